This is an optimization exercise on Yosys and OpenROAD, whose aim is small area, not a production implementation.
At most, simulation tests tie the RTL to the original design; equivalence was not proved.
The runs stand in the order in which they began. Some may have run side by side, so a run need not build on the results above it, and the first need not be the original design.
Not every run is shown, and edits may drop behaviour that the tests do not exercise.
For runs 5 and 6, only the layout was checked, not whether the RTL still works.
No driver is modelled on the clock port, so clocking that relies on it looks cheaper here than on a real chip.
Power is estimated from default activity; no workload was simulated.

### flow/design.v
module VGA(
	input CLOCK_50,
	input rst,
	input [11:0] TRI_P1X,
	input [11:0] TRI_P1Y,
	input [11:0] TRI_P2X,
	input [11:0] TRI_P2Y,
	input [11:0] TRI_P3X,
	input [11:0] TRI_P3Y,
	output [3:0] VGA_R,
	output [3:0] VGA_G,
	output [3:0] VGA_B,
   	output [3:0] LEDG,
	output VGA_HS,
	output VGA_VS
);
reg [30:0] h_count;
reg [30:0] v_count;
reg [3:0] R;
reg [3:0] G;
reg [3:0] B;
assign LEDG = 4'b1111;
assign VGA_HS = ~(h_count < 190);
assign VGA_VS = ~(v_count < 2);
wire [12:0] x;
wire [12:0] y;
assign x = h_count - 285;
assign y = v_count - 35;
wire q = (x >= 0) & (x < 1300) & (y >= 0) & (y < 505);
reg [11:0] P1X;
reg [11:0] P1Y;
reg [11:0] P2X;
reg [11:0] P2Y;
reg [11:0] P3X;
reg [11:0] P3Y;
wire [11:0] PTX;
wire [11:0] PTY;
assign PTX = x;
assign PTY = y;
wire InTriangle;
PointInTriangle pt( P1X, P1Y, P2X, P2Y, P3X, P3Y, PTX, PTY, InTriangle);
wire visible;
assign visible = (v_count > 35) & (v_count < 515) & (h_count > 285) & (h_count < 1505);
assign VGA_R = visible ? R : 0;
assign VGA_G = visible ? G : 0;
assign VGA_B = visible ? B : 0;
always @(posedge CLOCK_50) begin
	if(rst || (h_count == 1585 && v_count == 525)) begin
		P1X <= TRI_P1X;
		P1Y <= TRI_P1Y;
		P2X <= TRI_P2X;
		P2Y <= TRI_P2Y;
		P3X <= TRI_P3X;
		P3Y <= TRI_P3Y;
	end
end
always @(posedge CLOCK_50) begin
	if(rst) begin
		h_count <= 0;
		v_count <= 0;
	end
	else if(h_count == 1585) begin
    	h_count <= 0;
    	if(v_count == 525) begin
        	v_count <= 0;
    	end
    	else begin
        	v_count <= v_count + 1;
    	end
	end
	else begin
    	h_count <= h_count + 1;
	end
end
always@(*) begin
	if(InTriangle) begin
		R <= 4'hf;
		G <= 4'h0;
		B <= 4'h0;
	end
	else begin
		R <= 4'hf;
		G <= 4'hf;
		B <= 4'hf;
	end
end
endmodule
module sing(
    input [11:0] PTX,
    input [11:0] PTY,
    input [11:0] P1X,
    input [11:0] P1Y,
    input [11:0] P2X,
    input [11:0] P2Y,
    output sin
);
    wire signed [11:0] Sub1;
    wire signed [11:0] Sub2;
    wire signed [11:0] Sub3;
    wire signed [11:0] Sub4;
    wire signed [22:0] Sub5;
    wire signed [22:0] Mult1;
    wire signed [22:0] Mult2;
    assign Sub1 = PTX - P2X;
    assign Sub2 = P1Y - P2Y;
    assign Sub3 = P1X - P2X;
    assign Sub4 = PTY - P2Y;
    assign Mult1 = Sub1 * Sub2;
    assign Mult2 = Sub3 * Sub4;
    assign Sub5 = Mult1 - Mult2;
    assign sin = (Sub5 >= 0) ? 1 : 0;
endmodule
module PointInTriangle(
    input [11:0] P1X,
    input [11:0] P1Y,
    input [11:0] P2X,
    input [11:0] P2Y,
    input [11:0] P3X,
    input [11:0] P3Y,
    input [11:0] PTX,
    input [11:0] PTY,
    output inTriangle
);
    wire sin1;
    wire sin2;
    wire sin3;
    sing S1(PTX, PTY, P1X, P1Y, P2X, P2Y, sin1);
    sing S2(PTX, PTY, P2X, P2Y, P3X, P3Y, sin2);
    sing S3(PTX, PTY, P3X, P3Y, P1X, P1Y, sin3);
    assign inTriangle = (sin1 == sin2 && sin2 == sin3) ? 1 : 0;
endmodule
### flow/run.sh
#!/bin/bash
# synth_recipe.tcl (not shown) runs the flow's synth.tcl, then flattens the netlist and writes it again
# the make line also repeats each setting of config.mk as NAME=value (left out here)
make -C /OpenROAD-flow-scripts/flow DESIGN_CONFIG=/design/flow/config.mk WORK_HOME=/design/flow/orfs CLKGATE_MAP_FILE= SYNTH_SCRIPT=/design/flow/synth_recipe.tcl finish
### flow/config.mk
export PLATFORM = sky130hd
export DESIGN_NAME = VGA
export DESIGN_NICKNAME = VGA
export VERILOG_FILES = /design/flow/design.v
export SDC_FILE = /design/flow/constraint.sdc
export NUM_CORES = 4
export LEC_CHECK = 0
export CAP_MARGIN = 20
export CORE_MARGIN = 2
export CORE_UTILIZATION = 40
export SLEW_MARGIN = 20
### flow/constraint.sdc
create_clock -name core_clock -period 20.0 [get_ports {CLOCK_50}]
set_input_delay 4.0000 -clock core_clock [delete_from_list [all_inputs] [get_ports {CLOCK_50}]]
set_output_delay 4.0000 -clock core_clock [all_outputs]
set_load 0.01 [all_outputs]
==> summary.md, run 1 <==
| Metric | Value |
|---|---|
| Status | no timing/DRC/antenna violations |
| Final Setup Violations | 0 |
| Ports | between 90 and 100 |
| Die Y-Extent | roughly 330 um |
| CTS sink cnt | around 130 |
| Wire length per cell | between 15 and 20 um |
| CP max-delay cell | fa_1 |
| Initial core utilization | ~40% |
| Number of global-route vias before repair | between 30000 and 40000 |
| Final TNS setup | 0 ns |
| CTS tree | built |
| GRT Overall Usage | 22.4% |
| First-pass GRT wire length | ~190 mm |
| Initial drt markers | 2100 |
| Worst rel slew slack | 25.9% |
| Clk Latency, worst-skew pair | about 0.47 ns |
| Final Max Tran Viols | 0 |
| HPWL Detailed | 102 mm |
| Crit start category | flop |
| Rows | around 120 |
| Layout cells sized above 1 | approximately 3.4% |
| DR pass1 iterations | 6 |
| Fmax | 0.0626 GHz |
| Resized cells post-CTS | 0 |
| Tightest Pin Transition | roughly 1.1 ns |
| Worst EP arrival | roughly 12 ns |
| Via Count | about 30000 |
| Synthesized area per cell | around 9.4 sq um |
| WS Path Type | reg2out |
| Core ar. | 105000 sq um |
| Post-Syn Area | 42200 sq um |
| Num CTS Buffers | 17 |
| Initial antenna violation count | 3 |
| Crit path required time | between 15 and 20 ns |
| Grt total ovfl | 0 |
| Worst Hold Class | reg2reg |
| Yosys Warn Count | 1 |
| Async SR Flop Fraction | 0% |
| Worst Setup End Kind | output pin |
| Die width | 329 um |
| Post-Synthesis Cells | approximately 4500 |
| Post-CTS Setup Inserts | 0 |
| Clock Skew | ~0.018 ns |
| Largest net degree at the start of global routing | 60 |
| Final Hold Fails | 0 |
| Layout Nets | 5995 |
| Number of flops mapped to enable cells by yosys | 72 |
| Root Driver | clkbuf_16 |
| Longest Clk Path Bufs | 2 |
| Max_cap viols | 0 |
| Total Wirelength | 115 mm |
| Seq/Total Area, Yosys | under 10% |
| Worst-path clk slew | ~0.070 ns |
| # hold bufs at CTS | 0 |
| Antenna cells | 0 |
| Max incr delay on CP | approximately 0.7 ns |
| Port Buf Inserts | 87 |
| Period utilisation layout | approximately four fifths |
| Synth Register Bits | between 100 and 150 |
| Clock H-tree levels | 4 |
| Post-synthesis cell type count | 77 |
| GPL Wtd Cong | between 0.9 and 1 |
| Critical path peak fanout | 11 |
| ANT nets after route | 0 |
| DRC Markers | 0 |
| Unrepaired setup endpoints after global routing | no |
| Ys flop type | edfxtp_1 |
| Via-to-Cell Ratio | roughly 5 |
| Final worst path period need | ~16 ns |
| Die ar. | roughly 110000 sq um |
| Area Growth Syn to Fin | 7.78% |
cells by family (layout without fill, tap and decap cells):
family / after synthesis / in the layout / synth area share, %
fa+ha+maj: 1361 / 1361 / 56.8
simple gates: 1298 / 1298 / 14.0
buf+inv: 1117 / 1178 / 10.1
xor+xnor: 314 / 314 / 6.62
compound gates: 274 / 274 / 4.09
flops: 134 / 134 / 8.06
mux: 10 / 10 / 0.237
other cells: 1 / 4 / 0.00888
final timing paths:
kind                                  start           to  slack, ns  cells after the start
worst max-delay path             h_count[0]     VGA_B[2]       4.03                     36
worst min-delay path            v_count[27]  v_count[27]       0.50                      2
worst max register to register  h_count[23]       P2Y[5]      16.08                      8
worst min register to register  v_count[27]  v_count[27]       0.50                      2
placed cells by master, fill, tap and decap left out, types with 58 or more instances in the layout:
cell,synthesis,final
nor2b_1,69,69
fa_1,930,930
xnor2_1,199,190
and2_1,90,90
nor2_1,413,412
o21ai_0,58,58
clkdlybuf4s50_1,0,87
buf_4,15,63
edfxtp_1,72,72
dfxtp_1,62,62
nand2b_1,72,72
ha_1,431,431
a21oi_1,92,91
inv_1,992,992
nand2_1,456,456
xor2_1,109,105
Yosys cell counts (5+ instances only):
master,n,area share [%]
o31a_1,5,0.10
or3_1,19,0.28
and2_1,90,1.3
nand2b_1,72,1.1
dfxtp_1,62,2.9
o21ai_0,58,0.69
and3_1,22,0.33
o21a_1,15,0.27
nor3_1,33,0.39
buf_2,9,0.11
nor2b_1,69,1.0
xor2_1,109,2.3
nand4_1,21,0.31
a21oi_1,92,1.1
inv_1,992,8.8
mux2i_1,10,0.24
or2_2,25,0.37
clkbuf_1,97,0.86
nand2_1,456,4.1
xnor2_1,199,4.1
edfxtp_1,72,5.1
nor2_1,413,3.7
o21bai_1,16,0.28
o211ai_1,7,0.12
nand3_1,34,0.40
fa_1,930,44
a21o_1,31,0.55
nor4_1,16,0.24
a211oi_1,7,0.12
buf_4,15,0.27
a31oi_1,5,0.074
ha_1,431,13
final cells by class:
| cell class | instances | area [sq um] |
|---|---|---|
| fillers | 10300 | 59400 |
| multi-input cells | 3261 | 34700 |
| inverters | 995 | 3730 |
| flip-flops and latches | 134 | 3400 |
| well taps | 1391 | 1740 |
| repair buffers | 151 | 1360 |
| clock buffers | 18 | 429 |
| clock inverters | 14 | 163 |
stage by stage:
stage	setup WS (ns)	util, %	cells	cell area, sq um	hold slack, ns
floorplan	6.94	-	4512	42300	0.461
finish	4.03	43.4	5964	45500	0.502
global route	3.46	43.4	5964	45500	0.529
global placement	4.56	42.7	5931	44900	0.477
detailed placement	4.55	42.7	5931	44900	0.490
CTS	4.01	43.3	5963	45500	0.500
state kept, by name, summed over array words and instances, names as in the netlist:
signal	count
P1X	12
P1Y	12
P2X	12
P2Y	12
P3X	12
P3Y	12
h_count	31
v_count	31
per-layer routing:
layer / global-route usage [%] / wire length [um] / vias up
met3: 3.23 / 6910 / 116
met2: 35.8 / 53100 / 869
met4: 4.63 / 2500 / 4
met5: 0 / 28 / -
li1: - / - / 13600
met1: 32.5 / 52900 / 15400
worst max-delay path, delay by kind of cell (launching register included):
kind | cells | cell delay (ns)
adders and majority gates | 10 | 5.01
and+or+nand+nor | 7 | 1.85
buffers and inverters | 8 | 1.37
xor gates and xnor gates | 4 | 1.36
AOI/OAI and AO/OA | 7 | 1.29
DFF | 1 | 0.63
Power of run 1 is left out: the tool's default activity adds up to more than one toggle a clock period on the data nets, which glitch-free logic cannot reach.
==> run 2, diff against run 1 <==
==> flow/design.v (replaced) <==
module VGA(
	input CLOCK_50,
	input rst,
	input [11:0] TRI_P1X,
	input [11:0] TRI_P1Y,
	input [11:0] TRI_P2X,
	input [11:0] TRI_P2Y,
	input [11:0] TRI_P3X,
	input [11:0] TRI_P3Y,
	output [3:0] VGA_R,
	output [3:0] VGA_G,
	output [3:0] VGA_B,
	output [3:0] LEDG,
	output VGA_HS,
	output VGA_VS
);
reg [10:0] hx;
reg [9:0]  vy;
wire h_end = (hx == 11'd1300);
wire v_end = (vy == 10'd490);
wire frame_end = h_end & v_end;
always @(posedge CLOCK_50) begin
	if (rst) begin
		hx <= 11'h6e3;           
		vy <= 10'h3dd;           
	end else if (h_end) begin
		hx <= 11'h6e3;
		vy <= v_end ? 10'h3dd : vy + 10'd1;
	end else
		hx <= hx + 11'd1;
end
assign LEDG = 4'b1111;
assign VGA_HS = ~((hx > 11'd1300) & (hx < 11'd1953));
assign VGA_VS = ~((vy > 10'd490) & (vy < 10'd991));
wire visible = (hx != 11'd0) & (hx < 11'd1220) & (vy != 10'd0) & (vy < 10'd480);
reg [9:0] V0X, V0Y, V1X, V1Y, V2X, V2Y;
wire win  = (hx[10:8] == 3'b111);           
wire [2:0] job  = hx[7:5];
wire [4:0] step = hx[4:0];
wire act  = win & (job != 3'd3) & ~job[2];
wire rot  = act & (step == 5'd31);
always @(posedge CLOCK_50) begin
	if (rst | frame_end) begin
		V0X <= TRI_P1X[9:0]; V0Y <= TRI_P1Y[9:0];
		V1X <= TRI_P2X[9:0]; V1Y <= TRI_P2Y[9:0];
		V2X <= TRI_P3X[9:0]; V2Y <= TRI_P3Y[9:0];
	end else if (rot) begin
		V0X <= V1X; V0Y <= V1Y;
		V1X <= V2X; V1Y <= V2Y;
		V2X <= V0X; V2Y <= V0Y;
	end
end
wire signed [10:0] a  = {1'b0, V0Y} - {1'b0, V1Y};
wire signed [10:0] bp = {1'b0, V1X} - {1'b0, V0X};
wire negA = a[10];
reg [21:0] Z;
reg s;
wire mul = (step < 5'd10);
wire yk  = vy[step[3:0]];
wire bk  = V1Y[step[3:0]];
wire [11:0] opm = (yk == bk) ? 12'd0 : (yk ? {bp[10], bp} : -{bp[10], bp});
wire [11:0] X   = (step == 5'd0) ? 12'd0 : Z[21:10];
wire [11:0] S   = X + opm;
wire first = (step == 5'd10);
wire sg    = first ? Z[21] : s;
wire [9:0]  R    = Z[21:12] ^ {10{first & Z[21]}};
wire [10:0] cand = {R, Z[11] ^ sg};
wire [11:0] diff = {1'b0, cand} + ({a[10], a} ^ {12{~negA}}) + {11'd0, ~negA};
wire q = ~diff[11];
wire [9:0] Rn = q ? diff[9:0] : cand[9:0];
always @(posedge CLOCK_50) begin
	if (mul)
		Z <= {S[11], S, Z[9:1]};
	else
		Z <= {Rn, Z[10:0], q};
	if (first)
		s <= Z[21];
end
wire [11:0] Q = Z[11:0];
wire m = s ^ negA;
wire [13:0] Tsum = {4'd0, V1X} + ({2'd0, Q} ^ {14{~m}}) + 14'd1;
wire [10:0] Tc = Tsum[13] ? 11'd0 : ((Tsum[12:11] != 2'd0) ? 11'd2047 : Tsum[10:0]);
wire wr = win & (step == 5'd22);
reg [10:0] T0, T1, T2;
reg inv0, inv1, inv2;
always @(posedge CLOCK_50) begin
	if (wr & (job == 3'd0)) begin T0 <= Tc; inv0 <= negA; end
	if (wr & (job == 3'd1)) begin T1 <= Tc; inv1 <= negA; end
	if (wr & (job == 3'd2)) begin T2 <= Tc; inv2 <= negA; end
end
wire sin0 = (hx >= T0) ^ inv0;
wire sin1 = (hx >= T1) ^ inv1;
wire sin2 = (hx >= T2) ^ inv2;
wire intri = (sin0 == sin1) & (sin1 == sin2);
assign VGA_R = {4{visible}};
assign VGA_G = {4{visible & ~intri}};
assign VGA_B = {4{visible & ~intri}};
endmodule
==> run 2 against run 1 <==
Against the previous run:
- critical path depth shrank 24
- register-to-register slack got worse by 1.6 ns
- die area is 76% lower
- first-iteration DRC count down 87%
- sequential cell count rose by 6
==> summary.md, run 2 <==
| Metric | Value |
|---|---|
| Clock H-tree levels | 4 (unchanged) |
| Root Driver | clkbuf_16 |
| Critical Path Start | hx[0] |
| First-pass GRT wire length | 34.6 mm (-81%) |
| Crit start category | flop |
| Critical path peak fanout | 13 (+2) |
| # hold bufs at CTS | 0 (unchanged) |
| Flop-to-flop setup slack | 14.47 ns (-1.61 ns) |
| Via-to-Cell Ratio | 5.20 (+3.3%) |
| Clk Latency, worst-skew pair | 0.43 ns (-0.04 ns) |
| Longest Clk Path Bufs | 2 (unchanged) |
| Worst rel slew slack | 42.6% (+17 points) |
| Ports | 92 (unchanged) |
| Top reg by flops | Z |
| P_leak | about 4.7 nW |
| Total Power | around 1.5 mW |
| Critical Path Most Common Cell | a21o_1 |
| Crit path required time | 16.00 ns (about the same) |
| Net Sw Frac | between 30 and 40% |
| Unrepaired setup endpoints after global routing | no |
| Post-Syn Area | 9860 sq um (-77%) |
| Port Buf Inserts | 75 (-14%) |
| Ys flop type | edfxtp_1 |
| Die ar. | 25900 sq um (-76%) |
| Fmax | 0.130 GHz (+110%) |
| Initial antenna violation count | 0 (-3) |
| Max_cap viols | 0 (unchanged) |
| Layout cells sized above 1 | 11.8% (+8.4 points) |
| Rows | 57 (-52%) |
| Seq/Total Area, Yosys | 38.2% (+30 points) |
| Worst Setup End Kind | output pin |
| Largest net degree at the start of global routing | 69 (+15%) |
| Grt total ovfl | 0 (unchanged) |
| Async SR Flop Fraction | 0% (unchanged) |
| Worst-path clk slew | 0.06 ns (about the same) |
| Final TNS setup | 0 ns (unchanged) |
| CTS tree | built |
| Max reg flops | 22 |
| Synth Register Bits | 140 (+4.5%) |
| Fillers | 2345 (-77%) |
| CTS sink cnt | 140 (+4.5%) |
| Internal power component | just over 900 uW |
| CP max-delay cell | clkdlybuf4s50_1 |
| CP Cell Sequence | buf_4 -> inv_1 -> ha_1 -> nand2b_1 -> a21o_1 -> a21o_1 -> a211oi_1 -> o21ai_0 -> a31oi_1 -> xor2_1 -> o311a_1 -> clkdlybuf4s50_1 |
| Maximum VDD drop | about 0.00008 V |
| Commonest non-fill, non-tap cell in the layout | edfxtp_1 |
| Buf/Inv on CP | 3 (-5) |
| Initial core utilization | 40.7% (+0.41 points) |
| Status | no timing/DRC/antenna violations |
| Layout Nets | 1209 (-80%) |
| Die width | 161 um (-51%) |
| Wire length per cell | 14.9 um (-23%) |
| Core ar. | 24200 sq um (-77%) |
| Power Dens Cells | approximately 130 nW/um^2 |
| Post-synthesis cell type count | 74 (-3.9%) |
| Final Hold Fails | 0 (unchanged) |
| Comb power frac | between 40% and 50% |
| Num CTS Buffers | 17 (unchanged) |
| Worst Hold Class | reg2reg |
| Net Sw Power | ~550 uW |
| Synthesized area per cell | 10.1 sq um (+7.4%) |
| Via Count | 7151 (-76%) |
| Crit path max-delay family | compound AO/OA/AOI/OAI gates |
| Clock Skew | 0.00928 ns (-0.00848 ns) |
| Post-CTS Setup Inserts | 0 (unchanged) |
| DR pass1 iterations | 5 (-1) |
| Post-Synthesis Cells | 980 (-78%) |
| Resized cells post-CTS | 0 (unchanged) |
| Synth top area share | 29.2% (-15 points) |
| Yosys Warn Count | 1 (unchanged) |
| Antenna cells | 0 (unchanged) |
| DRC Markers | 0 (unchanged) |
| RR Startpoint | V1Y[0] |
| Clk pwr share | between 20% and 30% |
| GPL Wtd Cong | 0.831 (-13%) |
| FF/Latch Area | 3760 sq um (+11%) |
| Cell taking the most area after synthesis | edfxtp_1 |
| Number of flops mapped to enable cells by yosys | 96 (+33%) |
| WS Path Type | reg2out |
| Synth top area cells | edfxtp_1, ha_1, dfxtp_1 |
| Seq pwr share | 28.3% |
| Multi-input combinational cell area | 5600 sq um (-84%) |
| Period utilisation layout | 38.5% (-41 points) |
| HPWL Detailed | 15.3 mm (-85%) |
| Area Growth Syn to Fin | 16.2% |
| Hold Startpoint | Z[0] |
| ANT nets after route | 0 (unchanged) |
| Most frequent cells in the layout | edfxtp_1, ha_1, nand2_1, clkdlybuf4s50_1, inv_1 |
| Number of global-route vias before repair | 7069 (-78%) |
| GRT Overall Usage | 16.6% (-5.9 points) |
| Top-count cell post-synth | edfxtp_1 |
| Final Setup Violations | 0 (unchanged) |
| Tightest Pin Transition | 0.858 ns (-0.245 ns) |
| Final Max Tran Viols | 0 (unchanged) |
| Initial drt markers | 280 (-87%) |
| Final worst path period need | 7.70 ns (-8.28 ns) |
| Max incr delay on CP | 0.58 ns (-0.14 ns) |
| Top cells by count, synth | edfxtp_1, ha_1, nand2_1 |
| Die Y-Extent | 161 um (-51%) |
| Total Wirelength | 20.5 mm (-82%) |
| Worst EP arrival | 3.70 ns (-8.27 ns) |
==> run 2: cell type report <==
cell class / instances / area share (%)
Multi-Input combinational cell: 725 / 48.9
Timing Repair Buffer: 84 / 7.14
Sequential cell: 140 / 32.8
Clock buffer: 20 / 3.81
Tap cell: 324 / 3.54
Inverter: 70 / 2.29
Clock inverter: 12 / 1.50
==> run 2: layer usage <==
metal / wire length (um) / vias to the layer above / global-route usage (%)
li1: - / 3632 / -
met1: 9860 / 3374 / 22.0
met2: 9680 / 121 / 27.8
met3: 596 / 24 / 2.52
met4: 333 / 0 / 5.40
met5: 0 / - / 0
==> run 2: power by group through the flow <==
stage          clock network, mW  logic (mW)  registers [mW]
2_1_floorplan                  0       0.581           0.408
3_3_place_gp                   0       0.707           0.419
3_5_place_dp                   0       0.713           0.420
4_1_cts                    0.341       0.719           0.414
5_1_grt                    0.353       0.807           0.419
6_report                   0.334       0.710           0.413
==> run 2: worst min-delay path, cell delays in order, from the launching register on <==
cell and delay [ns]:
dfxtp_1 0.32, nand2_1 0.05, nand2_1 0.04
==> run 2: path summary, 6_finish.rpt <==
check,to,cells past startpoint
worst max-delay path,VGA_B[2],12
worst min-delay path,Z[1],2
worst max register to register,T0[9],21
worst min register to register,Z[1],2
==> run 2: per-stage QoR <==
stage	util [%]	area, sq um	setup slack [ns]	hold WS [ns]	std cells
final	47.3	11500	12.30	0.461	1375
after global routing	47.3	11500	12.03	0.490	1375
after CTS	47.2	11500	12.26	0.464	1375
after detailed placement	44.7	10800	12.73	0.450	1343
after global placement	44.7	10800	12.77	0.447	1343
after floorplan	-	9870	13.23	0.435	983
==> run 2: kinds of logic (layout without fill, tap and decap cells) <==
| logic type | after synthesis | in the layout | synth area share [%] |
|---|---|---|---|
| AND/OR/NAND/NOR | 267 | 267 | 13.6 |
| AO/OA/AOI/OAI | 187 | 187 | 12.7 |
| flip-flops | 140 | 140 | 38.2 |
| buffers and inverters | 118 | 186 | 5.27 |
| adder cells (fa/ha/maj) | 97 | 97 | 12.7 |
| XOR/XNOR | 90 | 90 | 8.00 |
| multiplexers | 80 | 80 | 9.47 |
| other | 1 | 4 | 0.0380 |
==> run 3, diff against run 2 <==
--- a/flow/design.v
+++ b/flow/design.v
@@ -15,4 +15,43 @@
 	output VGA_VS
 );
+function automatic [11:0] add12(input [11:0] x, input [11:0] y, input ci);
+	integer i; reg c;
+	begin
+		c = ci;
+		for (i = 0; i < 12; i = i + 1) begin
+			add12[i] = x[i] ^ y[i] ^ c;
+			c = (x[i] & y[i]) | (c & (x[i] ^ y[i]));
+		end
+	end
+endfunction
+function automatic [13:0] add14(input [13:0] x, input [13:0] y, input ci);
+	integer i; reg c;
+	begin
+		c = ci;
+		for (i = 0; i < 14; i = i + 1) begin
+			add14[i] = x[i] ^ y[i] ^ c;
+			c = (x[i] & y[i]) | (c & (x[i] ^ y[i]));
+		end
+	end
+endfunction
+function automatic ge11(input [10:0] x, input [10:0] yn);
+	integer i; reg c;
+	begin
+		c = 1'b1;
+		for (i = 0; i < 11; i = i + 1)
+			c = (x[i] & yn[i]) | (x[i] & c) | (yn[i] & c);
+		ge11 = c;
+	end
+endfunction
+function automatic [10:0] inc11(input [10:0] x);
+	integer i; reg c;
+	begin
+		c = 1'b1;
+		for (i = 0; i < 11; i = i + 1) begin
+			inc11[i] = x[i] ^ c;
+			c = c & x[i];
+		end
+	end
+endfunction
 reg [10:0] hx;
 reg [9:0]  vy;
@@ -20,4 +59,5 @@
 wire v_end = (vy == 10'd490);
 wire frame_end = h_end & v_end;
+wire [10:0] vy1 = inc11({1'b0, vy});
 always @(posedge CLOCK_50) begin
 	if (rst) begin
@@ -26,7 +66,7 @@
 	end else if (h_end) begin
 		hx <= 11'h6e3;
-		vy <= v_end ? 10'h3dd : vy + 10'd1;
+		vy <= v_end ? 10'h3dd : vy1[9:0];
 	end else
-		hx <= hx + 11'd1;
+		hx <= inc11(hx);
 end
 assign LEDG = 4'b1111;
@@ -51,6 +91,8 @@
 	end
 end
-wire signed [10:0] a  = {1'b0, V0Y} - {1'b0, V1Y};
-wire signed [10:0] bp = {1'b0, V1X} - {1'b0, V0X};
+wire [11:0] a_w  = add12({2'b0, V0Y}, ~{2'b0, V1Y}, 1'b1);
+wire [11:0] bp_w = add12({2'b0, V1X}, ~{2'b0, V0X}, 1'b1);
+wire [10:0] a  = a_w[10:0];
+wire [10:0] bp = bp_w[10:0];
 wire negA = a[10];
 reg [21:0] Z;
@@ -59,12 +101,14 @@
 wire yk  = vy[step[3:0]];
 wire bk  = V1Y[step[3:0]];
-wire [11:0] opm = (yk == bk) ? 12'd0 : (yk ? {bp[10], bp} : -{bp[10], bp});
+wire nz  = yk ^ bk;
+wire ng  = bk;                        
+wire [11:0] opm = ({bp[10], bp} ^ {12{ng}}) & {12{nz}};
 wire [11:0] X   = (step == 5'd0) ? 12'd0 : Z[21:10];
-wire [11:0] S   = X + opm;
+wire [11:0] S   = add12(X, opm, nz & ng);
 wire first = (step == 5'd10);
 wire sg    = first ? Z[21] : s;
 wire [9:0]  R    = Z[21:12] ^ {10{first & Z[21]}};
 wire [10:0] cand = {R, Z[11] ^ sg};
-wire [11:0] diff = {1'b0, cand} + ({a[10], a} ^ {12{~negA}}) + {11'd0, ~negA};
+wire [11:0] diff = add12({1'b0, cand}, {a[10], a} ^ {12{~negA}}, ~negA);
 wire q = ~diff[11];
 wire [9:0] Rn = q ? diff[9:0] : cand[9:0];
@@ -79,17 +123,17 @@
 wire [11:0] Q = Z[11:0];
 wire m = s ^ negA;
-wire [13:0] Tsum = {4'd0, V1X} + ({2'd0, Q} ^ {14{~m}}) + 14'd1;
+wire [13:0] Tsum = add14({4'd0, V1X}, {2'd0, Q} ^ {14{~m}}, 1'b1);
 wire [10:0] Tc = Tsum[13] ? 11'd0 : ((Tsum[12:11] != 2'd0) ? 11'd2047 : Tsum[10:0]);
 wire wr = win & (step == 5'd22);
-reg [10:0] T0, T1, T2;
+reg [10:0] T0, T1, T2;       
 reg inv0, inv1, inv2;
 always @(posedge CLOCK_50) begin
-	if (wr & (job == 3'd0)) begin T0 <= Tc; inv0 <= negA; end
-	if (wr & (job == 3'd1)) begin T1 <= Tc; inv1 <= negA; end
-	if (wr & (job == 3'd2)) begin T2 <= Tc; inv2 <= negA; end
+	if (wr & (job == 3'd0)) begin T0 <= ~Tc; inv0 <= negA; end
+	if (wr & (job == 3'd1)) begin T1 <= ~Tc; inv1 <= negA; end
+	if (wr & (job == 3'd2)) begin T2 <= ~Tc; inv2 <= negA; end
 end
-wire sin0 = (hx >= T0) ^ inv0;
-wire sin1 = (hx >= T1) ^ inv1;
-wire sin2 = (hx >= T2) ^ inv2;
+wire sin0 = ge11(hx, T0) ^ inv0;
+wire sin1 = ge11(hx, T1) ^ inv1;
+wire sin2 = ge11(hx, T2) ^ inv2;
 wire intri = (sin0 == sin1) & (sin1 == sin2);
 assign VGA_R = {4{visible}};
==> run 3 against run 2 <==
Against the previous run:
- hold slack gained 0.047 ns
- clock-buffer cell count down 2
- synthesized cell count shrank 30%
- critical path type is now reg2reg
- power down 20%
- routed wire length fell by 18%
- final cell count down 25%
- non-clock buffer count is 2 lower
- die area down 16%
- critical endpoint is now T2[9]
- clock skew up 0.00073 ns
- highest routed layer unchanged
==> summary.md, run 3 <==
| Metric | Value |
|---|---|
| CTS tree | built |
| Ys flop type | edfxtp_1 |
| Power Dens Cells | 120 nW/um^2 (-5.8%) |
| Pre-CTS WS | 10.30 ns (-2.43 ns) |
| First-pass GRT wire length | 27.4 mm (-21%) |
| Reg2Reg Depth | 31 (+48%) |
| Smallest hold slack | 0.508 ns (+0.0467 ns) |
| Die width | 147 um (-8.4%) |
| Number of global-route vias before repair | 5549 (-22%) |
| Worst Setup End Kind | flop |
| GRT Overall Usage | 16.1% (-0.51 points) |
| Hold Startpoint | Z[0] |
| Grt total ovfl | 0 (unchanged) |
| Worst rel slew slack | 40.1% (-2.4 points) |
| Post-Place Cell Area | 9100 sq um (-16%) |
| Antenna cells | 0 (unchanged) |
| Initial drt markers | 329 (+18%) |
| Synth Register Bits | 140 (unchanged) |
| Fmax | 0.103 GHz (-21%) |
| Layout cells sized above 1 | 9.40% (-2.4 points) |
| Via Count | 5251 (-27%) |
| CP max-delay cell | fa_1 |
| Layout Nets | 889 (-26%) |
| Final worst path period need | 9.73 ns (+2.04 ns) |
| Crit path required time | 20.26 ns (+4.26 ns) |
| DRC Markers | 0 (unchanged) |
| Wire length per cell | 16.3 um (+9.8%) |
| Net Sw Power | 392 uW (-28%) |
| # hold bufs at CTS | 0 (unchanged) |
| Internal power component | 767 uW (-16%) |
| WHS Endpoint | Z[1] |
| HPWL Detailed | 12.3 mm (-20%) |
| Post-CTS Setup Inserts | 0 (unchanged) |
| Die ar. | 21700 sq um (-16%) |
| Synthesized area per cell | 12.0 sq um (+19%) |
| Initial core utilization | 40.7% (about the same) |
| Resized cells post-CTS | 0 (unchanged) |
| Clock Skew | 0.0100 ns (+0.000728 ns) |
| Ports | 92 (unchanged) |
| Status | no timing/DRC/antenna violations |
| Max incr delay on CP | 0.65 ns (+0.07 ns) |
| Number of flops mapped to enable cells by yosys | 96 (unchanged) |
| Cell taking the most area after synthesis | edfxtp_1 |
| Crit start category | flop |
| Via-to-Cell Ratio | 5.12 (-1.5%) |
| DR pass1 iterations | 4 (-1) |
| Max reg flops | 22 (unchanged) |
| Top-count cell post-synth | edfxtp_1 |
| Num CTS Buffers | 17 (unchanged) |
| Post-Syn Area | 8230 sq um (-16%) |
| ANT nets after route | 0 (unchanged) |
| Port Buf Inserts | 75 (unchanged) |
| P_leak | 3.67 nW (-22%) |
| Area Growth Syn to Fin | 17.5% |
| Critical Path Most Common Cell | fa_1 |
| RR Startpoint | V1Y[0] |
| Net Sw Frac | 33.8% (-3.6 points) |
| Worst Hold Class | reg2reg |
| Longest Clk Path Bufs | 2 (unchanged) |
| Worst r2r dst | T2[9] |
| Synth top area share | 35.0% (+5.8 points) |
| Final Hold Fails | 0 (unchanged) |
| Final instance area | 9680 sq um (-16%) |
| Die Y-Extent | 147 um (-8.4%) |
| Worst Setup Slack, final | 10.27 ns (-2.04 ns) |
| Root Driver | clkbuf_16 |
| WS Path Type | reg2reg |
| Hold path cells | 1 (-1) |
| Final TNS setup | 0 ns (unchanged) |
| Initial antenna violation count | 0 (unchanged) |
| GPL Wtd Cong | 0.836 (+0.54%) |
| Post-Synthesis Cells | 686 (-30%) |
| Clk Latency, worst-skew pair | 0.42 ns (about the same) |
| Worst-path clk slew | 0.06 ns (about the same) |
| Critical path peak fanout | 14 (+1) |
| Flop-to-flop setup slack | 10.27 ns (-4.20 ns) |
| Maximum VDD drop | 0.0000730 V (-11%) |
| Top reg by flops | Z |
| Unrepaired setup endpoints after global routing | no |
| Final Setup Violations | 0 (unchanged) |
| Seq pwr share | 35.0% (+6.7 points) |
| Post-synthesis cell type count | 61 (-18%) |
| Total Wirelength | 16.8 mm (-18%) |
| Worst EP arrival | 9.99 ns (+6.29 ns) |
| Core ar. | 20200 sq um (-17%) |
| Async SR Flop Fraction | 0% (unchanged) |
| Utilization after layout | 47.8% (+0.56 points) |
| Fillers | 1823 (-22%) |
| Final Max Tran Viols | 0 (unchanged) |
| Tightest Pin Transition | 0.898 ns (+0.0397 ns) |
| Seq/Total Area, Yosys | 45.7% (+7.5 points) |
| Clock H-tree levels | 4 (unchanged) |
| Max_cap viols | 0 (unchanged) |
| Largest net degree at the start of global routing | 89 (+29%) |
| Commonest non-fill, non-tap cell in the layout | edfxtp_1 |
| Period utilisation layout | 48.7% (+10 points) |
| Rows | 52 (-8.8%) |
| Top cells by count, synth | edfxtp_1, fa_1, nand2_1 |
| Synth top area cells | edfxtp_1, fa_1, dfxtp_1 |
| Comb power frac | 38.7% (-10 points) |
| CTS sink cnt | 140 (unchanged) |
| Clk pwr share | 26.3% (+3.4 points) |
| Yosys Warn Count | 1 (unchanged) |
| Most frequent cells in the layout | edfxtp_1, clkdlybuf4s50_1, nand2_1, fa_1, inv_1 |
-- run 3: cell types whose count changed after synthesis, sizes merged, moves of 12 or more --
cell   previous run  this run
xor2             40        11
nand2            89        47
ha               92        26
nor2             41        24
inv              70        47
a21oi            57        10
fa                5        47
o21ai            31        44
mux2             63        48
nand3            20         3
xnor2            50        38
-- run 3: layout make-up --
type,count,area [sq um],area share [%]
multi-input combinational,454,4020,41.6
timing repair buffer,82,803,8.30
clock buffer,18,439,4.54
tap,270,338,3.49
inverter,47,176,1.82
sequential,140,3760,38.9
clock inverter,14,134,1.38
-- run 3: power groups by stage --
stage	clock (mW)	sequential [mW]	combinational, mW
global placement	0	0.411	0.427
global route	0.323	0.411	0.510
floorplan	0	0.402	0.337
finish	0.305	0.406	0.448
CTS	0.311	0.406	0.453
detailed placement	0	0.412	0.446
-- run 3: worst max path at each step --
stage | from | end | slack, ns | cells after the start
after floorplan | V1Y[0] | T0[0] | 11.01 | 31
after global placement | V1Y[0] | T0[9] | 10.43 | 31
after detailed placement | V1Y[0] | T2[7] | 10.30 | 31
after CTS | V1Y[0] | T0[7] | 10.25 | 31
after global routing | V1Y[0] | T0[6] | 9.77 | 31
final | V1Y[0] | T2[9] | 10.27 | 31
-- run 3: critical path: cells and delay by family (launching register included) --
| family | cells | cell delay (ns) |
|---|---|---|
| flip-flops | 1 | 0.41 |
| AND/OR/NAND/NOR | 1 | 0.41 |
| buffers and inverters | 5 | 0.54 |
| XOR/XNOR | 2 | 0.29 |
| adder cells (fa/ha/maj) | 21 | 7.28 |
| multiplexers | 1 | 0.36 |
| AO/OA/AOI/OAI | 1 | 0.26 |
-- run 3: routing by layer --
| metal | part of all wire, % | routed length, um | global-route usage, % |
|---|---|---|---|
| met5 | 0 | 0 | 0 |
| met2 | 48 | 8060 | 27.0 |
| met4 | 2.3 | 378 | 6.63 |
| met1 | 46 | 7710 | 20.4 |
| met3 | 3.7 | 617 | 3.15 |
-- run 3: through the flow --
step	power, mW	cells
finish	1.16	1025
global route	1.24	1025
CTS	1.17	1025
detailed placement	0.858	993
global placement	0.838	993
floorplan	0.738	689
-- run 3: cells by family (layout without fill, tap and decap cells) --
kind of cell | count (synthesis) | in the layout | share of synthesized area, %
flops | 140 | 140 | 45.7
compound gates | 117 | 117 | 9.55
other cells | 1 | 4 | 0.0456
mux | 65 | 65 | 9.29
buf+inv | 95 | 161 | 5.61
xor+xnor | 49 | 49 | 5.21
fa+ha+maj | 73 | 73 | 15.4
simple gates | 146 | 146 | 9.20
==> run 4, diff against run 3 <==
==> flow/flow/run.sh (new file) <==
#!/bin/bash
# Standard ORFS layout (standard.sh), with two changes:
#  - port buffers use the smallest buffer cell (buf_1) instead of clkdlybuf4s50_1
#  - clock tree built from small clock buffers, without dummy loads
set -euo pipefail
export BUFFER_PORTS_ARGS="-buffer_cell sky130_fd_sc_hd__buf_1"
export CTS_ARGS="-sink_clustering_enable -repair_clock_nets -dont_use_dummy_load -buf_list {sky130_fd_sc_hd__clkbuf_2 sky130_fd_sc_hd__clkbuf_4 sky130_fd_sc_hd__clkbuf_8}"
bash standard.sh > standard.log 2>&1
==> flow/standard.sh (new file) <==
#!/bin/bash
# synth_recipe.tcl (not shown) runs the flow's synth.tcl, then flattens the netlist and writes it again
# the make line also repeats each setting of config.mk as NAME=value (left out here)
make -C /OpenROAD-flow-scripts/flow DESIGN_CONFIG=/design/flow/config.mk WORK_HOME=/design/flow/orfs CLKGATE_MAP_FILE= SYNTH_SCRIPT=/design/flow/synth_recipe.tcl "${@:-finish}"
removed: flow/run.sh
==> run 4 against run 3 <==
Against the previous run:
- still clean
- global-route usage shrank 0.30 points
- area after synthesis did not move
- routed wire length is 3.8% lower
- combinational power fell by 2%
- sequential share of layout area rose by 3.5 points
- die area is the same
- power fell by 13%
- hold slack better by 0.017 ns
- utilization decreased by 4.0 points
- register-to-register slack improved by 0.04 ns
- design area down 8.4%
- clock skew up 0.024 ns
- largest power group unchanged
==> summary.md, run 4 <==
| Metric | Value |
|---|---|
| Critical Path Start | V1Y[0] |
| Crit path capture | T1[7] |
| Commonest non-fill, non-tap cell in the layout | edfxtp_1 |
| Synthesized area per cell | 12.0 sq um (unchanged) |
| Met2 Use GR | 26.6% (-0.42 points) |
| CP max-delay cell | fa_1 |
| Worst rel slew slack | 40.1% (about the same) |
| Worst Hold Class | reg2reg |
| Ports | 92 (unchanged) |
| Seq/Total Area, Yosys | 45.7% (unchanged) |
| Worst EP arrival | 9.96 ns (-0.03 ns) |
| Via Count | 5107 (-2.7%) |
| Period utilisation layout | 48.5% (-0.20 points) |
| Num CTS Buffers | 17 (unchanged) |
| Tightest Pin Transition | 0.898 ns (-0.0000107 ns) |
| Cell taking the most area after synthesis | edfxtp_1 |
| Reg2Reg Depth | 31 (unchanged) |
| Number of flops mapped to enable cells by yosys | 96 (unchanged) |
| CTS sink cnt | 140 (unchanged) |
| WS Path Type | reg2reg |
| Die Y-Extent | 147 um (unchanged) |
| Area Growth Syn to Fin | 7.72% |
| Crit path required time | 20.27 ns (about the same) |
| Critical Path Most Common Cell | fa_1 |
| Max incr delay on CP | 0.63 ns (-0.02 ns) |
| Fillers | 1908 (+4.7%) |
| Core ar. | 20200 sq um (unchanged) |
| Async SR Flop Fraction | 0% (unchanged) |
| Max_cap viols | 0 (unchanged) |
| Top-count cell post-synth | edfxtp_1 |
| Worst r2r dst | T1[7] |
| Fmax | 0.103 GHz (+0.41%) |
| Initial antenna violation count | 0 (unchanged) |
| Final Max Tran Viols | 0 (unchanged) |
| GR Util met1 | 20.7% (+0.28 points) |
| Max reg flops | 22 (unchanged) |
| Final Setup Violations | 0 (unchanged) |
| HPWL Detailed | 12.0 mm (-2.0%) |
| Die width | 147 um (unchanged) |
| Post-synthesis cell type count | 61 (unchanged) |
| Port Buf Inserts | 75 (unchanged) |
| Met3 usage | 2.99% (-0.15 points) |
| Number of global-route vias before repair | 5379 (-3.1%) |
| Root Driver | clkbuf_8 |
| Synth top area cells | edfxtp_1, fa_1, dfxtp_1 |
| Multi-input combinational cell area | 4020 sq um (unchanged) |
| Rows | 52 (unchanged) |
| Layout cells sized above 1 | 7.57% (-1.8 points) |
| RR Startpoint | V1Y[0] |
| DRC Markers | 0 (unchanged) |
| Clk Latency, worst-skew pair | 0.44 ns (+0.02 ns) |
| Final worst path period need | 9.69 ns (-0.0399 ns) |
| ANT nets after route | 0 (unchanged) |
| Hold path cells | 2 (+1) |
| GPL Wtd Cong | 0.791 (-5.4%) |
| Clock H-tree levels | 4 (unchanged) |
| Initial core utilization | 40.7% (unchanged) |
| P_leak | 3.32 nW (-9.5%) |
| Post-CTS Setup Inserts | 0 (unchanged) |
| Crit start category | flop |
| Largest net degree at the start of global routing | 89 (unchanged) |
| Worst-path clk slew | 0.07 ns (about the same) |
| Clock Skew | 0.0339 ns (+0.0239 ns) |
| Critical path peak fanout | 14 (unchanged) |
| Wire length per cell | 16.0 um (-2.3%) |
| GR peak layer | met2 |
| Post-Synthesis Cells | 686 (unchanged) |
| Power Dens Cells | 114 nW/um^2 (-5.1%) |
| GRT Overall Usage | 15.8% (-0.30 points) |
| FF/Latch Area | 3760 sq um (unchanged) |
| Layout Nets | 889 (unchanged) |
| Post-Place Cell Area | 8630 sq um (-5.2%) |
| Ys flop type | edfxtp_1 |
| First-pass GRT wire length | 27.0 mm (-1.4%) |
| Initial drt markers | 263 (-20%) |
| Synth Register Bits | 140 (unchanged) |
| Synth top area share | 35.0% (unchanged) |
| Final Hold Fails | 0 (unchanged) |
| Status | no timing/DRC/antenna violations |
| DR pass1 iterations | 4 (unchanged) |
| Longest Clk Path Bufs | 2 (unchanged) |
| Resized cells post-CTS | 0 (unchanged) |
| Antenna cells | 0 (unchanged) |
| Post-Syn Area | 8230 sq um (unchanged) |
| Flop-to-flop setup slack | 10.31 ns (+0.04 ns) |
| Top reg by flops | Z |
| Via-to-Cell Ratio | 5.06 (-1.3%) |
| # hold bufs at CTS | 0 (unchanged) |
| Yosys Warn Count | 1 (unchanged) |
| Worst Setup End Kind | flop |
| Die ar. | 21700 sq um (unchanged) |
| Grt total ovfl | 0 (unchanged) |
| Unrepaired setup endpoints after global routing | no |
| Final TNS setup | 0 ns (unchanged) |
| Maximum VDD drop | 0.0000463 V (-37%) |
| Final instance area | 8870 sq um (-8.4%) |
| Top cells by count, synth | edfxtp_1, fa_1, nand2_1 |
| Most frequent cells in the layout | edfxtp_1, buf_1, nand2_1, fa_1, inv_1 |
| Total Wirelength | 16.1 mm (-3.8%) |
| CTS tree | built |
[run 4: changes by cell type in the layout (fill, tap and decap cells not counted), sizes merged]
cell           previous run  this run
clkinvlp                  4         0
inv                      53        47
bufinv                    1         0
clkinv                    3         0
clkdlybuf4s50            75         0
buf                       7        82
clkbuf                   18        17
[run 4: cell type report]
class,instances,share of cell area (%)
inverters,47,1.99
repair buffers,82,3.77
well taps,270,3.81
flip-flops and latches,140,42.4
clock buffers,17,2.64
multi-input cells,454,45.4
[run 4: kinds of logic (layout without fill, tap and decap cells)]
| logic type | Yosys count | count (layout) | synth area share (%) |
|---|---|---|---|
| AND/OR/NAND/NOR | 146 | 146 | 9.20 |
| flip-flops | 140 | 140 | 45.7 |
| AO/OA/AOI/OAI | 117 | 117 | 9.55 |
| buffers and inverters | 95 | 146 | 5.61 |
| adder cells (fa/ha/maj) | 73 | 73 | 15.4 |
| multiplexers | 65 | 65 | 9.29 |
| XOR/XNOR | 49 | 49 | 5.21 |
| other | 1 | 4 | 0.0456 |
[run 4: per-layer routing]
| layer | part of all wire [%] | wire (um) |
|---|---|---|
| met2 | 49 | 7900 |
| met5 | 0 | 0 |
| met3 | 3.1 | 506 |
| met1 | 47 | 7530 |
| met4 | 1.2 | 198 |
[run 4: critical path, delay by kind of cell (launching register included)]
family	cells	cell delay [ns]
adders and majority gates	21	7.28
buffers and inverters	5	0.52
xor gates and xnor gates	2	0.28
AOI/OAI and AO/OA	1	0.27
and+or+nand+nor	1	0.41
muxes	1	0.37
DFF	1	0.40
[run 4: report_power, final]
part	switching [mW]	total, mW	internal [mW]
Sequential	0.0278	0.406	0.378
Clock	0.0902	0.165	0.0748
Combinational	0.234	0.437	0.203
[run 4: worst min path at each step]
stage / start / endpoint / slack (ns)
finish: s / s / 0.52
floorplan: s / s / 0.47
detailed placement: s / s / 0.51
CTS: s / s / 0.53
global placement: Z[0] / Z[1] / 0.49
global route: s / s / 0.54
[run 4: metrics by stage]
step / hold slack [ns] / util, % / worst slack (ns) / power [mW] / std cells
finish: 0.525 / 43.8 / 10.31 / 1.01 / 1010
global route: 0.536 / 43.8 / 9.81 / 1.10 / 1010
CTS: 0.526 / 43.8 / 10.32 / 1.02 / 1010
detailed placement: 0.511 / 42.7 / 10.34 / 0.852 / 993
global placement: 0.493 / 42.7 / 10.40 / 0.831 / 993
floorplan: 0.467 / - / 11.01 / 0.738 / 689
==> run 5, diff against run 4 <==
--- a/flow/design.v
+++ b/flow/design.v
@@ -74,54 +74,54 @@
 assign VGA_VS = ~((vy > 10'd490) & (vy < 10'd991));
 wire visible = (hx != 11'd0) & (hx < 11'd1220) & (vy != 10'd0) & (vy < 10'd480);
-reg [9:0] V0X, V0Y, V1X, V1Y, V2X, V2Y;
+reg [9:0] C0, C1, C2, C3, C4, C5;
 wire win  = (hx[10:8] == 3'b111);           
 wire [2:0] job  = hx[7:5];
 wire [4:0] step = hx[4:0];
 wire act  = win & (job != 3'd3) & ~job[2];
-wire rot  = act & (step == 5'd31);
+wire rot  = act & ((step == 5'd9) | (step == 5'd22));
+wire ld  = rst | frame_end;
+wire [9:0] mld = {10{ld}};
+wire [9:0] mrt = {10{~ld & rot}};
+wire [9:0] mhd = {10{~ld & ~rot}};
 always @(posedge CLOCK_50) begin
-	if (rst | frame_end) begin
-		V0X <= TRI_P1X[9:0]; V0Y <= TRI_P1Y[9:0];
-		V1X <= TRI_P2X[9:0]; V1Y <= TRI_P2Y[9:0];
-		V2X <= TRI_P3X[9:0]; V2Y <= TRI_P3Y[9:0];
-	end else if (rot) begin
-		V0X <= V1X; V0Y <= V1Y;
-		V1X <= V2X; V1Y <= V2Y;
-		V2X <= V0X; V2Y <= V0Y;
-	end
+	C0 <= (mld & TRI_P1X[9:0]) | (mrt & C1) | (mhd & C0);
+	C1 <= (mld & TRI_P1Y[9:0]) | (mrt & C2) | (mhd & C1);
+	C2 <= (mld & TRI_P2X[9:0]) | (mrt & C3) | (mhd & C2);
+	C3 <= (mld & TRI_P2Y[9:0]) | (mrt & C4) | (mhd & C3);
+	C4 <= (mld & TRI_P3X[9:0]) | (mrt & C5) | (mhd & C4);
+	C5 <= (mld & TRI_P3Y[9:0]) | (mrt & C0) | (mhd & C5);
 end
-wire [11:0] a_w  = add12({2'b0, V0Y}, ~{2'b0, V1Y}, 1'b1);
-wire [11:0] bp_w = add12({2'b0, V1X}, ~{2'b0, V0X}, 1'b1);
-wire [10:0] a  = a_w[10:0];
-wire [10:0] bp = bp_w[10:0];
-wire negA = a[10];
-reg [21:0] Z;
+wire [11:0] df_w = add12({2'b0, C2}, ~{2'b0, C0}, 1'b1);
+wire [10:0] df = df_w[10:0];        
+wire nap  = df[10];                 
+wire negA = ~nap;                   
+reg [22:0] Z;
 reg s;
 wire mul = (step < 5'd10);
 wire yk  = vy[step[3:0]];
-wire bk  = V1Y[step[3:0]];
+wire bk  = C3[step[3:0]];
 wire nz  = yk ^ bk;
 wire ng  = bk;                        
-wire [11:0] opm = ({bp[10], bp} ^ {12{ng}}) & {12{nz}};
+wire [11:0] opm = ({df[10], df} ^ {12{ng}}) & {12{nz}};
 wire [11:0] X   = (step == 5'd0) ? 12'd0 : Z[21:10];
 wire [11:0] S   = add12(X, opm, nz & ng);
 wire first = (step == 5'd10);
-wire sg    = first ? Z[21] : s;
-wire [9:0]  R    = Z[21:12] ^ {10{first & Z[21]}};
-wire [10:0] cand = {R, Z[11] ^ sg};
-wire [11:0] diff = add12({1'b0, cand}, {a[10], a} ^ {12{~negA}}, ~negA);
+wire sg    = first ? Z[22] : s;
+wire [10:0] R    = Z[22:12] ^ {11{first & Z[22]}};
+wire [11:0] cand = {R, Z[11] ^ sg};
+wire sub  = ~(R[10] ^ nap);
+wire [11:0] diff = add12(cand, {df[10], df} ^ {12{sub}}, sub);
 wire q = ~diff[11];
-wire [9:0] Rn = q ? diff[9:0] : cand[9:0];
 always @(posedge CLOCK_50) begin
 	if (mul)
-		Z <= {S[11], S, Z[9:1]};
+		Z <= {S[11], S[11], S, Z[9:1]};
 	else
-		Z <= {Rn, Z[10:0], q};
+		Z <= {diff[10:0], Z[10:0], q};
 	if (first)
-		s <= Z[21];
+		s <= Z[22];
 end
 wire [11:0] Q = Z[11:0];
 wire m = s ^ negA;
-wire [13:0] Tsum = add14({4'd0, V1X}, {2'd0, Q} ^ {14{~m}}, 1'b1);
+wire [13:0] Tsum = add14({4'd0, C1}, {2'd0, Q} ^ {14{~m}}, 1'b1);
 wire [10:0] Tc = Tsum[13] ? 11'd0 : ((Tsum[12:11] != 2'd0) ? 11'd2047 : Tsum[10:0]);
 wire wr = win & (step == 5'd22);
==> flow/flow/run.sh (replaced) <==
#!/bin/bash
# Standard ORFS layout (standard.sh), with two changes:
#  - port buffers use the smallest buffer cell (buf_1) instead of clkdlybuf4s50_1
#  - clock tree built from small clock buffers in large sink clusters, without dummy loads
set -euo pipefail
export BUFFER_PORTS_ARGS="-buffer_cell sky130_fd_sc_hd__buf_1"
export CTS_ARGS="-sink_clustering_enable -repair_clock_nets -dont_use_dummy_load -sink_clustering_size 50 -sink_clustering_max_diameter 150 -buf_list {sky130_fd_sc_hd__clkbuf_8 sky130_fd_sc_hd__clkbuf_16}"
bash standard.sh > standard.log 2>&1
==> run 5 against run 4 <==
Against the previous run:
- highest routed layer unchanged
- critical path depth is 1 higher
- worst setup slack lost 0.093 ns
- power rose by 18%
- largest power group unchanged
- combinational power up 23%
- design area shrank 0.42%
- hold slack worse by 0.071 ns
- critical path type unchanged
- first-iteration DRC count is 6.1% higher
- clock-buffer cell count unchanged
- fmax is 0.95% lower
- routed wire length up 9.0%
- sequential power is essentially flat
- clock skew is 0.010 ns lower
==> summary.md, run 5 <==
| Metric | Value |
|---|---|
| Port Buf Inserts | 75 (unchanged) |
| Initial antenna violation count | 0 (unchanged) |
| Buf/Inv on CP | 6 (+1) |
| Crit start category | flop |
| Critical path peak fanout | 14 (unchanged) |
| Layout Nets | 1017 (+14%) |
| Total Wirelength | 17.6 mm (+9.0%) |
| Met2 wire len | 8.04 mm (+1.8%) |
| Ports | 92 (unchanged) |
| Post-synthesis cell type count | 60 (-1.6%) |
| Rows | 51 (-1.9%) |
| Number of flops mapped to enable cells by yosys | 36 (-63%) |
| Area Growth Syn to Fin | 10.4% |
| Worst Hold Class | reg2reg |
| Total Power | 1.19 mW (+18%) |
| Met1 wire length | 8.43 mm (+12%) |
| Async SR Flop Fraction | 0% (unchanged) |
| Top reg by flops | Z |
| Final TNS setup | 0 ns (unchanged) |
| GPL Wtd Cong | 0.787 (-0.49%) |
| Reg2Reg Depth | 32 (+3.2%) |
| Initial core utilization | 41.0% (+0.28 points) |
| Worst r2r dst | T1[9] |
| GRT Overall Usage | 17.2% (+1.4 points) |
| Ys flop type | dfxtp_1 |
| Grt total ovfl | 0 (unchanged) |
| Tightest Pin Transition | 1.04 ns (+0.145 ns) |
| Core ar. | 19500 sq um (-3.5%) |
| Fillers | 1960 (+2.7%) |
| WP depth | 32 (+3.2%) |
| Synth top area share | 26.3% (-8.7 points) |
| ANT nets after route | 0 (unchanged) |
| Top Layer Used | met4 |
| Wire length per cell | 15.4 um (-3.5%) |
| Layout cells sized above 1 | 5.14% (-2.4 points) |
| Synth Register Bits | 141 (+0.71%) |
| Final instance area | 8830 sq um (-0.42%) |
| Post-Place Cell Area | 8400 sq um (-2.7%) |
| Unrepaired setup endpoints after global routing | no |
| Final Hold Fails | 0 (unchanged) |
| Via-to-Cell Ratio | 5.11 (+1.1%) |
| Utilization after layout | 45.2% (+1.4 points) |
| Worst Setup Slack, final | 10.22 ns (-0.0928 ns) |
| Status | no timing/DRC/antenna violations |
| Yosys Warn Count | 1 (unchanged) |
| Synth top area cells | dfxtp_1, edfxtp_1, fa_1 |
| # hold bufs at CTS | 0 (unchanged) |
| P_leak | 3.82 nW (+15%) |
| First-pass GRT wire length | 28.7 mm (+6.2%) |
| Hold path cells | 2 (unchanged) |
| Maximum VDD drop | 0.0000689 V (+49%) |
| Post-CTS Setup Inserts | 0 (unchanged) |
| Crit path max-delay family | adder cells |
| Die Y-Extent | 145 um (-1.4%) |
| HPWL Detailed | 12.6 mm (+4.5%) |
| Largest net degree at the start of global routing | 80 (-10%) |
| Cell taking the most area after synthesis | dfxtp_1 |
| Crit path required time | 20.26 ns (about the same) |
| Top-count cell post-synth | dfxtp_1 |
| Hold Startpoint | Z[4] |
| Worst Setup End Kind | flop |
| Clk Latency, worst-skew pair | 0.43 ns (about the same) |
| Max reg flops | 23 (+4.5%) |
| Most frequent cells in the layout | dfxtp_1, nor2_1, a21oi_1, buf_1, nand2_1 |
| Clock Skew | 0.0238 ns (-0.0101 ns) |
| WHS Endpoint | Z[3] |
| Worst EP arrival | 10.05 ns (+0.09 ns) |
| Via Count | 5832 (+14%) |
| Max_cap viols | 0 (unchanged) |
| Critical Path Most Common Cell | fa_1 |
| Num CTS Buffers | 17 (unchanged) |
| Die ar. | 21100 sq um (-2.8%) |
| Worst rel slew slack | 30.5% (-9.7 points) |
| Post-Syn Area | 8000 sq um (-2.8%) |
| Seq/Total Area, Yosys | 39.8% (-5.9 points) |
| Synthesized area per cell | 9.60 sq um (-20%) |
| WS Path Type | reg2reg |
| DRC Markers | 0 (unchanged) |
| Commonest non-fill, non-tap cell in the layout | dfxtp_1 |
| CTS tree | built |
| Root Driver | clkbuf_16 |
| Final Setup Violations | 0 (unchanged) |
| Worst-path clk slew | 0.06 ns (about the same) |
| Period utilisation layout | 48.9% (+0.46 points) |
| Post-Synthesis Cells | 833 (+21%) |
| Top cells by count, synth | dfxtp_1, nor2_1, a21oi_1 |
| Power Dens Cells | 135 nW/um^2 (+19%) |
| Antenna cells | 0 (unchanged) |
| Flop-to-flop setup slack | 10.22 ns (-0.09 ns) |
| Met3 wire len | 765 um (+51%) |
| RR Startpoint | C0[0] |
| Final Max Tran Viols | 0 (unchanged) |
| CTS sink cnt | 141 (+0.71%) |
| Longest Clk Path Bufs | 2 (unchanged) |
| Final worst path period need | 9.79 ns (+0.0928 ns) |
| Pre-CTS WS | 10.29 ns (-0.0524 ns) |
| CP max-delay cell | nor2_1 |
| Initial drt markers | 279 (+6.1%) |
| Die width | 145 um (-1.4%) |
| Number of global-route vias before repair | 5692 (+5.8%) |
| Resized cells post-CTS | 0 (unchanged) |
| Fmax | 0.102 GHz (-0.95%) |
| Max incr delay on CP | 0.43 ns (-0.20 ns) |
| Clock H-tree levels | 4 (unchanged) |
| DR pass1 iterations | 5 (+1) |
run 5: report_power, final:
| part | leakage (nW) | internal, mW | switching, mW | total (mW) |
|---|---|---|---|---|
| clock | 0.209 | 0.147 | 0.104 | 0.250 |
| sequential | 1.20 | 0.374 | 0.0342 | 0.408 |
| combinational | 2.41 | 0.236 | 0.300 | 0.536 |
| total | 3.82 | 0.756 | 0.438 | 1.19 |
run 5: per-stage QoR:
stage                     hold WS [ns]  std cells
final                            0.454       1141
after global routing             0.480       1141
after CTS                        0.455       1141
after detailed placement         0.462       1124
after global placement           0.460       1124
after floorplan                  0.435        836
run 5: area by class of cell:
class                   count  area (sq um)  share of cell area [%]
repair buffers             85           357                    4.04
inverters                  38           143                    1.62
clock buffers              17           425                    4.82
flip-flops and latches    141          3180                    36.0
well taps                 265           332                    3.76
multi-input cells         595          4390                    49.7
run 5: logic make-up after synthesis:
logic type                 count (synthesis)  synth area share (%)
and+or+nand+nor                          257                  14.6
AOI/OAI and AO/OA                        169                  13.3
DFF                                      141                  39.8
buffers and inverters                    100                  5.77
adders and majority gates                 65                  13.7
muxes                                     51                  7.32
xor gates and xnor gates                  49                  5.46
other                                      1                0.0469
run 5: worst reg2reg max path, delay by kind of cell (launching register included):
family | cells | cell delay [ns]
buffers and inverters | 6 | 0.57
XOR/XNOR | 2 | 0.28
flip-flops | 1 | 0.38
multiplexers | 1 | 0.36
adder cells (fa/ha/maj) | 21 | 7.37
AO/OA/AOI/OAI | 1 | 0.27
AND/OR/NAND/NOR | 1 | 0.43
run 5: worst max-delay path by stage:
stage	from	to	slack (ns)
after global placement	C0[0]	T1[9]	10.38
after floorplan	C2[0]	T0[0]	10.79
final	C0[0]	T1[9]	10.22
after CTS	C0[0]	T2[6]	10.24
after global routing	C2[0]	T2[6]	9.79
after detailed placement	C0[0]	T1[9]	10.29
run 5: per-layer routing:
metal | GRT usage (%) | up-vias
li1 | - | 2922
met1 | 22.9 | 2745
met2 | 27.8 | 144
met3 | 3.29 | 21
met4 | 6.37 | 0
met5 | 0 | -
==> run 6, diff against run 5 <==
==> flow/flow/run.sh (replaced) <==
#!/bin/bash
# Standard ORFS layout (standard.sh), with two changes:
#  - port buffers use the smallest buffer cell (buf_1) instead of clkdlybuf4s50_1
#  - clock tree built from small clock buffers in large sink clusters, without dummy loads
set -euo pipefail
export BUFFER_PORTS_ARGS="-buffer_cell sky130_fd_sc_hd__buf_1"
export CTS_ARGS="-sink_clustering_enable -repair_clock_nets -dont_use_dummy_load -sink_clustering_size 30 -sink_clustering_max_diameter 80 -buf_list {sky130_fd_sc_hd__clkbuf_4 sky130_fd_sc_hd__clkbuf_8}"
bash standard.sh > standard.log 2>&1
==> run 6 against run 5 <==
Against the previous run:
- routed wire length down 1.1%
- via count about the same
- critical path depth unchanged
- utilization down 0.98 points
- die area unchanged
- register-to-register slack better by 0.02 ns
==> summary.md, run 6 <==
| Metric | Value |
|---|---|
| Status | no timing/DRC/antenna violations |
| Final Max Tran Viols | 0 (unchanged) |
| Worst Setup End Kind | flop |
| Die width | 145 um (unchanged) |
| Final Hold Fails | 0 (unchanged) |
| Top cells by count, synth | dfxtp_1, nor2_1, a21oi_1 |
| Post-Synthesis Cells | 833 (unchanged) |
| Async SR Flop Fraction | 0% (unchanged) |
| Clock H-tree levels | 4 (unchanged) |
| Worst Setup Slack, final | 10.24 ns (+0.0242 ns) |
| Initial drt markers | 256 (-8.2%) |
| GPL Wtd Cong | 0.787 (unchanged) |
| Initial antenna violation count | 0 (unchanged) |
| Yosys Warn Count | 1 (unchanged) |
| Max_cap viols | 0 (unchanged) |
| Total Power | 1.11 mW (-7.2%) |
| Final std cells w/o fill | 1141 (unchanged) |
| Rows | 51 (unchanged) |
| Layout cells sized above 1 | 5.14% (unchanged) |
| Worst Hold Class | reg2reg |
| Crit path required time | 20.29 ns (+0.03 ns) |
| P_leak | 3.73 nW (-2.3%) |
| Die Y-Extent | 145 um (unchanged) |
| Most frequent cells in the layout | dfxtp_1, nor2_1, a21oi_1, buf_1, nand2_1 |
| CTS sink cnt | 141 (unchanged) |
| Tightest Pin Transition | 1.03 ns (-0.0109 ns) |
| Critical Path Most Common Cell | fa_1 |
| Number of flops mapped to enable cells by yosys | 36 (unchanged) |
| Root Driver | clkbuf_8 |
| CTS tree | built |
| Longest Clk Path Bufs | 2 (unchanged) |
| Post-synthesis cell type count | 60 (unchanged) |
| Post-Place Cell Area | 8400 sq um (unchanged) |
| Antenna cells | 0 (unchanged) |
| Seq/Total Area, Yosys | 39.8% (unchanged) |
| Max reg flops | 23 (unchanged) |
| Synth top area cells | dfxtp_1, edfxtp_1, fa_1 |
| Clock Skew | 0.0367 ns (+0.0129 ns) |
| Ports | 92 (unchanged) |
| Synth Register Bits | 141 (unchanged) |
| Synthesized area per cell | 9.60 sq um (unchanged) |
| Post-Syn Area | 8000 sq um (unchanged) |
| Post-CTS Setup Inserts | 0 (unchanged) |
| Via Count | 5829 (-0.051%) |
| Wire length per cell | 15.2 um (-1.1%) |
| # hold bufs at CTS | 0 (unchanged) |
| Total Wirelength | 17.4 mm (-1.1%) |
| Power Dens Cells | 128 nW/um^2 (-5.1%) |
| Fillers | 1986 (+1.3%) |
| HPWL Detailed | 12.6 mm (unchanged) |
| Largest net degree at the start of global routing | 80 (unchanged) |
| DR pass1 iterations | 5 (unchanged) |
| Utilization after layout | 44.2% (-0.98 points) |
| Grt total ovfl | 0 (unchanged) |
| Layout Nets | 1017 (unchanged) |
| Placed Cells | 1124 (unchanged) |
| DRC Markers | 0 (unchanged) |
| Final TNS setup | 0 ns (unchanged) |
| Ys flop type | dfxtp_1 |
| GRT Overall Usage | 17.0% (-0.16 points) |
| Top-count cell post-synth | dfxtp_1 |
| Maximum VDD drop | 0.0000662 V (-4.0%) |
| Critical path peak fanout | 14 (unchanged) |
| Crit start category | flop |
| Unrepaired setup endpoints after global routing | no |
| Worst EP arrival | 10.05 ns (about the same) |
| Die ar. | 21100 sq um (unchanged) |
| Port Buf Inserts | 75 (unchanged) |
| Worst-path clk slew | 0.07 ns (about the same) |
| Commonest non-fill, non-tap cell in the layout | dfxtp_1 |
| ANT nets after route | 0 (unchanged) |
| Top reg by flops | Z |
| Via-to-Cell Ratio | 5.11 (about the same) |
| Max incr delay on CP | 0.43 ns (about the same) |
| Core ar. | 19500 sq um (unchanged) |
| Smallest hold slack | 0.443 ns (-0.0108 ns) |
| Pre-CTS WS | 10.29 ns (unchanged) |
| Cell taking the most area after synthesis | dfxtp_1 |
| Area Growth Syn to Fin | 8.01% |
| Number of global-route vias before repair | 5610 (-1.4%) |
| Synth top area share | 26.3% (unchanged) |
| Resized cells post-CTS | 0 (unchanged) |
| Fmax | 0.102 GHz (+0.25%) |
| Final instance area | 8640 sq um (-2.2%) |
| Final worst path period need | 9.76 ns (-0.0242 ns) |
| Final Setup Violations | 0 (unchanged) |
| First-pass GRT wire length | 28.4 mm (-0.96%) |
| Clk Latency, worst-skew pair | 0.46 ns (+0.03 ns) |
| WS Path Type | reg2reg |
| Num CTS Buffers | 17 (unchanged) |
| Initial core utilization | 41.0% (unchanged) |
| Worst rel slew slack | 31.2% (+0.73 points) |
| Period utilisation layout | 48.8% (-0.12 points) |
| CP max-delay cell | nor2_1 |
run 6: cell counts after synthesis:
No cell type changed its count.
run 6: worst max-delay path: cells and delay by family, from the launching register on:
family / cells / cell delay (ns)
fa+ha+maj: 21 / 7.34
simple gates: 1 / 0.43
xor+xnor: 2 / 0.27
compound gates: 1 / 0.27
mux: 1 / 0.36
flops: 1 / 0.38
buf+inv: 6 / 0.57
run 6: cells by family (layout without fill, tap and decap cells):
family,after synthesis,in the layout,share of synthesized area (%)
and+or+nand+nor,257,257,14.6
xor gates and xnor gates,49,49,5.46
adders and majority gates,65,65,13.7
other,1,4,0.0469
buffers and inverters,100,140,5.77
AOI/OAI and AO/OA,169,169,13.3
DFF,141,141,39.8
muxes,51,51,7.32
run 6: routing by layer:
layer / vias to the layer above / part of all wire [%] / GRT usage (%)
met4: 0 / 1.5 / 5.69
met2: 151 / 46 / 27.7
li1: 2922 / - / -
met1: 2741 / 47 / 22.8
met3: 15 / 5.2 / 3.29
met5: - / 0 / 0
run 6: cell type report:
cell class	count	area, sq um	area share [%]
multi-input combinational	595	4390	50.8
tap	265	332	3.84
sequential	141	3180	36.8
clock buffer	17	234	2.71
inverter	38	143	1.65
timing repair buffer	85	357	4.13
run 6: final timing paths:
path	from	end	slack, ns	cells past startpoint
max	C0[0]	T1[9]	10.24	32
min	Z[4]	Z[3]	0.44	2
min reg2reg	Z[4]	Z[3]	0.44	2
max reg2reg	C0[0]	T1[9]	10.24	32
run 6: where the power goes:
group          switching, mW  total [mW]  internal (mW)
Combinational          0.298       0.533          0.236
Sequential            0.0342       0.407          0.373
Clock                 0.0928       0.167         0.0747
Total                  0.425        1.11          0.683
==> run 7, diff against run 6 <==
--- a/flow/design.v
+++ b/flow/design.v
@@ -74,63 +74,73 @@
 assign VGA_VS = ~((vy > 10'd490) & (vy < 10'd991));
 wire visible = (hx != 11'd0) & (hx < 11'd1220) & (vy != 10'd0) & (vy < 10'd480);
-reg [9:0] C0, C1, C2, C3, C4, C5;
+wire [9:0] C0, C1, C2, C3, C4, C5;
 wire win  = (hx[10:8] == 3'b111);           
 wire [2:0] job  = hx[7:5];
 wire [4:0] step = hx[4:0];
-wire act  = win & (job != 3'd3) & ~job[2];
-wire rot  = act & ((step == 5'd9) | (step == 5'd22));
+wire busy = win & (job[1:0] != 2'd0) & (step < 5'd23);
+wire rot  = win & (((step == 5'd31) & (job[1:0] != 2'd3)) |
+                   ((step == 5'd10) & (job[1:0] != 2'd0)));
 wire ld  = rst | frame_end;
 wire [9:0] mld = {10{ld}};
 wire [9:0] mrt = {10{~ld & rot}};
 wire [9:0] mhd = {10{~ld & ~rot}};
+reg [9:0] C0n, C1n, C2n, C3n, C4n, C5n;
 always @(posedge CLOCK_50) begin
-	C0 <= (mld & TRI_P1X[9:0]) | (mrt & C1) | (mhd & C0);
-	C1 <= (mld & TRI_P1Y[9:0]) | (mrt & C2) | (mhd & C1);
-	C2 <= (mld & TRI_P2X[9:0]) | (mrt & C3) | (mhd & C2);
-	C3 <= (mld & TRI_P2Y[9:0]) | (mrt & C4) | (mhd & C3);
-	C4 <= (mld & TRI_P3X[9:0]) | (mrt & C5) | (mhd & C4);
-	C5 <= (mld & TRI_P3Y[9:0]) | (mrt & C0) | (mhd & C5);
+	C0n <= ~((mld & TRI_P1Y[9:0]) | (mrt & C1) | (mhd & C0));
+	C1n <= ~((mld & TRI_P2X[9:0]) | (mrt & C2) | (mhd & C1));
+	C2n <= ~((mld & TRI_P2Y[9:0]) | (mrt & C3) | (mhd & C2));
+	C3n <= ~((mld & TRI_P3X[9:0]) | (mrt & C4) | (mhd & C3));
+	C4n <= ~((mld & TRI_P3Y[9:0]) | (mrt & C5) | (mhd & C4));
+	C5n <= ~((mld & TRI_P1X[9:0]) | (mrt & C0) | (mhd & C5));
 end
+assign C0 = ~C0n; assign C1 = ~C1n; assign C2 = ~C2n;
+assign C3 = ~C3n; assign C4 = ~C4n; assign C5 = ~C5n;
 wire [11:0] df_w = add12({2'b0, C2}, ~{2'b0, C0}, 1'b1);
 wire [10:0] df = df_w[10:0];        
 wire nap  = df[10];                 
 wire negA = ~nap;                   
-reg [22:0] Z;
+reg [22:12] Zh;
+reg [11:0]  Zl;
+wire [22:0] Z = {Zh, Zl};
 reg s;
-wire mul = (step < 5'd10);
-wire yk  = vy[step[3:0]];
-wire bk  = C3[step[3:0]];
-wire nz  = yk ^ bk;
-wire ng  = bk;                        
-wire [11:0] opm = ({df[10], df} ^ {12{ng}}) & {12{nz}};
-wire [11:0] X   = (step == 5'd0) ? 12'd0 : Z[21:10];
-wire [11:0] S   = add12(X, opm, nz & ng);
-wire first = (step == 5'd10);
-wire sg    = first ? Z[22] : s;
-wire [10:0] R    = Z[22:12] ^ {11{first & Z[22]}};
-wire [11:0] cand = {R, Z[11] ^ sg};
-wire sub  = ~(R[10] ^ nap);
-wire [11:0] diff = add12(cand, {df[10], df} ^ {12{sub}}, sub);
-wire q = ~diff[11];
+wire mul = (step < 5'd11);
+wire yk  = vy[step[3:0]] & ~step[3] | vy[{2'b10, step[1:0]}] & step[3] & ~step[1];
+wire bk  = C3[step[3:0]] & ~step[3] | C3[{2'b10, step[1:0]}] & step[3] & ~step[1];
+wire [11:0] U = Z[22:11];
+wire sub = ~(U[11] ^ nap);                
+wire inv = mul ? bk : sub;                
+wire en  = ~mul | (yk ^ bk);
+wire [11:0] A = (step == 5'd0) ? 12'd0 : U;
+wire [11:0] S = add12(A, ({df[10], df} ^ {12{inv}}) & {12{en}}, inv & en);
+wire q = ~S[11];
+wire first = (step == 5'd11);
 always @(posedge CLOCK_50) begin
 	if (mul)
-		Z <= {S[11], S[11], S, Z[9:1]};
+		Zh <= {S[11], S[11:2]};
 	else
-		Z <= {diff[10:0], Z[10:0], q};
-	if (first)
+		Zh <= S[10:0];
+	if (busy) begin
+		if (mul)
+			Zl <= {S[1:0], Z[10:1]};
+		else
+			Zl <= {Z[10:0], q};
+	end
+	if (first & busy)
 		s <= Z[22];
 end
-wire [11:0] Q = Z[11:0];
-wire m = s ^ negA;
-wire [13:0] Tsum = add14({4'd0, C1}, {2'd0, Q} ^ {14{~m}}, 1'b1);
-wire [10:0] Tc = Tsum[13] ? 11'd0 : ((Tsum[12:11] != 2'd0) ? 11'd2047 : Tsum[10:0]);
-wire wr = win & (step == 5'd22);
-reg [10:0] T0, T1, T2;       
-reg inv0, inv1, inv2;
+wire [11:0] F = Z[11:0];
+wire o = F[11] ^ s;
+wire [13:0] Tsum = add14({4'd0, C1}, {{2{F[11]}}, F} ^ {14{~negA}}, 1'b1);
+wire [10:0] Tc = o ? {11{s ^ negA}} :
+                 Tsum[13] ? 11'd0 : ((Tsum[12:11] != 2'd0) ? 11'd2047 : Tsum[10:0]);
+wire wr = win & (step == 5'd23);
+reg [10:0] T1, T2;       
+reg inv1, inv2;
 always @(posedge CLOCK_50) begin
-	if (wr & (job == 3'd0)) begin T0 <= ~Tc; inv0 <= negA; end
 	if (wr & (job == 3'd1)) begin T1 <= ~Tc; inv1 <= negA; end
 	if (wr & (job == 3'd2)) begin T2 <= ~Tc; inv2 <= negA; end
 end
+wire [10:0] T0 = ~Tc;
+wire inv0 = negA;
 wire sin0 = ge11(hx, T0) ^ inv0;
 wire sin1 = ge11(hx, T1) ^ inv1;
==> run 7 against run 6 <==
Against the previous run:
- still clean on timing, DRC and antenna
- area after synthesis shrank 5.8%
- clock power is essentially flat
- synthesized cell count shrank 4.4%
- register-to-register slack lost 0.50 ns
- clock skew shrank 0.0087 ns
- utilization shrank 0.73 points
- non-clock buffer count shrank 3
- clock-buffer cell count is the same
- routed wire length shrank 1.5%
- sequential share of layout area shrank 0.32 points
- worst setup slack lost 5.5 ns
- global-route usage grew 1.0 points
- critical path type is now reg2out
- critical endpoint is now VGA_G[0]
- largest cell class unchanged
==> summary.md, run 7 <==
| Metric | Value |
|---|---|
| Final Hold Fails | 0 (unchanged) |
| Hold Startpoint | Zh[22] |
| CTS tree | built |
| Synth top area cells | dfxtp_1, edfxtp_1, fa_1 |
| Unrepaired setup endpoints after global routing | no |
| DRC Markers | 0 (unchanged) |
| Antenna cells | 0 (unchanged) |
| Final instance area | 8080 sq um (-6.4%) |
| Max reg flops | 12 (-48%) |
| GPL Wtd Cong | 0.781 (-0.80%) |
| CP max-delay cell | ha_1 |
| Die ar. | 19900 sq um (-5.6%) |
| Most frequent cells in the layout | dfxtp_1, a21oi_1, buf_1, nor2_1, a211oi_1 |
| Layout cells sized above 1 | 7.00% (+1.9 points) |
| Top reg by flops | Zl |
| Period utilisation layout | 76.2% (+27 points) |
| Largest net degree at the start of global routing | 121 (+51%) |
| Synth Register Bits | 129 (-8.5%) |
| Status | no timing/DRC/antenna violations |
| HPWL Detailed | 12.2 mm (-3.0%) |
| Crit path required time | 16.00 ns (-4.29 ns) |
| Grt total ovfl | 0 (unchanged) |
| Post-synthesis cell type count | 68 (+13%) |
| Post-Syn Area | 7530 sq um (-5.8%) |
| Num CTS Buffers | 17 (unchanged) |
| Critical Path Start | C0n[0] |
| Max_cap viols | 0 (unchanged) |
| Ports | 92 (unchanged) |
| Wire length per cell | 16.1 um (+5.7%) |
| Total Power | 857 uW (-23%) |
| Cell taking the most area after synthesis | dfxtp_1 |
| CTS sink cnt | 129 (-8.5%) |
| Worst EP arrival | 11.25 ns (+1.20 ns) |
| WS Path Type | reg2out |
| Synth top area share | 24.4% (-1.8 points) |
| Critical Path Most Common Cell | fa_1 |
| Critical path peak fanout | 20 (+6) |
| Area Growth Syn to Fin | 7.31% |
| Final TNS setup | 0 ns (unchanged) |
| Root Driver | clkbuf_8 |
| Reg2Reg Depth | 33 (+3.1%) |
| Top-count cell post-synth | dfxtp_1 |
| Worst Hold Class | reg2reg |
| GRT Overall Usage | 18.0% (+1.0 points) |
| Final Setup Violations | 0 (unchanged) |
| Yosys Warn Count | 1 (unchanged) |
| ANT nets after route | 0 (unchanged) |
| Resized cells post-CTS | 0 (unchanged) |
| Crit start category | flop |
| Clk Latency, worst-skew pair | 0.45 ns (about the same) |
| Worst rel slew slack | 25.8% (-5.4 points) |
| Synthesized area per cell | 9.46 sq um (-1.4%) |
| Initial drt markers | 453 (+77%) |
| Flop-to-flop setup slack | 9.74 ns (-0.50 ns) |
| Tightest Pin Transition | 1.11 ns (+0.0817 ns) |
| Final worst path period need | 15.25 ns (+5.49 ns) |
| Post-Synthesis Cells | 796 (-4.4%) |
| Post-CTS Setup Inserts | 0 (unchanged) |
| Worst r2r dst | Zl[0] |
| Initial antenna violation count | 0 (unchanged) |
| Longest Clk Path Bufs | 2 (unchanged) |
| Crit path capture | VGA_G[0] |
| Multi-input combinational cell area | 4120 sq um (-6.2%) |
| Top cells by count, synth | dfxtp_1, a21oi_1, nor2_1 |
| Via-to-Cell Ratio | 5.36 (+4.9%) |
| Fillers | 1820 (-8.4%) |
| Fmax | 0.0656 GHz (-36%) |
| Die Y-Extent | 141 um (-2.9%) |
| Async SR Flop Fraction | 0% (unchanged) |
| First-pass GRT wire length | 28.1 mm (-1.3%) |
| Port Buf Inserts | 75 (unchanged) |
| Worst Setup End Kind | output pin |
| Seq/Total Area, Yosys | 39.2% (-0.60 points) |
| Number of global-route vias before repair | 5290 (-5.7%) |
| Layout Nets | 958 (-5.8%) |
| Rows | 50 (-2.0%) |
| Number of flops mapped to enable cells by yosys | 37 (+2.8%) |
| P_leak | 3.03 nW (-19%) |
| Maximum VDD drop | 0.0000563 V (-15%) |
| Final Max Tran Viols | 0 (unchanged) |
| Worst-path clk slew | 0.07 ns (about the same) |
| DR pass1 iterations | 5 (unchanged) |
| Power Dens Cells | 106 nW/um^2 (-17%) |
| Clock Skew | 0.0280 ns (-0.00872 ns) |
| Via Count | 5696 (-2.3%) |
| Ys flop type | dfxtp_1 |
| Max incr delay on CP | 0.49 ns (+0.06 ns) |
| RR Startpoint | C0n[0] |
| Initial core utilization | 40.5% (-0.41 points) |
| Commonest non-fill, non-tap cell in the layout | dfxtp_1 |
| Utilization after layout | 43.5% (-0.73 points) |
| Post-Place Cell Area | 7850 sq um (-6.6%) |
| Clock H-tree levels | 4 (unchanged) |
| # hold bufs at CTS | 0 (unchanged) |
| FF/Latch Area | 2950 sq um (-7.2%) |
| Core ar. | 18600 sq um (-4.8%) |
| Die width | 141 um (-2.9%) |
| Total Wirelength | 17.1 mm (-1.5%) |
run 7: where the power goes:
| part | leakage, nW | switching (mW) | total, mW | internal (mW) |
|---|---|---|---|---|
| clock network | 0.122 | 0.0891 | 0.164 | 0.0746 |
| logic | 1.81 | 0.188 | 0.362 | 0.174 |
| registers | 1.10 | 0.0225 | 0.332 | 0.309 |
| total | 3.03 | 0.300 | 0.857 | 0.558 |
run 7: layout make-up:
| cell class | instances | share of cell area [%] |
|---|---|---|
| clock buffers | 17 | 2.89 |
| inverters | 39 | 1.81 |
| multi-input cells | 562 | 51.0 |
| repair buffers | 82 | 4.18 |
| flip-flops and latches | 129 | 36.5 |
| well taps | 234 | 3.62 |
run 7: kinds of logic (layout without fill, tap and decap cells):
| logic type | after synthesis | after routing | share of synthesized area, % |
|---|---|---|---|
| AND/OR/NAND/NOR | 222 | 222 | 15.3 |
| XOR/XNOR | 34 | 34 | 3.95 |
| adder cells (fa/ha/maj) | 55 | 55 | 12.0 |
| multiplexers | 25 | 25 | 4.27 |
| other | 1 | 4 | 0.0498 |
| buffers and inverters | 108 | 138 | 6.46 |
| flip-flops | 129 | 129 | 39.2 |
| AO/OA/AOI/OAI | 222 | 222 | 18.8 |
run 7: through the flow:
stage	std cells	hold slack [ns]	worst slack, ns
after detailed placement	1046	0.486	5.21
after floorplan	799	0.450	6.01
after CTS	1063	0.509	4.69
final	1063	0.510	4.75
after global routing	1063	0.527	4.04
after global placement	1046	0.471	5.32
run 7: layer usage:
| metal | GRT usage, % | routed length, um | part of all wire (%) | up-vias |
|---|---|---|---|---|
| met5 | 0 | 0 | 0 | - |
| met3 | 3.80 | 724 | 4.2 | 14 |
| met1 | 26.2 | 8590 | 50 | 2686 |
| li1 | - | - | - | 2864 |
| met2 | 27.0 | 7650 | 45 | 132 |
| met4 | 5.21 | 176 | 1.0 | 0 |
run 7: worst min-delay path by stage:
stage	endpoint	slack, ns	cells past startpoint
after CTS	s	0.51	0
final	s	0.51	0
after global routing	s	0.53	0
after global placement	s	0.47	0
after detailed placement	s	0.49	0
after floorplan	s	0.45	0
run 7: critical path, delay by kind of cell, from the launching register on:
family	cells	cell delay, ns
xor+xnor	2	0.43
mux	1	0.39
compound gates	6	1.10
simple gates	1	0.32
flops	1	0.34
fa+ha+maj	22	7.36
buf+inv	8	0.83
==> run 8, diff against run 7 <==
==> flow/flow/run.sh (replaced) <==
#!/bin/bash
# Standard ORFS layout (standard.sh), with two changes:
#  - port buffers use the smallest buffer cell (buf_1) instead of clkdlybuf4s50_1
#  - clock tree built from small clock buffers, without dummy loads
set -euo pipefail
export BUFFER_PORTS_ARGS="-buffer_cell sky130_fd_sc_hd__buf_1"
export CTS_ARGS="-repair_clock_nets -dont_use_dummy_load -buf_list {sky130_fd_sc_hd__clkbuf_8}"
bash standard.sh > standard.log 2>&1
==> run 8 against run 7 <==
Against the previous run:
- still clean on timing, DRC and antenna
- sequential power is essentially flat
- critical path depth is the same
- fmax is the same
- area after synthesis is the same
- hold slack is the same
- routed wire length is the same
- sequential share of layout area is the same
- via count is the same
- clock-buffer cell count is the same
- sequential cell count is the same
- synthesized cell count is the same
- non-clock buffer count is the same
==> summary.md, run 8 <==
| Metric | Value |
|---|---|
| Port Buf Inserts | 75 (unchanged) |
| WS Path Type | reg2out |
| Status | no timing/DRC/antenna violations |
| Clk pwr share | 19.1% (about the same) |
| DRC Markers | 0 (unchanged) |
| Final Setup Violations | 0 (unchanged) |
| Ys flop type | dfxtp_1 |
| P_leak | 3.03 nW (unchanged) |
| # hold bufs at CTS | 0 (unchanged) |
| Final TNS setup | 0 ns (unchanged) |
| Met2 Use GR | 27.0% (unchanged) |
| Number of flops mapped to enable cells by yosys | 37 (unchanged) |
| Final worst path period need | 15.25 ns (unchanged) |
| GPL Wtd Cong | 0.781 (unchanged) |
| Longest Clk Path Bufs | 2 (unchanged) |
| Clock H-tree levels | 4 (unchanged) |
| Maximum VDD drop | 0.0000563 V (unchanged) |
| Resized cells post-CTS | 0 (unchanged) |
| Net Sw Power | 300 uW (unchanged) |
| GRT Overall Usage | 18.0% (unchanged) |
| GR Util met1 | 26.2% (unchanged) |
| Most frequent cells in the layout | dfxtp_1, a21oi_1, buf_1, nor2_1, a211oi_1 |
| Critical path peak fanout | 20 (unchanged) |
| Initial antenna violation count | 0 (unchanged) |
| Tightest Pin Transition | 1.11 ns (unchanged) |
| Num CTS Buffers | 17 (unchanged) |
| Worst-path clk slew | 0.07 ns (about the same) |
| CTS sink cnt | 129 (unchanged) |
| Synthesized area per cell | 9.46 sq um (unchanged) |
| Rows | 50 (unchanged) |
| Post-synthesis cell type count | 68 (unchanged) |
| Power Dens Cells | 106 nW/um^2 (unchanged) |
| Post-Syn Area | 7530 sq um (unchanged) |
| DR pass1 iterations | 5 (unchanged) |
| Async SR Flop Fraction | 0% (unchanged) |
| Layout cells sized above 1 | 7.00% (unchanged) |
| Antenna cells | 0 (unchanged) |
| Top reg by flops | Zl |
| Largest net degree at the start of global routing | 121 (unchanged) |
| Max_cap viols | 0 (unchanged) |
| Via Count | 5696 (unchanged) |
| Die ar. | 19900 sq um (unchanged) |
| Wire length per cell | 16.1 um (unchanged) |
| Placed Cells | 1046 (unchanged) |
| Yosys Warn Count | 1 (unchanged) |
| Fmax | 0.0656 GHz (unchanged) |
| HPWL Detailed | 12.2 mm (unchanged) |
| Worst Hold Class | reg2reg |
| Worst Setup End Kind | output pin |
| Cell taking the most area after synthesis | dfxtp_1 |
| Worst EP arrival | 11.25 ns (about the same) |
| Crit path required time | 16.00 ns (about the same) |
| Die Y-Extent | 141 um (unchanged) |
| ANT nets after route | 0 (unchanged) |
| Unrepaired setup endpoints after global routing | no |
| Die width | 141 um (unchanged) |
| Crit start category | flop |
| Ports | 92 (unchanged) |
| CTS tree | built |
| Max reg flops | 12 (unchanged) |
| Comb power frac | 42.2% (about the same) |
| Met3 usage | 3.80% (unchanged) |
| Top-count cell post-synth | dfxtp_1 |
| Layout Nets | 958 (unchanged) |
| Seq pwr share | 38.7% (about the same) |
| Post-Synthesis Cells | 796 (unchanged) |
| CP max-delay cell | ha_1 |
| Fillers | 1820 (unchanged) |
| Commonest non-fill, non-tap cell in the layout | dfxtp_1 |
| Clock Skew | 0.0280 ns (unchanged) |
| First-pass GRT wire length | 28.1 mm (unchanged) |
| Initial drt markers | 453 (unchanged) |
| Area Growth Syn to Fin | 7.31% (unchanged) |
| Core ar. | 18600 sq um (unchanged) |
| Final std cells w/o fill | 1063 (unchanged) |
| Final Hold Fails | 0 (unchanged) |
| Worst rel slew slack | 25.8% (unchanged) |
| Synth top area share | 24.4% (unchanged) |
| Grt total ovfl | 0 (unchanged) |
| Critical Path Most Common Cell | fa_1 |
| Total Wirelength | 17.1 mm (unchanged) |
| Post-CTS Setup Inserts | 0 (unchanged) |
| Clk Latency, worst-skew pair | 0.45 ns (about the same) |
| Final Max Tran Viols | 0 (unchanged) |
| Net Sw Frac | 35.0% (unchanged) |
| Top cells by count, synth | dfxtp_1, a21oi_1, nor2_1 |
| Initial core utilization | 40.5% (unchanged) |
| Via-to-Cell Ratio | 5.36 (unchanged) |
| Synth top area cells | dfxtp_1, edfxtp_1, fa_1 |
| Synth Register Bits | 129 (unchanged) |
| GR peak layer | met2 |
| Internal power component | 558 uW (unchanged) |
| Root Driver | clkbuf_8 |
| Period utilisation layout | 76.2% (unchanged) |
| Seq/Total Area, Yosys | 39.2% (unchanged) |
| Number of global-route vias before repair | 5290 (unchanged) |
| Smallest hold slack | 0.510 ns (unchanged) |
| Max incr delay on CP | 0.49 ns (about the same) |
==> run 8: worst paths after layout <==
kind | slack (ns) | start | depth (start not counted) | endpoint
max reg2reg | 9.74 | C0n[0] | 33 | Zl[0]
min reg2reg | 0.51 | Zh[22] | 0 | s
max | 4.75 | C0n[0] | 40 | VGA_G[0]
min | 0.51 | Zh[22] | 0 | s
==> run 8: power groups by stage <==
stage	clock network, mW	logic (mW)	registers (mW)
CTS	0.169	0.367	0.332
global placement	0	0.358	0.337
detailed placement	0	0.364	0.338
global route	0.180	0.417	0.335
floorplan	0	0.291	0.325
finish	0.164	0.362	0.332
==> run 8: stage by stage <==
stage / worst slack (ns) / total power, mW / utilization [%] / cell area, sq um
detailed placement: 5.21 / 0.702 / 42.2 / 7850
finish: 4.75 / 0.857 / 43.5 / 8080
global route: 4.04 / 0.932 / 43.5 / 8080
CTS: 4.69 / 0.868 / 43.5 / 8080
global placement: 5.32 / 0.695 / 42.2 / 7850
floorplan: 6.01 / 0.615 / - / 7540
==> run 8: kinds of logic after synthesis <==
| logic type | after synthesis | share of synthesized area, % |
|---|---|---|
| xor gates and xnor gates | 34 | 3.95 |
| muxes | 25 | 4.27 |
| DFF | 129 | 39.2 |
| AOI/OAI and AO/OA | 222 | 18.8 |
| and+or+nand+nor | 222 | 15.3 |
| other | 1 | 0.0498 |
| buffers and inverters | 108 | 6.46 |
| adders and majority gates | 55 | 12.0 |
==> run 8: routing by layer <==
metal | up-vias | wire length, um | share of wire, %
met2 | 132 | 7650 | 45
met1 | 2686 | 8590 | 50
met5 | - | 0 | 0
met3 | 14 | 724 | 4.2
li1 | 2864 | - | -
met4 | 0 | 176 | 1.0
==> run 8: worst max-delay path: cells and delay by family (launching register included) <==
family | cells | cell delay, ns
buffers and inverters | 8 | 0.83
AND/OR/NAND/NOR | 1 | 0.32
flip-flops | 1 | 0.34
XOR/XNOR | 2 | 0.43
AO/OA/AOI/OAI | 6 | 1.10
multiplexers | 1 | 0.39
adder cells (fa/ha/maj) | 22 | 7.36
==> run 8: cell type report <==
class | count | area [sq um] | share of cell area, %
Multi-Input combinational cell | 562 | 4120 | 51.0
Sequential cell | 129 | 2950 | 36.5
Timing Repair Buffer | 82 | 338 | 4.18
Tap cell | 234 | 293 | 3.62
Clock buffer | 17 | 234 | 2.89
Inverter | 39 | 146 | 1.81
==> run 9, diff against run 8 <==
--- a/flow/flow/run.sh
+++ b/flow/flow/run.sh
@@ -5,4 +5,4 @@
 set -euo pipefail
 export BUFFER_PORTS_ARGS="-buffer_cell sky130_fd_sc_hd__buf_1"
-export CTS_ARGS="-repair_clock_nets -dont_use_dummy_load -buf_list {sky130_fd_sc_hd__clkbuf_8}"
+export CTS_ARGS="-repair_clock_nets -dont_use_dummy_load -sink_clustering_enable -sink_clustering_size 20 -sink_clustering_max_diameter 200 -sink_clustering_levels 1 -buf_list {sky130_fd_sc_hd__clkbuf_8}"
 bash standard.sh > standard.log 2>&1
==> run 9 against run 8 <==
Against the previous run:
- still clean
- clock power about the same
- hold slack unchanged
- worst setup slack unchanged
- utilization unchanged
- power unchanged
- sequential share of layout area unchanged
- die area unchanged
- global-route usage unchanged
- area after synthesis unchanged
- largest cell class unchanged
- largest power group unchanged
==> summary.md, run 9 <==
| Metric | Value |
|---|---|
| First-pass GRT wire length | 28.1 mm (unchanged) |
| Buf/Inv on CP | 8 (unchanged) |
| Flop-to-flop setup slack | 9.74 ns (about the same) |
| Largest net degree at the start of global routing | 121 (unchanged) |
| Final instance area | 8080 sq um (unchanged) |
| Yosys Warn Count | 1 (unchanged) |
| Seq/Total Area, Yosys | 39.2% (unchanged) |
| Ports | 92 (unchanged) |
| GRT Overall Usage | 18.0% (unchanged) |
| Cell taking the most area after synthesis | dfxtp_1 |
| Tightest Pin Transition | 1.11 ns (unchanged) |
| Hold Startpoint | Zh[22] |
| Layout Nets | 958 (unchanged) |
| # hold bufs at CTS | 0 (unchanged) |
| Worst EP arrival | 11.25 ns (about the same) |
| Max incr delay on CP | 0.49 ns (about the same) |
| Max reg flops | 12 (unchanged) |
| Critical path peak fanout | 20 (unchanged) |
| Reg2Reg Depth | 33 (unchanged) |
| WS Path Type | reg2out |
| Post-Syn Area | 7530 sq um (unchanged) |
| Unrepaired setup endpoints after global routing | no |
| Met2 wire len | 7.65 mm (unchanged) |
| Worst rel slew slack | 25.8% (unchanged) |
| Layout cells sized above 1 | 7.00% (unchanged) |
| Clk Latency, worst-skew pair | 0.45 ns (about the same) |
| Longest Clk Path Bufs | 2 (unchanged) |
| DR pass1 iterations | 5 (unchanged) |
| Worst Hold Class | reg2reg |
| WHS Endpoint | s |
| Initial drt markers | 453 (unchanged) |
| Max_cap viols | 0 (unchanged) |
| Critical Path Most Common Cell | fa_1 |
| Synth top area share | 24.4% (unchanged) |
| Fillers | 1820 (unchanged) |
| Root Driver | clkbuf_8 |
| RR Startpoint | C0n[0] |
| Met3 wire len | 724 um (unchanged) |
| Met1 wire length | 8.59 mm (unchanged) |
| Port Buf Inserts | 75 (unchanged) |
| Async SR Flop Fraction | 0% (unchanged) |
| Worst r2r dst | Zl[0] |
| Final Hold Fails | 0 (unchanged) |
| Hold path cells | 0 (unchanged) |
| Resized cells post-CTS | 0 (unchanged) |
| Post-Synthesis Cells | 796 (unchanged) |
| Via Count | 5696 (unchanged) |
| Die Y-Extent | 141 um (unchanged) |
| Number of flops mapped to enable cells by yosys | 37 (unchanged) |
| Final worst path period need | 15.25 ns (unchanged) |
| Final Max Tran Viols | 0 (unchanged) |
| Via-to-Cell Ratio | 5.36 (unchanged) |
| Post-synthesis cell type count | 68 (unchanged) |
| Worst Setup End Kind | output pin |
| Period utilisation layout | 76.2% (unchanged) |
| Total Wirelength | 17.1 mm (unchanged) |
| Post-Place Cell Area | 7850 sq um (unchanged) |
| Antenna cells | 0 (unchanged) |
| CP max-delay cell | ha_1 |
| Rows | 50 (unchanged) |
| Worst-path clk slew | 0.07 ns (about the same) |
| Top cells by count, synth | dfxtp_1, a21oi_1, nor2_1 |
| Grt total ovfl | 0 (unchanged) |
| ANT nets after route | 0 (unchanged) |
| Commonest non-fill, non-tap cell in the layout | dfxtp_1 |
| Clock Skew | 0.0280 ns (unchanged) |
| Top Layer Used | met4 |
| HPWL Detailed | 12.2 mm (unchanged) |
| Area Growth Syn to Fin | 7.31% (unchanged) |
| Top-count cell post-synth | dfxtp_1 |
| CTS sink cnt | 129 (unchanged) |
| CTS tree | built |
| Crit path required time | 16.00 ns (about the same) |
| Clock H-tree levels | 4 (unchanged) |
| Post-CTS Setup Inserts | 0 (unchanged) |
| Fmax | 0.0656 GHz (unchanged) |
| Synth top area cells | dfxtp_1, edfxtp_1, fa_1 |
| Synthesized area per cell | 9.46 sq um (unchanged) |
| Core ar. | 18600 sq um (unchanged) |
| Maximum VDD drop | 0.0000563 V (unchanged) |
| Status | no timing/DRC/antenna violations |
| GPL Wtd Cong | 0.781 (unchanged) |
| Num CTS Buffers | 17 (unchanged) |
| Final Setup Violations | 0 (unchanged) |
| Top reg by flops | Zl |
| Die ar. | 19900 sq um (unchanged) |
| Wire length per cell | 16.1 um (unchanged) |
| Final TNS setup | 0 ns (unchanged) |
| Ys flop type | dfxtp_1 |
| Initial core utilization | 40.5% (unchanged) |
| Initial antenna violation count | 0 (unchanged) |
| Crit start category | flop |
| DRC Markers | 0 (unchanged) |
| Die width | 141 um (unchanged) |
| P_leak | 3.03 nW (unchanged) |
| Power Dens Cells | 106 nW/um^2 (unchanged) |
| Smallest hold slack | 0.510 ns (unchanged) |
| Most frequent cells in the layout | dfxtp_1, a21oi_1, buf_1, nor2_1, a211oi_1 |
| Synth Register Bits | 129 (unchanged) |
| Number of global-route vias before repair | 5290 (unchanged) |
| Crit path max-delay family | adder cells |
## run 9: worst max path at each step
stage            from  endpoint  slack (ns)  cells past startpoint
2_1_floorplan  C0n[0]  VGA_B[1]        6.01                     40
3_3_place_gp   C0n[0]  VGA_B[3]        5.32                     40
3_5_place_dp   C0n[0]  VGA_G[3]        5.21                     40
4_1_cts        C0n[0]  VGA_G[3]        4.69                     40
5_1_grt        C0n[0]  VGA_G[1]        4.04                     40
6_report       C0n[0]  VGA_G[0]        4.75                     40
## run 9: cell type report
type / instances / area (sq um) / area share, %
clock buffers: 17 / 234 / 2.89
inverters: 39 / 146 / 1.81
multi-input cells: 562 / 4120 / 51.0
flip-flops and latches: 129 / 2950 / 36.5
well taps: 234 / 293 / 3.62
repair buffers: 82 / 338 / 4.18
## run 9: power breakdown
group          leakage, nW  switching (mW)  internal (mW)  total [mW]
Combinational         1.81           0.188          0.174       0.362
Sequential            1.10          0.0225          0.309       0.332
Clock                0.122          0.0891         0.0746       0.164
## run 9: per-stage QoR
stage	setup WS, ns	utilization [%]	std cells	total power, mW
floorplan	6.01	-	799	0.615
global placement	5.32	42.2	1046	0.695
detailed placement	5.21	42.2	1046	0.702
CTS	4.69	43.5	1063	0.868
global route	4.04	43.5	1063	0.932
finish	4.75	43.5	1063	0.857
## run 9: worst reg2reg max path, delay by kind of cell, from the launching register on
family | cells | cell delay [ns]
adder cells (fa/ha/maj) | 21 | 7.55
flip-flops | 1 | 0.34
AND/OR/NAND/NOR | 2 | 0.19
multiplexers | 1 | 0.10
XOR/XNOR | 4 | 0.69
buffers and inverters | 4 | 0.49
AO/OA/AOI/OAI | 1 | 0.60
## run 9: layer usage
layer | up-vias | GRT usage (%)
met4 | 0 | 5.21
met5 | - | 0
met3 | 14 | 3.80
met1 | 2686 | 26.2
li1 | 2864 | -
met2 | 132 | 27.0
## run 9: cells by family (layout without fill, tap and decap cells)
group                    count (synthesis)  after routing  synth area share [%]
flip-flops                             129            129                  39.2
other                                    1              4                0.0498
multiplexers                            25             25                  4.27
AND/OR/NAND/NOR                        222            222                  15.3
buffers and inverters                  108            138                  6.46
adder cells (fa/ha/maj)                 55             55                  12.0
XOR/XNOR                                34             34                  3.95
AO/OA/AOI/OAI                          222            222                  18.8
==> run 10, diff against run 9 <==
--- a/flow/design.v
+++ b/flow/design.v
@@ -25,10 +25,10 @@
 	end
 endfunction
-function automatic [13:0] add14(input [13:0] x, input [13:0] y, input ci);
+function automatic [12:0] add13(input [12:0] x, input [12:0] y, input ci);
 	integer i; reg c;
 	begin
 		c = ci;
-		for (i = 0; i < 14; i = i + 1) begin
-			add14[i] = x[i] ^ y[i] ^ c;
+		for (i = 0; i < 13; i = i + 1) begin
+			add13[i] = x[i] ^ y[i] ^ c;
 			c = (x[i] & y[i]) | (c & (x[i] ^ y[i]));
 		end
@@ -131,7 +131,7 @@
 wire [11:0] F = Z[11:0];
 wire o = F[11] ^ s;
-wire [13:0] Tsum = add14({4'd0, C1}, {{2{F[11]}}, F} ^ {14{~negA}}, 1'b1);
+wire [12:0] Tsum = add13({3'd0, C1}, {F[11], F} ^ {13{~negA}}, 1'b1);    
 wire [10:0] Tc = o ? {11{s ^ negA}} :
-                 Tsum[13] ? 11'd0 : ((Tsum[12:11] != 2'd0) ? 11'd2047 : Tsum[10:0]);
+                 Tsum[12] ? 11'd0 : (Tsum[11] ? 11'd2047 : Tsum[10:0]);
 wire wr = win & (step == 5'd23);
 reg [10:0] T1, T2;       
==> flow/flow/run.sh (replaced) <==
#!/bin/bash
# Standard ORFS layout (standard.sh), with two changes:
#  - port buffers use the smallest buffer cell (buf_1) instead of clkdlybuf4s50_1
#  - clock tree built from small clock buffers in large sink clusters, without dummy loads
set -euo pipefail
export BUFFER_PORTS_ARGS="-buffer_cell sky130_fd_sc_hd__buf_1"
export CTS_ARGS="-sink_clustering_enable -repair_clock_nets -dont_use_dummy_load -sink_clustering_size 30 -sink_clustering_max_diameter 80 -buf_list {sky130_fd_sc_hd__clkbuf_4 sky130_fd_sc_hd__clkbuf_8}"
bash standard.sh > standard.log 2>&1
==> run 10 against run 9 <==
Against the previous run:
- final cell count is the same
- sequential share of layout area is the same
- fmax is the same
- die area is the same
- critical path depth is the same
- hold slack is the same
- register-to-register slack is essentially flat
- clock power is essentially flat
- sequential power is essentially flat
- clock skew is the same
- combinational power is essentially flat
- area after synthesis is the same
- largest cell class unchanged
- highest routed layer unchanged
==> summary.md, run 10 <==
| Metric | Value |
|---|---|
| Status | no timing/DRC/antenna violations |
| Final worst path period need | 15.25 ns (unchanged) |
| Pre-CTS WS | 5.21 ns (unchanged) |
| Total Wirelength | 17.1 mm (unchanged) |
| Synthesized area per cell | 9.46 sq um (unchanged) |
| Power Dens Cells | 106 nW/um^2 (unchanged) |
| Net Sw Power | 300 uW (unchanged) |
| Flop-to-flop setup slack | 9.74 ns (about the same) |
| GR peak layer | met2 |
| Final Hold Fails | 0 (unchanged) |
| # hold bufs at CTS | 0 (unchanged) |
| Clock H-tree levels | 4 (unchanged) |
| Max reg flops | 12 (unchanged) |
| ANT nets after route | 0 (unchanged) |
| CTS sink cnt | 129 (unchanged) |
| Worst-path clk slew | 0.07 ns (about the same) |
| Crit start category | flop |
| Cell taking the most area after synthesis | dfxtp_1 |
| Area Growth Syn to Fin | 7.31% (unchanged) |
| WS Path Type | reg2out |
| Crit path required time | 16.00 ns (about the same) |
| Num CTS Buffers | 17 (unchanged) |
| Tightest Pin Transition | 1.11 ns (unchanged) |
| Initial core utilization | 40.5% (unchanged) |
| Number of global-route vias before repair | 5290 (unchanged) |
| Rows | 50 (unchanged) |
| Top cells by count, synth | dfxtp_1, a21oi_1, nor2_1 |
| Hold path cells | 0 (unchanged) |
| First-pass GRT wire length | 28.1 mm (unchanged) |
| Worst Setup End Kind | output pin |
| Worst rel slew slack | 25.8% (unchanged) |
| Via Count | 5696 (unchanged) |
| Worst Hold Class | reg2reg |
| GRT Overall Usage | 18.0% (unchanged) |
| HPWL Detailed | 12.2 mm (unchanged) |
| Clk Latency, worst-skew pair | 0.45 ns (about the same) |
| CTS tree | built |
| Clock Skew | 0.0280 ns (unchanged) |
| Smallest hold slack | 0.510 ns (unchanged) |
| Critical path peak fanout | 20 (unchanged) |
| Post-CTS Setup Inserts | 0 (unchanged) |
| Synth top area cells | dfxtp_1, edfxtp_1, fa_1 |
| Post-Syn Area | 7530 sq um (unchanged) |
| Core ar. | 18600 sq um (unchanged) |
| Die width | 141 um (unchanged) |
| Post-Synthesis Cells | 796 (unchanged) |
| Final Max Tran Viols | 0 (unchanged) |
| Ports | 92 (unchanged) |
| Synth top area share | 24.4% (unchanged) |
| Period utilisation layout | 76.2% (unchanged) |
| Top reg by flops | Zl |
| Worst EP arrival | 11.25 ns (about the same) |
| DR pass1 iterations | 5 (unchanged) |
| Worst Setup Slack, final | 4.75 ns (unchanged) |
| Synth Register Bits | 129 (unchanged) |
| Number of flops mapped to enable cells by yosys | 37 (unchanged) |
| Seq/Total Area, Yosys | 39.2% (unchanged) |
| Largest net degree at the start of global routing | 121 (unchanged) |
| Most frequent cells in the layout | dfxtp_1, a21oi_1, buf_1, nor2_1, a211oi_1 |
| Grt total ovfl | 0 (unchanged) |
| Async SR Flop Fraction | 0% (unchanged) |
| Post-synthesis cell type count | 68 (unchanged) |
| Met3 usage | 3.80% (unchanged) |
| Longest Clk Path Bufs | 2 (unchanged) |
| Final TNS setup | 0 ns (unchanged) |
| Layout Nets | 958 (unchanged) |
| Comb power frac | 42.2% (about the same) |
| Port Buf Inserts | 75 (unchanged) |
| Net Sw Frac | 35.0% (unchanged) |
| Max_cap viols | 0 (unchanged) |
| CP max-delay cell | ha_1 |
| Met2 Use GR | 27.0% (unchanged) |
| Seq pwr share | 38.7% (about the same) |
| Max incr delay on CP | 0.49 ns (about the same) |
| Unrepaired setup endpoints after global routing | no |
| Hold Startpoint | Zh[22] |
| Via-to-Cell Ratio | 5.36 (unchanged) |
| Maximum VDD drop | 0.0000563 V (unchanged) |
| Antenna cells | 0 (unchanged) |
| Fmax | 0.0656 GHz (unchanged) |
| Initial antenna violation count | 0 (unchanged) |
| WHS Endpoint | s |
| DRC Markers | 0 (unchanged) |
| Yosys Warn Count | 1 (unchanged) |
| Root Driver | clkbuf_8 |
| Reg2Reg Depth | 33 (unchanged) |
| Critical Path Most Common Cell | fa_1 |
| Ys flop type | dfxtp_1 |
| GR Util met1 | 26.2% (unchanged) |
| Layout cells sized above 1 | 7.00% (unchanged) |
| Clk pwr share | 19.1% (about the same) |
| P_leak | 3.03 nW (unchanged) |
| Final Setup Violations | 0 (unchanged) |
| Wire length per cell | 16.1 um (unchanged) |
| Commonest non-fill, non-tap cell in the layout | dfxtp_1 |
| Die Y-Extent | 141 um (unchanged) |
| Die ar. | 19900 sq um (unchanged) |
| Resized cells post-CTS | 0 (unchanged) |
| Worst r2r dst | Zl[0] |
| Internal power component | 558 uW (unchanged) |
| RR Startpoint | C0n[0] |
| Top-count cell post-synth | dfxtp_1 |
| Initial drt markers | 453 (unchanged) |
| GPL Wtd Cong | 0.781 (unchanged) |
==> run 10: layout make-up <==
cell class	count	area, sq um
clock buffer	17	234
fill	1820	10500
inverter	39	146
multi-input combinational	562	4120
sequential	129	2950
tap	234	293
timing repair buffer	82	338
==> run 10: worst max-delay path: cells and delay by family, from the launching register on <==
kind	cells	cell delay (ns)
fa+ha+maj	22	7.36
compound gates	6	1.10
buf+inv	8	0.83
xor+xnor	2	0.43
mux	1	0.39
flops	1	0.34
simple gates	1	0.32
==> run 10: how the worst max path moves through the flow <==
stage,from,to,cells past startpoint
detailed placement,C0n[0],VGA_G[3],40
finish,C0n[0],VGA_G[0],40
floorplan,C0n[0],VGA_B[1],40
global placement,C0n[0],VGA_B[3],40
global route,C0n[0],VGA_G[1],40
CTS,C0n[0],VGA_G[3],40
==> run 10: per-stage QoR <==
stage,util [%],cell area [sq um],power [mW],instances
floorplan,-,7540,0.615,799
global placement,42.2,7850,0.695,1046
detailed placement,42.2,7850,0.702,1046
CTS,43.5,8080,0.868,1063
global route,43.5,8080,0.932,1063
finish,43.5,8080,0.857,1063
==> run 10: power by group through the flow <==
stage	Combinational [mW]	Clock [mW]	Sequential (mW)
finish	0.362	0.164	0.332
global route	0.417	0.180	0.335
CTS	0.367	0.169	0.332
global placement	0.358	0	0.337
floorplan	0.291	0	0.325
detailed placement	0.364	0	0.338
==> run 10: cells by family after synthesis <==
group                      after synthesis  synth area share [%]
AOI/OAI and AO/OA                      222                  18.8
and+or+nand+nor                        222                  15.3
DFF                                    129                  39.2
buffers and inverters                  108                  6.46
adders and majority gates               55                  12.0
xor gates and xnor gates                34                  3.95
muxes                                   25                  4.27
other                                    1                0.0498
==> run 10: per-layer routing <==
layer / up-vias / wire length, um
li1: 2864 / -
met1: 2686 / 8590
met2: 132 / 7650
met3: 14 / 724
met4: 0 / 176
met5: - / 0
==> run 11, diff against run 10 <==
--- a/flow/config.mk
+++ b/flow/config.mk
@@ -8,4 +8,5 @@
 export CAP_MARGIN = 20
 export CORE_MARGIN = 2
-export CORE_UTILIZATION = 40
+export CORE_UTILIZATION = 65
+export PLACE_DENSITY = 0.75
 export SLEW_MARGIN = 20
==> run 11 against run 10 <==
Against the previous run:
- die area is 38% lower
- worst setup slack improved by 0.18 ns
- clock skew shrank 0.0065 ns
- sequential cell count unchanged
- final cell count decreased by 8.6%
- via count grew 0.33%
- critical path type unchanged
- critical endpoint unchanged
==> summary.md, run 11 <==
| Metric | Value |
|---|---|
| Initial drt markers | 508 (+12%) |
| CP max-delay cell | ha_1 |
| Crit path required time | 16.00 ns (about the same) |
| Layout cells sized above 1 | 7.00% (unchanged) |
| Async SR Flop Fraction | 0% (unchanged) |
| Seq/Total Area, Yosys | 39.2% (unchanged) |
| Seq pwr share | 38.9% (+0.2 points) |
| Via-to-Cell Ratio | 5.88 (+9.7%) |
| Top cells by count, synth | dfxtp_1, a21oi_1, nor2_1 |
| Grt total ovfl | 0 (unchanged) |
| HPWL Detailed | 11.8 mm (-3.1%) |
| Via Count | 5715 (+0.33%) |
| Final instance area | 7980 sq um (-1.3%) |
| Clock H-tree levels | 4 (unchanged) |
| Critical Path Start | C0n[0] |
| # hold bufs at CTS | 0 (unchanged) |
| Total Wirelength | 16.1 mm (-5.9%) |
| Resized cells post-CTS | 0 (unchanged) |
| Post-CTS Setup Inserts | 0 (unchanged) |
| Root Driver | clkbuf_8 |
| RR Startpoint | C0n[0] |
| ANT nets after route | 0 (unchanged) |
| Net Sw Power | 296 uW (-1.3%) |
| Smallest hold slack | 0.513 ns (+0.00293 ns) |
| WHS Endpoint | C3n[2] |
| GRT Overall Usage | 27.1% (+9.1 points) |
| Status | no timing/DRC/antenna violations |
| Post-Synthesis Cells | 796 (unchanged) |
| Synth top area share | 24.4% (unchanged) |
| Layout Nets | 958 (unchanged) |
| Synth top area cells | dfxtp_1, edfxtp_1, fa_1 |
| Top-count cell post-synth | dfxtp_1 |
| Wire length per cell | 16.6 um (+2.9%) |
| Hold path cells | 2 (+2) |
| Die Y-Extent | 112 um (-21%) |
| Yosys Warn Count | 1 (unchanged) |
| Final TNS setup | 0 ns (unchanged) |
| Synth Register Bits | 129 (unchanged) |
| Ports | 92 (unchanged) |
| CTS tree | built |
| Flop-to-flop setup slack | 9.75 ns (about the same) |
| Maximum VDD drop | 0.000128 V (+130%) |
| DR pass1 iterations | 5 (unchanged) |
| Core ar. | 11400 sq um (-39%) |
| Worst EP arrival | 11.06 ns (-0.19 ns) |
| Max reg flops | 12 (unchanged) |
| Area Growth Syn to Fin | 5.96% |
| Power Dens Cells | 107 nW/um^2 (+0.68%) |
| Final Setup Violations | 0 (unchanged) |
| Port Buf Inserts | 75 (unchanged) |
| WS Path Type | reg2out |
| Worst rel slew slack | 47.1% (+21 points) |
| Die width | 112 um (-21%) |
| Crit start category | flop |
| Cell taking the most area after synthesis | dfxtp_1 |
| Worst Hold Class | reg2reg |
| Top reg by flops | Zl |
| Antenna cells | 0 (unchanged) |
| Post-synthesis cell type count | 68 (unchanged) |
| Max_cap viols | 0 (unchanged) |
| Final Hold Fails | 0 (unchanged) |
| Comb power frac | 42.5% (+0.3 points) |
| Post-Place Cell Area | 7720 sq um (-1.5%) |
| Fmax | 0.0664 GHz (+1.2%) |
| CTS sink cnt | 129 (unchanged) |
| Largest net degree at the start of global routing | 121 (unchanged) |
| Clock Skew | 0.0215 ns (-0.00648 ns) |
| GPL Wtd Cong | 0.879 (+13%) |
| DRC Markers | 0 (unchanged) |
| Net Sw Frac | 34.7% (-0.24 points) |
| Unrepaired setup endpoints after global routing | no |
| Reg2Reg Depth | 33 (unchanged) |
| Initial core utilization | 66.3% (+26 points) |
| Number of global-route vias before repair | 5407 (+2.2%) |
| Max incr delay on CP | 0.49 ns (about the same) |
| First-pass GRT wire length | 26.7 mm (-4.9%) |
| Final Max Tran Viols | 0 (unchanged) |
| Internal power component | 556 uW (-0.21%) |
| Period utilisation layout | 75.3% (-0.92 points) |
| Longest Clk Path Bufs | 2 (unchanged) |
| Worst Setup End Kind | output pin |
| Worst-path clk slew | 0.07 ns (about the same) |
| Rows | 39 (-22%) |
| Critical path peak fanout | 20 (unchanged) |
| Tightest Pin Transition | 0.793 ns (-0.320 ns) |
| Hold Startpoint | C4n[2] |
| Clk pwr share | 18.6% (-0.5 points) |
| P_leak | 3.03 nW (about the same) |
| Final worst path period need | 15.06 ns (-0.185 ns) |
| Num CTS Buffers | 17 (unchanged) |
| Synthesized area per cell | 9.46 sq um (unchanged) |
| Most frequent cells in the layout | dfxtp_1, a21oi_1, buf_1, nor2_1, a211oi_1 |
| Post-Syn Area | 7530 sq um (unchanged) |
| Number of flops mapped to enable cells by yosys | 37 (unchanged) |
| Critical Path Most Common Cell | fa_1 |
| Utilization after layout | 70.2% (+27 points) |
| Ys flop type | dfxtp_1 |
| Worst r2r dst | Zl[0] |
| Initial antenna violation count | 0 (unchanged) |
| Clk Latency, worst-skew pair | 0.45 ns (about the same) |
| Die ar. | 12500 sq um (-38%) |
| Commonest non-fill, non-tap cell in the layout | dfxtp_1 |
-- run 11: cell count changes in the layout (fill, tap and decap cells not counted) --
cell	change
buf_12	+1
buf_4	-1
-- run 11: kinds of logic after synthesis --
| logic type | after synthesis | synth area share (%) |
|---|---|---|
| other | 1 | 0.0498 |
| buffers and inverters | 108 | 6.46 |
| multiplexers | 25 | 4.27 |
| flip-flops | 129 | 39.2 |
| adder cells (fa/ha/maj) | 55 | 12.0 |
| AND/OR/NAND/NOR | 222 | 15.3 |
| XOR/XNOR | 34 | 3.95 |
| AO/OA/AOI/OAI | 222 | 18.8 |
-- run 11: critical path, delay by kind of cell, from the launching register on --
kind | cells | cell delay (ns)
AOI/OAI and AO/OA | 5 | 1.03
xor gates and xnor gates | 2 | 0.41
adders and majority gates | 22 | 7.36
buffers and inverters | 8 | 0.85
DFF | 1 | 0.33
and+or+nand+nor | 3 | 0.64
-- run 11: through the flow --
stage / total power [mW] / cells / setup WS [ns]
5_1_grt: 0.921 / 972 / 4.21
3_5_place_dp: 0.700 / 954 / 5.43
6_report: 0.852 / 972 / 4.94
4_1_cts: 0.858 / 971 / 4.93
2_1_floorplan: 0.615 / 799 / 6.01
3_3_place_gp: 0.681 / 954 / 5.59
-- run 11: worst max-delay path by stage --
| stage | endpoint | slack, ns |
|---|---|---|
| 6_report | VGA_G[0] | 4.94 |
| 2_1_floorplan | VGA_B[1] | 6.01 |
| 4_1_cts | VGA_G[0] | 4.93 |
| 5_1_grt | VGA_G[3] | 4.21 |
| 3_5_place_dp | VGA_G[0] | 5.43 |
| 3_3_place_gp | VGA_G[2] | 5.59 |
-- run 11: per-layer routing --
metal	up-vias	track usage [%]	part of all wire (%)
met2	167	44.2	48
met4	0	8.56	1.8
met1	2668	36.5	46
met5	-	0	0
met3	31	5.77	4.3
li1	2849	-	-
-- run 11: area by class of cell --
cell class                      instances  area, sq um
Multi-Input combinational cell        562         4120
Clock buffer                           17          234
Inverter                               39          146
Fill cell                             902         3390
Sequential cell                       129         2950
Tap cell                              143          179
Timing Repair Buffer                   82          350
-- run 11: power by group through the flow --
stage | logic [mW] | registers (mW) | clock network, mW
finish | 0.362 | 0.331 | 0.159
global route | 0.415 | 0.335 | 0.171
CTS | 0.365 | 0.331 | 0.162
detailed placement | 0.363 | 0.337 | 0
global placement | 0.345 | 0.336 | 0
floorplan | 0.291 | 0.325 | 0
==> run 12, diff against run 11 <==
==> flow/flow/run.sh (replaced) <==
#!/bin/bash
# The standard layout (standard.sh) with three changes:
#  - synthesis maps logic with an area-oriented ABC script (flow/synth.tcl,
#    flow/abc_area.script); registers are mapped exactly as in standard synthesis
#  - port buffers use the smallest buffer cell (buf_1) instead of clkdlybuf4s50_1
#  - clock tree built from clkbuf_8 cells, without dummy loads
set -euo pipefail
here=$(pwd)
export BUFFER_PORTS_ARGS="-buffer_cell sky130_fd_sc_hd__buf_1"
export CTS_ARGS="-sink_clustering_enable -repair_clock_nets -dont_use_dummy_load -sink_clustering_size 30 -sink_clustering_max_diameter 80 -buf_list {sky130_fd_sc_hd__clkbuf_4 sky130_fd_sc_hd__clkbuf_8}"
export FLOW_ABC_SCRIPT="$here/flow/abc_area.script"
sed "s#SYNTH_SCRIPT=[^ ]*#SYNTH_SCRIPT=$here/flow/synth.tcl#" standard.sh > standard_area.sh
grep -q "SYNTH_SCRIPT=$here/flow/synth.tcl" standard_area.sh
bash standard_area.sh > standard.log 2>&1
==> flow/flow/abc_area.script (new file) <==
strash
balance
rewrite
refactor
balance
rewrite
rewrite -z
balance
refactor -z
rewrite -z
balance
dch
amap
topo
==> flow/flow/synth.tcl (new file) <==
# The standard flow's synth_recipe.tcl (ORFS synthesis, -nofsm -noshare, flattened, function
# nets renamed), with one change: ABC maps the combinational logic with an
# area-oriented script (flow/abc_area.script) instead of ORFS's delay-oriented
# one.  Flip-flops are mapped by dfflibmap before ABC and are not touched.
proc synth {args} { yosys synth -nofsm -noshare {*}$args }
proc abc {args} {
  set i [lsearch -exact $args -script]
  if { $i >= 0 } { lset args [expr {$i + 1}] $::env(FLOW_ABC_SCRIPT) }
  set j [lsearch -exact $args -D]
  if { $j >= 0 } { set args [lreplace $args $j [expr {$j + 1}]] }
  yosys abc {*}$args
}
source $::env(SCRIPTS_DIR)/synth.tcl
# left out here: clear keep_hierarchy, flatten, clean up, hide names made inside functions, write 1_2_yosys.v
--- a/flow/config.mk
+++ b/flow/config.mk
@@ -8,5 +8,4 @@
 export CAP_MARGIN = 20
 export CORE_MARGIN = 2
-export CORE_UTILIZATION = 65
-export PLACE_DENSITY = 0.75
+export CORE_UTILIZATION = 40
 export SLEW_MARGIN = 20
==> run 12 against run 11 <==
Against the previous run:
- register-to-register slack worse by 0.99 ns
- largest cell class unchanged
- final cell count is 2.1% higher
- utilization is 24 points lower
- largest power group is now sequential cells
- via count is 3.9% lower
- worst setup slack worse by 2.0 ns
- sequential power is 2% lower
- non-clock buffer count is 2 higher
- clock power hardly changed
- sequential cell count stayed put
- power is 9.5% lower
- combinational power is 21% lower
==> summary.md, run 12 <==
| Metric | Value |
|---|---|
| Layout cells sized above 1 | 3.74% (-3.3 points) |
| Largest family of logic cells by synthesized area | compound AO/OA/AOI/OAI gates |
| Final std cells w/o fill | 992 (+2.1%) |
| CP max-delay cell | fa_1 |
| Post-Synthesis Cells | 687 (-14%) |
| Num CTS Buffers | 17 (unchanged) |
| Ys flop type | dfxtp_1 |
| Maximum VDD drop | 0.0000424 V (-67%) |
| Post-Syn Area | 6580 sq um (-13%) |
| Buf/Inv on CP | 9 (+1) |
| Critical Path Most Common Cell | fa_1 |
| Post-Place Cell Area | 7110 sq um (-8.0%) |
| Antenna cells | 0 (unchanged) |
| Final instance area | 7340 sq um (-8.0%) |
| Yosys Warn Count | 1 (unchanged) |
| Worst Hold Class | reg2reg |
| Final TNS setup | 0 ns (unchanged) |
| DR pass1 iterations | 4 (-1) |
| GPL Wtd Cong | 0.827 (-5.9%) |
| Core ar. | 16000 sq um (+41%) |
| Worst-path clk slew | 0.06 ns (about the same) |
| Fmax | 0.0587 GHz (-12%) |
| Max reg flops | 12 (unchanged) |
| Status | no timing/DRC/antenna violations |
| Largest net degree at the start of global routing | 62 (-49%) |
| Post-synthesis cell type count | 41 (-40%) |
| Initial core utilization | 41.1% (-25 points) |
| Worst Setup End Kind | output pin |
| First-pass GRT wire length | 27.5 mm (+2.9%) |
| Final Max Tran Viols | 0 (unchanged) |
| Clock Skew | 0.0250 ns (+0.00347 ns) |
| Die Y-Extent | 132 um (+18%) |
| Multiplexer area fraction after synthesis | 0% (-4.3 points) |
| Initial antenna violation count | 0 (unchanged) |
| Cell taking the most area after synthesis | dfxtp_1 |
| Via Count | 5492 (-3.9%) |
| Number of flops mapped to enable cells by yosys | 37 (unchanged) |
| Layout Nets | 905 (-5.5%) |
| Seq/Total Area, Yosys | 44.9% (+5.7 points) |
| Die width | 132 um (+18%) |
| Initial drt markers | 355 (-30%) |
| Root Driver | clkbuf_8 |
| Critical path peak fanout | 20 (unchanged) |
| Area Growth Syn to Fin | 11.7% |
| Top cells by count, synth | dfxtp_1, nor2_1, clkinv_1 |
| Max_cap viols | 0 (unchanged) |
| Synthesized area per cell | 9.57 sq um (+1.1%) |
| Power Dens Cells | 105 nW/um^2 (-1.6%) |
| WS Path Type | reg2out |
| Synth top area share | 28.0% (+3.6 points) |
| Post-CTS Setup Inserts | 0 (unchanged) |
| P_leak | 2.57 nW (-15%) |
| Worst rel slew slack | 45.9% (-1.2 points) |
| ANT nets after route | 0 (unchanged) |
| Final worst path period need | 17.05 ns (+1.98 ns) |
| Wire length per cell | 16.7 um (+0.54%) |
| Async SR Flop Fraction | 0% (unchanged) |
| Worst EP arrival | 13.05 ns (+1.99 ns) |
| Commonest non-fill, non-tap cell in the layout | dfxtp_1 |
| Final Hold Fails | 0 (unchanged) |
| Crit start category | flop |
| Grt total ovfl | 0 (unchanged) |
| Synth Area in XOR/XNOR | 0% (-4.0 points) |
| Max incr delay on CP | 0.70 ns (+0.21 ns) |
| Top-count cell post-synth | dfxtp_1 |
| Die ar. | 17500 sq um (+40%) |
| Number of global-route vias before repair | 5527 (+2.2%) |
| Longest Clk Path Bufs | 2 (unchanged) |
| HPWL Detailed | 12.3 mm (+3.8%) |
| Top reg by flops | Zl |
| Resized cells post-CTS | 0 (unchanged) |
| Fillers | 1609 (+78%) |
| Post-synthesis compound-gate area fraction | 23.3% (+4.5 points) |
| Post-synthesis adder-cell area fraction | 13.4% (+1.4 points) |
| GRT Overall Usage | 19.6% (-7.5 points) |
| Port Buf Inserts | 75 (unchanged) |
| Most frequent cells in the layout | dfxtp_1, nor2_1, clkinv_1, o22ai_1, buf_1 |
| Synth top area cells | dfxtp_1, edfxtp_1, fa_1 |
| Crit path required time | 16.00 ns (about the same) |
| Period utilisation layout | 85.2% (+9.9 points) |
| Utilization after layout | 45.9% (-24 points) |
| Crit path max-delay family | adder cells |
| Via-to-Cell Ratio | 5.54 (-5.8%) |
| # hold bufs at CTS | 0 (unchanged) |
| Unrepaired setup endpoints after global routing | no |
| Total Wirelength | 16.5 mm (+2.6%) |
| Final Setup Violations | 0 (unchanged) |
| Clk Latency, worst-skew pair | 0.44 ns (about the same) |
| DRC Markers | 0 (unchanged) |
| Tightest Pin Transition | 0.809 ns (+0.0160 ns) |
| Placed Cells | 975 (+2.2%) |
| Simple-gate area share of the yosys netlist | 11.8% (-3.6 points) |
| Clock H-tree levels | 4 (unchanged) |
| CTS sink cnt | 129 (unchanged) |
| Synth Register Bits | 129 (unchanged) |
| Ports | 92 (unchanged) |
| Rows | 46 (+18%) |
| CTS tree | built |
[run 12: final cells by class]
type                       count  area (sq um)  area share [%]
sequential                   129          2950            40.2
tap                          216           270            3.68
multi-input combinational    460          3220            43.8
clock buffer                  17           234            3.19
timing repair buffer          84           349            4.75
inverter                      86           323            4.40
[run 12: logic make-up (layout without fill, tap and decap cells)]
logic type                 Yosys count  in the layout
AOI/OAI and AO/OA                  232            232
other                                1              4
DFF                                129            129
buffers and inverters              101            187
and+or+nand+nor                    171            171
adders and majority gates           53             53
[run 12: layer usage]
layer  global-route usage [%]  up-vias  routed length (um)
li1                         -     2714                   -
met1                     25.1     2611                7500
met2                     33.1      154                7930
met3                     5.04       13                 901
met4                     5.20        0                 205
met5                        0        -                   0
[run 12: report_power, final]
| part | total (mW) | internal [mW] | switching, mW |
|---|---|---|---|
| Clock | 0.160 | 0.0746 | 0.0857 |
| Combinational | 0.286 | 0.117 | 0.169 |
| Sequential | 0.325 | 0.307 | 0.0182 |
[run 12: metrics by stage]
stage	power, mW	hold WS (ns)	setup slack (ns)
2_1_floorplan	0.542	0.439	4.92
3_3_place_gp	0.609	0.472	3.80
3_5_place_dp	0.618	0.473	3.44
4_1_cts	0.780	0.486	2.96
5_1_grt	0.837	0.518	1.93
6_report	0.772	0.485	2.95
[run 12: final timing paths]
kind	from	end	slack, ns	depth (start not counted)
setup reg to reg	C0n[0]	Zh[21]	8.76	33
hold / removal	Zh[22]	s	0.49	0
setup / recovery	C0n[0]	VGA_B[2]	2.95	49
hold reg to reg	Zh[22]	s	0.49	0
==> run 13, diff against run 12 <==
==> flow/flow/abc_area.script (replaced) <==
strash
balance
rewrite
refactor
balance
rewrite
rewrite -z
balance
refactor -z
rewrite -z
balance
dch
map -a
topo
==> run 13 against run 12 <==
Against the previous run:
- sequential cell count unchanged
- final cell count up 2.6%
- global-route usage down 1.3 points
- fmax up 6.3%
- non-clock buffer count down 3
- first-iteration DRC count down 7.3%
- combinational power down 9.8%
- sequential share of layout area unchanged
- worst setup slack better by 1.0 ns
- area after synthesis up 0.23%
- still clean on timing, DRC and antenna
==> summary.md, run 13 <==
| Metric | Value |
|---|---|
| Status | no timing/DRC/antenna violations |
| First-pass GRT wire length | 26.0 mm (-5.6%) |
| Reg2Reg Depth | 34 (+3.0%) |
| Core ar. | 16000 sq um (unchanged) |
| Resized cells post-CTS | 0 (unchanged) |
| Number of flops mapped to enable cells by yosys | 37 (unchanged) |
| CTS sink cnt | 129 (unchanged) |
| WHS Endpoint | s |
| ANT nets after route | 0 (unchanged) |
| Worst-path clk slew | 0.06 ns (about the same) |
| DR pass1 iterations | 5 (+1) |
| Tightest Pin Transition | 0.998 ns (+0.188 ns) |
| Maximum VDD drop | 0.0000564 V (+33%) |
| Total Power | 739 uW (-4.2%) |
| Number of global-route vias before repair | 5173 (-6.4%) |
| Rows | 46 (unchanged) |
| Flop-to-flop setup slack | 9.11 ns (+0.35 ns) |
| Die ar. | 17500 sq um (+0.22%) |
| Final Setup Violations | 0 (unchanged) |
| Layout cells sized above 1 | 4.99% (+1.3 points) |
| Synth top area cells | dfxtp_1, edfxtp_1, fa_1 |
| Root Driver | clkbuf_8 |
| Clock Skew | 0.0290 ns (+0.00407 ns) |
| Top cells by count, synth | a21oi_1, dfxtp_1, clkinv_1 |
| CTS tree | built |
| Die Y-Extent | 132 um (+0.11%) |
| Ports | 92 (unchanged) |
| Unrepaired setup endpoints after global routing | no |
| Worst Setup End Kind | output pin |
| Post-CTS Setup Inserts | 0 (unchanged) |
| Antenna cells | 0 (unchanged) |
| Port Buf Inserts | 75 (unchanged) |
| Grt total ovfl | 0 (unchanged) |
| Yosys Warn Count | 1 (unchanged) |
| Ys flop type | dfxtp_1 |
| Initial core utilization | 41.2% (+0.094 points) |
| Via-to-Cell Ratio | 5.22 (-5.7%) |
| Num CTS Buffers | 17 (unchanged) |
| Synthesized area per cell | 9.20 sq um (-3.8%) |
| Final Hold Fails | 0 (unchanged) |
| Fillers | 1678 (+4.3%) |
| Max_cap viols | 0 (unchanged) |
| Post-Syn Area | 6590 sq um (+0.23%) |
| Die width | 132 um (+0.11%) |
| Commonest non-fill, non-tap cell in the layout | a21oi_1 |
| Post-synthesis cell type count | 33 (-20%) |
| Max reg flops | 12 (unchanged) |
| Worst r2r dst | Zh[22] |
| Synth Register Bits | 129 (unchanged) |
| Final TNS setup | 0 ns (unchanged) |
| Initial drt markers | 329 (-7.3%) |
| Synth top area share | 27.9% (-0.064 points) |
| Critical path peak fanout | 20 (unchanged) |
| Period utilisation layout | 80.2% (-5.0 points) |
| Worst rel slew slack | 33.3% (-13 points) |
| Crit path required time | 16.00 ns (about the same) |
| Largest net degree at the start of global routing | 64 (+3.2%) |
| Clock H-tree levels | 4 (unchanged) |
| Critical Path Most Common Cell | fa_1 |
| RR Startpoint | C0n[0] |
| Async SR Flop Fraction | 0% (unchanged) |
| Power Dens Cells | 101 nW/um^2 (-4.2%) |
| Area Growth Syn to Fin | 11.4% |
| GPL Wtd Cong | 0.817 (-1.2%) |
| Fmax | 0.0623 GHz (+6.3%) |
| P_leak | 2.59 nW (+0.47%) |
| Hold Startpoint | Zh[22] |
| Max incr delay on CP | 0.83 ns (+0.13 ns) |
| Via Count | 5317 (-3.2%) |
| Post-Synthesis Cells | 716 (+4.2%) |
| Final Max Tran Viols | 0 (unchanged) |
| HPWL Detailed | 10.9 mm (-11%) |
| Worst EP arrival | 12.04 ns (-1.01 ns) |
| Clk Latency, worst-skew pair | 0.44 ns (about the same) |
| Initial antenna violation count | 0 (unchanged) |
| # hold bufs at CTS | 0 (unchanged) |
| Top-count cell post-synth | a21oi_1 |
| CP max-delay cell | fa_1 |
| Final worst path period need | 16.04 ns (-1.01 ns) |
| Total Wirelength | 15.2 mm (-7.8%) |
| Most frequent cells in the layout | a21oi_1, dfxtp_1, clkinv_1, buf_1, o22ai_1 |
| Hold path cells | 0 (unchanged) |
| Top reg by flops | Zl |
| GRT Overall Usage | 18.4% (-1.3 points) |
| DRC Markers | 0 (unchanged) |
| WS Path Type | reg2out |
| Layout Nets | 931 (+2.9%) |
| Longest Clk Path Bufs | 2 (unchanged) |
| Cell taking the most area after synthesis | dfxtp_1 |
| Crit start category | flop |
| Seq/Total Area, Yosys | 44.8% (-0.10 points) |
| Wire length per cell | 15.0 um (-10%) |
| Worst Hold Class | reg2reg |
[run 13: cell families (layout without fill, tap and decap cells)]
group / Yosys count / count (layout) / synth area share [%]
XOR/XNOR: 19 / 19 / 2.53
other: 1 / 4 / 0.0569
AO/OA/AOI/OAI: 257 / 257 / 22.5
buffers and inverters: 104 / 187 / 6.78
flip-flops: 129 / 129 / 44.8
AND/OR/NAND/NOR: 150 / 150 / 9.53
adder cells (fa/ha/maj): 56 / 56 / 13.8
[run 13: routing by layer]
layer	wire, um	vias up	GRT usage (%)
li1	-	2716	-
met1	7450	2452	25.7
met2	6910	141	28.3
met3	766	8	4.81
met4	127	0	4.84
met5	0	-	0
[run 13: how the worst max path moves through the flow]
stage,startpoint,end,slack [ns],cells after the start
2_1_floorplan,C0n[0],VGA_B[1],5.31,48
3_3_place_gp,C0n[0],VGA_B[1],4.40,48
3_5_place_dp,C0n[0],VGA_G[2],4.33,48
4_1_cts,C0n[0],VGA_G[2],3.84,48
5_1_grt,C0n[0],VGA_G[3],2.95,48
6_report,C0n[0],VGA_G[2],3.96,48
[run 13: cell type report]
| class | instances | area [sq um] | area share (%) |
|---|---|---|---|
| tap | 216 | 270 | 3.68 |
| multi-input combinational | 486 | 3230 | 43.9 |
| inverter | 89 | 334 | 4.55 |
| sequential | 129 | 2950 | 40.2 |
| clock buffer | 17 | 234 | 3.19 |
| timing repair buffer | 81 | 327 | 4.45 |
[run 13: critical path, delay by kind of cell, from the launching register on]
family / cells / cell delay, ns
buf+inv: 8 / 0.78
simple gates: 5 / 0.46
flops: 1 / 0.36
xor+xnor: 2 / 0.40
compound gates: 11 / 1.78
fa+ha+maj: 22 / 7.80
[run 13: per-stage QoR]
| stage | hold slack [ns] | utilization (%) | setup slack [ns] | cell area, sq um | instances |
|---|---|---|---|---|---|
| after floorplan | 0.451 | - | 5.31 | 6600 | 719 |
| after global placement | 0.473 | 44.4 | 4.40 | 7110 | 1001 |
| after detailed placement | 0.471 | 44.4 | 4.33 | 7110 | 1001 |
| after CTS | 0.498 | 45.9 | 3.84 | 7340 | 1018 |
| after global routing | 0.523 | 45.9 | 2.95 | 7340 | 1018 |
| final | 0.500 | 45.9 | 3.96 | 7340 | 1018 |
[run 13: where the power goes]
| group | leakage, nW | total [mW] | switching [mW] | internal, mW |
|---|---|---|---|---|
| Clock | 0.122 | 0.159 | 0.0841 | 0.0745 |
| Combinational | 1.36 | 0.258 | 0.153 | 0.105 |
| Sequential | 1.10 | 0.322 | 0.0192 | 0.303 |
| Total | 2.59 | 0.739 | 0.257 | 0.482 |
==> run 14, diff against run 13 <==
--- a/flow/design.v
+++ b/flow/design.v
@@ -114,4 +114,5 @@
 wire [11:0] S = add12(A, ({df[10], df} ^ {12{inv}}) & {12{en}}, inv & en);
 wire q = ~S[11];
+wire qs = S[11] ^ negA;                   
 wire first = (step == 5'd11);
 always @(posedge CLOCK_50) begin
@@ -124,14 +125,15 @@
 			Zl <= {S[1:0], Z[10:1]};
 		else
-			Zl <= {Z[10:0], q};
+			Zl <= {Z[10:0], qs};
 	end
 	if (first & busy)
 		s <= Z[22];
 end
-wire [11:0] F = Z[11:0];
-wire o = F[11] ^ s;
-wire [12:0] Tsum = add13({3'd0, C1}, {F[11], F} ^ {13{~negA}}, 1'b1);    
-wire [10:0] Tc = o ? {11{s ^ negA}} :
-                 Tsum[12] ? 11'd0 : (Tsum[11] ? 11'd2047 : Tsum[10:0]);
+wire [11:0] Fs = Z[11:0];
+wire o = Fs[11] ^ nap ^ s;
+wire [12:0] Tsum = add13({3'd0, C1}, {Fs[11], Fs}, 1'b1);    
+wire lo = o ? ~(s ^ negA) : Tsum[12];     
+wire hi = o ? (s ^ negA) : Tsum[11];      
+wire [10:0] Tc = {11{~lo}} & ({11{hi}} | Tsum[10:0]);
 wire wr = win & (step == 5'd23);
 reg [10:0] T1, T2;       
==> run 14 against run 13 <==
Against the previous run:
- critical path depth decreased by 17
- global-route usage rose by 1.2 points
- design area decreased by 2.2%
- final cell count down 3.2%
- fmax grew 34%
- sequential share of layout area increased by 0.92 points
- critical path type unchanged
- largest cell class unchanged
==> summary.md, run 14 <==
| Metric | Value |
|---|---|
| Largest net degree at the start of global routing | 63 (-1.6%) |
| CTS sink cnt | 129 (unchanged) |
| DR pass1 iterations | 7 (+2) |
| Final worst path period need | 11.94 ns (-4.10 ns) |
| Wire length per cell | 15.7 um (+5.1%) |
| Clock H-tree levels | 4 (unchanged) |
| Root Driver | clkbuf_8 |
| Worst r2r dst | Zl[0] |
| Commonest non-fill, non-tap cell in the layout | a21oi_1 |
| Hold Startpoint | C5n[6] |
| Cell taking the most area after synthesis | dfxtp_1 |
| Critical Path Start | C0n[0] |
| CP max-delay cell | fa_1 |
| Critical Path Most Common Cell | fa_1 |
| Most frequent cells in the layout | a21oi_1, dfxtp_1, clkinv_1, buf_1, o22ai_1 |
| WS Path Type | reg2out |
| Crit path required time | 16.00 ns (about the same) |
| Layout cells sized above 1 | 5.46% (+0.47 points) |
| Max incr delay on CP | 0.45 ns (-0.38 ns) |
| Final Setup Violations | 0 (unchanged) |
| Core ar. | 15800 sq um (-1.4%) |
| Worst Hold Class | reg2reg |
| Via Count | 5338 (+0.39%) |
| Total Wirelength | 15.5 mm (+1.7%) |
| Top-count cell post-synth | a21oi_1 |
| GRT Overall Usage | 19.5% (+1.2 points) |
| Initial core utilization | 40.7% (-0.46 points) |
| Top cells by count, synth | a21oi_1, dfxtp_1, clkinv_1 |
| Die Y-Extent | 131 um (-1.2%) |
| GPL Wtd Cong | 0.837 (+2.4%) |
| Final TNS setup | 0 ns (unchanged) |
| Die ar. | 17100 sq um (-2.5%) |
| Num CTS Buffers | 17 (unchanged) |
| DRC Markers | 0 (unchanged) |
| CTS tree | built |
| Tightest Pin Transition | 1.05 ns (+0.0562 ns) |
| Ys flop type | dfxtp_1 |
| Pre-CTS WS | 8.52 ns (+4.19 ns) |
| Async SR Flop Fraction | 0% (unchanged) |
| Clk Latency, worst-skew pair | 0.45 ns (about the same) |
| Hold path cells | 2 (+2) |
| Period utilisation layout | 59.7% (-20 points) |
| First-pass GRT wire length | 25.8 mm (-0.66%) |
| Post-Synthesis Cells | 684 (-4.5%) |
| Die width | 131 um (-1.2%) |
| Initial antenna violation count | 0 (unchanged) |
| # hold bufs at CTS | 0 (unchanged) |
| Critical path peak fanout | 10 (-50%) |
| Power Dens Cells | 101 nW/um^2 (+0.62%) |
| Crit start category | flop |
| Unrepaired setup endpoints after global routing | no |
| Worst Setup End Kind | output pin |
| Via-to-Cell Ratio | 5.42 (+3.8%) |
| Longest Clk Path Bufs | 2 (unchanged) |
| Fillers | 1557 (-7.2%) |
| Layout Nets | 898 (-3.5%) |
| Final Hold Fails | 0 (unchanged) |
| Grt total ovfl | 0 (unchanged) |
| Initial drt markers | 322 (-2.1%) |
| P_leak | 2.52 nW (-2.5%) |
| Seq/Total Area, Yosys | 46.0% (+1.2 points) |
| Top reg by flops | Zl |
| Worst EP arrival | 7.94 ns (-4.10 ns) |
| Synth top area cells | dfxtp_1, edfxtp_1, fa_1 |
| Worst rel slew slack | 29.5% (-3.8 points) |
| Number of global-route vias before repair | 5333 (+3.1%) |
| Worst-path clk slew | 0.07 ns (about the same) |
| Antenna cells | 0 (unchanged) |
| Resized cells post-CTS | 0 (unchanged) |
| Clock Skew | 0.0229 ns (-0.00613 ns) |
| Max_cap viols | 0 (unchanged) |
| Flop-to-flop setup slack | 9.10 ns (about the same) |
| Ports | 92 (unchanged) |
| HPWL Detailed | 11.3 mm (+3.7%) |
| Worst Setup Slack, final | 8.06 ns (+4.10 ns) |
| Synth top area share | 28.7% (+0.73 points) |
| Placed Cells | 968 (-3.3%) |
| Post-Syn Area | 6420 sq um (-2.5%) |
| Port Buf Inserts | 75 (unchanged) |
| Post-CTS Setup Inserts | 0 (unchanged) |
| Number of flops mapped to enable cells by yosys | 37 (unchanged) |
| Synthesized area per cell | 9.39 sq um (+2.0%) |
| RR Startpoint | C0n[0] |
| WHS Endpoint | C4n[6] |
| Max reg flops | 12 (unchanged) |
| Fmax | 0.0837 GHz (+34%) |
| Yosys Warn Count | 1 (unchanged) |
| Maximum VDD drop | 0.0000481 V (-15%) |
| Final Max Tran Viols | 0 (unchanged) |
| Smallest hold slack | 0.511 ns (+0.0107 ns) |
| ANT nets after route | 0 (unchanged) |
| Status | no timing/DRC/antenna violations |
| Final std cells w/o fill | 985 (-3.2%) |
| Rows | 46 (unchanged) |
| Post-synthesis cell type count | 34 (+3.0%) |
| Area Growth Syn to Fin | 11.8% |
| Synth Register Bits | 129 (unchanged) |
| Reg2Reg Depth | 32 (-5.9%) |
run 14: cell types whose count changed after synthesis, sizes merged, moves of 3 or more:
cell,before,now
clkinv,89,79
nor2,57,48
o21ai,55,48
xnor2,12,6
o22ai,68,72
a22oi,8,5
nor4,3,6
run 14: metal layers:
layer	routed length [um]	vias to the layer above	global-route usage, %
li1	-	2610	-
met1	6920	2528	24.8
met2	7400	178	32.6
met3	842	22	4.19
met4	346	0	7.82
met5	0	-	0
run 14: cell type report:
type	instances	area [sq um]	share of cell area [%]
clock buffers	17	234	3.26
inverters	79	297	4.13
multi-input cells	464	3110	43.3
flip-flops and latches	129	2950	41.1
well taps	216	270	3.76
repair buffers	80	319	4.44
run 14: how the worst max path moves through the flow:
stage | to | cells after the start
floorplan | VGA_B[1] | 31
detailed placement | VGA_G[1] | 31
finish | VGA_G[1] | 31
global placement | VGA_B[3] | 31
global route | VGA_G[1] | 31
CTS | VGA_G[1] | 31
run 14: kinds of logic (layout without fill, tap and decap cells):
family | count (synthesis) | count (layout) | share of synthesized area (%)
and+or+nand+nor | 145 | 145 | 9.72
other | 1 | 4 | 0.0584
buffers and inverters | 94 | 176 | 6.37
AOI/OAI and AO/OA | 248 | 248 | 22.2
xor gates and xnor gates | 12 | 12 | 1.64
DFF | 129 | 129 | 46.0
adders and majority gates | 55 | 55 | 14.0
run 14: through the flow:
| stage | power, mW | utilization (%) | instance area [sq um] |
|---|---|---|---|
| 2_1_floorplan | 0.506 | - | 6430 |
| 3_3_place_gp | 0.561 | 44.0 | 6940 |
| 3_5_place_dp | 0.572 | 44.0 | 6940 |
| 4_1_cts | 0.734 | 45.5 | 7180 |
| 5_1_grt | 0.782 | 45.5 | 7180 |
| 6_report | 0.727 | 45.5 | 7180 |
run 14: power breakdown:
group | leakage, nW | internal [mW] | switching, mW
registers | 1.10 | 0.303 | 0.0204
logic | 1.30 | 0.0981 | 0.145
clock network | 0.122 | 0.0745 | 0.0865
total | 2.52 | 0.475 | 0.252
run 14: critical path, delay by kind of cell, from the launching register on:
family | cells | cell delay, ns
xor gates and xnor gates | 3 | 0.63
AOI/OAI and AO/OA | 12 | 1.79
buffers and inverters | 4 | 0.49
DFF | 1 | 0.37
adders and majority gates | 10 | 3.84
and+or+nand+nor | 2 | 0.34
==> run 15, diff against run 14 <==
--- a/flow/design.v
+++ b/flow/design.v
@@ -121,10 +121,6 @@
 	else
 		Zh <= S[10:0];
-	if (busy) begin
-		if (mul)
-			Zl <= {S[1:0], Z[10:1]};
-		else
-			Zl <= {Z[10:0], qs};
-	end
+	Zl <= ({12{busy & mul}} & {S[1:0], Z[10:1]}) | ({12{busy & ~mul}} & {Z[10:0], qs}) |
+	      ({12{~busy}} & Zl);
 	if (first & busy)
 		s <= Z[22];
==> run 15 against run 14 <==
Against the previous run:
- sequential share of layout area shrank 1.4 points
- via count grew 0.84%
- hold slack lost 0.037 ns
- highest routed layer unchanged
- register-to-register slack gained 0.31 ns
- die area shrank 0.79%
- critical path type unchanged
- area after synthesis shrank 0.82%
- first-iteration DRC count grew 29%
- utilization shrank 0.14 points
- routed wire length shrank 2.3%
- clock-buffer cell count is the same
- synthesized cell count grew 0.88%
- design area shrank 0.68%
==> summary.md, run 15 <==
| Metric | Value |
|---|---|
| Final Hold Fails | 0 (unchanged) |
| HPWL Detailed | 11.2 mm (-0.25%) |
| Port Buf Inserts | 75 (unchanged) |
| Status | no timing/DRC/antenna violations |
| # hold bufs at CTS | 0 (unchanged) |
| Rows | 46 (unchanged) |
| Core ar. | 15700 sq um (-0.36%) |
| Tightest Pin Transition | 0.873 ns (-0.181 ns) |
| Period utilisation layout | 60.1% (+0.36 points) |
| Pre-CTS WS | 8.48 ns (-0.0477 ns) |
| Hold path cells | 2 (unchanged) |
| Worst Hold Class | reg2reg |
| Worst-path clk slew | 0.07 ns (about the same) |
| CTS tree | built |
| CTS sink cnt | 129 (unchanged) |
| Via Count | 5383 (+0.84%) |
| Ports | 92 (unchanged) |
| Initial core utilization | 40.5% (-0.19 points) |
| Worst EP arrival | 8.01 ns (+0.07 ns) |
| Seq/Total Area, Yosys | 44.5% (-1.5 points) |
| Top-count cell post-synth | dfxtp_1 |
| Largest net degree at the start of global routing | 63 (unchanged) |
| GRT Overall Usage | 19.3% (-0.26 points) |
| Top reg by flops | Zl |
| Ys flop type | dfxtp_1 |
| Synthesized area per cell | 9.23 sq um (-1.7%) |
| Die Y-Extent | 130 um (-0.40%) |
| Antenna cells | 0 (unchanged) |
| Num CTS Buffers | 17 (unchanged) |
| Reg2Reg Depth | 33 (+3.1%) |
| P_leak | 2.56 nW (+1.4%) |
| Synth Register Bits | 129 (unchanged) |
| Multi-input combinational cell area | 3130 sq um (+0.68%) |
| Post-CTS Setup Inserts | 0 (unchanged) |
| Clk Latency, worst-skew pair | 0.44 ns (about the same) |
| Clock Skew | 0.0181 ns (-0.00479 ns) |
| ANT nets after route | 0 (unchanged) |
| Max incr delay on CP | 0.46 ns (about the same) |
| FF/Latch Area | 2830 sq um (-4.1%) |
| Flop-to-flop setup slack | 9.41 ns (+0.31 ns) |
| Met1 wire length | 7.08 mm (+2.3%) |
| Final Max Tran Viols | 0 (unchanged) |
| Power Dens Cells | 110 nW/um^2 (+8.8%) |
| Maximum VDD drop | 0.0000605 V (+26%) |
| RR Startpoint | C0n[0] |
| Fillers | 1530 (-1.7%) |
| Wire length per cell | 15.3 um (-3.0%) |
| CP max-delay cell | fa_1 |
| Utilization after layout | 45.4% (-0.14 points) |
| Area Growth Syn to Fin | 12.0% |
| Max_cap viols | 0 (unchanged) |
| Number of global-route vias before repair | 5207 (-2.4%) |
| Post-synthesis cell type count | 36 (+5.9%) |
| Crit path required time | 16.00 ns (about the same) |
| Unrepaired setup endpoints after global routing | no |
| GPL Wtd Cong | 0.885 (+5.7%) |
| Fmax | 0.0832 GHz (-0.60%) |
| Die width | 130 um (-0.40%) |
| Total Power | 786 uW (+8.1%) |
| Yosys Warn Count | 1 (unchanged) |
| Number of flops mapped to enable cells by yosys | 25 (-32%) |
| Most frequent cells in the layout | dfxtp_1, a21oi_1, clkinv_1, buf_1, o22ai_1 |
| Max reg flops | 12 (unchanged) |
| DR pass1 iterations | 5 (-2) |
| Worst r2r dst | Zl[0] |
| Longest Clk Path Bufs | 2 (unchanged) |
| Critical Path Start | C0n[0] |
| Grt total ovfl | 0 (unchanged) |
| Hold Startpoint | Zl[8] |
| Crit start category | flop |
| Layout Nets | 905 (+0.78%) |
| Total Wirelength | 15.1 mm (-2.3%) |
| Final worst path period need | 12.01 ns (+0.0718 ns) |
| Post-Syn Area | 6370 sq um (-0.82%) |
| Layout cells sized above 1 | 5.15% (-0.31 points) |
| DRC Markers | 0 (unchanged) |
| Initial antenna violation count | 0 (unchanged) |
| Met2 wire len | 7.03 mm (-5.1%) |
| Worst Setup Slack, final | 7.99 ns (-0.0719 ns) |
| Met3 wire len | 717 um (-15%) |
| Async SR Flop Fraction | 0% (unchanged) |
| Commonest non-fill, non-tap cell in the layout | dfxtp_1 |
| WS Path Type | reg2out |
| Die ar. | 16900 sq um (-0.79%) |
| Clock H-tree levels | 4 (unchanged) |
| Critical path peak fanout | 10 (unchanged) |
| WHS Endpoint | Zl[9] |
| Post-Synthesis Cells | 690 (+0.88%) |
| Initial drt markers | 416 (+29%) |
| Top Layer Used | met4 |
| Synth top area cells | dfxtp_1, edfxtp_1, fa_1 |
| Critical Path Most Common Cell | fa_1 |
| Cell taking the most area after synthesis | dfxtp_1 |
| Via-to-Cell Ratio | 5.43 (+0.13%) |
| Resized cells post-CTS | 0 (unchanged) |
| Root Driver | clkbuf_8 |
| Synth top area share | 32.7% (+4.0 points) |
| First-pass GRT wire length | 25.4 mm (-1.3%) |
| Worst rel slew slack | 41.6% (+12 points) |
| Worst Setup End Kind | output pin |
| Final Setup Violations | 0 (unchanged) |
| Top cells by count, synth | dfxtp_1, a21oi_1, clkinv_1 |
| Final TNS setup | 0 ns (unchanged) |
run 15: cell count changes after synthesis, sizes merged, moves of 3 or more:
cell    previous run  this run
a21oi            102        97
clkinv            79        87
dfxtp             92       104
edfxtp            37        25
nand3              7        12
nand4             10         4
o21ai             48        40
o221ai             1        15
xnor2              6         3
run 15: worst max-delay path: cells and delay by family, from the launching register on:
kind | cells | cell delay, ns
adders and majority gates | 10 | 3.82
AOI/OAI and AO/OA | 12 | 1.85
DFF | 1 | 0.36
xor gates and xnor gates | 3 | 0.68
and+or+nand+nor | 2 | 0.34
buffers and inverters | 4 | 0.52
run 15: cell families after synthesis:
family                     Yosys count  share of synthesized area [%]
buffers and inverters              102                           6.89
and+or+nand+nor                    139                           9.17
other                                1                         0.0589
xor gates and xnor gates            11                           1.51
adders and majority gates           56                           14.3
AOI/OAI and AO/OA                  252                           23.6
DFF                                129                           44.5
run 15: worst max-delay path by stage:
stage	endpoint	slack [ns]	cells after the start
final	VGA_G[2]	7.99	31
after global routing	VGA_B[3]	7.29	31
after CTS	VGA_G[2]	7.96	31
after detailed placement	VGA_G[2]	8.48	31
after global placement	VGA_B[0]	8.56	31
after floorplan	VGA_B[1]	9.13	31
run 15: metal layers:
metal / up-vias / track usage (%)
met1: 2551 / 25.7
li1: 2651 / -
met2: 158 / 30.5
met4: 0 / 8.03
met5: - / 0
met3: 23 / 4.18
run 15: metrics by stage:
stage | instances | instance area (sq um) | hold WS (ns)
6_report | 992 | 7130 | 0.474
5_1_grt | 992 | 7130 | 0.501
4_1_cts | 991 | 7110 | 0.477
3_5_place_dp | 974 | 6880 | 0.457
3_3_place_gp | 974 | 6880 | 0.449
2_1_floorplan | 693 | 6380 | 0.444
run 15: layout make-up:
type	instances	area share, %
clock buffer	17	3.28
inverter	87	4.58
multi-input combinational	462	43.9
sequential	129	39.7
tap	216	3.79
timing repair buffer	81	4.75
run 15: power breakdown:
part / total [mW] / switching (mW) / internal [mW]
registers: 0.334 / 0.0230 / 0.311
logic: 0.292 / 0.177 / 0.115
clock network: 0.160 / 0.0851 / 0.0746
total: 0.786 / 0.285 / 0.501
==> run 16, diff against run 15 <==
==> flow/flow/run.sh (replaced) <==
#!/bin/bash
# The standard layout (standard.sh) with these changes:
#  - synthesis maps logic with an area-oriented ABC script (flow/synth.tcl,
#    flow/abc_area.script); registers are mapped exactly as in standard synthesis
#  - port buffers use the smallest buffer cell (buf_1) instead of clkdlybuf4s50_1
#  - clock tree built from clkbuf_8 cells, without dummy loads; leaf buffers
#    with at most 8 sinks are then swapped for clkbuf_4 (flow/cts_downsize.tcl)
set -euo pipefail
here=$(pwd)
export BUFFER_PORTS_ARGS="-buffer_cell sky130_fd_sc_hd__buf_1"
export CTS_ARGS="-sink_clustering_enable -repair_clock_nets -dont_use_dummy_load -sink_clustering_size 30 -sink_clustering_max_diameter 80 -buf_list {sky130_fd_sc_hd__clkbuf_4 sky130_fd_sc_hd__clkbuf_8}"
export PRE_CTS_TCL="$here/flow/cts_downsize.tcl"
export FLOW_ABC_SCRIPT="$here/flow/abc_area.script"
sed "s#SYNTH_SCRIPT=[^ ]*#SYNTH_SCRIPT=$here/flow/synth.tcl#" standard.sh > standard_area.sh
grep -q "SYNTH_SCRIPT=$here/flow/synth.tcl" standard_area.sh
bash standard_area.sh > standard.log 2>&1
==> flow/flow/cts_downsize.tcl (new file) <==
# Sourced by ORFS cts.tcl before CTS (PRE_CTS_TCL). Wraps clock_tree_synthesis:
# after TritonCTS has built the tree from clkbuf_8 cells, each clock buffer that
# drives at most 8 sinks is swapped for a clkbuf_4. The rest of cts.tcl
# (legalisation, timing repair) then runs as usual.
rename clock_tree_synthesis my_tritoncts
proc clock_tree_synthesis { args } {
  my_tritoncts {*}$args
  set n 0
  foreach inst [get_cells *] {
    if { [get_property $inst ref_name] != "sky130_fd_sc_hd__clkbuf_8" } { continue }
    set name [get_property $inst name]
    set net [get_nets -of_objects [get_pins $name/X]]
    set fanout [expr {[llength [get_pins -of_objects $net]] - 1}]
    if { $fanout <= 8 } {
      replace_cell $inst sky130_fd_sc_hd__clkbuf_4
      incr n
    }
  }
  puts "flow: $n clock buffers downsized to sky130_fd_sc_hd__clkbuf_4"
}
==> run 16 against run 15 <==
Against the previous run:
- clock power decreased by 16%
- hold slack improved by 0.0024 ns
- sequential power about the same
- utilization decreased by 0.44 points
==> summary.md, run 16 <==
| Metric | Value |
|---|---|
| Top-count cell post-synth | dfxtp_1 |
| Largest family of logic cells by synthesized area | compound AO/OA/AOI/OAI gates |
| Worst Setup End Kind | output pin |
| Flop-to-flop setup slack | 9.47 ns (+0.06 ns) |
| Final Max Tran Viols | 0 (unchanged) |
| HPWL Detailed | 11.2 mm (unchanged) |
| Total Power | 759 uW (-3.4%) |
| Clk Latency, worst-skew pair | 0.44 ns (about the same) |
| Post-synthesis adder-cell area fraction | 14.3% (unchanged) |
| Grt total ovfl | 0 (unchanged) |
| Top cells by count, synth | dfxtp_1, a21oi_1, clkinv_1 |
| Worst EP arrival | 7.95 ns (-0.06 ns) |
| Final TNS setup | 0 ns (unchanged) |
| Worst rel slew slack | 41.5% (-0.076 points) |
| Final Hold Fails | 0 (unchanged) |
| Ports | 92 (unchanged) |
| RR Startpoint | C0n[0] |
| Number of global-route vias before repair | 5196 (-0.21%) |
| Initial antenna violation count | 0 (unchanged) |
| Synth top area share | 32.7% (unchanged) |
| Layout cells sized above 1 | 5.15% (unchanged) |
| Synth top area cells | dfxtp_1, edfxtp_1, fa_1 |
| # hold bufs at CTS | 0 (unchanged) |
| Final std cells w/o fill | 992 (unchanged) |
| CTS tree | built |
| GPL Wtd Cong | 0.885 (unchanged) |
| Unrepaired setup endpoints after global routing | no |
| Synth Area in XOR/XNOR | 1.51% (unchanged) |
| Maximum VDD drop | 0.0000598 V (-1.1%) |
| Critical Path Most Common Cell | fa_1 |
| Crit path max-delay family | adder cells |
| Post-synthesis compound-gate area fraction | 23.6% (unchanged) |
| Initial drt markers | 410 (-1.4%) |
| Most frequent cells in the layout | dfxtp_1, a21oi_1, clkinv_1, buf_1, o22ai_1 |
| Port Buf Inserts | 75 (unchanged) |
| Synth Register Bits | 129 (unchanged) |
| DRC Markers | 0 (unchanged) |
| CTS sink cnt | 129 (unchanged) |
| Top reg by flops | Zl |
| ANT nets after route | 0 (unchanged) |
| FF/Latch Area | 2830 sq um (unchanged) |
| Post-CTS Setup Inserts | 0 (unchanged) |
| CP max-delay cell | fa_1 |
| Synthesized area per cell | 9.23 sq um (unchanged) |
| Via Count | 5362 (-0.39%) |
| Ys flop type | dfxtp_1 |
| Max incr delay on CP | 0.46 ns (about the same) |
| DR pass1 iterations | 5 (unchanged) |
| Period utilisation layout | 59.8% (-0.31 points) |
| GRT Overall Usage | 19.3% (+0.026 points) |
| Core ar. | 15700 sq um (unchanged) |
| Cell taking the most area after synthesis | dfxtp_1 |
| Crit path required time | 16.00 ns (about the same) |
| Total Wirelength | 15.1 mm (-0.41%) |
| Yosys Warn Count | 1 (unchanged) |
| Seq/Total Area, Yosys | 44.5% (unchanged) |
| Die ar. | 16900 sq um (unchanged) |
| Wire length per cell | 15.2 um (-0.41%) |
| P_leak | 2.53 nW (-1.1%) |
| Die width | 130 um (unchanged) |
| Clock Skew | 0.0424 ns (+0.0243 ns) |
| Simple-gate area share of the yosys netlist | 9.17% (unchanged) |
| WS Path Type | reg2out |
| Area Growth Syn to Fin | 10.9% |
| Fmax | 0.0837 GHz (+0.52%) |
| Hold path cells | 2 (unchanged) |
| Layout Nets | 905 (unchanged) |
| Power Dens Cells | 107 nW/um^2 (-2.5%) |
| Critical path peak fanout | 10 (unchanged) |
| Resized cells post-CTS | 0 (unchanged) |
| Antenna cells | 0 (unchanged) |
| Multiplexer area fraction after synthesis | 0% (unchanged) |
| Number of flops mapped to enable cells by yosys | 25 (unchanged) |
| First-pass GRT wire length | 25.5 mm (+0.16%) |
| Final worst path period need | 11.95 ns (-0.0616 ns) |
| Hold Startpoint | Zl[4] |
| Post-Synthesis Cells | 690 (unchanged) |
| Multi-input combinational cell area | 3130 sq um (unchanged) |
| Post-synthesis cell type count | 36 (unchanged) |
| Die Y-Extent | 130 um (unchanged) |
| Worst r2r dst | Zl[0] |
| Reg2Reg Depth | 33 (unchanged) |
| WHS Endpoint | Zl[5] |
| Smallest hold slack | 0.476 ns (+0.00240 ns) |
| Max reg flops | 12 (unchanged) |
| Rows | 46 (unchanged) |
| Crit start category | flop |
| Commonest non-fill, non-tap cell in the layout | dfxtp_1 |
| Num CTS Buffers | 17 (unchanged) |
| Async SR Flop Fraction | 0% (unchanged) |
| Largest net degree at the start of global routing | 63 (unchanged) |
| Post-Syn Area | 6370 sq um (unchanged) |
| Max_cap viols | 0 (unchanged) |
| Via-to-Cell Ratio | 5.41 (-0.39%) |
| Worst-path clk slew | 0.09 ns (+0.02 ns) |
| Final Setup Violations | 0 (unchanged) |
| Buf/Inv on CP | 4 (unchanged) |
| Initial core utilization | 40.5% (unchanged) |
| Worst Hold Class | reg2reg |
| Tightest Pin Transition | 0.874 ns (+0.00113 ns) |
| Placed Cells | 974 (unchanged) |
| Status | no timing/DRC/antenna violations |
| Fillers | 1539 (+0.59%) |
==> run 16: cell counts after synthesis <==
Identical to the previous run, type by type.
==> run 16: stage by stage <==
step | utilization [%] | setup slack [ns] | instance area [sq um]
after detailed placement | 43.8 | 8.48 | 6880
after global placement | 43.8 | 8.56 | 6880
final | 45.0 | 8.05 | 7060
after CTS | 44.8 | 7.99 | 7040
after floorplan | - | 9.13 | 6380
after global routing | 45.0 | 7.33 | 7060
==> run 16: cell families after synthesis <==
group / Yosys count
xor+xnor: 11
flops: 129
compound gates: 252
buf+inv: 102
other cells: 1
fa+ha+maj: 56
simple gates: 139
==> run 16: final cells by class <==
cell class	instances	area share [%]
inverter	87	4.62
multi-input combinational	462	44.3
clock buffer	17	2.34
timing repair buffer	81	4.80
sequential	129	40.1
tap	216	3.83
==> run 16: worst max-delay path by stage <==
stage | to | from | depth (start not counted)
2_1_floorplan | VGA_B[1] | C0n[0] | 31
3_3_place_gp | VGA_B[0] | C0n[0] | 31
3_5_place_dp | VGA_G[2] | C0n[0] | 31
4_1_cts | VGA_G[2] | C0n[0] | 31
5_1_grt | VGA_B[3] | C0n[0] | 31
6_report | VGA_G[2] | C0n[0] | 31
==> run 16: power breakdown <==
part / internal, mW / switching (mW)
clock: 0.0520 / 0.0816
sequential: 0.311 / 0.0230
combinational: 0.115 / 0.177
==> run 16: metal layers <==
layer	wire length, um	track usage [%]
met1	7010	25.8
met2	7030	30.6
met3	774	4.26
met4	262	7.46
met5	0	0
==> run 16: worst min-delay path, stage by stage, from the launching register on <==
cell	delay, ns
dfxtp_1	0.33
nand2_1	0.07
o221ai_1	0.06
==> run 17, diff against run 16 <==
--- a/flow/config.mk
+++ b/flow/config.mk
@@ -6,6 +6,6 @@
 export NUM_CORES = 4
 export LEC_CHECK = 0
-export CAP_MARGIN = 20
+export CAP_MARGIN = 0
 export CORE_MARGIN = 2
 export CORE_UTILIZATION = 40
-export SLEW_MARGIN = 20
+export SLEW_MARGIN = 0
==> run 17 against run 16 <==
Against the previous run:
- first-iteration DRC count is 13% lower
- final cell count shrank 0.10%
- sequential cell count is the same
- global-route usage did not move
- critical path depth unchanged
- die area did not move
- worst setup slack got worse by 0.0045 ns
- non-clock buffer count shrank 1
- sequential share of layout area is 0.11 points higher
- design area is 0.28% lower
- hold slack improved by 0.0023 ns
- power about the same
==> summary.md, run 17 <==
| Metric | Value |
|---|---|
| Top reg by flops | Zl |
| Fillers | 1541 (+0.13%) |
| Die ar. | 16900 sq um (unchanged) |
| WS Path Type | reg2out |
| Tightest Pin Transition | 1.09 ns (+0.211 ns) |
| ANT nets after route | 0 (unchanged) |
| Core ar. | 15700 sq um (unchanged) |
| Seq pwr share | 44.0% (about the same) |
| Worst EP arrival | 7.96 ns (about the same) |
| Number of flops mapped to enable cells by yosys | 25 (unchanged) |
| Crit start category | flop |
| Reg2Reg Depth | 33 (unchanged) |
| Rows | 46 (unchanged) |
| Power Dens Cells | 108 nW/um^2 (+0.27%) |
| Die Y-Extent | 130 um (unchanged) |
| Die width | 130 um (unchanged) |
| Hold path cells | 2 (unchanged) |
| Via Count | 5423 (+1.1%) |
| Area Growth Syn to Fin | 10.6% |
| Synth Register Bits | 129 (unchanged) |
| P_leak | 2.52 nW (-0.42%) |
| Post-Synthesis Cells | 690 (unchanged) |
| Unrepaired setup endpoints after global routing | no |
| CTS sink cnt | 129 (unchanged) |
| Worst-path clk slew | 0.09 ns (about the same) |
| Commonest non-fill, non-tap cell in the layout | dfxtp_1 |
| Synthesized area per cell | 9.23 sq um (unchanged) |
| Internal power component | 478 uW (about the same) |
| DR pass1 iterations | 5 (unchanged) |
| Comb power frac | 38.4% (about the same) |
| Ports | 92 (unchanged) |
| Layout cells sized above 1 | 5.03% (-0.12 points) |
| Final worst path period need | 11.96 ns (+0.00447 ns) |
| Total Wirelength | 15.1 mm (+0.25%) |
| Layout Nets | 904 (-0.11%) |
| Top cells by count, synth | dfxtp_1, a21oi_1, clkinv_1 |
| Critical path peak fanout | 10 (unchanged) |
| Async SR Flop Fraction | 0% (unchanged) |
| Max_cap viols | 0 (unchanged) |
| Grt total ovfl | 0 (unchanged) |
| Clk Latency, worst-skew pair | 0.44 ns (about the same) |
| Worst r2r dst | Zl[0] |
| Max incr delay on CP | 0.46 ns (about the same) |
| First-pass GRT wire length | 25.5 mm (unchanged) |
| Initial antenna violation count | 0 (unchanged) |
| Antenna cells | 0 (unchanged) |
| Number of global-route vias before repair | 5196 (unchanged) |
| Wire length per cell | 15.3 um (+0.35%) |
| Max reg flops | 12 (unchanged) |
| GPL Wtd Cong | 0.885 (unchanged) |
| Port Buf Inserts | 75 (unchanged) |
| Clk pwr share | 17.6% (about the same) |
| Final Max Tran Viols | 0 (unchanged) |
| Post-Syn Area | 6370 sq um (unchanged) |
| Initial core utilization | 40.5% (unchanged) |
| DRC Markers | 0 (unchanged) |
| Net Sw Power | 281 uW (about the same) |
| Ys flop type | dfxtp_1 |
| Status | no timing/DRC/antenna violations |
| Final Hold Fails | 0 (unchanged) |
| Smallest hold slack | 0.479 ns (+0.00229 ns) |
| Cell taking the most area after synthesis | dfxtp_1 |
| Fmax | 0.0836 GHz (about the same) |
| CP max-delay cell | fa_1 |
| Period utilisation layout | 59.8% (about the same) |
| RR Startpoint | C0n[0] |
| Hold Startpoint | Zl[4] |
| Yosys Warn Count | 1 (unchanged) |
| Synth top area share | 32.7% (unchanged) |
| CTS tree | built |
| HPWL Detailed | 11.2 mm (unchanged) |
| Initial drt markers | 358 (-13%) |
| Final TNS setup | 0 ns (unchanged) |
| Seq/Total Area, Yosys | 44.5% (unchanged) |
| Post-synthesis cell type count | 36 (unchanged) |
| Synth top area cells | dfxtp_1, edfxtp_1, fa_1 |
| Largest net degree at the start of global routing | 63 (unchanged) |
| Net Sw Frac | 37.0% (about the same) |
| Resized cells post-CTS | 0 (unchanged) |
| # hold bufs at CTS | 0 (unchanged) |
| GRT Overall Usage | 19.3% (unchanged) |
| Top-count cell post-synth | dfxtp_1 |
| Crit path required time | 16.00 ns (about the same) |
| Final Setup Violations | 0 (unchanged) |
| Most frequent cells in the layout | dfxtp_1, a21oi_1, clkinv_1, buf_1, o22ai_1 |
| Critical Path Most Common Cell | fa_1 |
| Flop-to-flop setup slack | 9.48 ns (about the same) |
| Worst Setup End Kind | output pin |
| Num CTS Buffers | 17 (unchanged) |
| WHS Endpoint | Zl[5] |
| Clock Skew | 0.0436 ns (+0.00119 ns) |
| Worst rel slew slack | 27.4% (-14 points) |
| Via-to-Cell Ratio | 5.47 (+1.2%) |
| Worst Hold Class | reg2reg |
| Post-CTS Setup Inserts | 0 (unchanged) |
| Maximum VDD drop | 0.0000606 V (+1.4%) |
run 17: final cells by class:
class | instances | area (sq um) | area share [%]
clock buffers | 17 | 165 | 2.34
inverters | 87 | 327 | 4.64
multi-input cells | 462 | 3130 | 44.4
flip-flops and latches | 129 | 2830 | 40.2
well taps | 216 | 270 | 3.84
repair buffers | 80 | 319 | 4.53
run 17: logic make-up after synthesis:
kind of cell	Yosys count	synth area share, %
compound gates	252	23.6
simple gates	139	9.17
flops	129	44.5
buf+inv	102	6.89
fa+ha+maj	56	14.3
xor+xnor	11	1.51
other cells	1	0.0589
run 17: how the worst max path moves through the flow:
| stage | start | end | slack, ns | depth (start not counted) |
|---|---|---|---|---|
| finish | C0n[0] | VGA_G[2] | 8.04 | 31 |
| global route | C0n[0] | VGA_B[3] | 7.33 | 31 |
| CTS | C0n[0] | VGA_G[2] | 7.99 | 31 |
| detailed placement | C0n[0] | VGA_G[2] | 8.48 | 31 |
| global placement | C0n[0] | VGA_B[0] | 8.56 | 31 |
| floorplan | C0n[0] | VGA_B[1] | 9.13 | 31 |
run 17: power groups by stage:
stage	logic, mW	clock network (mW)	registers, mW
after floorplan	0.222	0	0.333
after global placement	0.283	0	0.339
after detailed placement	0.294	0	0.340
after CTS	0.295	0.139	0.334
after global routing	0.339	0.151	0.338
final	0.292	0.133	0.334
run 17: routing by layer:
layer	routed length [um]	vias up	part of all wire, %	GRT usage, %
met5	0	-	0	0
met4	306	0	2.0	7.46
met3	843	24	5.6	4.26
met2	7060	176	47	30.6
met1	6920	2571	46	25.8
li1	-	2652	-	-
run 17: through the flow:
| stage | area, sq um | setup WS (ns) | total power [mW] | std cells | utilization (%) |
|---|---|---|---|---|---|
| 2_1_floorplan | 6380 | 9.13 | 0.555 | 693 | - |
| 3_3_place_gp | 6880 | 8.56 | 0.622 | 974 | 43.8 |
| 3_5_place_dp | 6880 | 8.48 | 0.634 | 974 | 43.8 |
| 4_1_cts | 7040 | 7.99 | 0.768 | 991 | 44.8 |
| 5_1_grt | 7040 | 7.33 | 0.828 | 991 | 44.8 |
| 6_report | 7040 | 8.04 | 0.759 | 991 | 44.8 |
run 17: worst max-delay path, delay by kind of cell (launching register included):
kind                     cells  cell delay (ns)
AO/OA/AOI/OAI               12             1.83
XOR/XNOR                     3             0.67
adder cells (fa/ha/maj)     10             3.83
buffers and inverters        4             0.51
flip-flops                   1             0.36
AND/OR/NAND/NOR              2             0.34

-- port drivers added, routing unchanged --
No port has a modelled driver above. Below, the same layouts with a new extraction and two added sets of constraints.
Step 1 sets driving cells, clkbuf_16 on the clock port and buf_2 on the other inputs (assumed; they add their load-dependent delay and slew).
Step 2 also shifts input and output timing later by t, the mid clock arrival at the registers, as if the neighbouring blocks saw the same clock.
a / b / c = ideal ports / drivers / drivers and shift; a / b = the first two.
| run | shift t [ns] | setup slack, ns | latest minus earliest clock arrival (ns) | worst register clock-pin slew, ns |
|---|---|---|---|---|
| run 1 | 0.521 | 4.026 / 3.969 / 4.490 | 0.017 / 0.018 | 0.08 / 0.08 |
| run 2 | 0.467 | 12.305 / 12.261 / 12.728 | 0.009 / 0.010 | 0.06 / 0.06 |
| run 3 | 0.457 | 10.268 / 10.268 / 10.268 | 0.010 / 0.010 | 0.06 / 0.06 |
| run 4 | 0.464 | 10.308 / 10.308 / 10.308 | 0.034 / 0.034 | 0.08 / 0.08 |
| run 5 | 0.457 | 10.215 / 10.215 / 10.215 | 0.024 / 0.024 | 0.07 / 0.07 |
| run 6 | 0.478 | 10.239 / 10.239 / 10.239 | 0.037 / 0.037 | 0.09 / 0.09 |
| run 7 | 0.479 | 4.750 / 4.712 / 5.191 | 0.028 / 0.028 | 0.08 / 0.08 |
| run 8 | 0.479 | 4.750 / 4.712 / 5.191 | 0.028 / 0.028 | 0.08 / 0.08 |
| run 9 | 0.479 | 4.750 / 4.712 / 5.191 | 0.028 / 0.028 | 0.08 / 0.08 |
| run 10 | 0.479 | 4.750 / 4.712 / 5.191 | 0.028 / 0.028 | 0.08 / 0.08 |
| run 11 | 0.477 | 4.935 / 4.899 / 5.376 | 0.022 / 0.022 | 0.07 / 0.07 |
| run 12 | 0.468 | 2.954 / 2.916 / 3.383 | 0.025 / 0.025 | 0.08 / 0.08 |
| run 13 | 0.464 | 3.960 / 3.922 / 4.385 | 0.029 / 0.029 | 0.08 / 0.08 |
| run 14 | 0.475 | 8.058 / 8.022 / 8.497 | 0.023 / 0.023 | 0.07 / 0.07 |
| run 15 | 0.466 | 7.986 / 7.953 / 8.419 | 0.018 / 0.018 | 0.07 / 0.07 |
| run 16 | 0.453 | 8.048 / 8.015 / 8.467 | 0.043 / 0.043 | 0.11 / 0.11 |
| run 17 | 0.455 | 8.043 / 8.010 / 8.465 | 0.044 / 0.043 | 0.11 / 0.11 |
After both steps every run listed still meets setup and hold.
